Source: an optimization exercise on an open RTL-to-GDS flow (aim: small area). Production flows keep margins and buffers that such runs may drop.
Where RTL was checked, it was by simulation tests only, not by an equivalence proof against the original.
Runs are listed by start time; runs that overlapped did not see each other's results, and the first one shown may already differ from the original design.
The series may have gaps, and a smaller design here may also do less where the tests do not look.
No functional check of the RTL was part of run 1.
The clock cells of runs 6 and 9 to 12 come from the design's own scripts or RTL, not from TritonCTS.
No driver is modelled on the clock port, so clock power and skew are understated where the tree is cut down; a real chip needs a root buffer or a tree.
Power figures rest on the tool's default switching activity, not on a simulated workload.

$ cat flow/config.mk
export PLATFORM = sky130hd
export DESIGN_NAME = Top
export DESIGN_NICKNAME = Top
export VERILOG_FILES = /design/flow/design.v
export SDC_FILE = /design/flow/constraint.sdc
export NUM_CORES = 4
export LEC_CHECK = 0
export CAP_MARGIN = 20
export CORE_MARGIN = 2
export CORE_UTILIZATION = 40
export SLEW_MARGIN = 20
$ cat flow/run.sh
#!/bin/bash
# synth_recipe.tcl (not shown) runs the flow's synth.tcl, then flattens the netlist and writes it again
# the make line also repeats each setting of config.mk as NAME=value (left out here)
make -C /OpenROAD-flow-scripts/flow DESIGN_CONFIG=/design/flow/config.mk WORK_HOME=/design/flow/orfs CLKGATE_MAP_FILE= SYNTH_SCRIPT=/design/flow/synth_recipe.tcl finish
$ cat flow/constraint.sdc
create_clock -name core_clock -period 10.0 [get_ports {clk}]
set_input_delay 2.0000 -clock core_clock [delete_from_list [all_inputs] [get_ports {clk}]]
set_output_delay 2.0000 -clock core_clock [all_outputs]
set_load 0.01 [all_outputs]
$ cat flow/design.v
localparam COLOR_BOARD  = 12'h985;
localparam COLOR_BG     = 12'h333;
localparam COLOR_BLACK  = 12'h111;
localparam COLOR_WHITE  = 12'heee;
localparam COLOR_CURSOR = 12'h4af;
localparam COLOR_ERROR  = 12'he3e;
`timescale 1ns/1ps
`default_nettype none
module Debounce(
    input var logic clk,
    input var logic rst,
    input var logic in,
    output var logic out
);
    parameter THRES = 32'd63;
    logic [31:0] consec_high, consec_low;
    always_ff @(posedge clk) begin
        if (rst) begin
            out <= 1'b0;
        end else begin
            case ({out, (consec_high == THRES), (consec_low == THRES)})
                3'b010 : out <= 1'b1;
                3'b011 : out <= 1'b1;
                3'b101 : out <= 1'b0;
                3'b111 : out <= 1'b0;
                default : out <= out;
            endcase
        end
    end
    always_ff @(posedge clk) begin
        if (rst) begin
            consec_high <= 32'b0;
        end else begin
            if (in) begin
                if (consec_high < THRES) begin
                    consec_high <= consec_high + 32'b1;
                end else begin
                    consec_high <= consec_high;
                end
            end else begin
                consec_high <= 32'b0;
            end
        end
    end
    always_ff @(posedge clk) begin
        if (rst) begin
            consec_low <= 32'b0;
        end else begin
            if (~in) begin
                if (consec_low < THRES) begin
                    consec_low <= consec_low + 32'b1;
                end else begin
                    consec_low <= consec_low;
                end
            end else begin
                consec_low <= 32'b0;
            end
        end
    end
endmodule
`timescale 1ns/1ps
`default_nettype none
module Button(
    input var logic clk,
    input var logic rst,
    input var logic in,
    output var logic out
);
    logic deb_out, out_delay;
    Debounce deb(
        .clk, .rst, .in, .out(deb_out)
    );
    always_ff @(posedge clk) begin
        out <= deb_out & (~out_delay);
        out_delay <= deb_out;
    end
endmodule
`timescale 1ns/1ps
`default_nettype none
module VgaClockDiv(
    input var logic clk,
    input var logic rst,
    output var logic clk_out
);
    logic [1:0] num;
    assign clk_out = (num == 2'b00);
    always_ff @(posedge clk) begin
        if (rst) begin
            num <= 2'b00;
        end else begin
            num <= num + 2'b01;
        end
    end
endmodule
`timescale 1ns/1ps
`default_nettype none
module VgaCtrl(
    input var logic clk,
    input var logic reset,
    output var logic hsync,
    output var logic vsync,
    output var logic valid,
    output var logic [9:0] h_cnt,
    output var logic [9:0] v_cnt
);
    logic en;
    VgaClockDiv vga_clock_div(
        .clk,
        .rst(reset),
        .clk_out(en)
    );
    logic [9:0] pixel_cnt;
    logic [9:0] line_cnt;
    logic hsync_i, vsync_i;
    logic hsync_default, vsync_default;
    logic [9:0] HD, HF, HS, HT, VD, VF, VS, VT;
    assign hsync = hsync_i;
    assign vsync = vsync_i;
    assign valid = ((pixel_cnt < HD) && (line_cnt < VD));
    assign h_cnt = (pixel_cnt < HD) ? pixel_cnt : 10'd0;
    assign v_cnt = (line_cnt < VD) ? line_cnt : 10'd0;
    assign HD = 640;
    assign HF = 16;
    assign HS = 96;
    assign HT = 800;
    assign VD = 480;
    assign VF = 10;
    assign VS = 2;
    assign VT = 525;
    assign hsync_default = 1'b1;
    assign vsync_default = 1'b1;
    always_ff @(posedge clk) begin
        if (reset) begin
            pixel_cnt <= 0;
        end else begin
            if (en) begin
                if (pixel_cnt < (HT - 1)) begin
                    pixel_cnt <= pixel_cnt + 1;
                end else begin
                    pixel_cnt <= 0;
                end
            end else begin
                pixel_cnt <= pixel_cnt;
            end
        end
    end
    always_ff @(posedge clk) begin
        if (reset) begin
            hsync_i <= hsync_default;
        end else begin
            if (en) begin
                if ((pixel_cnt >= (HD + HF - 1))
                    &&(pixel_cnt < (HD + HF + HS - 1))) begin
                    hsync_i <= ~hsync_default;
                end else begin
                    hsync_i <= hsync_default;
                end
            end else begin
                hsync_i <= hsync_i;
            end
        end
    end
    always_ff @(posedge clk) begin
        if (reset) begin
            line_cnt <= 0;
        end else begin
            if (en) begin
                if (pixel_cnt == (HT -1)) begin
                    if (line_cnt < (VT - 1)) begin
                        line_cnt <= line_cnt + 1;
                    end else begin
                        line_cnt <= 0;
                    end
                end
            end else begin
                line_cnt <= line_cnt;
            end
        end
    end
    always_ff @(posedge clk) begin
        if (reset) begin
            vsync_i <= vsync_default;
        end else begin
            if (en) begin
                if ((line_cnt >= (VD + VF - 1))
                    &&(line_cnt < (VD + VF + VS - 1))) begin
                    vsync_i <= ~vsync_default;
                end else begin
                    vsync_i <= vsync_default;
                end
            end else begin
                vsync_i <= vsync_i;
            end
        end
    end
endmodule
`timescale 1ns/1ps
`default_nettype none
module CellCoordDecoder(
    input var logic [2:0] x,
    input var logic [2:0] y,
    output var logic [5:0] cell_addr
);
    logic oob;
    assign oob = (x >= 3'd6) || (y >= 3'd6);
    logic [5:0] xs, ys;
    assign xs = {3'b0, x};
    assign ys = {3'b0, y};
    always_comb begin
        if (oob) begin
            cell_addr = 6'd0;
        end else begin
            cell_addr = xs * 5'd6 + ys;
        end
    end
endmodule
`timescale 1ns/1ps
`default_nettype none
module CellPixelLut(
    input var logic [5:0] local_v,
    input var logic [5:0] local_h,
    input var logic [1:0] cell_value,
    input var logic cell_selected,
    output var logic [11:0] cell_rgb
);
    logic [11:0] circle_color;
    logic non_empty;
    assign non_empty = (cell_value != 2'b00);
    always_comb begin
        case (cell_value)
            2'b00 : circle_color = COLOR_BOARD;
            2'b01 : circle_color = COLOR_BLACK;
            2'b10 : circle_color = COLOR_WHITE;
            default : circle_color = COLOR_ERROR;
        endcase
    end
    logic [5:0] h_lower, h_upper;
    logic local_h_in_circle;
    logic local_v_h_on_grid;
    logic local_v_h_on_border;
    always_comb begin
        if (cell_selected & local_v_h_on_border) begin
            cell_rgb = COLOR_CURSOR;
        end else begin
            if (non_empty) begin
                if (local_h_in_circle) begin
                    cell_rgb = circle_color;
                end else begin
                    cell_rgb = (local_v_h_on_grid) ? COLOR_BG : COLOR_BOARD;
                end
            end else begin
                cell_rgb = (local_v_h_on_grid) ? COLOR_BG : COLOR_BOARD;
            end
        end
    end
    logic [3:0] on_grid_cases;
    assign on_grid_cases[0] = (local_v == 6'd31);
    assign on_grid_cases[1] = (local_v == 6'd32);
    assign on_grid_cases[2] = (local_h == 6'd31);
    assign on_grid_cases[3] = (local_h == 6'd32);
    assign local_v_h_on_grid = |on_grid_cases;
    logic [7:0] on_border_cases;
    assign on_border_cases[0] = (local_v == 6'd00);
    assign on_border_cases[1] = (local_v == 6'd01);
    assign on_border_cases[2] = (local_v == 6'd62);
    assign on_border_cases[3] = (local_v == 6'd63);
    assign on_border_cases[4] = (local_h == 6'd00);
    assign on_border_cases[5] = (local_h == 6'd01);
    assign on_border_cases[6] = (local_h == 6'd62);
    assign on_border_cases[7] = (local_h == 6'd63);
    assign local_v_h_on_border = |on_border_cases;
    localparam EMPTY = 6'b111111;
    assign local_h_in_circle = (local_h >= h_lower) & (local_h < h_upper);
    assign h_upper = 6'd00 - h_lower;
    always_comb begin
        case (local_v)
            6'd00, 6'd01, 6'd02 : h_lower = EMPTY;
            6'd03, 6'd60 : h_lower = 6'd25;
            6'd04, 6'd59 : h_lower = 6'd21;
            6'd05, 6'd58 : h_lower = 6'd19;
            6'd06, 6'd57 : h_lower = 6'd17;
            6'd07, 6'd56 : h_lower = 6'd16;
            6'd08, 6'd55 : h_lower = 6'd14;
            6'd09, 6'd54 : h_lower = 6'd13;
            6'd10, 6'd53 : h_lower = 6'd12;
            6'd11, 6'd52 : h_lower = 6'd11;
            6'd12, 6'd51 : h_lower = 6'd10;
            6'd13, 6'd50 : h_lower = 6'd09;
            6'd14, 6'd49 : h_lower = 6'd09;
            6'd15, 6'd48 : h_lower = 6'd08;
            6'd16, 6'd47 : h_lower = 6'd07;
            6'd17, 6'd46 : h_lower = 6'd07;
            6'd18, 6'd45 : h_lower = 6'd06;
            6'd19, 6'd44 : h_lower = 6'd06;
            6'd20, 6'd43 : h_lower = 6'd05;
            6'd21, 6'd42 : h_lower = 6'd05;
            6'd22, 6'd41 : h_lower = 6'd04;
            6'd23, 6'd40 : h_lower = 6'd04;
            6'd24, 6'd39 : h_lower = 6'd04;
            6'd25, 6'd38 : h_lower = 6'd04;
            6'd26, 6'd37 : h_lower = 6'd03;
            6'd27, 6'd36 : h_lower = 6'd03;
            6'd28, 6'd35 : h_lower = 6'd03;
            6'd29, 6'd34 : h_lower = 6'd03;
            6'd30, 6'd33 : h_lower = 6'd03;
            6'd31, 6'd32 : h_lower = 6'd03;
            6'd61, 6'd62, 6'd63 : h_lower = EMPTY;
            default : h_lower = EMPTY;
        endcase
    end
endmodule
`timescale 1ns/1ps
`default_nettype none
module VgaPixelGen(
    input var logic [9:0] h_cnt,
    input var logic [9:0] v_cnt,
    input var logic valid,
    output var logic [3:0] vga_red,
    output var logic [3:0] vga_grn,
    output var logic [3:0] vga_blu,
    input var logic [36-1:0][1:0] board,
    input var logic [1:0] player,
    input var logic [5:0] cursor
);
    logic disabled;
    logic [2:0] disabled_cases;
    assign disabled = |disabled_cases;
    assign disabled_cases[0] = ~valid;
    assign disabled_cases[1] = h_cnt > 10'd640;
    assign disabled_cases[2] = v_cnt > 10'd480;
    logic oob;
    logic [3:0] oob_cases;
    assign oob = |oob_cases;
    assign oob_cases[0] = h_cnt < 10'd128;   
    assign oob_cases[1] = h_cnt >= 10'd512;  
    assign oob_cases[2] = v_cnt < 10'd48;    
    assign oob_cases[3] = v_cnt >= 10'd432;  
    logic [9:0] v, h;
    assign v = v_cnt - 10'd48;  
    assign h = h_cnt - 10'd128;  
    logic [5:0] local_v, local_h;
    logic [2:0] x, y;
    assign {x, local_v} = v[8:0];
    assign {y, local_h} = h[8:0];
    logic [11:0] cell_rgb;
    logic [5:0] cell_addr;
    logic [1:0] cell_value;
    logic cell_selected;
    assign cell_value = board[cell_addr];
    assign cell_selected = (cursor == cell_addr);
    CellCoordDecoder cell_coord_decoder(.x, .y, .cell_addr);
    CellPixelLut cell_pixel_lut(
        .local_v, .local_h, .cell_value, .cell_rgb, .cell_selected
    );
    always_comb begin
        if (disabled) begin
            {vga_red, vga_grn, vga_blu} = 12'h0;
        end else begin
            if (oob) begin
                {vga_red, vga_grn, vga_blu} = COLOR_BG;
            end else begin
                {vga_red, vga_grn, vga_blu} = cell_rgb;
            end
        end
    end
endmodule
`timescale 1ns/1ps
`default_nettype none
module GameStatusGen(
    input var logic [36-1:0][1:0] board,
    output var logic [1:0] status
);
    localparam B = 2'b01;
    localparam W = 2'b10;
    localparam E = 2'b00;
    logic [11:0] rows [5:0];
    logic [11:0] cols [5:0];
    generate
        for (genvar i = 0; i < 6; i++) begin : gen_rows
            assign rows[i] = {
                board[6 * i + 0],
                board[6 * i + 1],
                board[6 * i + 2],
                board[6 * i + 3],
                board[6 * i + 4],
                board[6 * i + 5]
            };
        end
        for (genvar i = 0; i < 6; i++) begin : gen_cols
            assign cols[i] = {
                board[6 * 0 + i],
                board[6 * 1 + i],
                board[6 * 2 + i],
                board[6 * 3 + i],
                board[6 * 4 + i],
                board[6 * 5 + i]
            };
        end
    endgenerate
    logic [59:0] black_win_cases, white_win_cases;
    logic black_win, white_win;
    assign black_win = |black_win_cases;
    assign white_win = |white_win_cases;
    always_comb begin
        if (black_win) begin
            status = 2'b01;
        end else begin
            if (white_win) begin
                status = 2'b10;
            end else begin
                status = 2'b00;
            end
        end
    end
    generate
        for (genvar i = 0; i < 6; i++) begin : gen0
            assign black_win_cases[i] = (rows[i] == {B, B, B, B, B, W});
            assign white_win_cases[i] = (rows[i] == {W, W, W, W, W, B});
        end
        for (genvar i = 0; i < 6; i++) begin : gen6
            assign black_win_cases[6 + i] = (rows[i] == {B, B, B, B, B, E});
            assign white_win_cases[6 + i] = (rows[i] == {W, W, W, W, W, E});
        end
        for (genvar i = 0; i < 6; i++) begin : gen12
            assign black_win_cases[12 + i] = (rows[i] == {W, B, B, B, B, B});
            assign white_win_cases[12 + i] = (rows[i] == {B, W, W, W, W, W});
        end
        for (genvar i = 0; i < 6; i++) begin : gen18
            assign black_win_cases[18 + i] = (rows[i] == {E, B, B, B, B, B});
            assign white_win_cases[18 + i] = (rows[i] == {E, W, W, W, W, W});
        end
    endgenerate
    generate
        for (genvar i = 0; i < 6; i++) begin : gen24
            assign black_win_cases[24 + i] = (cols[i] == {B, B, B, B, B, W});
            assign white_win_cases[24 + i] = (cols[i] == {W, W, W, W, W, B});
        end
        for (genvar i = 0; i < 6; i++) begin : gen30
            assign black_win_cases[30 + i] = (cols[i] == {B, B, B, B, B, E});
            assign white_win_cases[30 + i] = (cols[i] == {W, W, W, W, W, E});
        end
        for (genvar i = 0; i < 6; i++) begin : gen36
            assign black_win_cases[36 + i] = (cols[i] == {W, B, B, B, B, B});
            assign white_win_cases[36 + i] = (cols[i] == {B, W, W, W, W, W});
        end
        for (genvar i = 0; i < 6; i++) begin : gen42
            assign black_win_cases[42 + i] = (cols[i] == {E, B, B, B, B, B});
            assign white_win_cases[42 + i] = (cols[i] == {E, W, W, W, W, W});
        end
    endgenerate
    assign black_win_cases[48]
        = ({
            board[0 * 6 + 0],
            board[1 * 6 + 1],
            board[2 * 6 + 2],
            board[3 * 6 + 3],
            board[4 * 6 + 4],
            board[5 * 6 + 5]
        } == {B, B, B, B, B, W});
    assign black_win_cases[49]
        = ({
            board[0 * 6 + 0],
            board[1 * 6 + 1],
            board[2 * 6 + 2],
            board[3 * 6 + 3],
            board[4 * 6 + 4],
            board[5 * 6 + 5]
        } == {B, B, B, B, B, E});
    assign black_win_cases[50]
        = ({
            board[0 * 6 + 0],
            board[1 * 6 + 1],
            board[2 * 6 + 2],
            board[3 * 6 + 3],
            board[4 * 6 + 4],
            board[5 * 6 + 5]
        } == {W, B, B, B, B, B});
    assign black_win_cases[51]
        = ({
            board[0 * 6 + 0],
            board[1 * 6 + 1],
            board[2 * 6 + 2],
            board[3 * 6 + 3],
            board[4 * 6 + 4],
            board[5 * 6 + 5]
        } == {E, B, B, B, B, B});
    assign black_win_cases[52]
        = ({
            board[0 * 6 + 1],
            board[1 * 6 + 2],
            board[2 * 6 + 3],
            board[3 * 6 + 4],
            board[4 * 6 + 5]
        } == {B, B, B, B, B});
    assign black_win_cases[53]
        = ({
            board[1 * 6 + 0],
            board[2 * 6 + 1],
            board[3 * 6 + 2],
            board[4 * 6 + 3],
            board[5 * 6 + 4]
        } == {B, B, B, B, B});
    assign black_win_cases[54]
        = ({
            board[0 * 6 + 5],
            board[1 * 6 + 4],
            board[2 * 6 + 3],
            board[3 * 6 + 2],
            board[4 * 6 + 1],
            board[5 * 6 + 0]
        } == {B, B, B, B, B, W});
    assign black_win_cases[55]
        = ({
            board[0 * 6 + 5],
            board[1 * 6 + 4],
            board[2 * 6 + 3],
            board[3 * 6 + 2],
            board[4 * 6 + 1],
            board[5 * 6 + 0]
        } == {B, B, B, B, B, E});
    assign black_win_cases[56]
        = ({
            board[0 * 6 + 5],
            board[1 * 6 + 4],
            board[2 * 6 + 3],
            board[3 * 6 + 2],
            board[4 * 6 + 1],
            board[5 * 6 + 0]
        } == {W, B, B, B, B, B});
    assign black_win_cases[57]
        = ({
            board[0 * 6 + 5],
            board[1 * 6 + 4],
            board[2 * 6 + 3],
            board[3 * 6 + 2],
            board[4 * 6 + 1],
            board[5 * 6 + 0]
        } == {E, B, B, B, B, B});
    assign black_win_cases[58]
        = ({
            board[0 * 6 + 4],
            board[1 * 6 + 3],
            board[2 * 6 + 2],
            board[3 * 6 + 1],
            board[4 * 6 + 0]
        } == {B, B, B, B, B});
    assign black_win_cases[59]
        = ({
            board[1 * 6 + 5],
            board[2 * 6 + 4],
            board[3 * 6 + 3],
            board[4 * 6 + 2],
            board[5 * 6 + 1]
        } == {B, B, B, B, B});
    assign white_win_cases[48]
        = ({
            board[0 * 6 + 0],
            board[1 * 6 + 1],
            board[2 * 6 + 2],
            board[3 * 6 + 3],
            board[4 * 6 + 4],
            board[5 * 6 + 5]
        } == {W, W, W, W, W, B});
    assign white_win_cases[49]
        = ({
            board[0 * 6 + 0],
            board[1 * 6 + 1],
            board[2 * 6 + 2],
            board[3 * 6 + 3],
            board[4 * 6 + 4],
            board[5 * 6 + 5]
        } == {W, W, W, W, W, E});
    assign white_win_cases[50]
        = ({
            board[0 * 6 + 0],
            board[1 * 6 + 1],
            board[2 * 6 + 2],
            board[3 * 6 + 3],
            board[4 * 6 + 4],
            board[5 * 6 + 5]
        } == {B, W, W, W, W, W});
    assign white_win_cases[51]
        = ({
            board[0 * 6 + 0],
            board[1 * 6 + 1],
            board[2 * 6 + 2],
            board[3 * 6 + 3],
            board[4 * 6 + 4],
            board[5 * 6 + 5]
        } == {E, W, W, W, W, W});
    assign white_win_cases[52]
        = ({
            board[0 * 6 + 1],
            board[1 * 6 + 2],
            board[2 * 6 + 3],
            board[3 * 6 + 4],
            board[4 * 6 + 5]
        } == {W, W, W, W, W});
    assign white_win_cases[53]
        = ({
            board[1 * 6 + 0],
            board[2 * 6 + 1],
            board[3 * 6 + 2],
            board[4 * 6 + 3],
            board[5 * 6 + 4]
        } == {W, W, W, W, W});
    assign white_win_cases[54]
        = ({
            board[0 * 6 + 5],
            board[1 * 6 + 4],
            board[2 * 6 + 3],
            board[3 * 6 + 2],
            board[4 * 6 + 1],
            board[5 * 6 + 0]
        } == {W, W, W, W, W, B});
    assign white_win_cases[55]
        = ({
            board[0 * 6 + 5],
            board[1 * 6 + 4],
            board[2 * 6 + 3],
            board[3 * 6 + 2],
            board[4 * 6 + 1],
            board[5 * 6 + 0]
        } == {W, W, W, W, W, E});
    assign white_win_cases[56]
        = ({
            board[0 * 6 + 5],
            board[1 * 6 + 4],
            board[2 * 6 + 3],
            board[3 * 6 + 2],
            board[4 * 6 + 1],
            board[5 * 6 + 0]
        } == {B, W, W, W, W, W});
    assign white_win_cases[57]
        = ({
            board[0 * 6 + 5],
            board[1 * 6 + 4],
            board[2 * 6 + 3],
            board[3 * 6 + 2],
            board[4 * 6 + 1],
            board[5 * 6 + 0]
        } == {E, W, W, W, W, W});
    assign white_win_cases[58]
        = ({
            board[0 * 6 + 4],
            board[1 * 6 + 3],
            board[2 * 6 + 2],
            board[3 * 6 + 1],
            board[4 * 6 + 0]
        } == {W, W, W, W, W});
    assign white_win_cases[59]
        = ({
            board[1 * 6 + 5],
            board[2 * 6 + 4],
            board[3 * 6 + 3],
            board[4 * 6 + 2],
            board[5 * 6 + 1]
        } == {W, W, W, W, W});
endmodule
`timescale 1ns/1ps
`default_nettype none
module GameFsm(
    input var logic clk,
    input var logic rst,
    output var logic [36-1:0][1:0] board,
    output var logic [1:0] player,
    output var logic [5:0] cursor,
    output var logic [1:0] status,
    input var up, down, left, right, center
);
    logic [36-1:0][1:0] next_board;
    logic [1:0] next_player;
    logic [5:0] next_cursor;
    always_ff @(posedge clk) begin
        if (rst) begin
            board <= '0;
            player <= 2'b01;
            cursor <= 6'd0;
        end else begin
            board <= next_board;
            player <= next_player;
            cursor <= next_cursor;
        end
    end
    logic cursor_at_empty_cell;
    assign cursor_at_empty_cell
        = (cursor < 6'd36) ? (board[cursor] == 2'b00) : 1'b0;
    generate
        for (genvar i = 0; i < 36; i++) begin : gen_nextboard_comb
            always_comb begin
                if (center & (cursor == i) & cursor_at_empty_cell) begin
                    next_board[i] = player;
                end else begin
                    next_board[i] = board[i];
                end
            end
        end
    endgenerate
    always_comb begin
        if (center & cursor_at_empty_cell) begin
            next_player = ~player;
        end else begin
            next_player = player;
        end
    end
    always_comb begin
        casez ({left, right, up, down})
            4'b1??? : next_cursor
                = (cursor - 6'd1 >= 6'd36) ? cursor : (cursor - 6'd1);
            4'b01?? : next_cursor
                = (cursor + 6'd1 >= 6'd36) ? cursor : (cursor + 6'd1);
            4'b001? : next_cursor
                = (cursor - 6'd6 >= 6'd36) ? cursor : (cursor - 6'd6);
            4'b0001 : next_cursor
                = (cursor + 6'd6 >= 6'd36) ? cursor : (cursor + 6'd6);
            default : next_cursor = cursor;
        endcase
    end
    GameStatusGen game_status_gen(
        .board,
        .status
    );
endmodule
`timescale 1ns/1ps
`default_nettype none
module Top(
    input var logic clk,
    input var logic rst,
    output var logic [3:0] vga_red,
    output var logic [3:0] vga_grn,
    output var logic [3:0] vga_blu,
    output var logic hsync,
    output var logic vsync,
    input var logic raw_up,
    input var logic raw_down,
    input var logic raw_left,
    input var logic raw_right,
    input var logic raw_center,
    output var logic [15:0] led
);
    logic valid;
    logic [9:0] h_cnt;  
    logic [9:0] v_cnt;  
    logic [1:0] player;
    logic [1:0] status;
    logic [36-1:0][1:0] board;
    logic [5:0] cursor;
    logic up, down, left, right, center;
    Button btn_up(.clk, .rst, .in(raw_up), .out(up));
    Button btn_down(.clk, .rst, .in(raw_down), .out(down));
    Button btn_left(.clk, .rst, .in(raw_left), .out(left));
    Button btn_right(.clk, .rst, .in(raw_right), .out(right));
    Button btn_center(.clk, .rst, .in(raw_center), .out(center));
    assign led[15:2] = 14'b0;
    assign led[1:0] = status;
    GameFsm game_fsm(
        .clk,
        .rst,
        .board,
        .player,
        .cursor,
        .status,
        .up, .down, .left, .right, .center
    );
    VgaPixelGen vga_pixel_gen(
        .h_cnt,
        .v_cnt,
        .valid,
        .vga_red,
        .vga_grn,
        .vga_blu,
        .board,
        .player,
        .cursor
    );
    VgaCtrl vga_ctrl(
        .clk,
        .reset(rst),
        .hsync,
        .vsync,
        .valid,
        .h_cnt,
        .v_cnt
    );
endmodule
==> results.tsv, run 1 <==
stage	metric	value	unit
place	Post-DP HPWL	32700	um
place	port buffer count	22	
clock_tree	Reg clk slew, reported paths	0.06	ns
place	GPL Wtd Cong	0.969	
critical_path	critical path's slowest cell	ha_1	
min_path	min-delay worst type	flip-flop to flip-flop	
layout	area added between synthesis and finish	10.2	%
sta	# setup viols final	0	
routing	metal2 WL	21100	um
grt	number of global-route vias before repair	14780	
sta	FMAX	117	MHz
power_and_ir_drop	VDD IR max	0.130	mV
critical_path	Worst Setup SP	vga_ctrl.line_cnt[7]	
sta	Total Neg Setup Slack	0	ns
clock_tree	Hold Buf Count CTS	0	
grt	first-pass GRT wire length	77600	um
clock_tree	setup bufs post-CTS	0	
clock_tree	post_cts resized	0	
power_and_ir_drop	PD cells	156	mW/mm2
logic_synthesis	synthesized cell area	0.0197	mm2
clock_tree	Worst-Skew Late Latency	0.54	ns
power_and_ir_drop	Leak Pwr	8.52	nW
sta	Final Skew	0.0186	ns
die	I/O pins	37	
logic_synthesis	ys async rst share	0	
critical_path	WS Path Type	flip-flop to primary output	
critical_path	Critical Path RT	8.00	ns
die	cell row count	81	
sta	Slew HR	0.346	
routing	met3 wire len	2770	um
critical_path	CP Launch Type	flip-flop	
critical_path	max incr delay on CP	0.81	ns
clock_tree	CTS Buf Count	44	
power_and_ir_drop	Pwr Total	3.39	mW
routing	uppermost layer routed	met4	
sta	Final Critical Period	8.51	ns
grt	grt total ovfl	0	
min_path	hold path start	btn_right.out_delay	
grt	antenna violations before repair	0	
critical_path	Crit. End Element	primary output	
clock_tree	Root Buffer	clkbuf_16	
logic_synthesis	mean post-synth cell area	9.01	um2
sta	fin. max-slew vios	0	
logic_synthesis	Post-synth EDFFs	0	
sta	Worst-Margin Slew	0.967	ns
run	MaxCap Viol Count	0	
clock_tree	CTS max path bufs	3	
grt	total track usage	0.187	
critical_path	WP data arrival	6.51	ns
logic_synthesis	Gate Count Post-Synth	2184	
sta	Final Hold Viols	0	
sta	hold_ws	0.381	ns
logic_synthesis	commonest register cell after synthesis	dfxtp_1	
routing	DRC	0	
layout	final core utilization	0.445	
clock_tree	htree depth	2	
layout	final net count	2212	
routing	antenna-violating nets left	0	
routing	total number of vias	15370	
clock_tree	clk sinks	439	
routing	Routed WL	47600	um
routing	met1 WL	22300	um
routing	WL/cell	16.7	um
outcome	outcome	complete, no violations	
critical_path	r2r startpoint	game_fsm.cursor[2]	
layout	share of layout cells above drive strength 1	0.0596	
grt	pin count of the biggest net entering global routing	77	
logic_synthesis	sequential area share after synthesis	0.447	
routing	DR vias/cell	5.40	
die	die width	226	um
die	Die Span Y	226	um
layout	number of diodes	0	
die	Initial Util	0.404	
critical_path	CP max FO	21	
critical_path	critical-path cell list	a41oi_2 -> nand2_1 -> inv_1 -> ha_1 -> xor2_1 -> ha_1 -> nor3b_2 -> mux2_2 -> a211oi_1 -> o211ai_1 -> nor4b_1 -> a211oi_1 -> o21bai_1 -> a41oi_1 -> clkdlybuf4s50_1	
routing	Starting DRT DRC Count	1116	
logic_synthesis	number of synthesized register bits	439	
logic_synthesis	Synth cell types	91	
sta	Period Utilization, post-route	0.851	
die	DIE AREA	0.0510	mm2
sta	RSZ-0062 raised after global routing	false	
routing	drt pass-1 iters	7	
logic_synthesis	YS warnings	11	
clock_tree	CTS tree	done	
die	area of the core	0.0487	mm2
==> cell type report <==
cell class | instances | area (um2)
fill | 4665 | 27100
multi-input combinational | 1596 | 10200
sequential | 439 | 8790
clock buffer | 66 | 1290
tap | 664 | 831
timing repair buffer | 32 | 293
inverter | 39 | 146
clock inverter | 11 | 85.1
==> where the power goes <==
group	switching, mW	total (mW)	internal, mW
sequential	0.00689	1.76	1.76
combinational	0.0411	0.0598	0.0187
clock	0.648	1.56	0.917
total	0.696	3.39	2.69
==> cells by family after synthesis <==
family | Yosys count | share of synthesized area
xor+xnor | 77 | 0.0343
simple gates | 1063 | 0.295
other cells | 1 | 0.000191
compound gates | 291 | 0.0955
flops | 439 | 0.447
mux | 98 | 0.0571
buf+inv | 162 | 0.0363
fa+ha+maj | 53 | 0.0345
==> Yosys cell counts, drive strengths merged, types with 7 or more instances <==
cell type | instances | share of area
nand4 | 51 | 0.016
mux2i | 84 | 0.043
o211ai | 11 | 0.0042
and4 | 12 | 0.0055
a21oi | 87 | 0.022
buf | 40 | 0.013
and2 | 268 | 0.085
xor2 | 41 | 0.018
mux4 | 11 | 0.013
and3 | 31 | 0.010
nor3b | 11 | 0.0045
a31oi | 18 | 0.0057
nand3b | 7 | 0.0027
nor4 | 69 | 0.023
inv | 37 | 0.0071
or3 | 16 | 0.0051
or2 | 15 | 0.0048
dfxtp | 439 | 0.45
nor2 | 252 | 0.049
xnor2 | 36 | 0.016
o21ai | 66 | 0.017
nor2b | 49 | 0.016
o22ai | 19 | 0.0060
clkbuf | 83 | 0.016
ha | 51 | 0.032
nand4b | 7 | 0.0031
or4 | 8 | 0.0031
nand2 | 110 | 0.022
nand3 | 62 | 0.016
nor3 | 37 | 0.0094
nand2b | 47 | 0.015
==> worst paths after layout <==
check	endpoint	slack, ns	depth (start not counted)
setup / recovery	vga_grn[1]	1.49	15
hold reg to reg	btn_right.out	0.38	1
setup reg to reg	game_fsm.cursor[1]	6.23	10
hold / removal	btn_right.out	0.38	1
==> worst max-delay path, delay by kind of cell, from the launching register on <==
| family | cells | cell delay, ns |
|---|---|---|
| and+or+nand+nor | 3 | 1.24 |
| adders and majority gates | 2 | 1.15 |
| xor gates and xnor gates | 1 | 0.15 |
| muxes | 1 | 0.42 |
| DFF | 1 | 0.42 |
| buffers and inverters | 2 | 0.71 |
| AOI/OAI and AO/OA | 6 | 1.88 |
==> cells in the final DEF (no fill, tap or decap), types with 8 or more instances in the layout <==
cell type        Yosys  routed
mux2i_1             84      84
xor2_1              41      41
xnor2_1             36      36
nor4_1              68      68
nor3_1              37      37
or4_1                8       8
clkbuf_1            83      12
o211ai_1            11      11
nand2_1            107     107
buf_4               18      11
ha_1                51      51
and4_1              11      11
nor2b_1             49      44
a31oi_1             18      18
clkbuf_8             0       9
o22ai_1             19      19
nand3_1             62      62
nand2b_1            47      47
clkinv_2             0       8
mux4_2              11      11
nor2_1             251     246
nor3b_1             10      10
inv_1               36      36
and3_1              30      30
nand4_1             51      51
o21ai_0             62      62
dfxtp_1            439     439
or3_1               16      16
conb_1               1      14
a21oi_1             86      86
or2_2                8       8
and2_1             268     268
clkdlybuf4s50_1      0      21
clkbuf_16            0      45
==> routing by layer <==
| layer | track usage | vias to the layer above |
|---|---|---|
| met2 | 0.300 | 493 |
| met1 | 0.257 | 7244 |
| met3 | 0.0273 | 109 |
| li1 | - | 7524 |
| met4 | 0.0645 | 0 |
| met5 | 0 | - |
==> flip-flops by register name, summed over array words and instances (netlist names), 10 cells and up <==
signal,cells
game_fsm.board,72
btn_center.deb.consec_high,32
btn_center.deb.consec_low,32
btn_down.deb.consec_high,32
btn_down.deb.consec_low,32
btn_left.deb.consec_high,32
btn_left.deb.consec_low,32
btn_right.deb.consec_high,32
btn_right.deb.consec_low,32
btn_up.deb.consec_high,32
btn_up.deb.consec_low,32
vga_ctrl.line_cnt,10
vga_ctrl.pixel_cnt,10
==> stage by stage <==
stage	area, um2	cells	worst slack [ns]
after floorplan	19700	2197	3.14
after global placement	20300	2769	2.18
after detailed placement	20300	2769	2.09
after CTS	21600	2846	1.51
after global routing	21700	2847	0.931
final	21700	2847	1.49
==> run 2, diff against run 1 <==
==> flow/design.v (replaced) <==
localparam COLOR_BOARD  = 12'h985;
localparam COLOR_BG     = 12'h333;
localparam COLOR_BLACK  = 12'h111;
localparam COLOR_WHITE  = 12'heee;
localparam COLOR_CURSOR = 12'h4af;
localparam COLOR_ERROR  = 12'he3e;
`timescale 1ns/1ps
`default_nettype none
module Debounce(
    input var logic clk,
    input var logic rst,
    input var logic in,
    output var logic out
);
    logic [5:0] cnt;
    logic lvl;
    logic change, z, fb, sat, clr;
    assign change = in ^ lvl;
    assign z = ~(|cnt[4:0]);
    assign fb = cnt[5] ^ cnt[4] ^ z;
    assign sat = cnt[5] & z;
    assign clr = rst | change;
    always_ff @(posedge clk) begin
        lvl <= in;
        cnt[0] <= ~rst & (change | fb);
        cnt[4:1] <= clr ? 4'b0 : cnt[3:0];
        cnt[5] <= ~clr & (cnt[4] | sat);
        if (rst) out <= 1'b0;
        else if (sat) out <= lvl;
    end
endmodule
`timescale 1ns/1ps
`default_nettype none
module Button(
    input var logic clk,
    input var logic rst,
    input var logic in,
    output var logic out
);
    logic deb_out, out_delay;
    Debounce deb(
        .clk, .rst, .in, .out(deb_out)
    );
    always_ff @(posedge clk) begin
        out <= deb_out & (~out_delay);
        out_delay <= deb_out;
    end
endmodule
`timescale 1ns/1ps
`default_nettype none
module VgaCtrl(
    input var logic clk,
    input var logic reset,
    output var logic hsync,
    output var logic vsync,
    output var logic [11:0] hc,
    output var logic [9:0] lc
);
    logic h_end, v_end;
    logic [9:0] px;
    assign px = hc[11:2];
    assign h_end = hc[11] & hc[10] & (&hc[6:0]);
    assign v_end = lc[9] & lc[4] & lc[3] & lc[2];
    logic [11:0] hcy;
    logic [9:0] lcy;
    always_comb begin
        hcy[0] = 1'b1;
        for (int i = 1; i < 12; i++) hcy[i] = hcy[i - 1] & hc[i - 1];
        lcy[0] = h_end;
        for (int i = 1; i < 10; i++) lcy[i] = lcy[i - 1] & lc[i - 1];
    end
    always_ff @(posedge clk) begin
        if (reset) begin
            hc <= 12'd3;
            lc <= 10'd16;
        end else begin
            hc <= h_end ? 12'd0 : hc ^ hcy;
            if (h_end & v_end) lc <= 10'd16;
            else lc <= lc ^ lcy;
        end
    end
    assign hsync = ~(px[9] & ~px[8] & px[7] & (|px[6:4]) & ~(&px[6:4]));
    logic px0;
    assign px0 = ~(|px);
    assign vsync = ~((lc[9:3] == 7'b0111111)
                     & (px0 ? (~lc[2] & lc[1]) : (~lc[2] & (lc[1] ^ lc[0]))));
endmodule
`timescale 1ns/1ps
`default_nettype none
module CellPixelLut(
    input var logic [5:0] local_v,
    input var logic [5:0] local_h,
    input var logic black,
    input var logic white,
    input var logic cell_selected,
    output var logic [11:0] cell_rgb
);
    logic [4:0] fv, fh;
    assign fv = local_v[4:0] ^ {5{local_v[5]}};
    assign fh = local_h[4:0] ^ {5{local_h[5]}};
    logic on_grid, on_border, in_circle;
    assign on_grid = (fv == 5'd31) | (fh == 5'd31);
    assign on_border = (fv[4:1] == 4'd0) | (fh[4:1] == 4'd0);
    logic [31:0] mask;
    always_comb begin
        case (fv)
            5'd0 : mask = 32'h00000000;
            5'd1 : mask = 32'h00000000;
            5'd2 : mask = 32'h00000000;
            5'd3 : mask = 32'hfe000000;
            5'd4 : mask = 32'hffe00000;
            5'd5 : mask = 32'hfff80000;
            5'd6 : mask = 32'hfffe0000;
            5'd7 : mask = 32'hffff0000;
            5'd8 : mask = 32'hffffc000;
            5'd9 : mask = 32'hffffe000;
            5'd10 : mask = 32'hfffff000;
            5'd11 : mask = 32'hfffff800;
            5'd12 : mask = 32'hfffffc00;
            5'd13 : mask = 32'hfffffe00;
            5'd14 : mask = 32'hfffffe00;
            5'd15 : mask = 32'hffffff00;
            5'd16 : mask = 32'hffffff80;
            5'd17 : mask = 32'hffffff80;
            5'd18 : mask = 32'hffffffc0;
            5'd19 : mask = 32'hffffffc0;
            5'd20 : mask = 32'hffffffe0;
            5'd21 : mask = 32'hffffffe0;
            5'd22 : mask = 32'hfffffff0;
            5'd23 : mask = 32'hfffffff0;
            5'd24 : mask = 32'hfffffff0;
            5'd25 : mask = 32'hfffffff0;
            5'd26 : mask = 32'hfffffff8;
            5'd27 : mask = 32'hfffffff8;
            5'd28 : mask = 32'hfffffff8;
            5'd29 : mask = 32'hfffffff8;
            5'd30 : mask = 32'hfffffff8;
            5'd31 : mask = 32'hfffffff8;
            default : mask = 32'h0;
        endcase
    end
    assign in_circle = mask[fh];
    always_comb begin
        if (cell_selected & on_border) cell_rgb = COLOR_CURSOR;
        else if (black & in_circle) cell_rgb = COLOR_BLACK;
        else if (white & in_circle) cell_rgb = COLOR_WHITE;
        else if (on_grid) cell_rgb = COLOR_BG;
        else cell_rgb = COLOR_BOARD;
    end
endmodule
`timescale 1ns/1ps
`default_nettype none
module VgaPixelGen(
    input var logic [11:0] hc,
    input var logic [9:0] lc,
    output var logic [3:0] vga_red,
    output var logic [3:0] vga_grn,
    output var logic [3:0] vga_blu,
    input var logic [35:0][1:0] bw,
    input var logic [2:0] cr,
    input var logic [2:0] cc
);
    logic [9:0] px;
    assign px = hc[11:2];
    logic visible;
    assign visible = ~(px[9] & (px[8] | px[7])) & ~(lc[9] | (&lc[8:4]));
    logic on_board;
    assign on_board = ~px[9] & (px[8] | px[7])
                      & ~lc[9] & (lc[8:6] != 3'd0) & (lc[8:6] != 3'd7);
    logic [5:0] vr, vcol;
    always_comb begin
        for (int k = 0; k < 6; k++) begin
            vr[k] = (lc[8:6] == 3'(k + 1));
            vcol[k] = (px[8:6] == 3'(k + 2));
        end
    end
    logic [1:0] cellv;
    always_comb begin
        cellv = 2'b00;
        for (int r = 0; r < 6; r++)
            for (int c = 0; c < 6; c++)
                cellv = cellv | ({2{vr[r] & vcol[c]}} & bw[6 * r + c]);
    end
    logic selected;
    assign selected = (cr == lc[8:6]) & (cc == px[8:6]);
    logic [11:0] cell_rgb;
    CellPixelLut cell_pixel_lut(
        .local_v(lc[5:0]), .local_h(px[5:0]),
        .black(cellv[0]), .white(cellv[1]),
        .cell_selected(selected), .cell_rgb
    );
    always_comb begin
        if (~visible) {vga_red, vga_grn, vga_blu} = 12'h0;
        else if (~on_board) {vga_red, vga_grn, vga_blu} = COLOR_BG;
        else {vga_red, vga_grn, vga_blu} = cell_rgb;
    end
endmodule
`timescale 1ns/1ps
`default_nettype none
module GameStatusGen(
    input var logic [35:0][1:0] bw,
    output var logic [1:0] status
);
    logic black_win, white_win;
    assign black_win =
        (bw[1][0] & bw[2][0] & bw[3][0] & bw[4][0] & (bw[0][0] ^ bw[5][0]))
        | (bw[6][0] & bw[12][0] & bw[18][0] & bw[24][0] & (bw[0][0] ^ bw[30][0]))
        | (bw[7][0] & bw[8][0] & bw[9][0] & bw[10][0] & (bw[6][0] ^ bw[11][0]))
        | (bw[7][0] & bw[13][0] & bw[19][0] & bw[25][0] & (bw[1][0] ^ bw[31][0]))
        | (bw[13][0] & bw[14][0] & bw[15][0] & bw[16][0] & (bw[12][0] ^ bw[17][0]))
        | (bw[8][0] & bw[14][0] & bw[20][0] & bw[26][0] & (bw[2][0] ^ bw[32][0]))
        | (bw[19][0] & bw[20][0] & bw[21][0] & bw[22][0] & (bw[18][0] ^ bw[23][0]))
        | (bw[9][0] & bw[15][0] & bw[21][0] & bw[27][0] & (bw[3][0] ^ bw[33][0]))
        | (bw[25][0] & bw[26][0] & bw[27][0] & bw[28][0] & (bw[24][0] ^ bw[29][0]))
        | (bw[10][0] & bw[16][0] & bw[22][0] & bw[28][0] & (bw[4][0] ^ bw[34][0]))
        | (bw[31][0] & bw[32][0] & bw[33][0] & bw[34][0] & (bw[30][0] ^ bw[35][0]))
        | (bw[11][0] & bw[17][0] & bw[23][0] & bw[29][0] & (bw[5][0] ^ bw[35][0]))
        | (bw[7][0] & bw[14][0] & bw[21][0] & bw[28][0] & (bw[0][0] ^ bw[35][0]))
        | (bw[10][0] & bw[15][0] & bw[20][0] & bw[25][0] & (bw[5][0] ^ bw[30][0]))
        | (bw[1][0] & bw[8][0] & bw[15][0] & bw[22][0] & bw[29][0])
        | (bw[6][0] & bw[13][0] & bw[20][0] & bw[27][0] & bw[34][0])
        | (bw[4][0] & bw[9][0] & bw[14][0] & bw[19][0] & bw[24][0])
        | (bw[11][0] & bw[16][0] & bw[21][0] & bw[26][0] & bw[31][0]);
    assign white_win =
        (bw[1][1] & bw[2][1] & bw[3][1] & bw[4][1] & (bw[0][1] ^ bw[5][1]))
        | (bw[6][1] & bw[12][1] & bw[18][1] & bw[24][1] & (bw[0][1] ^ bw[30][1]))
        | (bw[7][1] & bw[8][1] & bw[9][1] & bw[10][1] & (bw[6][1] ^ bw[11][1]))
        | (bw[7][1] & bw[13][1] & bw[19][1] & bw[25][1] & (bw[1][1] ^ bw[31][1]))
        | (bw[13][1] & bw[14][1] & bw[15][1] & bw[16][1] & (bw[12][1] ^ bw[17][1]))
        | (bw[8][1] & bw[14][1] & bw[20][1] & bw[26][1] & (bw[2][1] ^ bw[32][1]))
        | (bw[19][1] & bw[20][1] & bw[21][1] & bw[22][1] & (bw[18][1] ^ bw[23][1]))
        | (bw[9][1] & bw[15][1] & bw[21][1] & bw[27][1] & (bw[3][1] ^ bw[33][1]))
        | (bw[25][1] & bw[26][1] & bw[27][1] & bw[28][1] & (bw[24][1] ^ bw[29][1]))
        | (bw[10][1] & bw[16][1] & bw[22][1] & bw[28][1] & (bw[4][1] ^ bw[34][1]))
        | (bw[31][1] & bw[32][1] & bw[33][1] & bw[34][1] & (bw[30][1] ^ bw[35][1]))
        | (bw[11][1] & bw[17][1] & bw[23][1] & bw[29][1] & (bw[5][1] ^ bw[35][1]))
        | (bw[7][1] & bw[14][1] & bw[21][1] & bw[28][1] & (bw[0][1] ^ bw[35][1]))
        | (bw[10][1] & bw[15][1] & bw[20][1] & bw[25][1] & (bw[5][1] ^ bw[30][1]))
        | (bw[1][1] & bw[8][1] & bw[15][1] & bw[22][1] & bw[29][1])
        | (bw[6][1] & bw[13][1] & bw[20][1] & bw[27][1] & bw[34][1])
        | (bw[4][1] & bw[9][1] & bw[14][1] & bw[19][1] & bw[24][1])
        | (bw[11][1] & bw[16][1] & bw[21][1] & bw[26][1] & bw[31][1]);
    assign status = black_win ? 2'b01 : (white_win ? 2'b10 : 2'b00);
endmodule
`timescale 1ns/1ps
`default_nettype none
module GameFsm(
    input var logic clk,
    input var logic rst,
    output var logic [35:0][1:0] bw,
    output var logic pw,
    output var logic [2:0] cr,
    output var logic [2:0] cc,
    input var logic up, down, left, right, center
);
    logic [5:0] rs, cs;
    always_comb begin
        for (int k = 0; k < 6; k++) begin
            rs[k] = (cr == 3'(k + 1));
            cs[k] = (cc == 3'(k + 2));
        end
    end
    logic occ;
    always_comb begin
        occ = 1'b0;
        for (int r = 0; r < 6; r++)
            for (int c = 0; c < 6; c++)
                occ = occ | (rs[r] & cs[c] & (bw[6 * r + c][0] | bw[6 * r + c][1]));
    end
    logic place;
    assign place = center & ~occ;
    logic [5:0] ycol, xb, xw;
    always_comb begin
        for (int k = 0; k < 6; k++) begin
            ycol[k] = ~rst & cs[k];
            xb[k] = place & ~pw & rs[k];
            xw[k] = place & pw & rs[k];
        end
    end
    always_ff @(posedge clk) begin
        for (int r = 0; r < 6; r++)
            for (int c = 0; c < 6; c++) begin
                bw[6 * r + c][0] <= (bw[6 * r + c][0] & ~rst) | (xb[r] & ycol[c]);
                bw[6 * r + c][1] <= (bw[6 * r + c][1] & ~rst) | (xw[r] & ycol[c]);
            end
        if (rst) pw <= 1'b0;
        else if (place) pw <= ~pw;
    end
    logic [2:0] cr_dec, cr_inc, cc_dec, cc_inc;
    always_comb begin
        case (cr)
            3'd2: begin cr_dec = 3'd1; cr_inc = 3'd3; end
            3'd3: begin cr_dec = 3'd2; cr_inc = 3'd4; end
            3'd4: begin cr_dec = 3'd3; cr_inc = 3'd5; end
            3'd5: begin cr_dec = 3'd4; cr_inc = 3'd6; end
            3'd6: begin cr_dec = 3'd5; cr_inc = 3'bx; end
            default: begin cr_dec = 3'bx; cr_inc = 3'd2; end
        endcase
        case (cc)
            3'd3: begin cc_dec = 3'd2; cc_inc = 3'd4; end
            3'd4: begin cc_dec = 3'd3; cc_inc = 3'd5; end
            3'd5: begin cc_dec = 3'd4; cc_inc = 3'd6; end
            3'd6: begin cc_dec = 3'd5; cc_inc = 3'd7; end
            3'd7: begin cc_dec = 3'd6; cc_inc = 3'bx; end
            default: begin cc_dec = 3'bx; cc_inc = 3'd3; end
        endcase
    end
    logic c_lo, c_hi, r_lo, r_hi;
    assign c_lo = (cc == 3'd2);
    assign c_hi = (cc == 3'd7);
    assign r_lo = (cr == 3'd1);
    assign r_hi = (cr == 3'd6);
    always_ff @(posedge clk) begin
        if (rst) begin
            cr <= 3'd1;
            cc <= 3'd2;
        end else if (left) begin
            if (~c_lo) cc <= cc_dec;
            else if (~r_lo) begin
                cc <= 3'd7;
                cr <= cr_dec;
            end
        end else if (right) begin
            if (~c_hi) cc <= cc_inc;
            else if (~r_hi) begin
                cc <= 3'd2;
                cr <= cr_inc;
            end
        end else if (up) begin
            if (~r_lo) cr <= cr_dec;
        end else if (down) begin
            if (~r_hi) cr <= cr_inc;
        end
    end
endmodule
`timescale 1ns/1ps
`default_nettype none
module Top(
    input var logic clk,
    input var logic rst,
    output var logic [3:0] vga_red,
    output var logic [3:0] vga_grn,
    output var logic [3:0] vga_blu,
    output var logic hsync,
    output var logic vsync,
    input var logic raw_up,
    input var logic raw_down,
    input var logic raw_left,
    input var logic raw_right,
    input var logic raw_center,
    output var logic [15:0] led
);
    logic [11:0] hc;
    logic [9:0] lc;
    logic [35:0][1:0] bw;
    logic pw;
    logic [2:0] cr, cc;
    logic [1:0] status;
    logic up, down, left, right, center;
    Button btn_up(.clk, .rst, .in(raw_up), .out(up));
    Button btn_down(.clk, .rst, .in(raw_down), .out(down));
    Button btn_left(.clk, .rst, .in(raw_left), .out(left));
    Button btn_right(.clk, .rst, .in(raw_right), .out(right));
    Button btn_center(.clk, .rst, .in(raw_center), .out(center));
    assign led[15:2] = 14'b0;
    assign led[1:0] = status;
    GameFsm game_fsm(
        .clk, .rst, .bw, .pw, .cr, .cc,
        .up, .down, .left, .right, .center
    );
    GameStatusGen game_status_gen(.bw, .status);
    VgaPixelGen vga_pixel_gen(
        .hc, .lc, .vga_red, .vga_grn, .vga_blu, .bw, .cr, .cc
    );
    VgaCtrl vga_ctrl(
        .clk, .reset(rst), .hsync, .vsync, .hc, .lc
    );
endmodule
==> run 2 against run 1 <==
  * Critical path depth fell by 7
  * Global-route usage rose by 4.0 points
  * Non-clock buffer count fell by 6
  * Count of clock-buffer cells in the layout fell by 48
  * Register-to-register slack improved by 0.30 ns
  * Area after synthesis fell by 57%
  * Critical endpoint is now vga_grn[3]
==> results.tsv, run 2 <==
stage	metric	value	unit	change
critical_path	r2r setup slk	6.53	ns	was 6.23 ns
die	area of the core	0.0204	mm2	was 0.0487 mm2
grt	first-pass GRT wire length	39600	um	was 77600 um
routing	antenna-violating nets left	0		unchanged
die	Die Span Y	149	um	was 226 um
clock_tree	post_cts resized	0		unchanged
place	Post-DP HPWL	17100	um	was 32700 um
logic_synthesis	Post-synth EDFFs	0		unchanged
outcome	outcome	complete, no violations		unchanged
logic_synthesis	ys async rst share	0		unchanged
critical_path	critical-path cell list	mux2_2 -> a22oi_1 -> nor3_1 -> o22a_1 -> nor4_1 -> nor3b_2 -> o31ai_1 -> clkdlybuf4s50_1		was a41oi_2 -> nand2_1 -> inv_1 -> ha_1 -> xor2_1 -> ha_1 -> nor3b_2 -> mux2_2 -> a211oi_1 -> o211ai_1 -> nor4b_1 -> a211oi_1 -> o21bai_1 -> a41oi_1 -> clkdlybuf4s50_1
routing	Starting DRT DRC Count	949		was 1116
sta	Final Hold Viols	0		unchanged
clock_tree	htree depth	4		was 2
routing	drt pass-1 iters	5		was 7
logic_synthesis	top post-synthesis cells by count	dfxtp_1, nor2_1, nand4_1, nand2_1, a21oi_1		was dfxtp_1, and2_1, nor2_1, nand2_1, a21oi_1
layout	number of diodes	0		unchanged
layout	commonest cells after routing, fill and taps aside	dfxtp_1, nor2_1, nand4_1		was dfxtp_1, and2_1, nor2_1
critical_path	r2r startpoint	game_fsm.cc[0]		was game_fsm.cursor[2]
clock_tree	clk sinks	151		was 439
sta	Final Critical Period	5.80	ns	was 8.51 ns
logic_synthesis	sequential area share after synthesis	0.361		was 0.447
clock_tree	CTS Buf Count	17		was 44
layout	share of layout cells above drive strength 1	0.0592		was 0.0596
critical_path	CP Launch Type	flip-flop		unchanged
critical_path	critical path's slowest cell	dfxtp_1		was ha_1
routing	DRC	0		unchanged
place	GPL Wtd Cong	0.967		was 0.969
logic_synthesis	YS warnings	6		was 11
clock_tree	Hold Buf Count CTS	0		unchanged
place	port buffer count	22		unchanged
layout	final net count	1013		was 2212
layout	max reg flops	72		unchanged
power_and_ir_drop	Leak Pwr	3.34	nW	was 8.52 nW
clock_tree	Root Buffer	clkbuf_16		unchanged
logic_synthesis	number of synthesized register bits	151		was 439
grt	number of global-route vias before repair	7082		was 14780
routing	total number of vias	7795		was 15370
routing	DR vias/cell	6.15		was 5.40
critical_path	reg2reg end	game_fsm.bw[50]		was game_fsm.cursor[1]
min_path	min-delay worst type	flip-flop to flip-flop		unchanged
sta	Final Skew	0.00802	ns	was 0.0186 ns
die	I/O pins	37		unchanged
die	die width	149	um	was 226 um
clock_tree	CTS tree	done		unchanged
critical_path	WP buf/inv	1		was 2
layout	Post-Layout Inst Area	0.00918	mm2	was 0.0217 mm2
die	cell row count	52		was 81
die	Initial Util	0.410		was 0.404
layout	area added between synthesis and finish	9.55	%	was 10.2%
routing	Routed WL	24900	um	was 47600 um
logic_synthesis	Synth cell types	67		was 91
critical_path	CP max FO	23		was 21
run	MaxCap Viol Count	0		unchanged
clock_tree	setup bufs post-CTS	0		unchanged
logic_synthesis	synth top area cells	dfxtp_1, nor2_1, nand4_1		was dfxtp_1, and2_1, nor2_1
logic_synthesis	commonest register cell after synthesis	dfxtp_1		unchanged
layout	top flop regs	game_fsm.bw x72, vga_ctrl.hc x12, vga_ctrl.lc x10		
clock_tree	Reg clk slew, reported paths	0.06	ns	about the same
critical_path	Crit. End Element	primary output		unchanged
min_path	Hold EP	btn_left.out_delay		was btn_right.out
power_and_ir_drop	VDD IR max	0.129	mV	was 0.130 mV
sta	Slew HR	0.335		was 0.346
critical_path	Critical Path RT	8.00	ns	about the same
logic_synthesis	Synth area leader	dfxtp_1		unchanged
logic_synthesis	synthesized cell area	0.00838	mm2	was 0.0197 mm2
power_and_ir_drop	PD cells	146	mW/mm2	was 156 mW/mm2
logic_synthesis	mean post-synth cell area	8.31	um2	was 9.01 um2
die	DIE AREA	0.0221	mm2	was 0.0510 mm2
critical_path	WP data arrival	3.80	ns	was 6.51 ns
layout	Largest Register	game_fsm.bw		was game_fsm.board
grt	total track usage	0.228		was 0.187
power_and_ir_drop	Pwr Total	1.34	mW	was 3.39 mW
min_path	Hold Path Cell Cnt	0		was 1
critical_path	max incr delay on CP	0.88	ns	was 0.81 ns
sta	# setup viols final	0		unchanged
sta	fin. max-slew vios	0		unchanged
min_path	hold path start	btn_left.deb.out		was btn_right.out_delay
routing	WL/cell	19.7	um	was 16.7 um
logic_synthesis	most numerous cell in the Yosys netlist	dfxtp_1		unchanged
logic_synthesis	Gate Count Post-Synth	1009		was 2184
critical_path	R2R depth	7		was 10
sta	Total Neg Setup Slack	0	ns	unchanged
sta	FMAX	172	MHz	was 117 MHz
sta	Worst-Margin Slew	0.996	ns	was 0.967 ns
critical_path	cell family with most CP delay	flip-flops		was compound AO/OA/AOI/OAI gates
sta	RSZ-0062 raised after global routing	false		unchanged
grt	antenna violations before repair	0		unchanged
grt	pin count of the biggest net entering global routing	77		unchanged
place	Post-DP Area	0.00856	mm2	was 0.0203 mm2
sta	Period Utilization, post-route	0.580		was 0.851
clock_tree	Worst-Skew Late Latency	0.43	ns	was 0.54 ns
clock_tree	CTS max path bufs	2		was 3
logic_synthesis	Yosys top cell area share	0.361		was 0.447
layout	commonest non-fill, non-tap cell in the layout	dfxtp_1		unchanged
grt	grt total ovfl	0		unchanged
critical_path	WS Path Type	flip-flop to primary output		unchanged
==> run 2: changes by cell type after synthesis, moves of 27 or more <==
cell / before / now
nor2b_1: 49 / 22
mux2i_1: 84 / 19
a21oi_1: 86 / 38
o21ai_0: 62 / 30
and2_1: 268 / 20
nand3_1: 62 / 25
nand2_1: 107 / 42
nand2b_1: 47 / 11
clkbuf_1: 83 / 29
nor4_1: 68 / 15
nor2_1: 251 / 133
dfxtp_1: 439 / 151
ha_1: 51 / 22
==> run 2: power breakdown <==
part / switching, mW / internal (mW)
Clock: 0.283 / 0.386
Sequential: 0.0121 / 0.609
Combinational: 0.0316 / 0.0188
Total: 0.327 / 1.01
==> run 2: layout make-up <==
type | count | area [um2]
tap | 270 | 338
sequential | 151 | 3020
clock inverter | 14 | 184
fill | 2025 | 11200
clock buffer | 18 | 439
inverter | 35 | 131
multi-input combinational | 753 | 4820
timing repair buffer | 26 | 245
==> run 2: worst max-delay path by stage <==
stage              startpoint         end  slack (ns)  depth (start not counted)
2_1_floorplan  vga_ctrl.hc[7]  vga_grn[3]        5.33                         10
3_3_place_gp   vga_ctrl.lc[8]  vga_grn[3]        4.72                          8
3_5_place_dp   vga_ctrl.hc[9]  vga_grn[3]        4.69                          8
4_1_cts        vga_ctrl.hc[9]  vga_grn[3]        4.23                          8
5_1_grt        vga_ctrl.lc[8]  vga_grn[3]        3.92                          8
6_report       vga_ctrl.lc[8]  vga_grn[3]        4.20                          8
==> run 2: logic make-up (layout without fill, tap and decap cells) <==
kind of cell / Yosys count / count (layout) / synth area share
AO/OA/AOI/OAI: 247 / 247 / 0.205
XOR/XNOR: 43 / 43 / 0.0449
adder cells (fa/ha/maj): 22 / 22 / 0.0328
buffers and inverters: 118 / 93 / 0.0708
flip-flops: 151 / 151 / 0.361
multiplexers: 31 / 31 / 0.0388
other: 1 / 14 / 0.000447
AND/OR/NAND/NOR: 396 / 396 / 0.247
==> run 2: worst register-to-register path: stages, from the launching register on <==
cell	delay [ns]
dfxtp_1	0.79
or3b_1	0.43
o22ai_1	0.13
nor4_1	0.37
o311ai_1	0.22
a211oi_4	0.64
nand3_1	0.53
o2bb2ai_1	0.28
==> run 2: metrics by stage <==
stage	hold WS, ns	worst slack (ns)	utilization	cells
2_1_floorplan	0.343	5.33	-	1022
4_1_cts	0.365	4.23	0.449	1267
3_5_place_dp	0.356	4.69	0.419	1235
5_1_grt	0.372	3.92	0.449	1267
3_3_place_gp	0.355	4.72	0.419	1235
6_report	0.363	4.20	0.449	1267
==> run 2: layer usage <==
metal	wire length, um	up-vias	global-route usage
li1	-	3656	-
met1	10800	3659	0.311
met2	11000	400	0.344
met3	2230	80	0.0544
met4	889	0	0.0986
met5	0	-	0
==> run 3, diff against run 2 <==
--- a/flow/config.mk
+++ b/flow/config.mk
@@ -5,6 +5,7 @@
 export SDC_FILE = /design/flow/constraint.sdc
 export NUM_CORES = 4
 export LEC_CHECK = 0
+export ABC_AREA = 1
 export CAP_MARGIN = 20
 export CORE_MARGIN = 2
 export CORE_UTILIZATION = 40
==> run 3 against run 2 <==
  * Final cell count up 17%
  * Via count up 2.3%
  * Flip-flop and latch count is the same
  * Non-clock buffer count grew 3
  * Worst hold slack lost 0.014 ns
  * Utilization hardly changed
  * Synthesized cell count is 19% higher
  * Critical path type unchanged
==> results.tsv, run 3 <==
stage	metric	value	unit	change
outcome	outcome	complete, no violations		unchanged
sta	Final Critical Period	5.31	ns	was 5.80 ns
layout	final net count	1225		was 1013
clock_tree	Hold Buf Count CTS	0		unchanged
sta	fin. max-slew vios	0		unchanged
clock_tree	htree depth	4		unchanged
routing	drt pass-1 iters	6		was 5
logic_synthesis	top post-synthesis cells by count	nand2_1, nand3_1, dfxtp_1, inv_1, nor2_1		was dfxtp_1, nor2_1, nand4_1, nand2_1, a21oi_1
place	port buffer count	22		unchanged
routing	DR vias/cell	5.39		was 6.15
logic_synthesis	commonest register cell after synthesis	dfxtp_1		unchanged
min_path	min-delay worst type	flip-flop to flip-flop		unchanged
grt	grt total ovfl	0		unchanged
logic_synthesis	Yosys top cell area share	0.369		was 0.361
clock_tree	post_cts resized	0		unchanged
logic_synthesis	mean post-synth cell area	6.81	um2	was 8.31 um2
logic_synthesis	Synth cell types	47		was 67
sta	# setup viols final	0		unchanged
logic_synthesis	Synth area leader	dfxtp_1		unchanged
layout	number of diodes	0		unchanged
sta	Total Neg Setup Slack	0	ns	unchanged
critical_path	CP Launch Type	flip-flop		unchanged
logic_synthesis	number of synthesized register bits	151		unchanged
logic_synthesis	most numerous cell in the Yosys netlist	nand2_1		was dfxtp_1
die	area of the core	0.0202	mm2	was 0.0204 mm2
sta	Period Utilization, post-route	0.531		was 0.580
logic_synthesis	ys async rst share	0		unchanged
critical_path	Worst Setup SP	vga_ctrl.lc[7]		was vga_ctrl.lc[8]
place	Post-DP HPWL	17800	um	was 17100 um
layout	commonest cells after routing, fill and taps aside	nand2_1, nand3_1, dfxtp_1		was dfxtp_1, nor2_1, nand4_1
routing	total number of vias	7973		was 7795
layout	Largest Register	game_fsm.bw		unchanged
grt	number of global-route vias before repair	7406		was 7082
routing	antenna-violating nets left	0		unchanged
logic_synthesis	Post-synth EDFFs	0		unchanged
sta	RSZ-0062 raised after global routing	false		unchanged
place	GPL Wtd Cong	1.00		was 0.967
place	DP Worst Slack	5.17	ns	was 4.69 ns
logic_synthesis	YS warnings	6		unchanged
place	Post-DP Area	0.00849	mm2	was 0.00856 mm2
critical_path	Critical Path RT	8.00	ns	about the same
power_and_ir_drop	PD cells	142	mW/mm2	was 146 mW/mm2
layout	commonest non-fill, non-tap cell in the layout	nand2_1		was dfxtp_1
critical_path	CP max FO	12		was 23
die	Die Span Y	147	um	was 149 um
logic_synthesis	synth top area cells	dfxtp_1, nand2_1, nand3_1		was dfxtp_1, nor2_1, nand4_1
critical_path	critical path capture point	vga_grn[0]		was vga_grn[3]
clock_tree	Worst-Skew Late Latency	0.43	ns	about the same
clock_tree	setup bufs post-CTS	0		unchanged
logic_synthesis	synthesized cell area	0.00819	mm2	was 0.00838 mm2
critical_path	R2R depth	13		was 7
layout	fillcell total	2153		was 2025
critical_path	r2r setup slk	6.99	ns	was 6.53 ns
die	DIE AREA	0.0216	mm2	was 0.0221 mm2
critical_path	reg2reg end	vga_ctrl.lc[9]		was game_fsm.bw[50]
power_and_ir_drop	VDD IR max	0.108	mV	was 0.129 mV
layout	share of layout cells above drive strength 1	0.0587		was 0.0592
routing	Starting DRT DRC Count	827		was 949
layout	area added between synthesis and finish	10.6	%	was 9.55%
grt	first-pass GRT wire length	41000	um	was 39600 um
clock_tree	clk sinks	151		unchanged
clock_tree	CTS Buf Count	17		unchanged
clock_tree	Root Buffer	clkbuf_16		unchanged
layout	max reg flops	72		unchanged
layout	final core utilization	0.449		about the same
sta	Final Hold Viols	0		unchanged
grt	antenna violations before repair	0		unchanged
die	die width	147	um	was 149 um
sta	FMAX	188	MHz	was 172 MHz
power_and_ir_drop	Pwr Total	1.29	mW	was 1.34 mW
sta	Final Skew	0.0168	ns	was 0.00802 ns
layout	top flop regs	game_fsm.bw x72, vga_ctrl.hc x12, vga_ctrl.lc x10		unchanged
sta	final worst slack	4.69	ns	was 4.20 ns
logic_synthesis	Gate Count Post-Synth	1202		was 1009
grt	total track usage	0.241		was 0.228
critical_path	WS Path Type	flip-flop to primary output		unchanged
critical_path	Crit. End Element	primary output		unchanged
clock_tree	CTS tree	done		unchanged
critical_path	r2r startpoint	vga_ctrl.hc[10]		was game_fsm.cc[0]
logic_synthesis	sequential area share after synthesis	0.369		was 0.361
routing	Routed WL	25500	um	was 24900 um
run	MaxCap Viol Count	0		unchanged
layout	Post-Layout Inst Area	0.00906	mm2	was 0.00918 mm2
sta	Slew HR	0.277		was 0.335
die	I/O pins	37		unchanged
routing	DRC	0		unchanged
sta	Worst-Margin Slew	1.08	ns	was 0.996 ns
die	cell row count	52		unchanged
grt	pin count of the biggest net entering global routing	78		was 77
clock_tree	CTS max path bufs	2		unchanged
power_and_ir_drop	Leak Pwr	4.06	nW	was 3.34 nW
die	Initial Util	0.406		was 0.410
routing	WL/cell	17.3	um	was 19.7 um
clock_tree	Reg clk slew, reported paths	0.07	ns	was 0.06 ns
critical_path	WP data arrival	3.31	ns	was 3.80 ns
[run 3: changes by cell type after synthesis, sizes merged, moves of 14 or more]
cell   delta
nand2   +271
nand3   +140
inv      +97
o22ai    -30
o21ai    +29
and3     -27
a31oi    -25
nor2b    -22
and2     -20
buf      -19
mux2i    -19
nor2     -14
[run 3: logic make-up (layout without fill, tap and decap cells)]
group                      Yosys count  after routing  synth area share
adders and majority gates           22             22            0.0336
and+or+nand+nor                    666            666             0.360
other                                1             14          0.000458
xor gates and xnor gates            42             42            0.0449
buffers and inverters              202            196             0.109
AOI/OAI and AO/OA                  118            118            0.0834
DFF                                151            151             0.369
[run 3: through the flow]
stage,std cells,hold slack [ns]
floorplan,1215,0.331
global placement,1447,0.332
detailed placement,1447,0.335
CTS,1479,0.351
global route,1479,0.362
finish,1479,0.350
[run 3: final cells by class]
type                       instances  area (um2)  share of cell area
inverter                         135         507              0.0559
clock buffer                      18         429              0.0474
timing repair buffer              29         273              0.0301
multi-input combinational        862        4360               0.481
sequential                       151        3020               0.334
clock inverter                    14         134              0.0148
tap                              270         338              0.0373
[run 3: where the power goes]
part	total, mW	switching (mW)	internal (mW)
combinational	0.0467	0.0307	0.0160
clock	0.626	0.295	0.331
sequential	0.613	0.00505	0.608
[run 3: how the worst min path moves through the flow]
stage / startpoint / end / slack, ns / cells after the start
CTS: btn_right.deb.out / btn_right.out_delay / 0.35 / 0
detailed placement: btn_right.deb.out / btn_right.out_delay / 0.33 / 0
finish: btn_right.deb.out / btn_right.out_delay / 0.35 / 0
global placement: btn_left.deb.out / btn_left.out_delay / 0.33 / 0
floorplan: btn_center.deb.out / btn_center.out_delay / 0.33 / 0
global route: btn_down.deb.out / btn_down.out_delay / 0.36 / 0
[run 3: layer usage]
metal / part of all wire / GRT usage / vias to the layer above
li1: - / - / 3889
met1: 0.44 / 0.325 / 3641
met2: 0.43 / 0.371 / 355
met3: 0.089 / 0.0565 / 88
met4: 0.044 / 0.105 / 0
met5: 0 / 0 / -
[run 3: critical path: stages, from the launching register on]
cell and delay (ns):
dfxtp_1 0.51, nand2_1 0.15, nor2_1 0.72, nand3_1 0.15, nand2_1 0.12, nor2_1 0.04, nand4_1 0.07, nor2_1 0.05
nand3b_1 0.12, nand2_1 0.11, nand2_1 0.12, nand2_1 0.06, a21oi_1 0.13, clkdlybuf4s50_1 0.54
==> run 4, diff against run 3 <==
--- a/flow/config.mk
+++ b/flow/config.mk
@@ -9,4 +9,7 @@
 export CAP_MARGIN = 20
 export CORE_MARGIN = 2
 export CORE_UTILIZATION = 40
+export CTS_BUF_LIST = sky130_fd_sc_hd__clkbuf_8
+export CTS_CLUSTER_DIAMETER = 200
+export CTS_CLUSTER_SIZE = 50
 export SLEW_MARGIN = 20
==> run 4 against run 3 <==
  * Clock skew grew 0.0089 ns
  * Synthesized cell count is the same
  * Wire length grew 0.49%
  * Setup slack lost 0.027 ns
  * Fmax shrank 0.50%
  * Final area shrank 2.1%
  * Global-route usage is essentially flat
  * Clock power shrank 27%
  * Power shrank 13%
  * Flip-flop and latch count is the same
  * Final cell count is the same
  * Critical path depth is the same
  * Critical path type unchanged
  * Critical endpoint unchanged
  * Largest power group is now registers
==> results.tsv, run 4 <==
stage	metric	value	unit	change
min_path	min-delay worst type	flip-flop to flip-flop		unchanged
place	Post-DP Area	0.00849	mm2	unchanged
power_and_ir_drop	VDD IR max	0.0819	mV	was 0.108 mV
layout	final core utilization	0.440		was 0.449
power_and_ir_drop	switching power	0.312	mW	was 0.330 mW
layout	Largest Register	game_fsm.bw		unchanged
routing	Routed WL	25700	um	was 25500 um
layout	Storage cell area	0.00302	mm2	unchanged
routing	WL/cell	17.4	um	was 17.3 um
power_and_ir_drop	sequential power share	0.547		was 0.477
min_path	hold path start	btn_right.deb.out		unchanged
logic_synthesis	top post-synthesis cells by count	nand2_1, nand3_1, dfxtp_1, inv_1, nor2_1		unchanged
sta	Final Critical Period	5.34	ns	was 5.31 ns
logic_synthesis	synthesized cell area	0.00819	mm2	unchanged
place	GPL Wtd Cong	1.00		unchanged
power_and_ir_drop	sw frac	0.279		was 0.257
clock_tree	post_cts resized	0		unchanged
outcome	outcome	complete, no violations		unchanged
critical_path	WP data arrival	3.34	ns	was 3.31 ns
die	die width	147	um	unchanged
sta	Total Neg Setup Slack	0	ns	unchanged
layout	commonest cells after routing, fill and taps aside	nand2_1, nand3_1, dfxtp_1		unchanged
routing	drt pass-1 iters	6		unchanged
power_and_ir_drop	internal power	0.808	mW	was 0.955 mW
grt	grt total ovfl	0		unchanged
power_and_ir_drop	Leak Pwr	3.97	nW	was 4.06 nW
layout	max reg flops	72		unchanged
critical_path	r2r startpoint	vga_ctrl.hc[10]		unchanged
clock_tree	CTS tree	done		unchanged
grt	total track usage	0.241		about the same
sta	FMAX	187	MHz	was 188 MHz
grt	antenna violations before repair	0		unchanged
critical_path	CP max FO	12		unchanged
logic_synthesis	ys async rst share	0		unchanged
min_path	Hold EP	btn_right.out_delay		unchanged
place	DP Worst Slack	5.17	ns	unchanged
sta	final worst slack	4.66	ns	was 4.69 ns
grt	first-pass GRT wire length	40800	um	was 41000 um
clock_tree	CTS Buf Count	17		unchanged
critical_path	reg2reg end	vga_ctrl.lc[9]		unchanged
logic_synthesis	commonest register cell after synthesis	dfxtp_1		unchanged
critical_path	Crit. End Element	primary output		unchanged
layout	top flop regs	game_fsm.bw x72, vga_ctrl.hc x12, vga_ctrl.lc x10		unchanged
logic_synthesis	Synth cell types	47		unchanged
layout	area of the multi-input gates	0.00436	mm2	unchanged
logic_synthesis	Gate Count Post-Synth	1202		unchanged
layout	share of layout cells above drive strength 1	0.0587		unchanged
logic_synthesis	Synth area leader	dfxtp_1		unchanged
layout	number of diodes	0		unchanged
critical_path	R2R depth	13		unchanged
sta	Worst-Margin Slew	1.10	ns	was 1.08 ns
logic_synthesis	sequential area share after synthesis	0.369		unchanged
clock_tree	setup bufs post-CTS	0		unchanged
logic_synthesis	Yosys top cell area share	0.369		unchanged
power_and_ir_drop	PD cells	126	mW/mm2	was 142 mW/mm2
sta	# setup viols final	0		unchanged
sta	fin. max-slew vios	0		unchanged
layout	fillcell total	2166		was 2153
die	I/O pins	37		unchanged
die	Initial Util	0.406		unchanged
sta	Final Hold Viols	0		unchanged
layout	commonest non-fill, non-tap cell in the layout	nand2_1		unchanged
min_path	Hold Path Cell Cnt	0		unchanged
layout	Post-Layout Inst Area	0.00887	mm2	was 0.00906 mm2
die	Die Span Y	147	um	unchanged
critical_path	CP Launch Type	flip-flop		unchanged
die	cell row count	52		unchanged
logic_synthesis	Post-synth EDFFs	0		unchanged
grt	number of global-route vias before repair	7380		was 7406
sta	RSZ-0062 raised after global routing	false		unchanged
layout	final net count	1225		unchanged
die	area of the core	0.0202	mm2	unchanged
clock_tree	CTS max path bufs	2		unchanged
routing	total number of vias	7925		was 7973
critical_path	WS Path Type	flip-flop to primary output		unchanged
power_and_ir_drop	power share of the combinational group	0.042		was 0.036
routing	antenna-violating nets left	0		unchanged
power_and_ir_drop	Clock power frac	0.411		was 0.487
critical_path	Critical Path RT	8.00	ns	about the same
sta	Period Utilization, post-route	0.534		was 0.531
clock_tree	htree depth	4		unchanged
logic_synthesis	synth top area cells	dfxtp_1, nand2_1, nand3_1		unchanged
sta	Slew HR	0.265		was 0.277
run	MaxCap Viol Count	0		unchanged
clock_tree	Hold Buf Count CTS	0		unchanged
routing	Starting DRT DRC Count	936		was 827
logic_synthesis	mean post-synth cell area	6.81	um2	unchanged
routing	DRC	0		unchanged
clock_tree	clk sinks	151		unchanged
place	port buffer count	22		unchanged
clock_tree	Reg clk slew, reported paths	0.09	ns	was 0.07 ns
layout	area added between synthesis and finish	8.30	%	was 10.6%
logic_synthesis	YS warnings	6		unchanged
die	DIE AREA	0.0216	mm2	unchanged
place	Post-DP HPWL	17800	um	unchanged
routing	DR vias/cell	5.36		was 5.39
grt	pin count of the biggest net entering global routing	78		unchanged
sta	Final Skew	0.0257	ns	was 0.0168 ns
logic_synthesis	most numerous cell in the Yosys netlist	nand2_1		unchanged
logic_synthesis	number of synthesized register bits	151		unchanged
critical_path	r2r setup slk	7.01	ns	was 6.99 ns
clock_tree	Worst-Skew Late Latency	0.49	ns	was 0.43 ns
clock_tree	Root Buffer	clkbuf_8		was clkbuf_16
-- run 4: area by class of cell --
type,instances,share of cell area
Tap cell,270,0.0381
Sequential cell,151,0.341
Multi-Input combinational cell,862,0.491
Timing Repair Buffer,29,0.0308
Inverter,135,0.0571
Clock buffer,17,0.0264
Clock inverter,15,0.0155
-- run 4: routing by layer --
layer | vias to the layer above | GRT usage | part of all wire
met1 | 3639 | 0.323 | 0.45
met5 | - | 0 | 0
met4 | 0 | 0.109 | 0.043
li1 | 3885 | - | -
met3 | 76 | 0.0593 | 0.082
met2 | 325 | 0.368 | 0.43
-- run 4: power groups by stage --
stage          combinational (mW)  clock (mW)  sequential, mW
2_1_floorplan              0.0398           0           0.626
3_3_place_gp               0.0466           0           0.627
3_5_place_dp               0.0471           0           0.627
4_1_cts                    0.0473       0.469           0.613
5_1_grt                    0.0539       0.495           0.614
6_report                   0.0466       0.460           0.613
-- run 4: metrics by stage --
step | hold slack (ns) | power [mW] | cells
floorplan | 0.331 | 0.666 | 1215
global placement | 0.332 | 0.674 | 1447
detailed placement | 0.335 | 0.674 | 1447
CTS | 0.355 | 1.13 | 1479
global route | 0.367 | 1.16 | 1479
finish | 0.354 | 1.12 | 1479
-- run 4: cells by family after synthesis --
kind of cell,after synthesis,share of synthesized area
compound gates,118,0.0834
xor+xnor,42,0.0449
fa+ha+maj,22,0.0336
buf+inv,202,0.109
flops,151,0.369
other cells,1,0.000458
simple gates,666,0.360
-- run 4: worst max-delay path, cell delays in order, from the launching register on --
cell and delay [ns]:
dfxtp_1 0.51, nand2_1 0.15, nor2_1 0.71, nand3_1 0.14
nand2_1 0.12, nor2_1 0.04, nand4_1 0.08, nor2_1 0.05
nand3b_1 0.11, nand2_1 0.11, nand2_1 0.12, nand2_1 0.06
a21oi_1 0.13, clkdlybuf4s50_1 0.54
-- run 4: worst max path at each step --
stage | from | to | slack, ns | depth (start not counted)
floorplan | vga_ctrl.lc[8] | vga_grn[3] | 6.06 | 15
global placement | vga_ctrl.lc[8] | vga_grn[0] | 5.02 | 13
detailed placement | vga_ctrl.lc[7] | vga_blu[3] | 5.17 | 13
CTS | vga_ctrl.lc[7] | vga_blu[3] | 4.65 | 13
global route | vga_ctrl.hc[10] | vga_grn[0] | 4.32 | 13
finish | vga_ctrl.lc[7] | vga_grn[0] | 4.66 | 13
==> run 5, diff against run 4 <==
--- a/flow/design.v
+++ b/flow/design.v
@@ -12,21 +12,15 @@
     input var logic in,
     output var logic out
 );
-    logic [5:0] cnt;
-    logic lvl;
-    logic change, z, fb, sat, clr;
-    assign change = in ^ lvl;
-    assign z = ~(|cnt[4:0]);
-    assign fb = cnt[5] ^ cnt[4] ^ z;
-    assign sat = cnt[5] & z;
-    assign clr = rst | change;
+    logic [5:0] d;
+    logic z, flip, a;
+    assign z = ~(|d[4:0]);
+    assign flip = d[5] & z;
+    assign a = ~rst & (in ^ out ^ flip);
     always_ff @(posedge clk) begin
-        lvl <= in;
-        cnt[0] <= ~rst & (change | fb);
-        cnt[4:1] <= clr ? 4'b0 : cnt[3:0];
-        cnt[5] <= ~clr & (cnt[4] | sat);
-        if (rst) out <= 1'b0;
-        else if (sat) out <= lvl;
+        d[0] <= a & (z | (d[5] ^ d[4]));
+        d[5:1] <= {5{a}} & d[4:0];
+        out <= ~rst & (out ^ flip);
     end
 endmodule
 `timescale 1ns/1ps
@@ -157,8 +151,8 @@
     output var logic [3:0] vga_grn,
     output var logic [3:0] vga_blu,
     input var logic [35:0][1:0] bw,
-    input var logic [2:0] cr,
-    input var logic [2:0] cc
+    input var logic [5:0] rs,
+    input var logic [5:0] cs
 );
     logic [9:0] px;
     assign px = hc[11:2];
@@ -182,7 +176,7 @@
                 cellv = cellv | ({2{vr[r] & vcol[c]}} & bw[6 * r + c]);
     end
     logic selected;
-    assign selected = (cr == lc[8:6]) & (cc == px[8:6]);
+    assign selected = (|(rs & vr)) & (|(cs & vcol));
     logic [11:0] cell_rgb;
     CellPixelLut cell_pixel_lut(
         .local_v(lc[5:0]), .local_h(px[5:0]),
@@ -251,15 +245,14 @@
     output var logic pw,
     output var logic [2:0] cr,
     output var logic [2:0] cc,
+    output var logic [5:0] rs,
+    output var logic [5:0] cs,
     input var logic up, down, left, right, center
 );
-    logic [5:0] rs, cs;
-    always_comb begin
-        for (int k = 0; k < 6; k++) begin
-            rs[k] = (cr == 3'(k + 1));
-            cs[k] = (cc == 3'(k + 2));
-        end
-    end
+    assign rs = {cr[2] & ~cr[1], cr[1] & ~cr[0], cr[2] & cr[0],
+                 ~cr[2] & cr[1], ~cr[1] & cr[0], ~cr[2] & ~cr[0]};
+    assign cs = {cc[2] & ~cc[1], cc[1] & ~cc[0], cc[2] & cc[0],
+                 ~cc[2] & cc[1], ~cc[1] & cc[0], ~cc[2] & ~cc[0]};
     logic occ;
     always_comb begin
         occ = 1'b0;
@@ -286,44 +279,30 @@
         if (rst) pw <= 1'b0;
         else if (place) pw <= ~pw;
     end
-    logic [2:0] cr_dec, cr_inc, cc_dec, cc_inc;
-    always_comb begin
-        case (cr)
-            3'd2: begin cr_dec = 3'd1; cr_inc = 3'd3; end
-            3'd3: begin cr_dec = 3'd2; cr_inc = 3'd4; end
-            3'd4: begin cr_dec = 3'd3; cr_inc = 3'd5; end
-            3'd5: begin cr_dec = 3'd4; cr_inc = 3'd6; end
-            3'd6: begin cr_dec = 3'd5; cr_inc = 3'bx; end
-            default: begin cr_dec = 3'bx; cr_inc = 3'd2; end
-        endcase
-        case (cc)
-            3'd3: begin cc_dec = 3'd2; cc_inc = 3'd4; end
-            3'd4: begin cc_dec = 3'd3; cc_inc = 3'd5; end
-            3'd5: begin cc_dec = 3'd4; cc_inc = 3'd6; end
-            3'd6: begin cc_dec = 3'd5; cc_inc = 3'd7; end
-            3'd7: begin cc_dec = 3'd6; cc_inc = 3'bx; end
-            default: begin cc_dec = 3'bx; cc_inc = 3'd3; end
-        endcase
-    end
     logic c_lo, c_hi, r_lo, r_hi;
-    assign c_lo = (cc == 3'd2);
-    assign c_hi = (cc == 3'd7);
-    assign r_lo = (cr == 3'd1);
-    assign r_hi = (cr == 3'd6);
+    assign c_lo = cs[0];
+    assign c_hi = cs[5];
+    assign r_lo = rs[0];
+    assign r_hi = rs[5];
+    logic [2:0] cr_dec, cr_inc, cc_dec, cc_inc;
+    assign cr_inc = {cr[1], cr[0], ~cr[2]};
+    assign cr_dec = {~cr[0], cr[2], cr[1]};
+    assign cc_inc = {cc[1], cc[0], ~cc[2]};
+    assign cc_dec = {~cc[0], cc[2], cc[1]};
     always_ff @(posedge clk) begin
         if (rst) begin
-            cr <= 3'd1;
-            cc <= 3'd2;
+            cr <= 3'b000;
+            cc <= 3'b000;
         end else if (left) begin
             if (~c_lo) cc <= cc_dec;
             else if (~r_lo) begin
-                cc <= 3'd7;
+                cc <= 3'b100;
                 cr <= cr_dec;
             end
         end else if (right) begin
             if (~c_hi) cc <= cc_inc;
             else if (~r_hi) begin
-                cc <= 3'd2;
+                cc <= 3'b000;
                 cr <= cr_inc;
             end
         end else if (up) begin
@@ -355,6 +334,7 @@
     logic [35:0][1:0] bw;
     logic pw;
     logic [2:0] cr, cc;
+    logic [5:0] rs, cs;
     logic [1:0] status;
     logic up, down, left, right, center;
     Button btn_up(.clk, .rst, .in(raw_up), .out(up));
@@ -365,12 +345,12 @@
     assign led[15:2] = 14'b0;
     assign led[1:0] = status;
     GameFsm game_fsm(
-        .clk, .rst, .bw, .pw, .cr, .cc,
+        .clk, .rst, .bw, .pw, .cr, .cc, .rs, .cs,
         .up, .down, .left, .right, .center
     );
     GameStatusGen game_status_gen(.bw, .status);
     VgaPixelGen vga_pixel_gen(
-        .hc, .lc, .vga_red, .vga_grn, .vga_blu, .bw, .cr, .cc
+        .hc, .lc, .vga_red, .vga_grn, .vga_blu, .bw, .rs, .cs
     );
     VgaCtrl vga_ctrl(
         .clk, .reset(rst), .hsync, .vsync, .hc, .lc
==> flow/flow/run.sh (new file) <==
#!/bin/bash
# Layout flow: the standard flow (standard.sh) with three changes.
#  1. Synthesis runs ORFS's own synthesis script unchanged, but with a copy of
#     ORFS's scripts folder whose ABC area script (abc_area.script, selected by
#     ABC_AREA 1) is replaced by flow/abc_area.script: repeated choice
#     computation and area-oriented mapping. Registers are mapped before ABC
#     runs. The standard synthesis is also run on its own, and if the two
#     netlists' registers (instance name, cell type, output net) differ, the
#     standard synthesis is used instead.
#  2. CTS uses clkbuf_8 buffers only and no dummy loads.
#  3. Port buffers are buf_1 cells.
# Each tool's output goes to a log file in this folder.
set -euo pipefail
W=$PWD
RES=orfs/results/$FLOW_PLATFORM/Top/base

# the standard synthesis, in a folder of its own
sed -e "s|WORK_HOME=[^ ]*|WORK_HOME=$W/refsyn|" standard.sh > refsyn.sh
bash refsyn.sh synth > "$W/refsyn.log" 2>&1

# the synthesis with the replaced ABC script
rm -rf "$W/scripts_abc"
cp -r "$FLOW_HOME/scripts" "$W/scripts_abc"
cp "$W/flow/abc_area.script" "$W/scripts_abc/abc_area.script"
SCRIPTS_DIR="$W/scripts_abc" bash standard.sh synth > "$W/synth.log" 2>&1

regs() {
  python3 - "$1" <<'PY'
import re, sys
text = open(sys.argv[1]).read()
out = []
for m in re.finditer(r'^\s*(sky130_fd_sc_hd__(?:df|ed|sdf|dl)\w*)\s+(\S+)\s*\((.*?)\);', text, re.M | re.S):
    q = re.search(r'\.Q\(([^)]*)\)', m.group(3))
    out.append((m.group(2), re.sub(r'_\d+$', '', m.group(1)), q.group(1).strip() if q else ''))
for r in sorted(out):
    print(*r)
PY
}
regs "$W/refsyn/results/$FLOW_PLATFORM/Top/base/1_2_yosys.v" > regs_ref.txt
regs "$W/$RES/1_2_yosys.v" > regs_new.txt
if ! cmp -s regs_ref.txt regs_new.txt; then
  echo "registers differ from the standard synthesis; using it" >> "$W/synth.log"
  rm -rf orfs
  bash standard.sh synth > "$W/synth2.log" 2>&1
fi

export CTS_ARGS="-sink_clustering_enable -repair_clock_nets -buf_list sky130_fd_sc_hd__clkbuf_8 -dont_use_dummy_load"
export BUFFER_PORTS_ARGS="-buffer_cell sky130_fd_sc_hd__buf_1"
bash standard.sh > "$W/layout.log" 2>&1
==> flow/flow/abc_area.script (new file) <==
strash
dch -f
map -a
strash
dch -f
map -a
strash
dch -f
map -a
topo
dnsize -c
==> flow/standard.sh (new file) <==
#!/bin/bash
# synth_recipe.tcl (not shown) runs the flow's synth.tcl, then flattens the netlist and writes it again
# the make line also repeats each setting of config.mk as NAME=value (left out here)
make -C /OpenROAD-flow-scripts/flow DESIGN_CONFIG=/design/flow/config.mk WORK_HOME=/design/flow/orfs CLKGATE_MAP_FILE= SYNTH_SCRIPT=/design/flow/synth_recipe.tcl "${@:-finish}"
--- a/flow/config.mk
+++ b/flow/config.mk
@@ -9,7 +9,4 @@
 export CAP_MARGIN = 20
 export CORE_MARGIN = 2
 export CORE_UTILIZATION = 40
-export CTS_BUF_LIST = sky130_fd_sc_hd__clkbuf_8
-export CTS_CLUSTER_DIAMETER = 200
-export CTS_CLUSTER_SIZE = 50
 export SLEW_MARGIN = 20
removed: flow/run.sh
==> run 5 against run 4 <==
  * Still clean on timing, DRC and antenna
  * Clock power shrank 25%
  * Final area decreased by 13%
  * Final cell count is 19% lower
  * Critical path depth is 1 lower
  * Global-route usage grew 1.4 points
  * Power is 14% lower
==> results.tsv, run 5 <==
stage	metric	value	unit	change
grt	total track usage	0.256		was 0.241
sta	# setup viols final	0		unchanged
logic_synthesis	Synth Area in Compound Gates	0.213		was 0.0834
layout	fillcell total	1818		was 2166
power_and_ir_drop	switching power	0.222	mW	was 0.312 mW
logic_synthesis	most numerous cell in the Yosys netlist	clkinv_1		was nand2_1
run	MaxCap Viol Count	0		unchanged
layout	final net count	1008		was 1225
logic_synthesis	Synth area leader	dfxtp_1		unchanged
layout	share of layout cells above drive strength 1	0.0358		was 0.0587
logic_synthesis	mux share of post-synthesis cell area	0		unchanged
power_and_ir_drop	Clock power frac	0.355		was 0.411
logic_synthesis	top post-synthesis cells by count	clkinv_1, dfxtp_1, nor2_1, o22ai_1, nand2_1		was nand2_1, nand3_1, dfxtp_1, inv_1, nor2_1
power_and_ir_drop	Leak Pwr	2.59	nW	was 3.97 nW
logic_synthesis	synth top area cells	dfxtp_1, clkinv_1, o22ai_1		was dfxtp_1, nand2_1, nand3_1
clock_tree	CTS max path bufs	2		unchanged
routing	antenna-violating nets left	0		unchanged
sta	Slew HR	0.277		was 0.265
clock_tree	Reg clk slew, reported paths	0.08	ns	was 0.09 ns
place	Post-DP HPWL	17600	um	was 17800 um
outcome	outcome	complete, no violations		unchanged
logic_synthesis	Gate Count Post-Synth	935		was 1202
clock_tree	CTS tree	done		unchanged
grt	grt total ovfl	0		unchanged
die	Initial Util	0.411		was 0.406
logic_synthesis	largest family of logic cells by synthesized area	compound AO/OA/AOI/OAI gates		was simple AND/OR/NAND/NOR gates
clock_tree	Worst-Skew Late Latency	0.45	ns	was 0.49 ns
routing	DR vias/cell	5.83		was 5.36
critical_path	Crit. End Element	primary output		unchanged
logic_synthesis	ys async rst share	0		unchanged
layout	top flop regs	game_fsm.bw x72, vga_ctrl.hc x12, vga_ctrl.lc x10		unchanged
sta	final worst slack	4.40	ns	was 4.66 ns
logic_synthesis	synthesized cell area	0.00713	mm2	was 0.00819 mm2
layout	commonest cells after routing, fill and taps aside	clkinv_1, dfxtp_1, nor2_1		was nand2_1, nand3_1, dfxtp_1
routing	drt pass-1 iters	6		unchanged
grt	pin count of the biggest net entering global routing	82		was 78
sta	fin. max-slew vios	0		unchanged
die	Die Span Y	138	um	was 147 um
logic_synthesis	YS warnings	6		unchanged
sta	Worst-Margin Slew	1.08	ns	was 1.10 ns
critical_path	WS Path Type	flip-flop to primary output		unchanged
clock_tree	post_cts resized	0		unchanged
logic_synthesis	Yosys top cell area share	0.410		was 0.369
power_and_ir_drop	internal power	0.744	mW	was 0.808 mW
clock_tree	CTS Buf Count	17		unchanged
logic_synthesis	XOR/XNOR share of the synthesized area	0.0381		was 0.0449
routing	DRC	0		unchanged
layout	area added between synthesis and finish	8.03	%	was 8.30%
layout	final std cells w/o fill	1202		was 1479
routing	Starting DRT DRC Count	861		was 936
layout	number of diodes	0		unchanged
power_and_ir_drop	VDD IR max	0.0795	mV	was 0.0819 mV
layout	max reg flops	72		unchanged
clock_tree	Hold Buf Count CTS	0		unchanged
power_and_ir_drop	sw frac	0.229		was 0.279
power_and_ir_drop	PD cells	125	mW/mm2	was 126 mW/mm2
logic_synthesis	sequential area share after synthesis	0.410		was 0.369
place	GPL Wtd Cong	1.03		was 1.00
die	area of the core	0.0174	mm2	was 0.0202 mm2
layout	Post-Layout Inst Area	0.00771	mm2	was 0.00887 mm2
grt	antenna violations before repair	0		unchanged
logic_synthesis	mean post-synth cell area	7.63	um2	was 6.81 um2
grt	first-pass GRT wire length	36300	um	was 40800 um
die	I/O pins	37		unchanged
layout	Largest Register	game_fsm.bw		unchanged
clock_tree	setup bufs post-CTS	0		unchanged
critical_path	CP Launch Type	flip-flop		unchanged
critical_path	WP data arrival	3.60	ns	was 3.34 ns
power_and_ir_drop	power share of the combinational group	0.035		was 0.042
power_and_ir_drop	Pwr Total	0.966	mW	was 1.12 mW
die	DIE AREA	0.0189	mm2	was 0.0216 mm2
logic_synthesis	number of synthesized register bits	146		was 151
clock_tree	Root Buffer	clkbuf_8		unchanged
place	port buffer count	22		unchanged
logic_synthesis	Post-synth EDFFs	0		unchanged
critical_path	CP max FO	8		was 12
routing	WL/cell	19.5	um	was 17.4 um
sta	Total Neg Setup Slack	0	ns	unchanged
sta	Final Skew	0.0233	ns	was 0.0257 ns
place	DP Worst Slack	4.91	ns	was 5.17 ns
sta	Final Critical Period	5.60	ns	was 5.34 ns
routing	total number of vias	7003		was 7925
sta	Final Hold Viols	0		unchanged
place	dpl cells	1185		was 1447
critical_path	Critical Path RT	8.00	ns	about the same
clock_tree	htree depth	4		unchanged
die	cell row count	48		was 52
power_and_ir_drop	sequential power share	0.609		was 0.547
logic_synthesis	Adder-Cell Fraction of Synth Area	0.0386		was 0.0336
layout	commonest non-fill, non-tap cell in the layout	clkinv_1		was nand2_1
sta	Period Utilization, post-route	0.560		was 0.534
place	Post-DP Area	0.00747	mm2	was 0.00849 mm2
grt	number of global-route vias before repair	6537		was 7380
clock_tree	clk sinks	146		was 151
logic_synthesis	Synth cell types	34		was 47
logic_synthesis	Post-Synth Simple-Gate Area	0.191		was 0.360
logic_synthesis	commonest register cell after synthesis	dfxtp_1		unchanged
die	die width	138	um	was 147 um
sta	RSZ-0062 raised after global routing	false		unchanged
routing	Routed WL	23500	um	was 25700 um
sta	FMAX	178	MHz	was 187 MHz
min_path	min-delay worst type	flip-flop to flip-flop		unchanged
run 5: cell count changes in the layout (fill, tap and decap cells not counted), moves of 21 or more:
| cell | delta |
|---|---|
| o22ai_1 | +80 |
| clkinv_1 | +168 |
| nand2_1 | -243 |
| nor3_1 | +22 |
| clkdlybuf4s50_1 | -22 |
| nand3_1 | -133 |
| buf_1 | +21 |
| inv_1 | -118 |
run 5: metal layers:
layer	vias up	global-route usage	share of wire	routed length (um)
met2	374	0.388	0.43	10100
met3	82	0.0655	0.094	2200
met1	3194	0.345	0.44	10200
met5	-	0	0	0
li1	3353	-	-	-
met4	0	0.108	0.041	966
run 5: worst paths after layout:
| check | startpoint | slack (ns) | end | cells past startpoint |
|---|---|---|---|---|
| min | btn_right.deb.out | 0.38 | btn_right.out_delay | 0 |
| max | vga_ctrl.hc[10] | 4.40 | vga_grn[0] | 12 |
| max reg2reg | game_fsm.cc[2] | 7.00 | game_fsm.bw[54] | 9 |
| min reg2reg | btn_right.deb.out | 0.38 | btn_right.out_delay | 0 |
run 5: metrics by stage:
step                hold WS [ns]   util
floorplan                  0.366      -
global placement           0.370  0.431
detailed placement         0.373  0.431
CTS                        0.384  0.444
global route               0.391  0.444
finish                     0.382  0.444
run 5: cells by family (layout without fill, tap and decap cells):
kind of cell               after synthesis  after routing
other                                    1             14
buffers and inverters                  190            219
AOI/OAI and AO/OA                      246            246
and+or+nand+nor                        299            299
DFF                                    146            146
adders and majority gates               22             22
xor gates and xnor gates                31             31
run 5: power by group through the flow:
stage                     sequential, mW  combinational, mW  clock [mW]
after floorplan                    0.601             0.0253           0
after global placement             0.602             0.0342           0
after detailed placement           0.602             0.0340           0
after CTS                          0.589             0.0341       0.350
after global routing               0.589             0.0393       0.370
final                              0.589             0.0340       0.343
run 5: final cells by class:
type	count	area [um2]	share of cell area
inverters	172	646	0.0838
well taps	225	282	0.0365
multi-input cells	612	3480	0.451
repair buffers	30	144	0.0187
clock buffers	17	234	0.0304
flip-flops and latches	146	2920	0.379
run 5: critical path, cell delays in order, from the launching register on:
cell and delay, ns:
dfxtp_1 0.46, clkinv_1 0.15, nor3_1 0.68, clkinv_1 0.47, o311ai_0 0.42, nor3_1 0.08
o2111ai_1 0.15, nand4_1 0.21, o21ai_0 0.14, nand2_1 0.09, nand2_1 0.13, nor2_1 0.05
buf_1 0.12
==> run 6, diff against run 5 <==
==> flow/flow/run.sh (replaced) <==
#!/bin/bash
# Layout flow: the standard flow (standard.sh) with these changes.
#  1. Synthesis runs ORFS's own synthesis script with a copy of ORFS's
#     scripts folder in which the one ABC call maps the design with each
#     flow/abc_cand_*.script and keeps the smallest result (multi_abc.tcl).
#     Registers are mapped before ABC runs. The standard synthesis is also
#     run on its own, and if the two netlists' registers (instance name, cell
#     type, output net) differ, the standard synthesis is used instead.
#  2. Clock tree: manual_cts.tcl (sourced before ORFS's CTS step) replaces
#     TritonCTS with a two-level tree: a root buffer and MCTS_K leaf buffers,
#     each driving an equal share of the registers, grouped by position.
#  3. Port buffers are buf_1 cells; constant outputs share one tie cell.
# Each tool's output goes to a log file in this folder.
set -euo pipefail
W=$PWD
RES=orfs/results/$FLOW_PLATFORM/Top/base

# the standard synthesis, in a folder of its own
sed -e "s|WORK_HOME=[^ ]*|WORK_HOME=$W/refsyn|" standard.sh > refsyn.sh
bash refsyn.sh synth > "$W/refsyn.log" 2>&1

# the synthesis with the best of several ABC scripts
rm -rf "$W/scripts_abc"
cp -r "$FLOW_HOME/scripts" "$W/scripts_abc"
cp "$W"/flow/abc_cand_*.script "$W/flow/multi_abc.tcl" "$W/scripts_abc/"
python3 - "$W/scripts_abc/synth.tcl" <<'PY'
import sys
p = sys.argv[1]
s = open(p).read()
old = "  log_cmd abc {*}$abc_args\n"
assert s.count(old) == 1
s = s.replace(old, "  source $::env(SCRIPTS_DIR)/multi_abc.tcl\n"
                   "  set ::multi_abc_dir $::env(SCRIPTS_DIR)\n"
                   "  multi_abc $abc_args $lib_args\n")
open(p, "w").write(s)
PY
SCRIPTS_DIR="$W/scripts_abc" bash standard.sh synth > "$W/synth.log" 2>&1

regs() {
  python3 - "$1" <<'PY'
import re, sys
text = open(sys.argv[1]).read()
out = []
for m in re.finditer(r'^\s*(sky130_fd_sc_hd__(?:df|ed|sdf|dl)\w*)\s+(\S+)\s*\((.*?)\);', text, re.M | re.S):
    q = re.search(r'\.Q\(([^)]*)\)', m.group(3))
    out.append((m.group(2), re.sub(r'_\d+$', '', m.group(1)), q.group(1).strip() if q else ''))
for r in sorted(out):
    print(*r)
PY
}
regs "$W/refsyn/results/$FLOW_PLATFORM/Top/base/1_2_yosys.v" > regs_ref.txt
regs "$W/$RES/1_2_yosys.v" > regs_new.txt
if ! cmp -s regs_ref.txt regs_new.txt; then
  echo "registers differ from the standard synthesis; using it" >> "$W/synth.log"
  rm -rf orfs
  bash standard.sh synth > "$W/synth2.log" 2>&1
fi

export PRE_CTS_TCL="$W/flow/manual_cts.tcl"
export MCTS_K=${MCTS_K:-16}
export MCTS_BUF=${MCTS_BUF:-sky130_fd_sc_hd__clkbuf_4}
export MCTS_ROOT=${MCTS_ROOT:-sky130_fd_sc_hd__clkbuf_16}
export BUFFER_PORTS_ARGS="-buffer_cell sky130_fd_sc_hd__buf_1"
export SKIP_REPAIR_TIE_FANOUT=1
bash standard.sh > "$W/layout.log" 2>&1
==> flow/flow/abc_cand_s15.script (new file) <==
strash
dch -f
map -a
strash
dch -f
map -a
strash
dch -f
map -a
strash
dch -f
map -a
strash
dch -f
map -a
topo
dnsize -c
==> flow/flow/abc_cand_s18.script (new file) <==
&get -n
&st
&dch -f
&nf -R 1000 -E 1000
&put
==> flow/flow/abc_cand_s4.script (new file) <==
strash
dch -f
map -a
strash
dch -f
map -a
strash
dch -f
map -a
topo
dnsize -c
==> flow/flow/abc_cand_s7.script (new file) <==
&get -n
&st
&dch -f
&nf -R 1000
&put
topo
dnsize -c
==> flow/flow/manual_cts.tcl (new file) <==
# Clock distribution for a small design, in place of TritonCTS's H-tree:
# the clock port drives MCTS_K buffers (MCTS_BUF), each of which drives the
# clock pins of one cluster of registers (k-means on their placed positions).
# Sourced as PRE_CTS_TCL; it replaces the clock_tree_synthesis command that
# ORFS's cts.tcl then calls.
if { [info commands orig_clock_tree_synthesis] == "" } {
  rename clock_tree_synthesis orig_clock_tree_synthesis
}
proc clock_tree_synthesis { args } {
  set K [expr { [info exists ::env(MCTS_K)] ? $::env(MCTS_K) : 4 }]
  set bufname [expr { [info exists ::env(MCTS_BUF)] ? $::env(MCTS_BUF) : "sky130_fd_sc_hd__clkbuf_8" }]
  set db [ord::get_db]
  set block [ord::get_db_block]
  set master [$db findMaster $bufname]
  set clkport [$block findBTerm clk]
  set clknet [$clkport getNet]
  set sinks {}
  set xs {}
  set ys {}
  foreach it [$clknet getITerms] {
    set inst [$it getInst]
    set bb [$inst getBBox]
    lappend sinks $it
    lappend xs [expr { ([$bb xMin] + [$bb xMax]) / 2.0 }]
    lappend ys [expr { ([$bb yMin] + [$bb yMax]) / 2.0 }]
  }
  set n [llength $sinks]
  # clusters of equal size: split the sinks in halves by the median of the
  # wider coordinate, recursively, until there are K groups (K a power of 2)
  set groups [list [lsearch -all -inline -not [lrepeat $n x] y]]
  set groups [list {}]
  set all {}
  for { set i 0 } { $i < $n } { incr i } { lappend all $i }
  set groups [list $all]
  while { [llength $groups] < $K } {
    set next {}
    foreach g $groups {
      set gx [lmap i $g { lindex $xs $i }]
      set gy [lmap i $g { lindex $ys $i }]
      set wx [expr { [tcl::mathfunc::max {*}$gx] - [tcl::mathfunc::min {*}$gx] }]
      set wy [expr { [tcl::mathfunc::max {*}$gy] - [tcl::mathfunc::min {*}$gy] }]
      set key [expr { $wx >= $wy ? $gx : $gy }]
      set idx [lsort -real -indices $key]
      set h [expr { [llength $g] / 2 }]
      lappend next [lmap j [lrange $idx 0 [expr { $h - 1 }]] { lindex $g $j }]
      lappend next [lmap j [lrange $idx $h end] { lindex $g $j }]
    }
    set groups $next
  }
  set assign [lrepeat $n 0]
  set cx {}
  set cy {}
  set sc {}
  set k 0
  foreach g $groups {
    set sx 0.0
    set sy 0.0
    foreach i $g {
      lset assign $i $k
      set sx [expr { $sx + [lindex $xs $i] }]
      set sy [expr { $sy + [lindex $ys $i] }]
    }
    lappend cx [expr { $sx / [llength $g] }]
    lappend cy [expr { $sy / [llength $g] }]
    lappend sc [llength $g]
    incr k
  }
  set src $clknet
  if { $K > 4 } {
    set rootname [expr { [info exists ::env(MCTS_ROOT)] ? $::env(MCTS_ROOT) : "sky130_fd_sc_hd__clkbuf_8" }]
    set root [odb::dbInst_create $block [$db findMaster $rootname] "clkbuf_m_root"]
    set src [odb::dbNet_create $block "clknet_m_root"]
    $src setSigType CLOCK
    [$root findITerm A] connect $clknet
    [$root findITerm X] connect $src
    set mx 0.0
    set my 0.0
    for { set k 0 } { $k < $K } { incr k } {
      set mx [expr { $mx + [lindex $cx $k] / $K }]
      set my [expr { $my + [lindex $cy $k] / $K }]
    }
    $root setLocation [expr { int($mx) }] [expr { int($my) }]
    $root setPlacementStatus PLACED
  }
  for { set k 0 } { $k < $K } { incr k } {
    set buf [odb::dbInst_create $block $master "clkbuf_m_$k"]
    set net [odb::dbNet_create $block "clknet_m_$k"]
    $net setSigType CLOCK
    [$buf findITerm A] connect $src
    [$buf findITerm X] connect $net
    for { set i 0 } { $i < $n } { incr i } {
      if { [lindex $assign $i] == $k } {
        set it [lindex $sinks $i]
        $it disconnect
        $it connect $net
      }
    }
    $buf setLocation [expr { int([lindex $cx $k]) }] [expr { int([lindex $cy $k]) }]
    $buf setPlacementStatus PLACED
    puts "manual CTS: buffer clkbuf_m_$k drives [lindex $sc $k] clock pins"
  }
  $clknet setSigType CLOCK
  set_propagated_clock [all_clocks]
}
==> flow/flow/multi_abc.tcl (new file) <==
# Runs ABC once per candidate script (abc_cand_*.script beside this file) and
# keeps, for each module of the design, the mapping with the smallest area.
# abc_args are ORFS's abc arguments; their -script is replaced.
proc multi_abc { abc_args lib_args } {
  set cands [lsort [glob -nocomplain [file dirname [info script]]/abc_cand_*.script]]
  if { [info exists ::multi_abc_dir] } {
    set cands [lsort [glob -nocomplain $::multi_abc_dir/abc_cand_*.script]]
  }
  set si [lsearch -exact $abc_args -script]
  design -save multi_abc_pre
  array set best {}
  foreach c $cands {
    design -load multi_abc_pre
    set args [lreplace $abc_args [expr { $si + 1 }] [expr { $si + 1 }] $c]
    abc {*}$args
    set st [tee -q -s result.string stat {*}$lib_args]
    foreach {all m a} [regexp -all -inline {Chip area for module '\\?([^']+)': ([0-9.]+)} $st] {
      puts "multi_abc: $c $m $a"
      if { ![info exists best($m)] || $a < [lindex $best($m) 1] } {
        set best($m) [list $c $a]
      }
    }
  }
  design -load multi_abc_pre
  foreach m [array names best] {
    set c [lindex $best($m) 0]
    puts "multi_abc: module $m uses $c ([lindex $best($m) 1])"
    set args [lreplace $abc_args [expr { $si + 1 }] [expr { $si + 1 }] $c]
    abc {*}$args $m
  }
}
removed: flow/flow/abc_area.script
==> run 6 against run 5 <==
  * Fmax is 2.8% higher
  * Via count down 1.5%
  * Worst hold slack better by 0.0015 ns
  * Synthesized cell count fell by 0.21%
  * Critical path type unchanged
  * Wire length fell by 1.2%
  * Critical path depth unchanged
  * Clock power fell by 18%
==> results.tsv, run 6 <==
stage	metric	value	unit	change
outcome	outcome	complete, no violations		unchanged
logic_synthesis	YS warnings	6		unchanged
critical_path	r2r startpoint	game_fsm.cc[1]		was game_fsm.cc[2]
routing	DR vias/cell	5.80		was 5.83
logic_synthesis	Synth area leader	dfxtp_1		unchanged
power_and_ir_drop	internal power	0.688	mW	was 0.744 mW
power_and_ir_drop	Pwr Total	0.905	mW	was 0.966 mW
sta	Worst-Margin Slew	1.00	ns	was 1.08 ns
power_and_ir_drop	VDD IR max	0.0752	mV	was 0.0795 mV
power_and_ir_drop	switching power	0.217	mW	was 0.222 mW
sta	hold_ws	0.383	ns	was 0.382 ns
critical_path	Crit. End Element	primary output		unchanged
die	I/O pins	37		unchanged
routing	drt pass-1 iters	6		unchanged
layout	commonest cells after routing, fill and taps aside	clkinv_1, dfxtp_1, nor2_1		unchanged
critical_path	WP data arrival	3.45	ns	was 3.60 ns
routing	WL/cell	19.5	um	about the same
critical_path	R2R depth	9		unchanged
place	Post-DP HPWL	17300	um	was 17600 um
die	Die Span Y	137	um	was 138 um
die	DIE AREA	0.0188	mm2	was 0.0189 mm2
die	Initial Util	0.409		was 0.411
layout	final std cells w/o fill	1190		was 1202
logic_synthesis	synth top area cells	dfxtp_1, clkinv_1, o22ai_1		unchanged
logic_synthesis	Gate Count Post-Synth	933		was 935
sta	# setup viols final	0		unchanged
power_and_ir_drop	sw frac	0.240		was 0.229
clock_tree	Worst-Skew Late Latency	0.41	ns	was 0.45 ns
routing	DRC	0		unchanged
logic_synthesis	ys async rst share	0		unchanged
critical_path	CP Launch Type	flip-flop		unchanged
sta	Final Critical Period	5.45	ns	was 5.60 ns
min_path	min-delay worst type	flip-flop to flip-flop		unchanged
sta	Final Hold Viols	0		unchanged
grt	antenna violations before repair	0		unchanged
grt	grt total ovfl	0		unchanged
layout	area added between synthesis and finish	6.44	%	was 8.03%
critical_path	critical path capture point	vga_grn[1]		was vga_grn[0]
power_and_ir_drop	power share of the combinational group	0.039		was 0.035
layout	number of diodes	0		unchanged
die	cell row count	48		unchanged
layout	final net count	996		was 1008
place	Post-DP Area	0.00742	mm2	was 0.00747 mm2
clock_tree	Reg clk slew, reported paths	0.10	ns	was 0.08 ns
sta	final worst slack	4.55	ns	was 4.40 ns
logic_synthesis	sequential area share after synthesis	0.411		was 0.410
critical_path	Worst Setup SP	vga_ctrl.hc[10]		unchanged
layout	Largest Register	game_fsm.bw		unchanged
place	dpl cells	1173		was 1185
place	DP Worst Slack	5.02	ns	was 4.91 ns
layout	max reg flops	72		unchanged
logic_synthesis	commonest register cell after synthesis	dfxtp_1		unchanged
power_and_ir_drop	sequential power share	0.650		was 0.609
place	port buffer count	22		unchanged
grt	total track usage	0.246		was 0.256
grt	pin count of the biggest net entering global routing	44		was 82
clock_tree	setup bufs post-CTS	0		unchanged
sta	RSZ-0062 raised after global routing	false		unchanged
logic_synthesis	mean post-synth cell area	7.62	um2	was 7.63 um2
critical_path	Critical Path RT	8.00	ns	about the same
sta	fin. max-slew vios	0		unchanged
die	die width	137	um	was 138 um
critical_path	r2r setup slk	7.02	ns	was 7.00 ns
power_and_ir_drop	PD cells	120	mW/mm2	was 125 mW/mm2
power_and_ir_drop	Clock power frac	0.311		was 0.355
grt	first-pass GRT wire length	35700	um	was 36300 um
sta	Slew HR	0.328		was 0.277
routing	Starting DRT DRC Count	829		was 861
power_and_ir_drop	Leak Pwr	2.49	nW	was 2.59 nW
logic_synthesis	number of synthesized register bits	146		unchanged
critical_path	reg2reg end	game_fsm.bw[32]		was game_fsm.bw[54]
layout	commonest non-fill, non-tap cell in the layout	clkinv_1		unchanged
layout	top flop regs	game_fsm.bw x72, vga_ctrl.hc x12, vga_ctrl.lc x10		unchanged
routing	total number of vias	6900		was 7003
critical_path	WS Path Type	flip-flop to primary output		unchanged
routing	antenna-violating nets left	0		unchanged
layout	fillcell total	1801		was 1818
clock_tree	Hold Buf Count CTS	0		unchanged
logic_synthesis	top post-synthesis cells by count	clkinv_1, dfxtp_1, nor2_1, o22ai_1, nand2_1		unchanged
sta	Final Skew	0.0240	ns	was 0.0233 ns
die	area of the core	0.0174	mm2	unchanged
layout	final core utilization	0.436		was 0.444
layout	Post-Layout Inst Area	0.00756	mm2	was 0.00771 mm2
layout	share of layout cells above drive strength 1	0.0394		was 0.0358
logic_synthesis	most numerous cell in the Yosys netlist	clkinv_1		unchanged
critical_path	CP max FO	8		unchanged
grt	number of global-route vias before repair	6286		was 6537
logic_synthesis	Synth cell types	35		was 34
logic_synthesis	Post-synth EDFFs	0		unchanged
run	MaxCap Viol Count	0		unchanged
logic_synthesis	synthesized cell area	0.00711	mm2	was 0.00713 mm2
logic_synthesis	Yosys top cell area share	0.411		was 0.410
routing	Routed WL	23200	um	was 23500 um
clock_tree	post_cts resized	0		unchanged
sta	FMAX	184	MHz	was 178 MHz
sta	Total Neg Setup Slack	0	ns	unchanged
sta	Period Utilization, post-route	0.545		was 0.560
place	GPL Wtd Cong	1.01		was 1.03
## run 6: layout make-up
cell class                      count  area, um2  area share
Inverter                          169        634      0.0839
Timing Repair Buffer               33        166      0.0220
Tap cell                          225        282      0.0372
Sequential cell                   146       2920       0.386
Multi-Input combinational cell    600       3410       0.451
Buffer                             17        145      0.0192
## run 6: critical path: stages (launching register included)
cell and delay [ns]:
dfxtp_1 0.48, clkinv_1 0.16, nor3_1 0.59, clkinv_1 0.46, o22ai_1 0.23, a221oi_1 0.09, o221a_2 0.25, o2111ai_1 0.16
nand3b_1 0.19, nand3_1 0.10, nand2_1 0.08, o21ai_0 0.10, buf_1 0.14
## run 6: routing by layer
layer / GRT usage / vias to the layer above / part of all wire
met3: 0.0430 / 78 / 0.096
li1: - / 3341 / -
met5: 0 / - / 0
met1: 0.353 / 3126 / 0.45
met4: 0.0905 / 0 / 0.041
met2: 0.367 / 355 / 0.41
## run 6: worst min-delay path by stage
stage / from / end / slack, ns / cells past startpoint
4_1_cts: btn_right.out_delay / btn_right.out / 0.39 / 1
6_report: btn_right.out_delay / btn_right.out / 0.38 / 1
3_5_place_dp: btn_left.out_delay / btn_left.out / 0.37 / 1
2_1_floorplan: btn_down.out_delay / btn_down.out / 0.37 / 1
5_1_grt: btn_right.out_delay / btn_right.out / 0.39 / 1
3_3_place_gp: btn_right.out_delay / btn_right.out / 0.37 / 1
## run 6: cell families after synthesis
family          Yosys count  synth area share
simple gates            292             0.186
buf+inv                 187             0.108
other cells               1          0.000528
fa+ha+maj                22            0.0387
xor+xnor                 30            0.0370
flops                   146             0.411
compound gates          255             0.218
## run 6: power groups by stage
| stage | combinational [mW] | sequential, mW | clock [mW] |
|---|---|---|---|
| 6_report | 0.0352 | 0.588 | 0.282 |
| 3_5_place_dp | 0.0349 | 0.602 | 0 |
| 3_3_place_gp | 0.0349 | 0.602 | 0 |
| 2_1_floorplan | 0.0256 | 0.601 | 0 |
| 5_1_grt | 0.0394 | 0.589 | 0.312 |
| 4_1_cts | 0.0350 | 0.588 | 0.290 |
==> run 7, diff against run 6 <==
--- a/flow/design.v
+++ b/flow/design.v
@@ -197,39 +197,39 @@
 );
     logic black_win, white_win;
     assign black_win =
-        (bw[1][0] & bw[2][0] & bw[3][0] & bw[4][0] & (bw[0][0] ^ bw[5][0]))
-        | (bw[6][0] & bw[12][0] & bw[18][0] & bw[24][0] & (bw[0][0] ^ bw[30][0]))
-        | (bw[7][0] & bw[8][0] & bw[9][0] & bw[10][0] & (bw[6][0] ^ bw[11][0]))
-        | (bw[7][0] & bw[13][0] & bw[19][0] & bw[25][0] & (bw[1][0] ^ bw[31][0]))
-        | (bw[13][0] & bw[14][0] & bw[15][0] & bw[16][0] & (bw[12][0] ^ bw[17][0]))
-        | (bw[8][0] & bw[14][0] & bw[20][0] & bw[26][0] & (bw[2][0] ^ bw[32][0]))
-        | (bw[19][0] & bw[20][0] & bw[21][0] & bw[22][0] & (bw[18][0] ^ bw[23][0]))
-        | (bw[9][0] & bw[15][0] & bw[21][0] & bw[27][0] & (bw[3][0] ^ bw[33][0]))
-        | (bw[25][0] & bw[26][0] & bw[27][0] & bw[28][0] & (bw[24][0] ^ bw[29][0]))
-        | (bw[10][0] & bw[16][0] & bw[22][0] & bw[28][0] & (bw[4][0] ^ bw[34][0]))
-        | (bw[31][0] & bw[32][0] & bw[33][0] & bw[34][0] & (bw[30][0] ^ bw[35][0]))
-        | (bw[11][0] & bw[17][0] & bw[23][0] & bw[29][0] & (bw[5][0] ^ bw[35][0]))
-        | (bw[7][0] & bw[14][0] & bw[21][0] & bw[28][0] & (bw[0][0] ^ bw[35][0]))
-        | (bw[10][0] & bw[15][0] & bw[20][0] & bw[25][0] & (bw[5][0] ^ bw[30][0]))
+        (bw[1][0] & bw[2][0] & bw[3][0] & bw[4][0] & (bw[0][0] | bw[5][0]) & ~(bw[0][0] & bw[5][0]))
+        | (bw[6][0] & bw[12][0] & bw[18][0] & bw[24][0] & (bw[0][0] | bw[30][0]) & ~(bw[0][0] & bw[30][0]))
+        | (bw[7][0] & bw[8][0] & bw[9][0] & bw[10][0] & (bw[6][0] | bw[11][0]) & ~(bw[6][0] & bw[11][0]))
+        | (bw[7][0] & bw[13][0] & bw[19][0] & bw[25][0] & (bw[1][0] | bw[31][0]) & ~(bw[1][0] & bw[31][0]))
+        | (bw[13][0] & bw[14][0] & bw[15][0] & bw[16][0] & (bw[12][0] | bw[17][0]) & ~(bw[12][0] & bw[17][0]))
+        | (bw[8][0] & bw[14][0] & bw[20][0] & bw[26][0] & (bw[2][0] | bw[32][0]) & ~(bw[2][0] & bw[32][0]))
+        | (bw[19][0] & bw[20][0] & bw[21][0] & bw[22][0] & (bw[18][0] | bw[23][0]) & ~(bw[18][0] & bw[23][0]))
+        | (bw[9][0] & bw[15][0] & bw[21][0] & bw[27][0] & (bw[3][0] | bw[33][0]) & ~(bw[3][0] & bw[33][0]))
+        | (bw[25][0] & bw[26][0] & bw[27][0] & bw[28][0] & (bw[24][0] | bw[29][0]) & ~(bw[24][0] & bw[29][0]))
+        | (bw[10][0] & bw[16][0] & bw[22][0] & bw[28][0] & (bw[4][0] | bw[34][0]) & ~(bw[4][0] & bw[34][0]))
+        | (bw[31][0] & bw[32][0] & bw[33][0] & bw[34][0] & (bw[30][0] | bw[35][0]) & ~(bw[30][0] & bw[35][0]))
+        | (bw[11][0] & bw[17][0] & bw[23][0] & bw[29][0] & (bw[5][0] | bw[35][0]) & ~(bw[5][0] & bw[35][0]))
+        | (bw[7][0] & bw[14][0] & bw[21][0] & bw[28][0] & (bw[0][0] | bw[35][0]) & ~(bw[0][0] & bw[35][0]))
+        | (bw[10][0] & bw[15][0] & bw[20][0] & bw[25][0] & (bw[5][0] | bw[30][0]) & ~(bw[5][0] & bw[30][0]))
         | (bw[1][0] & bw[8][0] & bw[15][0] & bw[22][0] & bw[29][0])
         | (bw[6][0] & bw[13][0] & bw[20][0] & bw[27][0] & bw[34][0])
         | (bw[4][0] & bw[9][0] & bw[14][0] & bw[19][0] & bw[24][0])
         | (bw[11][0] & bw[16][0] & bw[21][0] & bw[26][0] & bw[31][0]);
     assign white_win =
-        (bw[1][1] & bw[2][1] & bw[3][1] & bw[4][1] & (bw[0][1] ^ bw[5][1]))
-        | (bw[6][1] & bw[12][1] & bw[18][1] & bw[24][1] & (bw[0][1] ^ bw[30][1]))
-        | (bw[7][1] & bw[8][1] & bw[9][1] & bw[10][1] & (bw[6][1] ^ bw[11][1]))
-        | (bw[7][1] & bw[13][1] & bw[19][1] & bw[25][1] & (bw[1][1] ^ bw[31][1]))
-        | (bw[13][1] & bw[14][1] & bw[15][1] & bw[16][1] & (bw[12][1] ^ bw[17][1]))
-        | (bw[8][1] & bw[14][1] & bw[20][1] & bw[26][1] & (bw[2][1] ^ bw[32][1]))
-        | (bw[19][1] & bw[20][1] & bw[21][1] & bw[22][1] & (bw[18][1] ^ bw[23][1]))
-        | (bw[9][1] & bw[15][1] & bw[21][1] & bw[27][1] & (bw[3][1] ^ bw[33][1]))
-        | (bw[25][1] & bw[26][1] & bw[27][1] & bw[28][1] & (bw[24][1] ^ bw[29][1]))
-        | (bw[10][1] & bw[16][1] & bw[22][1] & bw[28][1] & (bw[4][1] ^ bw[34][1]))
-        | (bw[31][1] & bw[32][1] & bw[33][1] & bw[34][1] & (bw[30][1] ^ bw[35][1]))
-        | (bw[11][1] & bw[17][1] & bw[23][1] & bw[29][1] & (bw[5][1] ^ bw[35][1]))
-        | (bw[7][1] & bw[14][1] & bw[21][1] & bw[28][1] & (bw[0][1] ^ bw[35][1]))
-        | (bw[10][1] & bw[15][1] & bw[20][1] & bw[25][1] & (bw[5][1] ^ bw[30][1]))
+        (bw[1][1] & bw[2][1] & bw[3][1] & bw[4][1] & (bw[0][1] | bw[5][1]) & ~(bw[0][1] & bw[5][1]))
+        | (bw[6][1] & bw[12][1] & bw[18][1] & bw[24][1] & (bw[0][1] | bw[30][1]) & ~(bw[0][1] & bw[30][1]))
+        | (bw[7][1] & bw[8][1] & bw[9][1] & bw[10][1] & (bw[6][1] | bw[11][1]) & ~(bw[6][1] & bw[11][1]))
+        | (bw[7][1] & bw[13][1] & bw[19][1] & bw[25][1] & (bw[1][1] | bw[31][1]) & ~(bw[1][1] & bw[31][1]))
+        | (bw[13][1] & bw[14][1] & bw[15][1] & bw[16][1] & (bw[12][1] | bw[17][1]) & ~(bw[12][1] & bw[17][1]))
+        | (bw[8][1] & bw[14][1] & bw[20][1] & bw[26][1] & (bw[2][1] | bw[32][1]) & ~(bw[2][1] & bw[32][1]))
+        | (bw[19][1] & bw[20][1] & bw[21][1] & bw[22][1] & (bw[18][1] | bw[23][1]) & ~(bw[18][1] & bw[23][1]))
+        | (bw[9][1] & bw[15][1] & bw[21][1] & bw[27][1] & (bw[3][1] | bw[33][1]) & ~(bw[3][1] & bw[33][1]))
+        | (bw[25][1] & bw[26][1] & bw[27][1] & bw[28][1] & (bw[24][1] | bw[29][1]) & ~(bw[24][1] & bw[29][1]))
+        | (bw[10][1] & bw[16][1] & bw[22][1] & bw[28][1] & (bw[4][1] | bw[34][1]) & ~(bw[4][1] & bw[34][1]))
+        | (bw[31][1] & bw[32][1] & bw[33][1] & bw[34][1] & (bw[30][1] | bw[35][1]) & ~(bw[30][1] & bw[35][1]))
+        | (bw[11][1] & bw[17][1] & bw[23][1] & bw[29][1] & (bw[5][1] | bw[35][1]) & ~(bw[5][1] & bw[35][1]))
+        | (bw[7][1] & bw[14][1] & bw[21][1] & bw[28][1] & (bw[0][1] | bw[35][1]) & ~(bw[0][1] & bw[35][1]))
+        | (bw[10][1] & bw[15][1] & bw[20][1] & bw[25][1] & (bw[5][1] | bw[30][1]) & ~(bw[5][1] & bw[30][1]))
         | (bw[1][1] & bw[8][1] & bw[15][1] & bw[22][1] & bw[29][1])
         | (bw[6][1] & bw[13][1] & bw[20][1] & bw[27][1] & bw[34][1])
         | (bw[4][1] & bw[9][1] & bw[14][1] & bw[19][1] & bw[24][1])
--- a/flow/flow/run.sh
+++ b/flow/flow/run.sh
@@ -6,11 +6,8 @@
 #     Registers are mapped before ABC runs. The standard synthesis is also
 #     run on its own, and if the two netlists' registers (instance name, cell
 #     type, output net) differ, the standard synthesis is used instead.
-#  2. Clock tree: manual_cts.tcl (sourced before ORFS's CTS step) replaces
-#     TritonCTS with a two-level tree: a root buffer and MCTS_K leaf buffers,
-#     each driving an equal share of the registers, grouped by position.
+#  2. CTS uses clkbuf_8 buffers only and no dummy loads.
 #  3. Port buffers are buf_1 cells; constant outputs share one tie cell.
-# Each tool's output goes to a log file in this folder.
 set -euo pipefail
 W=$PWD
 RES=orfs/results/$FLOW_PLATFORM/Top/base
@@ -56,10 +53,8 @@
   bash standard.sh synth > "$W/synth2.log" 2>&1
 fi
 
-export PRE_CTS_TCL="$W/flow/manual_cts.tcl"
-export MCTS_K=${MCTS_K:-16}
-export MCTS_BUF=${MCTS_BUF:-sky130_fd_sc_hd__clkbuf_4}
-export MCTS_ROOT=${MCTS_ROOT:-sky130_fd_sc_hd__clkbuf_16}
+export CTS_ARGS="-sink_clustering_enable -repair_clock_nets -buf_list sky130_fd_sc_hd__clkbuf_8 -dont_use_dummy_load"
+export REMOVE_ABC_BUFFERS=1
 export BUFFER_PORTS_ARGS="-buffer_cell sky130_fd_sc_hd__buf_1"
 export SKIP_REPAIR_TIE_FANOUT=1
 bash standard.sh > "$W/layout.log" 2>&1
--- a/flow/config.mk
+++ b/flow/config.mk
@@ -9,4 +9,5 @@
 export CAP_MARGIN = 20
 export CORE_MARGIN = 2
 export CORE_UTILIZATION = 40
+export GPL_TIMING_DRIVEN = 0
 export SLEW_MARGIN = 20
removed: flow/flow/manual_cts.tcl
==> run 7 against run 6 <==
  * Flip-flop and latch count is the same
  * Final cell count shrank 7.6%
  * Critical path depth grew 13
  * Area after synthesis shrank 0.12%
  * Die area shrank 0.12%
  * Power grew 5.6%
  * Clock power grew about 20%
  * First-iteration DRC count shrank 18%
  * Combinational power shrank 13%
  * Setup slack lost 2.8 ns
  * Sequential share of layout area shrank 0.73 points
==> results.tsv, run 7 <==
stage	metric	value	unit	change
clock_tree	CTS tree	done		
sta	Final Hold Viols	0		unchanged
clock_tree	Worst-Skew Late Latency	0.46	ns	was 0.41 ns
sta	Period Utilization, post-route	0.829		was 0.545
critical_path	R2R depth	10		was 9
logic_synthesis	number of synthesized register bits	146		unchanged
logic_synthesis	sequential area share after synthesis	0.412		was 0.411
critical_path	reg2reg end	game_fsm.bw[5]		was game_fsm.bw[32]
logic_synthesis	ys async rst share	0		unchanged
layout	fillcell total	1757		was 1801
routing	DR vias/cell	5.91		was 5.80
layout	number of diodes	0		unchanged
grt	pin count of the biggest net entering global routing	43		was 44
sta	Final Skew	0.0329	ns	was 0.0240 ns
die	die width	137	um	about the same
logic_synthesis	YS warnings	6		unchanged
die	DIE AREA	0.0188	mm2	about the same
clock_tree	setup bufs post-CTS	0		unchanged
logic_synthesis	largest family of logic cells by synthesized area	simple AND/OR/NAND/NOR gates		was compound AO/OA/AOI/OAI gates
layout	max reg flops	72		unchanged
power_and_ir_drop	VDD IR max	0.0916	mV	was 0.0752 mV
critical_path	r2r setup slk	6.40	ns	was 7.02 ns
die	cell row count	48		unchanged
die	area of the core	0.0173	mm2	was 0.0174 mm2
logic_synthesis	Post-synth EDFFs	0		unchanged
critical_path	WS Path Type	flip-flop to primary output		unchanged
routing	total number of vias	6505		was 6900
sta	RSZ-0062 raised after global routing	false		unchanged
die	I/O pins	37		unchanged
min_path	min-delay worst type	flip-flop to flip-flop		unchanged
layout	area added between synthesis and finish	8.64	%	was 6.44%
routing	Starting DRT DRC Count	678		was 829
grt	total track usage	0.221		was 0.246
place	GPL Wtd Cong	0.986		was 1.01
outcome	outcome	complete, no violations		unchanged
critical_path	CP max FO	10		was 8
critical_path	WP data arrival	6.29	ns	was 3.45 ns
critical_path	CP Launch Type	flip-flop		unchanged
place	port buffer count	22		unchanged
logic_synthesis	mux share of post-synthesis cell area	0.00423		was 0
sta	final worst slack	1.71	ns	was 4.55 ns
critical_path	Critical Path RT	8.00	ns	about the same
layout	share of layout cells above drive strength 1	0.0389		was 0.0394
logic_synthesis	synth top area cells	dfxtp_1, nor2_1, a21oi_1		was dfxtp_1, clkinv_1, o22ai_1
sta	fin. max-slew vios	0		unchanged
layout	top flop regs	game_fsm.bw x72, vga_ctrl.hc x12, vga_ctrl.lc x10		unchanged
min_path	Hold Path Cell Cnt	0		was 1
layout	Largest Register	game_fsm.bw		unchanged
layout	commonest non-fill, non-tap cell in the layout	nor2_1		was clkinv_1
grt	antenna violations before repair	0		unchanged
min_path	hold path start	btn_up.deb.out		was btn_right.out_delay
layout	final net count	906		was 996
sta	# setup viols final	0		unchanged
clock_tree	Reg clk slew, reported paths	0.08	ns	was 0.10 ns
routing	WL/cell	18.3	um	was 19.5 um
routing	Routed WL	20200	um	was 23200 um
logic_synthesis	Gate Count Post-Synth	847		was 933
min_path	Hold EP	btn_up.out_delay		was btn_right.out
logic_synthesis	synthesized cell area	0.00710	mm2	was 0.00711 mm2
routing	antenna-violating nets left	0		unchanged
logic_synthesis	commonest register cell after synthesis	dfxtp_1		unchanged
clock_tree	CTS max path bufs	2		
logic_synthesis	Adder-Cell Fraction of Synth Area	0.0388		was 0.0387
run	MaxCap Viol Count	0		unchanged
sta	Slew HR	0.305		was 0.328
clock_tree	htree depth	4		
place	Post-DP HPWL	14200	um	was 17300 um
clock_tree	CTS Buf Count	17		
sta	Worst-Margin Slew	1.03	ns	was 1.00 ns
clock_tree	Hold Buf Count CTS	0		unchanged
power_and_ir_drop	PD cells	124	mW/mm2	was 120 mW/mm2
logic_synthesis	Synth area leader	dfxtp_1		unchanged
clock_tree	Root Buffer	clkbuf_8		
logic_synthesis	Synth cell types	45		was 35
sta	Total Neg Setup Slack	0	ns	unchanged
critical_path	Crit. End Element	primary output		unchanged
grt	first-pass GRT wire length	32100	um	was 35700 um
logic_synthesis	mean post-synth cell area	8.38	um2	was 7.62 um2
sta	Final Critical Period	8.29	ns	was 5.45 ns
critical_path	r2r startpoint	game_fsm.cc[2]		was game_fsm.cc[1]
place	DP Worst Slack	2.32	ns	was 5.02 ns
clock_tree	clk sinks	146		
grt	number of global-route vias before repair	5946		was 6286
logic_synthesis	XOR/XNOR share of the synthesized area	0.0703		was 0.0370
power_and_ir_drop	Leak Pwr	2.67	nW	was 2.49 nW
logic_synthesis	Yosys top cell area share	0.412		was 0.411
layout	area of the multi-input gates	0.00405	mm2	was 0.00341 mm2
logic_synthesis	top post-synthesis cells by count	nor2_1, dfxtp_1, a21oi_1, o21ai_0, and2_0		was clkinv_1, dfxtp_1, nor2_1, o22ai_1, nand2_1
clock_tree	post_cts resized	0		unchanged
logic_synthesis	Synth Area in Compound Gates	0.198		was 0.218
sta	FMAX	121	MHz	was 184 MHz
routing	drt pass-1 iters	6		unchanged
logic_synthesis	Post-Synth Simple-Gate Area	0.253		was 0.186
grt	grt total ovfl	0		unchanged
layout	Storage cell area	0.00292	mm2	unchanged
routing	DRC	0		unchanged
die	Initial Util	0.410		was 0.409
die	Die Span Y	137	um	about the same
logic_synthesis	most numerous cell in the Yosys netlist	nor2_1		was clkinv_1
layout	commonest cells after routing, fill and taps aside	nor2_1, dfxtp_1, a21oi_1		was clkinv_1, dfxtp_1, nor2_1
[run 7: where the power goes]
| part | total (mW) | internal [mW] | switching, mW | leakage [nW] |
|---|---|---|---|---|
| Sequential | 0.589 | 0.586 | 0.00344 | 1.18 |
| Clock | 0.337 | 0.150 | 0.187 | 0.122 |
| Combinational | 0.0306 | 0.0108 | 0.0198 | 1.37 |
[run 7: worst max-delay path by stage]
stage / startpoint / endpoint / slack (ns) / cells after the start
detailed placement: vga_ctrl.hc[10] / vga_red[1] / 2.32 / 25
finish: vga_ctrl.hc[10] / vga_red[1] / 1.71 / 25
global route: vga_ctrl.hc[10] / vga_red[1] / 1.39 / 25
global placement: vga_ctrl.hc[10] / vga_red[1] / 2.27 / 25
floorplan: vga_ctrl.hc[10] / vga_red[0] / 2.81 / 24
CTS: vga_ctrl.hc[10] / vga_red[1] / 1.79 / 25
[run 7: cell type report]
class | instances | share of cell area
Clock buffer | 17 | 0.0303
Tap cell | 225 | 0.0365
Multi-Input combinational cell | 676 | 0.525
Sequential cell | 146 | 0.379
Timing Repair Buffer | 29 | 0.0253
Inverter | 7 | 0.00341
[run 7: logic make-up (layout without fill, tap and decap cells)]
logic type,Yosys count,in the layout
DFF,146,146
other,1,1
buffers and inverters,25,53
adders and majority gates,22,22
muxes,3,3
and+or+nand+nor,365,365
xor gates and xnor gates,57,57
AOI/OAI and AO/OA,228,228
[run 7: per-layer routing]
layer	vias up	share of wire	GRT usage
li1	3134	-	-
met3	67	0.091	0.0618
met5	-	0	0
met4	0	0.039	0.0968
met2	306	0.43	0.332
met1	2998	0.44	0.298
[run 7: through the flow]
stage | instances | power [mW] | cell area (um2) | hold WS [ns] | utilization
finish | 1100 | 0.956 | 7710 | 0.376 | 0.446
global route | 1100 | 0.999 | 7710 | 0.395 | 0.446
CTS | 1100 | 0.969 | 7700 | 0.382 | 0.445
detailed placement | 1083 | 0.633 | 7470 | 0.369 | 0.432
global placement | 1076 | 0.631 | 7330 | 0.366 | 0.424
floorplan | 829 | 0.620 | 6960 | 0.358 | -
[run 7: critical path, cell delays in order (launching register included)]
cell and delay (ns):
dfxtp_1 0.50, nor2b_1 0.14, nand2b_1 0.36, nor2_1 0.11
a22o_1 0.19, a21oi_1 0.13, nand4_1 0.13, a221oi_1 0.25
nand3_1 0.11, a221o_1 0.27, a221o_1 0.26, a221o_1 0.27
a221o_1 0.26, a221o_1 0.28, a221o_1 0.28, a221o_1 0.28
a221o_1 0.28, a221o_1 0.27, a221o_1 0.27, a221o_1 0.26
a221o_1 0.29, nand2_1 0.11, o21ai_0 0.11, nand2b_1 0.16
a21oi_1 0.13, buf_1 0.16
==> run 8, diff against run 7 <==
removed: flow/flow/abc_cand_s18.script
removed: flow/flow/abc_cand_s7.script
==> run 8 against run 7 <==
  * Register-to-register slack gained 0.74 ns
  * Non-clock buffer count shrank 5
  * Sequential power is essentially flat
  * Via count grew 5.7%
  * Area after synthesis is essentially flat
  * Synthesized cell count grew 11%
  * Wire length grew 11%
  * Clock skew shrank 0.014 ns
  * Global-route usage grew 2.2 points
  * Final cell count grew 7.7%
  * Critical path type unchanged
  * Clock power grew 2%
  * Power grew 1.2%
==> results.tsv, run 8 <==
stage	metric	value	unit	change
logic_synthesis	number of synthesized register bits	146		unchanged
sta	Final Skew	0.0194	ns	was 0.0329 ns
power_and_ir_drop	internal power	0.746	mW	about the same
clock_tree	Reg clk slew, reported paths	0.08	ns	about the same
logic_synthesis	most numerous cell in the Yosys netlist	clkinv_1		was nor2_1
routing	antenna-violating nets left	0		unchanged
power_and_ir_drop	VDD IR max	0.125	mV	was 0.0916 mV
critical_path	Critical Path Stages	14		was 25
logic_synthesis	Post-synth EDFFs	0		unchanged
logic_synthesis	sequential area share after synthesis	0.412		about the same
clock_tree	Worst-Skew Late Latency	0.46	ns	about the same
die	area of the core	0.0173	mm2	unchanged
place	Post-DP HPWL	16600	um	was 14200 um
routing	DR vias/cell	5.80		was 5.91
power_and_ir_drop	Clock power frac	0.356		was 0.352
place	port buffer count	22		unchanged
logic_synthesis	Gate Count Post-Synth	937		was 847
layout	share of layout cells above drive strength 1	0.0292		was 0.0389
power_and_ir_drop	sequential power share	0.608		was 0.616
critical_path	max incr delay on CP	0.71	ns	was 0.50 ns
routing	DRC	0		unchanged
critical_path	cell family with most CP delay	simple AND/OR/NAND/NOR gates		was compound AO/OA/AOI/OAI gates
logic_synthesis	synthesized cell area	0.00710	mm2	about the same
sta	Slew HR	0.260		was 0.305
critical_path	critical-path cell list	clkinv_1 -> nor3_1 -> clkinv_1 -> o22ai_1 -> o21ai_0 -> o2111a_1 -> a41oi_1 -> clkinv_1 -> nand2_1 -> nor2_1 -> a31oi_1 -> nand2_1 -> nor2_1 -> buf_1		
routing	Starting DRT DRC Count	834		was 678
critical_path	CP max FO	8		was 10
clock_tree	htree depth	4		unchanged
grt	first-pass GRT wire length	34800	um	was 32100 um
logic_synthesis	Yosys top cell area share	0.412		about the same
power_and_ir_drop	Leak Pwr	2.38	nW	was 2.67 nW
clock_tree	CTS tree	done		unchanged
layout	final net count	991		was 906
layout	fillcell total	1783		was 1757
sta	FMAX	161	MHz	was 121 MHz
die	cell row count	48		unchanged
clock_tree	post_cts resized	0		unchanged
routing	drt pass-1 iters	5		was 6
logic_synthesis	top post-synthesis cells by count	clkinv_1, dfxtp_1, nor2_1, o22ai_1, o21ai_0		was nor2_1, dfxtp_1, a21oi_1, o21ai_0, and2_0
layout	number of diodes	0		unchanged
die	I/O pins	37		unchanged
critical_path	r2r setup slk	7.14	ns	was 6.40 ns
clock_tree	clk sinks	146		unchanged
logic_synthesis	commonest register cell after synthesis	dfxtp_1		unchanged
power_and_ir_drop	PD cells	127	mW/mm2	was 124 mW/mm2
grt	antenna violations before repair	0		unchanged
clock_tree	CTS Buf Count	17		unchanged
routing	WL/cell	18.8	um	was 18.3 um
clock_tree	setup bufs post-CTS	0		unchanged
grt	total track usage	0.244		was 0.221
logic_synthesis	ys async rst share	0		unchanged
sta	Worst-Margin Slew	1.10	ns	was 1.03 ns
clock_tree	CTS max path bufs	2		unchanged
clock_tree	Root Buffer	clkbuf_8		unchanged
sta	Final Critical Period	6.20	ns	was 8.29 ns
outcome	outcome	complete, no violations		unchanged
layout	commonest non-fill, non-tap cell in the layout	clkinv_1		was nor2_1
logic_synthesis	Synth cell types	32		was 45
die	Die Span Y	137	um	about the same
sta	Final Hold Viols	0		unchanged
die	Initial Util	0.410		about the same
sta	fin. max-slew vios	0		unchanged
logic_synthesis	YS warnings	6		unchanged
critical_path	WP data arrival	4.20	ns	was 6.29 ns
critical_path	Crit. End Element	primary output		unchanged
run	MaxCap Viol Count	0		unchanged
sta	Total Neg Setup Slack	0	ns	unchanged
logic_synthesis	Synth area leader	dfxtp_1		unchanged
logic_synthesis	mean post-synth cell area	7.58	um2	was 8.38 um2
clock_tree	Hold Buf Count CTS	0		unchanged
layout	Largest Register	game_fsm.bw		unchanged
critical_path	R2R depth	11		was 10
sta	Period Utilization, post-route	0.620		was 0.829
grt	pin count of the biggest net entering global routing	39		was 43
die	DIE AREA	0.0188	mm2	about the same
layout	max reg flops	72		unchanged
power_and_ir_drop	Pwr Total	0.968	mW	was 0.956 mW
place	GPL Wtd Cong	1.02		was 0.986
layout	area added between synthesis and finish	7.17	%	was 8.64%
sta	RSZ-0062 raised after global routing	false		unchanged
critical_path	WS Path Type	flip-flop to primary output		unchanged
grt	number of global-route vias before repair	6318		was 5946
sta	hold_ws	0.358	ns	was 0.376 ns
critical_path	WP buf/inv	4		was 1
routing	Routed WL	22300	um	was 20200 um
min_path	Hold Path Cell Cnt	1		was 0
min_path	min-delay worst type	flip-flop to flip-flop		unchanged
critical_path	Critical Path RT	8.00	ns	about the same
die	die width	137	um	about the same
routing	total number of vias	6874		was 6505
power_and_ir_drop	sw frac	0.230		was 0.220
logic_synthesis	synth top area cells	dfxtp_1, clkinv_1, o22ai_1		was dfxtp_1, nor2_1, a21oi_1
critical_path	CP dominant cell by count	clkinv_1		was a221o_1
sta	# setup viols final	0		unchanged
power_and_ir_drop	switching power	0.222	mW	was 0.210 mW
power_and_ir_drop	power share of the combinational group	0.037		was 0.032
layout	commonest cells after routing, fill and taps aside	clkinv_1, dfxtp_1, nor2_1		was nor2_1, dfxtp_1, a21oi_1
critical_path	critical path's slowest cell	nor3_1		was dfxtp_1
critical_path	CP Launch Type	flip-flop		unchanged
grt	grt total ovfl	0		unchanged
layout	top flop regs	game_fsm.bw x72, vga_ctrl.hc x12, vga_ctrl.lc x10		unchanged
## run 8: through the flow
step | util | instances | setup WS (ns) | area [um2]
after floorplan | - | 919 | 5.38 | 6960
after CTS | 0.440 | 1185 | 3.74 | 7600
after global routing | 0.440 | 1185 | 3.37 | 7610
after global placement | 0.424 | 1166 | 1.72 | 7330
after detailed placement | 0.426 | 1168 | 4.24 | 7370
final | 0.440 | 1185 | 3.80 | 7610
## run 8: cell families after synthesis
logic type / count (synthesis) / share of synthesized area
other cells: 1 / 0.000528
xor+xnor: 34 / 0.0419
fa+ha+maj: 22 / 0.0388
buf+inv: 200 / 0.115
simple gates: 271 / 0.172
flops: 146 / 0.412
compound gates: 263 / 0.220
## run 8: worst register-to-register path: stages, from the launching register on
cell and delay [ns]:
dfxtp_1 0.41, clkinv_1 0.14, nor2_1 0.42, clkinv_1 0.41
a21oi_1 0.22, a21oi_1 0.06, a41oi_1 0.29, nor3_1 0.13
nand2_1 0.10, nor2_1 0.14, nand2_1 0.28, o22ai_1 0.10
## run 8: final timing paths
check,from,end
worst min register to register,btn_down.out_delay,btn_down.out
worst max-delay path,vga_ctrl.hc[10],vga_grn[0]
worst max register to register,game_fsm.cc[2],game_fsm.bw[13]
worst min-delay path,btn_down.out_delay,btn_down.out
## run 8: routing by layer
layer | up-vias | global-route usage | share of wire | wire [um]
met5 | - | 0 | 0 | 0
met4 | 0 | 0.125 | 0.044 | 974
met3 | 82 | 0.0508 | 0.083 | 1850
met2 | 358 | 0.378 | 0.44 | 9890
met1 | 3129 | 0.320 | 0.43 | 9600
li1 | 3305 | - | - | -
## run 8: final cells by class
cell class / count / area (um2) / area share
multi-input cells: 591 / 3360 / 0.442
flip-flops and latches: 146 / 2920 / 0.384
inverters: 182 / 683 / 0.0898
well taps: 225 / 282 / 0.0370
clock buffers: 17 / 234 / 0.0308
repair buffers: 24 / 124 / 0.0163
## run 8: power groups by stage
stage | clock network (mW) | registers [mW] | logic [mW]
5_1_grt | 0.374 | 0.589 | 0.0403
6_report | 0.344 | 0.588 | 0.0354
3_3_place_gp | 0 | 0.602 | 0.0339
2_1_floorplan | 0 | 0.601 | 0.0216
4_1_cts | 0.353 | 0.588 | 0.0355
3_5_place_dp | 0 | 0.602 | 0.0353
==> run 9, diff against run 8 <==
--- a/flow/flow/run.sh
+++ b/flow/flow/run.sh
@@ -53,7 +53,10 @@
   bash standard.sh synth > "$W/synth2.log" 2>&1
 fi
 
-export CTS_ARGS="-sink_clustering_enable -repair_clock_nets -buf_list sky130_fd_sc_hd__clkbuf_8 -dont_use_dummy_load"
+export PRE_CTS_TCL="$W/flow/manual_cts.tcl"
+export MCTS_K=16
+export MCTS_BUF=sky130_fd_sc_hd__clkbuf_4
+export MCTS_ROOT=sky130_fd_sc_hd__clkbuf_16
 export REMOVE_ABC_BUFFERS=1
 export BUFFER_PORTS_ARGS="-buffer_cell sky130_fd_sc_hd__buf_1"
 export SKIP_REPAIR_TIE_FANOUT=1
==> flow/flow/manual_cts.tcl (new file) <==
# Clock distribution for a small design, in place of TritonCTS's H-tree:
# the clock port drives MCTS_K buffers (MCTS_BUF), each of which drives the
# clock pins of one cluster of registers (k-means on their placed positions).
# Sourced as PRE_CTS_TCL; it replaces the clock_tree_synthesis command that
# ORFS's cts.tcl then calls.
if { [info commands orig_clock_tree_synthesis] == "" } {
  rename clock_tree_synthesis orig_clock_tree_synthesis
}
proc clock_tree_synthesis { args } {
  set K [expr { [info exists ::env(MCTS_K)] ? $::env(MCTS_K) : 4 }]
  set bufname [expr { [info exists ::env(MCTS_BUF)] ? $::env(MCTS_BUF) : "sky130_fd_sc_hd__clkbuf_8" }]
  set db [ord::get_db]
  set block [ord::get_db_block]
  set master [$db findMaster $bufname]
  set clkport [$block findBTerm clk]
  set clknet [$clkport getNet]
  set sinks {}
  set xs {}
  set ys {}
  foreach it [$clknet getITerms] {
    set inst [$it getInst]
    set bb [$inst getBBox]
    lappend sinks $it
    lappend xs [expr { ([$bb xMin] + [$bb xMax]) / 2.0 }]
    lappend ys [expr { ([$bb yMin] + [$bb yMax]) / 2.0 }]
  }
  set n [llength $sinks]
  # clusters of equal size: split the sinks in halves by the median of the
  # wider coordinate, recursively, until there are K groups (K a power of 2)
  set groups [list [lsearch -all -inline -not [lrepeat $n x] y]]
  set groups [list {}]
  set all {}
  for { set i 0 } { $i < $n } { incr i } { lappend all $i }
  set groups [list $all]
  while { [llength $groups] < $K } {
    set next {}
    foreach g $groups {
      set gx [lmap i $g { lindex $xs $i }]
      set gy [lmap i $g { lindex $ys $i }]
      set wx [expr { [tcl::mathfunc::max {*}$gx] - [tcl::mathfunc::min {*}$gx] }]
      set wy [expr { [tcl::mathfunc::max {*}$gy] - [tcl::mathfunc::min {*}$gy] }]
      set key [expr { $wx >= $wy ? $gx : $gy }]
      set idx [lsort -real -indices $key]
      set h [expr { [llength $g] / 2 }]
      lappend next [lmap j [lrange $idx 0 [expr { $h - 1 }]] { lindex $g $j }]
      lappend next [lmap j [lrange $idx $h end] { lindex $g $j }]
    }
    set groups $next
  }
  set assign [lrepeat $n 0]
  set cx {}
  set cy {}
  set sc {}
  set k 0
  foreach g $groups {
    set sx 0.0
    set sy 0.0
    foreach i $g {
      lset assign $i $k
      set sx [expr { $sx + [lindex $xs $i] }]
      set sy [expr { $sy + [lindex $ys $i] }]
    }
    lappend cx [expr { $sx / [llength $g] }]
    lappend cy [expr { $sy / [llength $g] }]
    lappend sc [llength $g]
    incr k
  }
  set nmid [expr { [info exists ::env(MCTS_MID)] ? $::env(MCTS_MID) : 1 }]
  set srcs [lrepeat $K $clknet]
  if { $K > 4 } {
    set midname [expr { [info exists ::env(MCTS_ROOT)] ? $::env(MCTS_ROOT) : "sky130_fd_sc_hd__clkbuf_8" }]
    set per [expr { $K / $nmid }]
    for { set m 0 } { $m < $nmid } { incr m } {
      set mid [odb::dbInst_create $block [$db findMaster $midname] "clkbuf_m_mid$m"]
      set mnet [odb::dbNet_create $block "clknet_m_mid$m"]
      $mnet setSigType CLOCK
      [$mid findITerm A] connect $clknet
      [$mid findITerm X] connect $mnet
      set mx 0.0
      set my 0.0
      for { set k [expr { $m * $per }] } { $k < [expr { ($m + 1) * $per }] } { incr k } {
        set mx [expr { $mx + [lindex $cx $k] / $per }]
        set my [expr { $my + [lindex $cy $k] / $per }]
        lset srcs $k $mnet
      }
      $mid setLocation [expr { int($mx) }] [expr { int($my) }]
      $mid setPlacementStatus PLACED
    }
  }
  for { set k 0 } { $k < $K } { incr k } {
    set buf [odb::dbInst_create $block $master "clkbuf_m_$k"]
    set net [odb::dbNet_create $block "clknet_m_$k"]
    $net setSigType CLOCK
    [$buf findITerm A] connect [lindex $srcs $k]
    [$buf findITerm X] connect $net
    for { set i 0 } { $i < $n } { incr i } {
      if { [lindex $assign $i] == $k } {
        set it [lindex $sinks $i]
        $it disconnect
        $it connect $net
      }
    }
    $buf setLocation [expr { int([lindex $cx $k]) }] [expr { int([lindex $cy $k]) }]
    $buf setPlacementStatus PLACED
    puts "manual CTS: buffer clkbuf_m_$k drives [lindex $sc $k] clock pins"
  }
  $clknet setSigType CLOCK
  set_propagated_clock [all_clocks]
}
==> run 9 against run 8 <==
  * Clock skew up 0.0034 ns
  * Worst hold slack better by 0.018 ns
  * Flip-flop and latch count unchanged
  * Final cell count unchanged
  * Wire length up 0.56%
==> results.tsv, run 9 <==
stage	metric	value	unit	change
outcome	outcome	complete, no violations		unchanged
layout	number of diodes	0		unchanged
sta	Slew HR	0.241		was 0.260
critical_path	Critical Path Stages	14		unchanged
power_and_ir_drop	Leak Pwr	2.35	nW	was 2.38 nW
grt	grt total ovfl	0		unchanged
run	MaxCap Viol Count	0		unchanged
min_path	min-delay worst type	flip-flop to flip-flop		unchanged
layout	commonest cells after routing, fill and taps aside	clkinv_1, dfxtp_1, nor2_1		unchanged
routing	Starting DRT DRC Count	730		was 834
power_and_ir_drop	VDD IR max	0.0926	mV	was 0.125 mV
critical_path	r2r setup slk	7.11	ns	was 7.14 ns
sta	fin. max-slew vios	0		unchanged
sta	FMAX	162	MHz	was 161 MHz
clock_tree	Reg clk slew, reported paths	0.10	ns	was 0.08 ns
place	GPL Wtd Cong	1.02		unchanged
logic_synthesis	ys async rst share	0		unchanged
routing	Routed WL	22400	um	was 22300 um
logic_synthesis	YS warnings	6		unchanged
layout	top flop regs	game_fsm.bw x72, vga_ctrl.hc x12, vga_ctrl.lc x10		unchanged
critical_path	WP data arrival	4.19	ns	was 4.20 ns
die	Initial Util	0.410		unchanged
logic_synthesis	Post-Synth Simple-Gate Area	0.172		unchanged
logic_synthesis	Synth Area in Compound Gates	0.220		unchanged
die	die width	137	um	unchanged
layout	final std cells w/o fill	1185		unchanged
die	DIE AREA	0.0188	mm2	unchanged
critical_path	Critical Path RT	8.00	ns	about the same
die	cell row count	48		unchanged
place	port buffer count	22		unchanged
routing	antenna-violating nets left	0		unchanged
routing	DR vias/cell	5.83		was 5.80
grt	first-pass GRT wire length	34900	um	was 34800 um
die	Die Span Y	137	um	unchanged
logic_synthesis	most numerous cell in the Yosys netlist	clkinv_1		unchanged
clock_tree	post_cts resized	0		unchanged
layout	max reg flops	72		unchanged
logic_synthesis	mean post-synth cell area	7.58	um2	unchanged
logic_synthesis	synth top area cells	dfxtp_1, clkinv_1, o22ai_1		unchanged
layout	area added between synthesis and finish	5.92	%	was 7.17%
grt	total track usage	0.235		was 0.244
routing	DRC	0		unchanged
routing	total number of vias	6912		was 6874
place	Post-DP HPWL	16600	um	unchanged
critical_path	CP Launch Type	flip-flop		unchanged
critical_path	CP dominant cell by count	clkinv_1		unchanged
logic_synthesis	Yosys top cell area share	0.412		unchanged
logic_synthesis	Synth area leader	dfxtp_1		unchanged
critical_path	reg2reg end	game_fsm.bw[21]		was game_fsm.bw[13]
critical_path	critical-path cell list	clkinv_1 -> nor3_1 -> clkinv_1 -> o22ai_1 -> o21ai_0 -> o2111a_1 -> a41oi_1 -> clkinv_1 -> nand2_1 -> nor2_1 -> a31oi_1 -> nand2_1 -> nor2_1 -> buf_1		unchanged
die	I/O pins	37		unchanged
critical_path	Worst Setup SP	vga_ctrl.hc[10]		unchanged
grt	antenna violations before repair	0		unchanged
grt	number of global-route vias before repair	6391		was 6318
layout	final net count	991		unchanged
logic_synthesis	Post-synth EDFFs	0		unchanged
place	dpl cells	1168		unchanged
critical_path	critical path capture point	vga_grn[0]		unchanged
sta	RSZ-0062 raised after global routing	false		unchanged
routing	drt pass-1 iters	5		unchanged
critical_path	WS Path Type	flip-flop to primary output		unchanged
layout	commonest non-fill, non-tap cell in the layout	clkinv_1		unchanged
logic_synthesis	largest family of logic cells by synthesized area	compound AO/OA/AOI/OAI gates		unchanged
sta	Worst-Margin Slew	1.13	ns	was 1.10 ns
layout	share of layout cells above drive strength 1	0.0292		unchanged
logic_synthesis	top post-synthesis cells by count	clkinv_1, dfxtp_1, nor2_1, o22ai_1, o21ai_0		unchanged
logic_synthesis	Gate Count Post-Synth	937		unchanged
logic_synthesis	Synth cell types	32		unchanged
clock_tree	Worst-Skew Late Latency	0.41	ns	was 0.46 ns
logic_synthesis	commonest register cell after synthesis	dfxtp_1		unchanged
critical_path	R2R depth	11		unchanged
logic_synthesis	Adder-Cell Fraction of Synth Area	0.0388		unchanged
critical_path	CP max FO	8		unchanged
power_and_ir_drop	Pwr Total	0.909	mW	was 0.968 mW
sta	Total Neg Setup Slack	0	ns	unchanged
logic_synthesis	XOR/XNOR share of the synthesized area	0.0419		unchanged
power_and_ir_drop	PD cells	121	mW/mm2	was 127 mW/mm2
critical_path	cell family with most CP delay	simple AND/OR/NAND/NOR gates		unchanged
logic_synthesis	number of synthesized register bits	146		unchanged
critical_path	Crit. End Element	primary output		unchanged
critical_path	critical path's slowest cell	nor3_1		unchanged
logic_synthesis	sequential area share after synthesis	0.412		unchanged
clock_tree	Hold Buf Count CTS	0		unchanged
sta	Final Critical Period	6.19	ns	was 6.20 ns
min_path	Hold Path Cell Cnt	1		unchanged
sta	Period Utilization, post-route	0.619		was 0.620
critical_path	WP buf/inv	4		unchanged
sta	Final Hold Viols	0		unchanged
grt	pin count of the biggest net entering global routing	39		unchanged
logic_synthesis	mux share of post-synthesis cell area	0		unchanged
clock_tree	setup bufs post-CTS	0		unchanged
routing	WL/cell	18.9	um	was 18.8 um
logic_synthesis	synthesized cell area	0.00710	mm2	unchanged
critical_path	r2r startpoint	game_fsm.cc[2]		unchanged
layout	Largest Register	game_fsm.bw		unchanged
sta	Final Skew	0.0228	ns	was 0.0194 ns
die	area of the core	0.0173	mm2	unchanged
critical_path	max incr delay on CP	0.72	ns	was 0.71 ns
sta	# setup viols final	0		unchanged
## run 9: per-layer routing
metal	up-vias	global-route usage	part of all wire
li1	3321	-	-
met1	3160	0.316	0.43
met2	338	0.378	0.45
met3	93	0.0386	0.082
met4	0	0.0916	0.042
met5	-	0	0
## run 9: through the flow
step | setup slack, ns | utilization | instance area (um2) | hold WS, ns
after floorplan | 5.38 | - | 6960 | 0.366
after detailed placement | 4.24 | 0.426 | 7370 | 0.374
after global routing | 3.43 | 0.435 | 7520 | 0.401
final | 3.81 | 0.435 | 7520 | 0.376
after CTS | 3.78 | 0.434 | 7510 | 0.384
after global placement | 1.72 | 0.424 | 7330 | 0.368
## run 9: how the worst min path moves through the flow
stage / slack, ns / end / from
after floorplan: 0.37 / btn_down.out / btn_down.out_delay
after global placement: 0.37 / btn_center.out / btn_center.out_delay
after detailed placement: 0.37 / btn_right.out / btn_right.out_delay
after CTS: 0.38 / btn_down.out_delay / btn_down.deb.out
after global routing: 0.40 / btn_down.out_delay / btn_down.deb.out
final: 0.38 / btn_left.out / btn_left.out_delay
## run 9: cell families after synthesis
group,count (synthesis)
xor gates and xnor gates,34
adders and majority gates,22
buffers and inverters,200
DFF,146
and+or+nand+nor,271
other,1
AOI/OAI and AO/OA,263
## run 9: final cells by class
| type | count | area [um2] |
|---|---|---|
| flip-flops and latches | 146 | 2920 |
| multi-input cells | 591 | 3360 |
| repair buffers | 24 | 124 |
| inverters | 182 | 683 |
| fillers | 1799 | 9780 |
| well taps | 225 | 282 |
| plain buffers | 17 | 145 |
## run 9: worst register-to-register path, cell delays in order (launching register included)
cell and delay, ns:
dfxtp_1 0.43, clkinv_1 0.13, nor2_1 0.44, clkinv_1 0.41, a21oi_1 0.22, a21oi_1 0.06, a41oi_1 0.29, nor3_1 0.13
nand2_1 0.10, nor2_1 0.14, nand2_1 0.29, o22ai_1 0.11
## run 9: power breakdown
part	internal, mW	total (mW)	switching, mW
registers	0.585	0.588	0.00277
logic	0.0106	0.0354	0.0248
clock network	0.0930	0.285	0.192
total	0.689	0.909	0.220
==> run 10, diff against run 9 <==
--- a/flow/config.mk
+++ b/flow/config.mk
@@ -6,8 +6,8 @@
 export NUM_CORES = 4
 export LEC_CHECK = 0
 export ABC_AREA = 1
-export CAP_MARGIN = 20
+export CAP_MARGIN = 0
 export CORE_MARGIN = 2
-export CORE_UTILIZATION = 40
+export CORE_UTILIZATION = 55
 export GPL_TIMING_DRIVEN = 0
-export SLEW_MARGIN = 20
+export SLEW_MARGIN = 0
==> run 10 against run 9 <==
  * Die area decreased by 27%
  * Area after synthesis did not move
  * First-iteration DRC count is 36% higher
  * Critical endpoint unchanged
==> results.tsv, run 10 <==
stage	metric	value	unit	change
place	GPL Wtd Cong	1.08		was 1.02
layout	top flop regs	game_fsm.bw x72, vga_ctrl.hc x12, vga_ctrl.lc x10		unchanged
sta	FMAX	155	MHz	was 162 MHz
logic_synthesis	most numerous cell in the Yosys netlist	clkinv_1		unchanged
logic_synthesis	Gate Count Post-Synth	937		unchanged
run	MaxCap Viol Count	0		unchanged
power_and_ir_drop	switching power	0.219	mW	was 0.220 mW
critical_path	r2r setup slk	7.09	ns	was 7.11 ns
layout	fillcell total	1219		was 1799
routing	antenna-violating nets left	0		unchanged
critical_path	CP dominant cell by count	clkinv_1		unchanged
logic_synthesis	synth top area cells	dfxtp_1, clkinv_1, o22ai_1		unchanged
critical_path	critical path's slowest cell	nor3_1		unchanged
die	die width	118	um	was 137 um
grt	antenna violations before repair	0		unchanged
outcome	outcome	complete, no violations		unchanged
die	Initial Util	0.563		was 0.410
sta	RSZ-0062 raised after global routing	false		unchanged
logic_synthesis	Yosys top cell area share	0.412		unchanged
power_and_ir_drop	PD cells	122	mW/mm2	was 121 mW/mm2
layout	commonest non-fill, non-tap cell in the layout	clkinv_1		unchanged
routing	Routed WL	22900	um	was 22400 um
die	I/O pins	37		unchanged
power_and_ir_drop	Clock power frac	0.311		was 0.314
die	Die Span Y	118	um	was 137 um
die	cell row count	41		was 48
clock_tree	Hold Buf Count CTS	0		unchanged
critical_path	CP Launch Type	flip-flop		unchanged
sta	Period Utilization, post-route	0.643		was 0.619
layout	max reg flops	72		unchanged
clock_tree	post_cts resized	0		unchanged
power_and_ir_drop	sw frac	0.241		was 0.242
layout	final core utilization	0.591		was 0.435
sta	# setup viols final	0		unchanged
grt	first-pass GRT wire length	35700	um	was 34900 um
logic_synthesis	number of synthesized register bits	146		unchanged
logic_synthesis	top post-synthesis cells by count	clkinv_1, dfxtp_1, nor2_1, o22ai_1, o21ai_0		unchanged
logic_synthesis	Post-synth EDFFs	0		unchanged
place	port buffer count	22		unchanged
min_path	min-delay worst type	flip-flop to flip-flop		unchanged
routing	DR vias/cell	6.31		was 5.83
routing	total number of vias	7138		was 6912
sta	Worst-Margin Slew	1.16	ns	was 1.13 ns
power_and_ir_drop	power share of the combinational group	0.041		was 0.039
layout	number of diodes	0		unchanged
critical_path	CP max FO	7		was 8
routing	WL/cell	20.2	um	was 18.9 um
sta	Final Hold Viols	0		unchanged
critical_path	max incr delay on CP	0.86	ns	was 0.72 ns
grt	pin count of the biggest net entering global routing	38		was 39
layout	commonest cells after routing, fill and taps aside	clkinv_1, dfxtp_1, nor2_1		unchanged
logic_synthesis	sequential area share after synthesis	0.412		unchanged
power_and_ir_drop	internal power	0.689	mW	about the same
grt	total track usage	0.320		was 0.235
logic_synthesis	mean post-synth cell area	7.58	um2	unchanged
layout	final net count	991		unchanged
critical_path	Crit. End Element	primary output		unchanged
critical_path	critical-path cell list	clkinv_1 -> nor3_1 -> clkinv_1 -> o22ai_1 -> o21ai_0 -> o2111a_1 -> a41oi_1 -> clkinv_1 -> nand2_1 -> nor2_1 -> a31oi_1 -> nand2_1 -> nor2_1 -> buf_1		unchanged
layout	share of layout cells above drive strength 1	0.0281		was 0.0292
critical_path	Critical Path RT	8.00	ns	about the same
die	DIE AREA	0.0138	mm2	was 0.0188 mm2
layout	area added between synthesis and finish	5.02	%	was 5.92%
logic_synthesis	Synth area leader	dfxtp_1		unchanged
logic_synthesis	Synth cell types	32		unchanged
power_and_ir_drop	Leak Pwr	2.35	nW	about the same
sta	Total Neg Setup Slack	0	ns	unchanged
sta	Final Skew	0.0299	ns	was 0.0228 ns
grt	grt total ovfl	0		unchanged
logic_synthesis	YS warnings	6		unchanged
layout	Largest Register	game_fsm.bw		unchanged
critical_path	WS Path Type	flip-flop to primary output		unchanged
place	Post-DP HPWL	17200	um	was 16600 um
sta	hold_ws	0.372	ns	was 0.376 ns
sta	Final Critical Period	6.43	ns	was 6.19 ns
critical_path	WP data arrival	4.43	ns	was 4.19 ns
clock_tree	Worst-Skew Late Latency	0.42	ns	was 0.41 ns
clock_tree	setup bufs post-CTS	0		unchanged
logic_synthesis	commonest register cell after synthesis	dfxtp_1		unchanged
clock_tree	Reg clk slew, reported paths	0.12	ns	was 0.10 ns
sta	fin. max-slew vios	0		unchanged
sta	Slew HR	0.221		was 0.241
logic_synthesis	ys async rst share	0		unchanged
routing	drt pass-1 iters	5		unchanged
power_and_ir_drop	VDD IR max	0.113	mV	was 0.0926 mV
routing	Starting DRT DRC Count	991		was 730
power_and_ir_drop	sequential power share	0.648		was 0.647
logic_synthesis	synthesized cell area	0.00710	mm2	unchanged
die	area of the core	0.0126	mm2	was 0.0173 mm2
grt	number of global-route vias before repair	6661		was 6391
routing	DRC	0		unchanged
## run 10: logic make-up after synthesis
group | share of synthesized area
adder cells (fa/ha/maj) | 0.0388
flip-flops | 0.412
AND/OR/NAND/NOR | 0.172
AO/OA/AOI/OAI | 0.220
other | 0.000528
buffers and inverters | 0.115
XOR/XNOR | 0.0419
## run 10: layer usage
metal	vias up	track usage	wire length [um]
met5	-	0	0
met4	0	0.148	1280
met3	111	0.0460	2080
met1	3286	0.441	9640
li1	3324	-	-
met2	417	0.498	9870
## run 10: area by class of cell
| class | instances | area, um2 | share of cell area |
|---|---|---|---|
| multi-input cells | 591 | 3360 | 0.450 |
| inverters | 182 | 683 | 0.0916 |
| well taps | 172 | 215 | 0.0289 |
| flip-flops and latches | 146 | 2920 | 0.392 |
| plain buffers | 17 | 145 | 0.0195 |
| repair buffers | 24 | 131 | 0.0176 |
## run 10: critical path: cells and delay by family (launching register included)
| kind | cells | cell delay [ns] |
|---|---|---|
| simple gates | 5 | 1.25 |
| compound gates | 5 | 1.23 |
| buf+inv | 4 | 1.08 |
| flops | 1 | 0.45 |
## run 10: final timing paths
check / from / end / cells after the start
worst max register to register: game_fsm.cc[1] / game_fsm.bw[23] / 11
worst min register to register: btn_left.out_delay / btn_left.out / 1
worst min-delay path: btn_left.out_delay / btn_left.out / 1
worst max-delay path: vga_ctrl.hc[9] / vga_grn[0] / 14
## run 10: metrics by stage
| step | cells | setup WS (ns) | instance area (um2) | power [mW] |
|---|---|---|---|---|
| after global routing | 1132 | 3.37 | 7460 | 0.939 |
| after CTS | 1132 | 3.73 | 7460 | 0.911 |
| after floorplan | 919 | 5.38 | 6960 | 0.623 |
| after global placement | 1113 | 2.04 | 7260 | 0.635 |
| final | 1132 | 3.57 | 7460 | 0.908 |
| after detailed placement | 1115 | 4.21 | 7310 | 0.638 |
## run 10: power by group through the flow
stage | registers (mW) | logic, mW | clock network [mW]
floorplan | 0.601 | 0.0216 | 0
global placement | 0.602 | 0.0327 | 0
detailed placement | 0.602 | 0.0360 | 0
CTS | 0.589 | 0.0363 | 0.286
global route | 0.590 | 0.0403 | 0.309
finish | 0.589 | 0.0368 | 0.282
==> run 11, diff against run 10 <==
--- a/flow/config.mk
+++ b/flow/config.mk
@@ -8,6 +8,6 @@
 export ABC_AREA = 1
 export CAP_MARGIN = 0
 export CORE_MARGIN = 2
-export CORE_UTILIZATION = 55
+export CORE_UTILIZATION = 40
 export GPL_TIMING_DRIVEN = 0
 export SLEW_MARGIN = 0
==> run 11 against run 10 <==
  * Still clean
  * Critical path depth stayed put
  * Clock power hardly changed
  * Sequential power hardly changed
  * Register-to-register slack better by 0.07 ns
  * Worst hold slack better by 0.0095 ns
  * Global-route usage is 8.6 points lower
  * Clock skew is 0.0097 ns lower
  * Critical endpoint unchanged
==> results.tsv, run 11 <==
stage	metric	value	unit	change
outcome	outcome	complete, no violations		unchanged
logic_synthesis	YS warnings	6		unchanged
grt	pin count of the biggest net entering global routing	39		was 38
die	cell row count	48		was 41
layout	commonest cells after routing, fill and taps aside	clkinv_1, dfxtp_1, nor2_1		unchanged
layout	max reg flops	72		unchanged
logic_synthesis	ys async rst share	0		unchanged
logic_synthesis	Synth area leader	dfxtp_1		unchanged
critical_path	WS Path Type	flip-flop to primary output		unchanged
grt	total track usage	0.234		was 0.320
clock_tree	Hold Buf Count CTS	0		unchanged
run	MaxCap Viol Count	0		unchanged
logic_synthesis	synthesized cell area	0.00710	mm2	unchanged
critical_path	CP Launch Type	flip-flop		unchanged
logic_synthesis	mean post-synth cell area	7.58	um2	unchanged
layout	area added between synthesis and finish	5.85	%	was 5.02%
routing	Starting DRT DRC Count	848		was 991
sta	Final Hold Viols	0		unchanged
sta	Slew HR	0.256		was 0.221
clock_tree	setup bufs post-CTS	0		unchanged
sta	# setup viols final	0		unchanged
die	Die Span Y	137	um	was 118 um
logic_synthesis	number of synthesized register bits	146		unchanged
routing	DR vias/cell	5.73		was 6.31
logic_synthesis	sequential area share after synthesis	0.412		unchanged
logic_synthesis	Synth cell types	32		unchanged
die	Initial Util	0.410		was 0.563
layout	number of diodes	0		unchanged
layout	share of layout cells above drive strength 1	0.0281		unchanged
sta	hold_ws	0.382	ns	was 0.372 ns
place	Post-DP Area	0.00737	mm2	was 0.00731 mm2
sta	Total Neg Setup Slack	0	ns	unchanged
place	Post-DP HPWL	16600	um	was 17200 um
place	GPL Wtd Cong	1.02		was 1.08
die	area of the core	0.0173	mm2	was 0.0126 mm2
logic_synthesis	Yosys top cell area share	0.412		unchanged
logic_synthesis	Gate Count Post-Synth	937		unchanged
layout	final net count	991		unchanged
layout	fillcell total	1805		was 1219
routing	Routed WL	22300	um	was 22900 um
critical_path	Critical Path RT	8.00	ns	about the same
power_and_ir_drop	power share of the combinational group	0.039		was 0.041
critical_path	WP data arrival	4.33	ns	was 4.43 ns
power_and_ir_drop	internal power	0.689	mW	about the same
sta	Period Utilization, post-route	0.633		was 0.643
power_and_ir_drop	PD cells	120	mW/mm2	was 122 mW/mm2
place	DP Worst Slack	4.19	ns	was 4.21 ns
die	die width	137	um	was 118 um
grt	number of global-route vias before repair	6275		was 6661
power_and_ir_drop	sw frac	0.238		was 0.241
logic_synthesis	commonest register cell after synthesis	dfxtp_1		unchanged
power_and_ir_drop	Clock power frac	0.311		about the same
power_and_ir_drop	switching power	0.216	mW	was 0.219 mW
sta	final worst slack	3.67	ns	was 3.57 ns
min_path	min-delay worst type	flip-flop to flip-flop		unchanged
sta	Final Skew	0.0202	ns	was 0.0299 ns
sta	fin. max-slew vios	0		unchanged
layout	top flop regs	game_fsm.bw x72, vga_ctrl.hc x12, vga_ctrl.lc x10		unchanged
layout	Largest Register	game_fsm.bw		unchanged
critical_path	critical-path cell list	clkinv_1 -> nor3_1 -> clkinv_1 -> o22ai_1 -> o21ai_0 -> o2111a_1 -> a41oi_1 -> clkinv_1 -> nand2_1 -> nor2_1 -> a31oi_1 -> nand2_1 -> nor2_1 -> buf_1		unchanged
logic_synthesis	Post-synth EDFFs	0		unchanged
power_and_ir_drop	VDD IR max	0.0832	mV	was 0.113 mV
grt	first-pass GRT wire length	34500	um	was 35700 um
layout	Post-Layout Inst Area	0.00751	mm2	was 0.00746 mm2
grt	antenna violations before repair	0		unchanged
routing	total number of vias	6785		was 7138
sta	Final Critical Period	6.33	ns	was 6.43 ns
grt	grt total ovfl	0		unchanged
routing	DRC	0		unchanged
critical_path	critical path's slowest cell	nor3_1		unchanged
critical_path	CP max FO	7		unchanged
logic_synthesis	top post-synthesis cells by count	clkinv_1, dfxtp_1, nor2_1, o22ai_1, o21ai_0		unchanged
logic_synthesis	most numerous cell in the Yosys netlist	clkinv_1		unchanged
sta	RSZ-0062 raised after global routing	false		unchanged
clock_tree	post_cts resized	0		unchanged
sta	Worst-Margin Slew	1.11	ns	was 1.16 ns
power_and_ir_drop	Leak Pwr	2.34	nW	was 2.35 nW
logic_synthesis	synth top area cells	dfxtp_1, clkinv_1, o22ai_1		unchanged
die	DIE AREA	0.0188	mm2	was 0.0138 mm2
critical_path	Crit. End Element	primary output		unchanged
die	I/O pins	37		unchanged
clock_tree	Reg clk slew, reported paths	0.09	ns	was 0.12 ns
routing	antenna-violating nets left	0		unchanged
layout	final core utilization	0.434		was 0.591
critical_path	CP dominant cell by count	clkinv_1		unchanged
routing	WL/cell	18.8	um	was 20.2 um
power_and_ir_drop	sequential power share	0.650		was 0.648
critical_path	max incr delay on CP	0.87	ns	was 0.86 ns
place	port buffer count	22		unchanged
clock_tree	Worst-Skew Late Latency	0.41	ns	was 0.42 ns
sta	FMAX	158	MHz	was 155 MHz
layout	commonest non-fill, non-tap cell in the layout	clkinv_1		unchanged
routing	drt pass-1 iters	7		was 5
## run 11: cell counts after synthesis
No cell type changed its count.
## run 11: cell families (layout without fill, tap and decap cells)
logic type,count (synthesis),count (layout),share of synthesized area
adders and majority gates,22,22,0.0388
buffers and inverters,200,223,0.115
other,1,1,0.000528
DFF,146,146,0.412
AOI/OAI and AO/OA,263,263,0.220
xor gates and xnor gates,34,34,0.0419
and+or+nand+nor,271,271,0.172
## run 11: worst max-delay path, delay by kind of cell, from the launching register on
kind | cells | cell delay, ns
simple gates | 5 | 1.25
compound gates | 5 | 1.19
buf+inv | 4 | 1.07
flops | 1 | 0.42
## run 11: layout make-up
class                      instances  area [um2]  area share
buffer                            17         145      0.0193
tap                              225         282      0.0375
multi-input combinational        591        3360       0.447
inverter                         182         683      0.0909
timing repair buffer              24         124      0.0165
sequential                       146        2920       0.389
## run 11: metrics by stage
stage | cells | power [mW]
2_1_floorplan | 919 | 0.623
3_5_place_dp | 1168 | 0.637
3_3_place_gp | 1166 | 0.635
6_report | 1185 | 0.905
5_1_grt | 1185 | 0.941
4_1_cts | 1185 | 0.914
## run 11: path summary, 6_finish.rpt
path	depth (start not counted)	slack [ns]	startpoint	endpoint
worst max-delay path	14	3.67	vga_ctrl.hc[9]	vga_grn[0]
worst min-delay path	1	0.38	btn_down.out_delay	btn_down.out
worst max register to register	11	7.16	game_fsm.cc[2]	game_fsm.bw[16]
worst min register to register	1	0.38	btn_down.out_delay	btn_down.out
## run 11: metal layers
| metal | GRT usage | up-vias | wire (um) |
|---|---|---|---|
| li1 | - | 3322 | - |
| met1 | 0.317 | 3108 | 9720 |
| met2 | 0.385 | 289 | 10200 |
| met3 | 0.0272 | 66 | 1470 |
| met4 | 0.0865 | 0 | 877 |
| met5 | 0 | - | 0 |
## run 11: power by group through the flow
| stage | logic (mW) | registers [mW] | clock network, mW |
|---|---|---|---|
| 5_1_grt | 0.0404 | 0.589 | 0.311 |
| 3_5_place_dp | 0.0356 | 0.602 | 0 |
| 2_1_floorplan | 0.0216 | 0.601 | 0 |
| 4_1_cts | 0.0359 | 0.588 | 0.290 |
| 3_3_place_gp | 0.0339 | 0.602 | 0 |
| 6_report | 0.0356 | 0.588 | 0.281 |
==> run 12, diff against run 11 <==
--- a/flow/flow/run.sh
+++ b/flow/flow/run.sh
@@ -6,7 +6,13 @@
 #     Registers are mapped before ABC runs. The standard synthesis is also
 #     run on its own, and if the two netlists' registers (instance name, cell
 #     type, output net) differ, the standard synthesis is used instead.
-#  2. CTS uses clkbuf_8 buffers only and no dummy loads.
+#  2. Clock tree: manual_cts.tcl, sourced before ORFS's CTS step (PRE_CTS_TCL),
+#     replaces TritonCTS's H-tree with a two-level tree: the clock port drives
+#     one root buffer (MCTS_ROOT), which drives MCTS_K leaf buffers (MCTS_BUF),
+#     each driving an equal share of the registers, grouped by recursive
+#     bisection of their placed positions. A leaf whose registers' estimated
+#     clock slew is over MCTS_SLEW ns gets a clkbuf_8. ORFS's CTS step then
+#     legalizes the buffers and repairs timing as usual.
 #  3. Port buffers are buf_1 cells; constant outputs share one tie cell.
 set -euo pipefail
 W=$PWD
@@ -56,7 +62,8 @@
 export PRE_CTS_TCL="$W/flow/manual_cts.tcl"
 export MCTS_K=16
 export MCTS_BUF=sky130_fd_sc_hd__clkbuf_4
-export MCTS_ROOT=sky130_fd_sc_hd__clkbuf_16
+export MCTS_ROOT=sky130_fd_sc_hd__clkbuf_8
+export MCTS_SLEW=0.105
 export REMOVE_ABC_BUFFERS=1
 export BUFFER_PORTS_ARGS="-buffer_cell sky130_fd_sc_hd__buf_1"
 export SKIP_REPAIR_TIE_FANOUT=1
--- a/flow/flow/manual_cts.tcl
+++ b/flow/flow/manual_cts.tcl
@@ -106,4 +106,21 @@
   }
   $clknet setSigType CLOCK
   set_propagated_clock [all_clocks]
+  # leaves whose registers' clock slew (estimated from placement) is above
+  # MCTS_SLEW ns get the bigger MCTS_BIG buffer
+  set lim [expr { [info exists ::env(MCTS_SLEW)] ? $::env(MCTS_SLEW) : 0.100 }]
+  set bigname [expr { [info exists ::env(MCTS_BIG)] ? $::env(MCTS_BIG) : "sky130_fd_sc_hd__clkbuf_8" }]
+  set big [$db findMaster $bigname]
+  estimate_parasitics -placement
+  for { set k 0 } { $k < $K } { incr k } {
+    set worst 0.0
+    foreach pin [get_pins -of_objects [get_nets "clknet_m_$k"] -filter "direction==input"] {
+      set sl [get_property $pin slew_max]
+      if { $sl > $worst } { set worst $sl }
+    }
+    if { $worst > $lim } {
+      [$block findInst "clkbuf_m_$k"] swapMaster $big
+      puts "manual CTS: clkbuf_m_$k drives pins with slew $worst ns; now $bigname"
+    }
+  }
 }
==> run 12 against run 11 <==
  * Still clean
  * Register-to-register slack is essentially flat
  * Clock skew grew 0.017 ns
  * Utilization hardly changed
  * Worst hold slack is essentially flat
  * Final area about the same
  * Sequential power hardly changed
  * First-iteration DRC count shrank 8.5%
  * Critical endpoint unchanged
==> results.tsv, run 12 <==
stage	metric	value	unit	change
logic_synthesis	ys async rst share	0		unchanged
critical_path	Critical Path RT	8.00	ns	about the same
sta	Final Skew	0.0369	ns	was 0.0202 ns
sta	FMAX	156	MHz	was 158 MHz
place	GPL Wtd Cong	1.02		unchanged
grt	pin count of the biggest net entering global routing	39		unchanged
power_and_ir_drop	VDD IR max	0.0802	mV	was 0.0832 mV
sta	Worst-Margin Slew	1.11	ns	about the same
grt	total track usage	0.235		was 0.234
sta	hold_ws	0.382	ns	about the same
layout	share of layout cells above drive strength 1	0.0281		unchanged
routing	drt pass-1 iters	5		was 7
sta	Period Utilization, post-route	0.642		was 0.633
routing	DRC	0		unchanged
logic_synthesis	largest family of logic cells by synthesized area	compound AO/OA/AOI/OAI gates		unchanged
routing	Starting DRT DRC Count	776		was 848
logic_synthesis	Post-synth EDFFs	0		unchanged
layout	final net count	991		unchanged
power_and_ir_drop	Leak Pwr	2.35	nW	was 2.34 nW
routing	total number of vias	6849		was 6785
layout	number of diodes	0		unchanged
routing	Routed WL	22300	um	about the same
critical_path	r2r startpoint	game_fsm.cc[2]		unchanged
logic_synthesis	most numerous cell in the Yosys netlist	clkinv_1		unchanged
die	DIE AREA	0.0188	mm2	unchanged
critical_path	CP max FO	7		unchanged
layout	final core utilization	0.435		was 0.434
logic_synthesis	Synth area leader	dfxtp_1		unchanged
logic_synthesis	Adder-Cell Fraction of Synth Area	0.0388		unchanged
place	port buffer count	22		unchanged
clock_tree	Reg clk slew, reported paths	0.09	ns	about the same
logic_synthesis	XOR/XNOR share of the synthesized area	0.0419		unchanged
critical_path	R2R depth	11		unchanged
grt	number of global-route vias before repair	6274		was 6275
logic_synthesis	mux share of post-synthesis cell area	0		unchanged
routing	DR vias/cell	5.78		was 5.73
logic_synthesis	Gate Count Post-Synth	937		unchanged
critical_path	reg2reg end	game_fsm.bw[13]		was game_fsm.bw[16]
critical_path	critical-path cell list	clkinv_1 -> nor3_1 -> clkinv_1 -> o22ai_1 -> o21ai_0 -> o2111a_1 -> a41oi_1 -> clkinv_1 -> nand2_1 -> nor2_1 -> a31oi_1 -> nand2_1 -> nor2_1 -> buf_1		unchanged
layout	Storage cell area	0.00292	mm2	unchanged
die	die width	137	um	unchanged
die	area of the core	0.0173	mm2	unchanged
logic_synthesis	sequential area share after synthesis	0.412		unchanged
min_path	min-delay worst type	flip-flop to flip-flop		unchanged
logic_synthesis	top post-synthesis cells by count	clkinv_1, dfxtp_1, nor2_1, o22ai_1, o21ai_0		unchanged
critical_path	WP data arrival	4.42	ns	was 4.33 ns
layout	fillcell total	1810		was 1805
logic_synthesis	Synth cell types	32		unchanged
critical_path	r2r setup slk	7.16	ns	about the same
sta	Slew HR	0.255		was 0.256
layout	Largest Register	game_fsm.bw		unchanged
min_path	Hold EP	btn_down.out_delay		was btn_down.out
logic_synthesis	number of synthesized register bits	146		unchanged
routing	antenna-violating nets left	0		unchanged
grt	antenna violations before repair	0		unchanged
sta	Total Neg Setup Slack	0	ns	unchanged
critical_path	CP dominant cell by count	clkinv_1		unchanged
run	MaxCap Viol Count	0		unchanged
critical_path	max incr delay on CP	0.87	ns	about the same
logic_synthesis	commonest register cell after synthesis	dfxtp_1		unchanged
clock_tree	Worst-Skew Late Latency	0.49	ns	was 0.41 ns
sta	Final Critical Period	6.42	ns	was 6.33 ns
clock_tree	Hold Buf Count CTS	0		unchanged
die	Initial Util	0.410		unchanged
layout	top flop regs	game_fsm.bw x72, vga_ctrl.hc x12, vga_ctrl.lc x10		unchanged
die	Die Span Y	137	um	unchanged
logic_synthesis	mean post-synth cell area	7.58	um2	unchanged
power_and_ir_drop	PD cells	121	mW/mm2	was 120 mW/mm2
logic_synthesis	YS warnings	6		unchanged
sta	RSZ-0062 raised after global routing	false		unchanged
layout	area of the multi-input gates	0.00336	mm2	unchanged
sta	fin. max-slew vios	0		unchanged
grt	grt total ovfl	0		unchanged
critical_path	Crit. End Element	primary output		unchanged
logic_synthesis	Post-Synth Simple-Gate Area	0.172		unchanged
critical_path	critical path's slowest cell	nor3_1		unchanged
layout	commonest non-fill, non-tap cell in the layout	clkinv_1		unchanged
clock_tree	setup bufs post-CTS	0		unchanged
min_path	hold path start	btn_down.deb.out		was btn_down.out_delay
critical_path	CP Launch Type	flip-flop		unchanged
power_and_ir_drop	Pwr Total	0.908	mW	was 0.905 mW
logic_synthesis	synth top area cells	dfxtp_1, clkinv_1, o22ai_1		unchanged
grt	first-pass GRT wire length	34500	um	about the same
layout	commonest cells after routing, fill and taps aside	clkinv_1, dfxtp_1, nor2_1		unchanged
layout	max reg flops	72		unchanged
min_path	Hold Path Cell Cnt	0		was 1
die	cell row count	48		unchanged
die	I/O pins	37		unchanged
outcome	outcome	complete, no violations		unchanged
logic_synthesis	Yosys top cell area share	0.412		unchanged
layout	area added between synthesis and finish	5.96	%	was 5.85%
clock_tree	post_cts resized	0		unchanged
sta	# setup viols final	0		unchanged
place	Post-DP HPWL	16600	um	unchanged
critical_path	WS Path Type	flip-flop to primary output		unchanged
logic_synthesis	Synth Area in Compound Gates	0.220		unchanged
logic_synthesis	synthesized cell area	0.00710	mm2	unchanged
sta	Final Hold Viols	0		unchanged
routing	WL/cell	18.8	um	about the same
-- run 12: changes by cell type in the layout (fill, tap and decap cells not counted) --
cell	delta
clkbuf_16	-1
clkbuf_8	+4
clkbuf_4	-3
-- run 12: worst max path at each step --
stage	start	endpoint	depth (start not counted)
floorplan	vga_ctrl.hc[9]	vga_grn[0]	13
global placement	rst	game_fsm.bw[58]	4
detailed placement	vga_ctrl.hc[9]	vga_grn[0]	14
CTS	vga_ctrl.hc[9]	vga_grn[0]	14
global route	vga_ctrl.hc[9]	vga_grn[0]	14
finish	vga_ctrl.hc[9]	vga_grn[0]	14
-- run 12: area by class of cell --
cell class | count | area share
Buffer | 17 | 0.0203
Inverter | 182 | 0.0908
Timing Repair Buffer | 24 | 0.0165
Multi-Input combinational cell | 591 | 0.446
Tap cell | 225 | 0.0374
Sequential cell | 146 | 0.389
-- run 12: logic make-up after synthesis --
group,Yosys count
flops,146
fa+ha+maj,22
buf+inv,200
xor+xnor,34
compound gates,263
other cells,1
simple gates,271
-- run 12: critical path: cells and delay by family (launching register included) --
kind	cells	cell delay, ns
buffers and inverters	4	1.08
and+or+nand+nor	5	1.25
DFF	1	0.42
AOI/OAI and AO/OA	5	1.20
-- run 12: metrics by stage --
stage,setup WS [ns],cell area [um2],instances
final,3.58,7520,1185
after global routing,3.18,7520,1185
after CTS,3.63,7520,1185
after detailed placement,4.19,7370,1168
after global placement,1.72,7330,1166
after floorplan,5.38,6960,919
-- run 12: report_power, final --
group / switching (mW) / internal, mW / total (mW)
combinational: 0.0249 / 0.0107 / 0.0355
sequential: 0.00272 / 0.585 / 0.588
clock: 0.189 / 0.0953 / 0.284
total: 0.216 / 0.691 / 0.908
-- run 12: metal layers --
layer  share of wire  GRT usage  vias up
li1                -          -     3309
met1            0.43      0.317     3141
met2            0.46      0.385      322
met3           0.073     0.0276       77
met4           0.041     0.0865        0
met5               0          0        -

-- re-timing with driven ports --
In the flow no input, the clock included, has a driving cell. The finished layouts below were timed again as built, in two steps.
Step 1: set_driving_cell puts a clkbuf_16 on clk and a buf_2 on each other input, an assumption about the parent block.
Step 2 times the ports against the registers' clock, not the clock port: input delays grow and output delays shrink by t, the midpoint of the rising clock arrivals with the driver on.
Three values: no drivers, after step 1, after step 2; two values: the first two.
| run | t, ns | setup WS [ns] | worst setup path after step 2 | worst data-port slew with drivers (ns) | pins driven straight from the clock port |
|---|---|---|---|---|---|
| run 1 | 0.584 | 1.486 / 1.433 / 2.017 | register to output | 0.04 | 1 |
| run 2 | 0.475 | 4.195 / 4.149 / 4.624 | register to output | 0.03 | 1 |
| run 3 | 0.469 | 4.691 / 4.646 / 5.115 | register to output | 0.03 | 1 |
| run 4 | 0.512 | 4.664 / 4.625 / 5.137 | register to output | 0.03 | 1 |
| run 5 | 0.479 | 4.396 / 4.356 / 4.834 | register to output | 0.03 | 1 |
| run 6 | 0.440 | 4.551 / 4.512 / 4.952 | register to output | 0.03 | 1 |
| run 7 | 0.482 | 1.715 / 1.674 / 2.155 | register to output | 0.04 | 1 |
| run 8 | 0.486 | 3.801 / 3.762 / 4.248 | register to output | 0.03 | 1 |
| run 9 | 0.438 | 3.814 / 3.776 / 4.214 | register to output | 0.03 | 1 |
| run 10 | 0.441 | 3.565 / 3.526 / 3.967 | register to output | 0.03 | 1 |
| run 11 | 0.438 | 3.672 / 3.631 / 4.069 | register to output | 0.03 | 1 |
| run 12 | 0.504 | 3.582 / 3.546 / 4.051 | register to output | 0.03 | 1 |
After both steps every run listed still meets setup and hold.
